This is an optimization exercise on Yosys and OpenROAD, whose aim is small area and a short achievable clock period, not a production implementation. Where RTL was checked, it was by simulation tests only, not by an equivalence proof against the original. Order is by start time. A run may have started before the one above it ended, and the first run may already hold edits. Some runs may be left out. An edit can pass the tests and still lose a function that they never use. No functional check of the RTL was part of runs 6 to 12, 16, 18 and 29. Power and IR drop assume default switching activity.

## flow/config.mk

```make
export PLATFORM = sky130hd
export DESIGN_NAME = Circuit4
export DESIGN_NICKNAME = Circuit4
export VERILOG_FILES = /design/flow/design.v
export SDC_FILE = /design/flow/constraint.sdc
export NUM_CORES = 4
export LEC_CHECK = 0
export CAP_MARGIN = 20
export CORE_MARGIN = 2
export CORE_UTILIZATION = 40
export SLEW_MARGIN = 20
```

## flow/constraint.sdc

```tcl
create_clock -name core_clock -period 7.0 [get_ports {clk}]
set_input_delay 1.4000 -clock core_clock [delete_from_list [all_inputs] [get_ports {clk}]]
set_output_delay 1.4000 -clock core_clock [all_outputs]
set_load 0.01 [all_outputs]
```

## flow/design.v

```verilog
`timescale 1ns / 1ps
module Adder #(parameter DATAWIDTH = 2)(a, b, sum
    );
    input [DATAWIDTH:0] a;
    input [DATAWIDTH:0] b;
    output reg [DATAWIDTH:0] sum;
    always @(a, b) begin
    sum <= a + b;
    end
endmodule
`timescale 1ns / 1ps
module Subtractor #(parameter DATAWIDTH = 32)(a, b, diff
    );
    input [DATAWIDTH:0] a;
    input [DATAWIDTH:0] b;
    output reg [DATAWIDTH:0] diff;
    always @(a, b) begin
    diff <= a - b;
    end
endmodule
`timescale 1ns / 1ps
module Comparator #(parameter DATAWIDTH = 32)(a, b, gt, lt, eq);
    input [DATAWIDTH-1:0] a, b;
    output reg gt, lt, eq;
    always @(a, b) begin
        if(a > b) begin
            gt <= 1;
            lt <= 0;
            eq <= 0;
        end
        else if(a == b) begin
            gt <= 0;
            lt <= 0;
            eq <= 1;
        end
        else begin
            gt <= 0;
            lt <= 1;
            eq <= 0;
        end
    end
endmodule
`timescale 1ns / 1ps
module Mux2To1 #(parameter DATAWIDTH = 2)(a, b, sel, d);
    input [DATAWIDTH-1:0] a, b;
    input sel;
    output reg [DATAWIDTH-1:0] d;
    always @(a, b, sel) begin
        if(sel == 1'b0) begin
            d <= a;
        end
        else begin
            d <= b;
        end
    end
endmodule
`timescale 1ns / 1ps
module Register #(parameter DATAWIDTH = 32)(d,clk, Rst, q
    );
    input [DATAWIDTH:0] d;
    input clk;
    input Rst;
    output reg [DATAWIDTH:0] q;
    always @(posedge clk)
       if (Rst)
         begin
           q <= 0;
       end else
         begin
           q <= d;
         end
endmodule
`timescale 1ns / 1ps
module shiftLeft #(parameter DATAWIDTH = 8)(sh_amt, a, d);
    input [DATAWIDTH-1 : 0] sh_amt;
    input [DATAWIDTH-1 : 0] a;
    output reg [DATAWIDTH-1 : 0] d;
    always@(sh_amt, a)begin
        d <= a << sh_amt;
    end
endmodule
`timescale 1ns / 1ps
module shiftRight #(parameter DATAWIDTH = 8)(sh_amt, a, d);
    input [DATAWIDTH-1 : 0] sh_amt;
    input [DATAWIDTH-1 : 0] a;
    output reg [DATAWIDTH-1 : 0] d;
    always@(sh_amt, a)begin
        d <= a >> sh_amt;
    end
endmodule
`timescale 1ns / 1ps
module Circuit4(  Rst, clk, a, b, c, z, x
    );
input clk, Rst;
input [63:0] a, b, c;
output [31:0] z, x;
wire [63:0] d, e, f, g, h;
wire dLTe, dEQe;
wire [63:0] xrin, zrin;
wire [63:0] greg, hreg;
Adder #(.DATAWIDTH(64)) Adder_0(a,b,d);
Adder #(.DATAWIDTH(64)) Adder_1(a, c, e);
Subtractor #(.DATAWIDTH(64)) Subtractor_1(a, b, f);
Comparator #(.DATAWIDTH(64)) Comparator_1(.a(d), .b(e), .lt(dLTe), .eq(dEQe));
Mux2To1 #(.DATAWIDTH(64)) Mux2To1_1(e, d, dLTe,g);
Mux2To1 #(.DATAWIDTH(64)) Mux2To1_2(f, g, dEQe,h);
Register #(.DATAWIDTH(64)) Register_1(g, clk, Rst, greg);
Register #(.DATAWIDTH(64)) Register_2(h, clk, Rst, hreg);
shiftLeft #(.DATAWIDTH(64)) shiftLeft_1({63'b0, dLTe}, hreg, xrin);
shiftRight #(.DATAWIDTH(64)) shiftRight_1({63'b0, dEQe}, greg, zrin);
Register #(.DATAWIDTH(64)) Register_3(xrin,clk, Rst, x);
Register #(.DATAWIDTH(64)) Register_4(zrin,clk, Rst, z);
endmodule
```

## flow/run.sh

```bash
#!/bin/bash
# synth_recipe.tcl (not shown) runs the flow's synth.tcl, then flattens the netlist and writes it again
# the make line also repeats each setting of config.mk as NAME=value (left out here)
make -C /OpenROAD-flow-scripts/flow DESIGN_CONFIG=/design/flow/config.mk WORK_HOME=/design/flow/orfs CLKGATE_MAP_FILE= SYNTH_SCRIPT=/design/flow/synth_recipe.tcl finish
```

==> results of run 1 <==
==> worst max-delay path, delay by kind of cell <==
| family | cells | cell delay [ps] |
|---|---|---|
| AOI/OAI and AO/OA | 9 | 2030 |
| and+or+nand+nor | 9 | 1770 |
| buffers and inverters | 2 | 770 |
| adders and majority gates | 2 | 710 |
| muxes | 1 | 320 |
| xor gates and xnor gates | 1 | 130 |
==> registers in the layout, summed over array words and instances (netlist names) <==
register	count
Register_2.q	32
Register_1.q	33
Register_3.q	32
Register_4.q	32
==> synthesized netlist by cell type, types with 6 or more instances <==
cell type and count:
nand2_1 186, dfxtp_1 129, xor2_1 47, a21oi_1 228, o21ai_0 77, clkbuf_1 68, a31oi_1 13, nor2b_1 24
inv_1 111, a221oi_1 7, o211ai_1 13, mux2i_1 57, nor3_1 34, or3_1 6, a211oi_1 19, nor4_1 11
ha_1 221, and3_1 15, o21ai_1 14, buf_2 11, o21bai_1 27, and2_1 9, nand4_1 40, a21o_1 99
xnor2_1 96, o31ai_1 23, nand3_1 35, nor2_1 162, o21a_1 16, nand2b_1 22
==> layer usage <==
layer / vias up / track usage [%] / routed length (um)
li1: 7837 / - / -
met1: 7030 / 35.1 / 23700
met2: 492 / 44.0 / 23400
met3: 73 / 3.04 / 2950
met4: 6 / 6.87 / 1130
met5: - / 0 / 33
==> power by group through the flow <==
stage | clock network, uW | logic [uW] | registers (uW)
2_1_floorplan | 0 | 1290 | 969
6_report | 987 | 2280 | 933
3_3_place_gp | 0 | 2190 | 943
3_5_place_dp | 0 | 2210 | 947
4_1_cts | 1000 | 2230 | 934
5_1_grt | 1040 | 2500 | 948
==> layout make-up <==
class,instances,area (um2),area share (%)
clock buffer,30,684,3.32
tap,461,577,2.80
sequential,129,2580,12.5
antenna,3,7.51,0.0364
inverter,116,435,2.11
multi-input combinational,1584,11300,54.9
timing repair buffer,568,5000,24.3
clock inverter,2,10.0,0.0486
==> timing repair <==
| action | CTS | global route |
|---|---|---|
| gates resized for setup | 16 | 38 |
| cloned | 0 | 1 |
| setup endpoints to repair | 103 | 123 |
| pin swaps | 10 | 23 |
| setup buffers | 1 | 0 |
==> cells by family after synthesis <==
| logic type | Yosys count | synth area share [%] |
|---|---|---|
| flops | 129 | 17.9 |
| mux | 59 | 4.12 |
| xor+xnor | 143 | 8.69 |
| buf+inv | 201 | 5.38 |
| compound gates | 591 | 26.0 |
| fa+ha+maj | 224 | 19.6 |
| simple gates | 567 | 18.3 |
==> through the flow <==
stage / worst slack [ps] / hold slack [ps] / TNS (ps)
final: 231 / 436 / 0
after global routing: 39.3 / 465 / 0
after CTS: 5.36 / 440 / 0
after detailed placement: -682 / 435 / -64400
after global placement: -514 / 423 / -45280
after floorplan: 294 / 417 / 0
==> layout by cell type, fill, tap and decap left out, types with 75 or more instances in the layout <==
cell type          n
xnor2_1           96
dfxtp_1          129
inv_1            110
o21ai_0           75
clkdlybuf4s50_1  248
a21o_1            99
buf_4            306
ha_1             215
a21oi_1          225
nor2_1           162
nand2_1          186
==> final timing paths <==
kind	slack, ps	cells after the start	end	from
max	230	24	Register_2.q[7]	a[16]
min	440	2	Register_4.q[0]	Register_1.q[0]
min reg2reg	440	2	Register_4.q[0]	Register_1.q[0]
max reg2reg	6330	2	Register_4.q[23]	Register_1.q[24]
==> results.json, run 1 <==
{
  "grt_pass1_wl_um": 79900,
  "synth_flop_cell": "dfxtp_1",
  "nFillCells": 3331,
  "arrival_ps": 7150,
  "criticalPathCategory": "in -> reg",
  "die_w_um": 194,
  "initial_core_util_pct": 40.6,
  "die-area_um2": 37600,
  "clockBufferDepth": 3,
  "worst_pin_slew_ps": 826,
  "pwr-share-seq_pct": 22.2,
  "hpwl_um": 44200,
  "cpPeakStageDelay_ps": 580,
  "drive_gt1_share_pct": 16.9,
  "ir_drop_mv": 0.260,
  "htree_levels": 4,
  "core-area_um2": 35500,
  "startpoint_type": "input pin",
  "rows": 69,
  "worstSetupEndpointType": "register",
  "clk_latency_ps": 450,
  "grt_use_total_pct": 26.1,
  "timing.fmax_ghz": 0.148,
  "cts_tree": "built",
  "placed_cells_incl_taps": 2856,
  "synth_top_area_share_pct": 19.2,
  "syn_area_per_cell_um2": 7.53,
  "ys_seq_area_share_pct": 17.9,
  "wl_per_cell_um": 17.7,
  "cts_hold_buf": 0,
  "switchingPower_uw": 1530,
  "postLayoutCellArea_um2": 20600,
  "hold_class": "reg -> reg",
  "path_cells": "clkdlybuf4s50_1, ha_1, nor4_1, nand2_1, o21bai_4, a21oi_2, o211ai_1, o31ai_2, a221oi_2, o31a_1, o311a_1, xnor2_1, ha_1, nand4_1, nor4_2, buf_4, nand4_1, or3_4, nand3_1, nor2_1, o211a_4, mux2_4, o21ai_1, nor2b_1",
  "place.gp.congestion": 0.997,
  "relSlewSlack_pct": 44.4,
  "period_needed_ps": 6770,
  "grt-ovfl-total": 0,
  "setup_viol": 0,
  "synth-edff-count": 0,
  "firstDrtPassIters": 5,
  "clockRootBuffer": "clkbuf_16",
  "grt_pass1_vias": 15300,
  "combPwrFrac_pct": 54.3,
  "viasPerCell": 5.34,
  "powerDensity_nw_per_um2": 204,
  "cts_sinks": 129,
  "fin_worst_skew_ps": 14.9,
  "finalPower_uw": 4200,
  "yosys_warnings": 24,
  "synth_nets": 2332,
  "final_nets": 2842,
  "pwr-share-clk_pct": 23.5,
  "grt_max_degree": 72,
  "cp_slowest_cell": "clkdlybuf4s50_1",
  "cts_buffers": 25,
  "internal_power_uw": 2670,
  "ys_ff_latch": 129,
  "maxSlewViolCount": 0,
  "min_period_over_period_pct": 96.7,
  "clk_pin_slew_worst_paths_ps": 50,
  "io_buffers": 257,
  "drc": 0,
  "synthCells": 1914,
  "ys_top_cells_by_area": "ha_1 (19%), dfxtp_1 (18%), a21oi_1 (7.9%), xnor2_1 (5.8%), a21o_1 (5.2%)",
  "die_y_um": 194,
  "cp_max_fo": 7,
  "fin_cells": 2893,
  "num_vias": 15400,
  "drt_iter0_markers": 894,
  "fin_util_pct": 58.0,
  "yosysTopAreaCell": "ha_1",
  "crit_required_ps": 7380,
  "rsz0062_at_grt": "false",
  "post_dp_cell_area_um2": 19600,
  "areaGrowthSynthToFinish_pct": 43.0,
  "wl_um": 51200,
  "finalHoldViolCount": 0,
  "ioPinCount": 258,
  "drtAntennaViolNets": 0,
  "yosysUniqueCellTypes": 77,
  "antenna_found_initial": 6,
  "maxCapViolations": 0,
  "syn_area_um2": 14400,
  "synthArstFlopShare_pct": 0,
  "switching_share_pct": 36.5,
  "status": "complete, no violations",
  "p_leak_uw": 0.00976
}
==> run 2, diff against run 1 <==
==> flow/design.v (replaced) <==
`timescale 1ns / 1ps
`timescale 1ns / 1ps
`timescale 1ns / 1ps
`timescale 1ns / 1ps
`timescale 1ns / 1ps
`timescale 1ns / 1ps
`timescale 1ns / 1ps
`timescale 1ns / 1ps
module Circuit4(Rst, clk, a, b, c, z, x);
  input clk, Rst;
  input [63:0] a, b, c;
  output reg [31:0] z, x;
  wire [64:0] sb = {1'b0, a} + {1'b0, b};
  wire [64:0] sc = {1'b0, a} + {1'b0, c};
  wire [31:0] f  = a[31:0] - b[31:0];
  wire bltc = b < c;
  wire dEQe = (b == c);
  wire dLTe = (sb[64] ^ sc[64]) ? sb[64] : bltc;
  wire [32:0] g = dLTe ? sb[32:0] : sc[32:0];
  wire [31:0] h = dEQe ? sb[31:0] : f;
  reg [32:0] greg;
  reg [31:0] hreg;
  reg rstd;
  always @(posedge clk) begin
    greg <= g;
    hreg <= h;
    rstd <= Rst;
    if (Rst | rstd) begin
      x <= 32'd0;
      z <= 32'd0;
    end else begin
      x <= dLTe ? {hreg[30:0], 1'b0} : hreg;
      z <= dEQe ? greg[32:1] : greg[31:0];
    end
  end
endmodule
==> run 2 against run 1 <==
Compared with the run above:
- still clean
- sequential share of layout area rose by 4.4 points
- die area fell by 17%
- register-to-register slack got worse by 650 ps
- via count fell by 28%
- flip-flop and latch count rose by 1
- wire length fell by 27%
- sequential power rose by 1%
- critical path type unchanged
==> results.json, run 2 <==
{
  "cts_sinks": 130,
  "final_nets": 2107,
  "yosysTopAreaCell": "ha_1",
  "regToRegSetupSlack_ps": 5680,
  "antenna_found_initial": 2,
  "wl_um": 37300,
  "drt_iter0_markers": 595,
  "cts_tree": "built",
  "fin_tns_setup_ps": 0,
  "maxCapViolations": 0,
  "drive_gt1_share_pct": 3.18,
  "pre_cts_slack_ps": 1140,
  "timing.fmax_ghz": 0.182,
  "synth_most_common_cell": "ha_1",
  "rows": 63,
  "synth_common_cells": "ha_1 (223), a21oi_1 (166), nand2_1 (146)",
  "firstDrtPassIters": 5,
  "areaGrowthSynthToFinish_pct": 29.1,
  "yosys_warnings": 1,
  "die_w_um": 177,
  "regMostFlops": "greg",
  "mostFrequentLayoutCells": "clkdlybuf4s50_1 (257), ha_1 (223), a21oi_1 (166)",
  "clockBufferDepth": 2,
  "synthArstFlopShare_pct": 0,
  "holdPathStages": 2,
  "grt_pass1_vias": 10900,
  "p_leak_uw": 0.00720,
  "core-area_um2": 29500,
  "grt-ovfl-total": 0,
  "syn_area_um2": 11900,
  "drtAntennaViolNets": 0,
  "arrival_ps": 5800,
  "post_dp_cell_area_um2": 14800,
  "syn_area_per_cell_um2": 8.19,
  "postLayoutCellArea_um2": 15400,
  "crit_required_ps": 7300,
  "min_period_over_period_pct": 78.6,
  "grt_pass1_wl_um": 59000,
  "post_cts_buffers": 0,
  "layout_commonest_cell": "clkdlybuf4s50_1",
  "synthCells": 1454,
  "cts_hold_buf": 0,
  "drc": 0,
  "cp_max_fo": 16,
  "cts_buffers": 17,
  "synth_flop_cell": "dfxtp_1",
  "nFillCells": 2816,
  "relSlewSlack_pct": 48.7,
  "r2r-start": "rstd",
  "synth-edff-count": 0,
  "status": "complete, no violations",
  "powerDensity_nw_per_um2": 190,
  "fin_worst_skew_ps": 10.3,
  "yosysUniqueCellTypes": 71,
  "setup_slack_ps": 1500,
  "r2r_cells": 3,
  "startpoint_type": "input pin",
  "die-area_um2": 31200,
  "worst_pin_slew_ps": 763,
  "hp-start": "hreg[0]",
  "synth_top_area_share_pct": 23.4,
  "synth_nets": 1874,
  "grt_use_total_pct": 24.0,
  "initial_core_util_pct": 40.4,
  "criticalPathCategory": "in -> reg",
  "grt_max_degree": 51,
  "hold_class": "reg -> reg",
  "ir_drop_mv": 0.163,
  "num_vias": 11100,
  "holdPathEnd": "x[0]",
  "maxSlewViolCount": 0,
  "largest_register_ffs": 33,
  "viasPerCell": 5.30,
  "finalHoldViolCount": 0,
  "worstSetupEndpointType": "register",
  "ys_seq_area_share_pct": 21.8,
  "place.gp.congestion": 0.934,
  "clk_pin_slew_worst_paths_ps": 50,
  "htree_levels": 4,
  "clockRootBuffer": "clkbuf_16",
  "die_y_um": 177,
  "ioPinCount": 258,
  "hpwl_um": 32100,
  "fin_util_pct": 52.2,
  "clk_latency_ps": 420,
  "setup_viol": 0,
  "io_buffers": 257,
  "rsz0062_at_grt": "false",
  "r2r-end": "x[12]",
  "period_needed_ps": 5500,
  "wl_per_cell_um": 17.8,
  "ys_ff_latch": 130,
  "ys_top_cells_by_area": "ha_1 (23%), dfxtp_1 (22%), a21oi_1 (7.0%), mux2i_1 (5.5%), xnor2_1 (5.4%)",
  "postCtsResizedCells": 0
}
## run 2: metrics by stage
stage | hold slack, ps | cells | power (uW)
2_1_floorplan | 417 | 1454 | 1620
3_3_place_gp | 437 | 2058 | 2040
3_5_place_dp | 440 | 2058 | 2050
4_1_cts | 448 | 2089 | 2930
5_1_grt | 469 | 2090 | 3100
6_report | 446 | 2090 | 2910
## run 2: logic make-up (layout without fill, tap and decap cells)
kind of cell               count (synthesis)  after routing  synth area share, %
other                                      0              1                    0
DFF                                      130            130                 21.8
xor gates and xnor gates                  89             89                 6.54
buffers and inverters                    188            433                 6.44
AOI/OAI and AO/OA                        408            408                 21.7
and+or+nand+nor                          340            340                 13.3
adders and majority gates                228            228                 24.1
muxes                                     71             71                 6.09
## run 2: area by class of cell
type | instances | area (um2) | area share [%]
repair buffers | 263 | 2630 | 17.1
clock buffers | 22 | 444 | 2.89
diodes | 1 | 2.50 | 0.0163
inverters | 139 | 522 | 3.39
clock inverters | 9 | 133 | 0.862
well taps | 390 | 488 | 3.17
multi-input cells | 1136 | 8560 | 55.6
flip-flops and latches | 130 | 2600 | 16.9
## run 2: how the worst max path moves through the flow
stage	start	endpoint	slack, ps	cells after the start
floorplan	a[0]	greg[19]	2400	15
global placement	b[7]	greg[14]	1330	14
detailed placement	b[7]	greg[14]	1140	14
CTS	b[7]	greg[14]	1570	14
global route	b[7]	greg[14]	1340	14
finish	b[7]	greg[14]	1500	14
## run 2: worst max-delay path, cell delays in order
cell and delay, ps:
clkdlybuf4s50_1 520, inv_1 60, ha_1 430, nor4_1 640
o211ai_1 260, nand4b_1 200, a311o_2 240, a41oi_2 180
o21a_2 300, o31ai_2 290, a31o_1 190, maj3_2 340
buf_4 350, mux2_2 380
## run 2: power breakdown
group / internal [uW] / switching (uW)
combinational: 527 / 572
clock: 558 / 316
sequential: 887 / 54.9
## run 2: layer usage
| metal | global-route usage (%) | vias to the layer above | part of all wire (%) |
|---|---|---|---|
| li1 | - | 5645 | - |
| met1 | 32.5 | 5032 | 47 |
| met2 | 39.9 | 363 | 46 |
| met3 | 4.16 | 44 | 5.8 |
| met4 | 5.13 | 2 | 1.6 |
| met5 | 0 | - | 0.035 |
==> run 3, diff against run 2 <==
==> flow/flow/run.sh (new file) <==
#!/bin/bash
# Standard ORFS layout (standard.sh, unchanged synthesis), with:
#  - port buffers of sky130_fd_sc_hd__buf_1 instead of the default choice
#    (every input and output port still gets its own buffer);
#  - clock tree synthesis without dummy loads.
# Each tool's full output is in orfs/logs/...; make's own output in make.log.
set -euo pipefail
export BUFFER_PORTS_ARGS="-buffer_cell sky130_fd_sc_hd__buf_1"
export CTS_ARGS="-sink_clustering_enable -repair_clock_nets -dont_use_dummy_load"
bash standard.sh finish > make.log 2>&1
==> flow/standard.sh (new file) <==
#!/bin/bash
# synth_recipe.tcl (not shown) runs the flow's synth.tcl, then flattens the netlist and writes it again
# the make line also repeats each setting of config.mk as NAME=value (left out here)
make -C /OpenROAD-flow-scripts/flow DESIGN_CONFIG=/design/flow/config.mk WORK_HOME=/design/flow/orfs CLKGATE_MAP_FILE= SYNTH_SCRIPT=/design/flow/synth_recipe.tcl "${@:-finish}"
removed: flow/run.sh
==> run 3 against run 2 <==
Compared with the run above:
- largest power group unchanged
- combinational power is 11% lower
- via count is 0.82% higher
- final cell count is 0.67% lower
- power is 10% lower
- sequential share of layout area is 2.2 points higher
- sequential power hardly changed
==> results.json, run 3 <==
{
  "htree_levels": 4,
  "synthCells": 1454,
  "hold_class": "reg -> reg",
  "initial_core_util_pct": 40.4,
  "worstSetupEndpointType": "register",
  "viasPerCell": 5.38,
  "regToRegSetupSlack_ps": 5610,
  "die_w_um": 177,
  "worst_pin_slew_ps": 865,
  "regMostFlops": "greg",
  "maxSlewViolCount": 0,
  "min_period_over_period_pct": 75.0,
  "drc": 0,
  "ir_drop_mv": 0.179,
  "yosysTopAreaCell": "ha_1",
  "cts_tree": "built",
  "synth_common_cells": "ha_1 (223), a21oi_1 (166), nand2_1 (146)",
  "startpoint_type": "input pin",
  "yosys_warnings": 1,
  "synth_top_family_by_area": "adder cells",
  "synthAdderAreaFrac_pct": 24.1,
  "drtAntennaViolNets": 0,
  "cts_sinks": 130,
  "syn_area_um2": 11900,
  "synth_simple_gate_area_share_pct": 13.3,
  "firstDrtPassIters": 5,
  "num_vias": 11200,
  "ys_top_cells_by_area": "ha_1 (23%), dfxtp_1 (22%), a21oi_1 (7.0%), mux2i_1 (5.5%), xnor2_1 (5.4%)",
  "die_y_um": 177,
  "grt_max_degree": 51,
  "synth_top_area_share_pct": 23.4,
  "layout_commonest_cell": "buf_1",
  "die-area_um2": 31200,
  "synth_flop_cell": "dfxtp_1",
  "clk_pin_slew_worst_paths_ps": 60,
  "status": "complete, no violations",
  "synthArstFlopShare_pct": 0,
  "synth-edff-count": 0,
  "drive_gt1_share_pct": 2.61,
  "largest_register_ffs": 33,
  "clockRootBuffer": "clkbuf_16",
  "relSlewSlack_pct": 42.3,
  "ys_ff_latch": 130,
  "mostFrequentLayoutCells": "buf_1 (257), ha_1 (223), a21oi_1 (166)",
  "criticalPathCategory": "in -> reg",
  "muxShareOfSynthArea_pct": 6.09,
  "cts_buffers": 17,
  "synth_xor_xnor_area_share_pct": 6.54,
  "period_needed_ps": 5250,
  "synth_most_common_cell": "ha_1",
  "rows": 63,
  "postCtsResizedCells": 0,
  "grt-ovfl-total": 0,
  "syn_area_per_cell_um2": 8.19,
  "drt_iter0_markers": 601,
  "crit_required_ps": 7330,
  "cp_max_fo": 26,
  "core-area_um2": 29500,
  "rsz0062_at_grt": "false",
  "io_buffers": 257,
  "synth_nets": 1874,
  "post_cts_buffers": 0,
  "cts_hold_buf": 0,
  "grt_use_total_pct": 23.3,
  "maxCapViolations": 0,
  "synth_compound_area_share_pct": 21.7,
  "place.gp.congestion": 0.937,
  "powerDensity_nw_per_um2": 193,
  "final_nets": 2106,
  "grt_pass1_vias": 10900,
  "p_leak_uw": 0.00645,
  "fin_tns_setup_ps": 0,
  "hpwl_um": 31400,
  "setup_viol": 0,
  "yosysUniqueCellTypes": 71,
  "ys_seq_area_share_pct": 21.8,
  "arrival_ps": 5580,
  "finalHoldViolCount": 0,
  "fin_worst_skew_ps": 13.7,
  "antenna_found_initial": 3,
  "clk_latency_ps": 410,
  "wl_um": 37100,
  "timing.fmax_ghz": 0.190,
  "finalPower_uw": 2620,
  "ioPinCount": 258,
  "grt_pass1_wl_um": 57200,
  "clockBufferDepth": 2,
  "areaGrowthSynthToFinish_pct": 14.3,
  "wl_per_cell_um": 17.9
}
==> run 3: cell counts after synthesis <==
Identical to the previous run, type by type.
==> run 3: power by group <==
part / internal [uW] / switching, uW
combinational: 404 / 579
clock: 419 / 277
sequential: 888 / 55.4
==> run 3: worst max-delay path, cell delays in order <==
cell and delay (ps):
buf_1 140, inv_1 60, ha_1 430, nor4_1 570, o211ai_1 260, nand4b_1 190, a311o_2 240, a41oi_2 190
o21a_2 300, o31ai_2 280, a31o_1 180, maj3_2 760, buf_12 300, mux2i_1 230
==> run 3: metrics by stage <==
step	hold WS, ps	setup slack, ps	area (um2)	util [%]	cells
floorplan	417	2400	11900	-	1454
global placement	432	1520	13200	44.7	2057
detailed placement	431	1410	13200	44.7	2057
CTS	448	1790	13600	46.2	2074
finish	446	1750	13600	46.2	2076
global route	464	1460	13600	46.2	2076
==> run 3: layout make-up <==
class	count	area, um2
antenna	2	5.00
clock buffer	17	425
fill	3119	15900
inverter	139	522
multi-input combinational	1136	8560
sequential	130	2600
tap	390	488
timing repair buffer	262	1010
==> run 3: logic make-up (layout without fill, tap and decap cells) <==
logic type,Yosys count,count (layout)
XOR/XNOR,89,89
AO/OA/AOI/OAI,408,408
adder cells (fa/ha/maj),228,228
buffers and inverters,188,418
other,0,2
multiplexers,71,71
flip-flops,130,130
AND/OR/NAND/NOR,340,340
==> run 3: path summary, 6_finish.rpt <==
check | end | from | cells past startpoint
worst min register to register | x[0] | hreg[0] | 2
worst max-delay path | x[11] | b[7] | 14
worst max register to register | x[11] | rstd | 3
worst min-delay path | x[0] | hreg[0] | 2
==> run 3: metal layers <==
layer	part of all wire, %	routed length [um]	global-route usage [%]	vias up
li1	-	-	-	5636
met1	46	17100	31.1	5108
met2	45	16500	38.0	383
met3	7.0	2610	4.82	48
met4	2.3	842	6.78	2
met5	0.035	13	0	-
==> run 4, diff against run 3 <==
--- a/flow/config.mk
+++ b/flow/config.mk
@@ -8,4 +8,5 @@
 export CAP_MARGIN = 20
 export CORE_MARGIN = 2
 export CORE_UTILIZATION = 40
+export SETUP_SLACK_MARGIN = 3.0
 export SLEW_MARGIN = 20
==> run 4 against run 3 <==
Compared with the run above:
- register-to-register slack worse by 20 ps
- sequential power up 3.6%
- critical endpoint is now x[4]
- count of clock-buffer cells in the layout unchanged
- highest routed layer is now met4
- power up 11%
- flip-flop and latch count unchanged
- via count up 5.0%
- still clean on timing, DRC and antenna
- synthesized cell count unchanged
- first-iteration DRC count down 16%
- clock skew up 4.5 ps
==> results.json, run 4 <==
{
  "antenna_found_initial": 5,
  "yosysTopAreaCell": "ha_1",
  "die-area_um2": 31200,
  "drc": 0,
  "grt_pass1_vias": 11600,
  "drive_gt1_share_pct": 20.9,
  "cp_max_fo": 10,
  "grt_pass1_wl_um": 61400,
  "wl_per_cell_um": 18.9,
  "largest_register_ffs": 33,
  "cts_buffers": 17,
  "multi_input_area_um2": 9910,
  "clockRootBuffer": "clkbuf_16",
  "r2r-start": "rstd",
  "rsz0062_at_grt": "true",
  "fin_cells": 2168,
  "ys_top_cells_by_area": "ha_1 (23%), dfxtp_1 (22%), a21oi_1 (7.0%), mux2i_1 (5.5%), xnor2_1 (5.4%)",
  "areaGrowthSynthToFinish_pct": 37.4,
  "clk_latency_ps": 410,
  "grt_max_degree": 51,
  "arrival_ps": 4750,
  "crit_required_ps": 7280,
  "syn_area_per_cell_um2": 8.19,
  "cts_tree": "built",
  "ioPinCount": 258,
  "final_nets": 2195,
  "num_vias": 11700,
  "ir_drop_mv": 0.172,
  "startpoint": "b[11]",
  "drtAntennaViolNets": 0,
  "r2r-end": "z[17]",
  "rows": 63,
  "powerDensity_nw_per_um2": 178,
  "p_leak_uw": 0.00760,
  "timing.fmax_ghz": 0.224,
  "grt_use_total_pct": 25.2,
  "r2r_cells": 2,
  "cts_hold_buf": 0,
  "fin_worst_skew_ps": 18.2,
  "period_needed_ps": 4470,
  "min_period_over_period_pct": 63.8,
  "layout_commonest_cell": "buf_1",
  "regToRegSetupSlack_ps": 5590,
  "worst_pin_slew_ps": 1060,
  "criticalPathCategory": "in -> reg",
  "die_y_um": 177,
  "yosys_warnings": 1,
  "finalHoldViolCount": 0,
  "worstSetupEndpointType": "register",
  "synth_most_common_cell": "ha_1",
  "worstSetupEndpoint": "x[4]",
  "io_buffers": 257,
  "hold_class": "reg -> reg",
  "core-area_um2": 29500,
  "relSlewSlack_pct": 29.5,
  "seq_area_um2": 2600,
  "wl_um": 40900,
  "synth-edff-count": 0,
  "maxCapViolations": 0,
  "startpoint_type": "input pin",
  "setup_viol": 0,
  "clockBufferDepth": 2,
  "ys_ff_latch": 130,
  "yosysUniqueCellTypes": 71,
  "nFillCells": 2721,
  "maxSlewViolCount": 0,
  "clk_pin_slew_worst_paths_ps": 50,
  "synth_flop_cell": "dfxtp_1",
  "firstDrtPassIters": 5,
  "fin_tns_setup_ps": 0,
  "initial_core_util_pct": 40.4,
  "status": "complete, no violations",
  "die_w_um": 177,
  "cts_sinks": 130,
  "htree_levels": 4,
  "syn_area_um2": 11900,
  "synth_top_area_share_pct": 23.4,
  "viasPerCell": 5.41,
  "drt_iter0_markers": 507,
  "regMostFlops": "greg",
  "place.gp.congestion": 0.949,
  "synthCells": 1454,
  "ys_seq_area_share_pct": 21.8,
  "placed_cells_incl_taps": 2057,
  "synth_common_cells": "ha_1 (223), a21oi_1 (166), nand2_1 (146)",
  "synthArstFlopShare_pct": 0,
  "grt-ovfl-total": 0,
  "synth_nets": 1874,
  "hpwl_um": 30500,
  "mostFrequentLayoutCells": "buf_1 (211), ha_1 (193), dfxtp_1 (130)"
}
-- run 4: cell counts after synthesis --
Identical to the previous run, type by type.
-- run 4: per-stage QoR --
stage	util [%]	cell area [um2]	hold slack (ps)	total power, uW	setup slack (ps)
floorplan	-	12000	417	1630	2560
global route	55.5	16400	486	3080	2480
finish	55.5	16400	452	2920	2530
detailed placement	44.9	13200	437	1930	1430
global placement	44.9	13200	430	1920	1510
CTS	52.5	15500	453	2810	2620
-- run 4: layout make-up --
class                   instances  share of cell area (%)
well taps                     390                    2.98
diodes                          5                  0.0765
clock buffers                  17                    2.60
flip-flops and latches        130                    15.9
multi-input cells            1140                    60.6
inverters                     139                    3.33
repair buffers                347                    14.5
-- run 4: worst min path at each step --
stage / from / endpoint / slack, ps / depth (start not counted)
4_1_cts: hreg[22] / x[22] / 450 / 2
3_3_place_gp: hreg[0] / x[0] / 430 / 2
2_1_floorplan: greg[0] / z[0] / 420 / 2
6_report: hreg[22] / x[22] / 450 / 2
3_5_place_dp: greg[0] / z[0] / 440 / 2
5_1_grt: greg[26] / z[25] / 490 / 2
-- run 4: where the power goes --
| group | switching [uW] | internal (uW) |
|---|---|---|
| clock network | 276 | 419 |
| registers | 89.2 | 889 |
| logic | 686 | 560 |
| total | 1050 | 1870 |
-- run 4: layer usage --
metal | track usage [%] | part of all wire, %
met3 | 4.57 | 6.6
met2 | 43.1 | 47
met1 | 32.1 | 44
met4 | 7.92 | 2.3
met5 | 0 | 0
-- run 4: what timing repair did --
action	4_1_cts	5_1_grt
pin swaps	96	78
setup buffers	64	11
endpoints found under the setup margin	123	123
cloned	13	1
resized for setup	220	200
-- run 4: worst max-delay path, stage by stage --
cell	delay, ps
buf_1	190
inv_1	110
ha_4	360
inv_1	90
a21oi_1	150
o211a_1	200
nand4b_1	150
a311o_2	440
a41oi_4	190
o21a_4	200
o31ai_4	100
a31o_1	250
maj3_4	420
buf_6	180
buf_12	150
mux2i_2	140
-- run 4: logic make-up after synthesis --
kind of cell               count (synthesis)  share of synthesized area [%]
xor gates and xnor gates                  89                           6.54
buffers and inverters                    188                           6.44
and+or+nand+nor                          340                           13.3
AOI/OAI and AO/OA                        408                           21.7
adders and majority gates                228                           24.1
muxes                                     71                           6.09
DFF                                      130                           21.8
==> run 5, diff against run 4 <==
--- a/flow/config.mk
+++ b/flow/config.mk
@@ -5,8 +5,8 @@
 export SDC_FILE = /design/flow/constraint.sdc
 export NUM_CORES = 4
 export LEC_CHECK = 0
+export ABC_AREA = 1
 export CAP_MARGIN = 20
 export CORE_MARGIN = 2
 export CORE_UTILIZATION = 40
-export SETUP_SLACK_MARGIN = 3.0
 export SLEW_MARGIN = 20
==> run 5 against run 4 <==
Compared with the run above:
- still clean on timing, DRC and antenna
- non-clock buffer count is 86 lower
- combinational power is 7% lower
- clock power is 32% higher
- critical path type unchanged
- largest cell class unchanged
==> results.json, run 5 <==
{
  "status": "complete, no violations",
  "viasPerCell": 5.10,
  "firstDrtPassIters": 5,
  "mostFrequentLayoutCells": "nand2_1 (568), inv_1 (285), buf_1 (257)",
  "setup_viol": 0,
  "largest_register_ffs": 33,
  "fin_tns_setup_ps": 0,
  "powerDensity_nw_per_um2": 196,
  "num_vias": 14300,
  "finalPower_uw": 3020,
  "finalHoldViolCount": 0,
  "maxCapViolations": 0,
  "criticalPathCategory": "in -> reg",
  "core-area_um2": 33400,
  "startpoint": "a[23]",
  "grt_use_total_pct": 26.4,
  "p_leak_uw": 0.00780,
  "drc": 0,
  "ys_ff_latch": 130,
  "relSlewSlack_pct": 38.2,
  "synth-edff-count": 0,
  "ir_drop_mv": 0.178,
  "worst_pin_slew_ps": 927,
  "cts_sinks": 130,
  "timing.fmax_ghz": 0.224,
  "ioPinCount": 258,
  "die_w_um": 188,
  "final_nets": 2773,
  "postCtsResizedCells": 0,
  "yosysUniqueCellTypes": 51,
  "grt_max_degree": 64,
  "synth_most_common_cell": "nand2_1",
  "hp-start": "greg[0]",
  "maxSlewViolCount": 0,
  "place.gp.congestion": 1.00,
  "crit_family": "simple AND/OR/NAND/NOR gates",
  "rsz0062_at_grt": "false",
  "hpwl_um": 41400,
  "min_period_over_period_pct": 63.8,
  "fin_worst_skew_ps": 14.0,
  "cts_tree": "built",
  "synthCells": 2120,
  "syn_area_per_cell_um2": 6.39,
  "synth_top_area_share_pct": 20.6,
  "path_buf_inv": 3,
  "cts_hold_buf": 0,
  "grt_pass1_wl_um": 73400,
  "r2r-start": "rstd",
  "synthArstFlopShare_pct": 0,
  "clockRootBuffer": "clkbuf_16",
  "syn_area_um2": 13500,
  "path_cells": "buf_1, ha_1, nand2_2, inv_1, a21oi_1, nand2_1, a21oi_1, nand2_2, nand2_2, nand3_4, nand2_4, inv_4, nand2_1, nand2_1",
  "antenna_found_initial": 2,
  "layout_commonest_cell": "nand2_1",
  "die_y_um": 188,
  "clk_latency_ps": 450,
  "grt_pass1_vias": 13900,
  "drt_iter0_markers": 872,
  "synth_flop_cell": "dfxtp_1",
  "arrival_ps": 4800,
  "post_cts_buffers": 0,
  "drtAntennaViolNets": 0,
  "initial_core_util_pct": 40.5,
  "wl_per_cell_um": 16.8,
  "grt-ovfl-total": 0,
  "clk_pin_slew_worst_paths_ps": 50,
  "ys_seq_area_share_pct": 19.2,
  "hold_class": "reg -> reg",
  "io_buffers": 257,
  "clockBufferDepth": 3,
  "cp_max_fo": 63,
  "cts_buffers": 25,
  "htree_levels": 4,
  "wl_um": 47000,
  "yosys_warnings": 1,
  "synth_nets": 2540,
  "cp_slowest_cell": "nand2_4",
  "period_needed_ps": 4470,
  "drive_gt1_share_pct": 2.72,
  "ys_top_cells_by_area": "ha_1 (21%), dfxtp_1 (19%), nand2_1 (16%), a21oi_1 (8.6%), inv_1 (7.9%)",
  "crit_required_ps": 7340,
  "worstSetupEndpointType": "register",
  "areaGrowthSynthToFinish_pct": 13.9,
  "synth_common_cells": "nand2_1 (568), inv_1 (285), a21oi_1 (232)",
  "cpPeakStageDelay_ps": 690,
  "nFillCells": 3621,
  "die-area_um2": 35300,
  "rows": 67,
  "startpoint_type": "input pin",
  "yosysTopAreaCell": "ha_1",
  "regMostFlops": "greg"
}
-- run 5: path summary, 6_finish.rpt --
check / cells after the start / slack [ps] / to
worst max-delay path: 14 / 2530 / greg[25]
worst min register to register: 2 / 450 / z[0]
worst min-delay path: 2 / 450 / z[0]
worst max register to register: 4 / 5330 / z[26]
-- run 5: cells by family after synthesis --
| logic type | after synthesis | share of synthesized area [%] |
|---|---|---|
| buffers and inverters | 348 | 10.4 |
| flip-flops | 130 | 19.2 |
| adder cells (fa/ha/maj) | 226 | 21.0 |
| XOR/XNOR | 68 | 4.40 |
| AO/OA/AOI/OAI | 388 | 15.5 |
| AND/OR/NAND/NOR | 960 | 29.4 |
-- run 5: layout make-up --
type,instances,area (um2),area share [%]
Antenna cell,2,5.00,0.0324
Multi-Input combinational cell,1642,9530,61.8
Sequential cell,130,2600,16.9
Inverter,293,1100,7.15
Tap cell,448,561,3.63
Clock buffer,25,626,4.06
Timing Repair Buffer,261,995,6.45
-- run 5: metrics by stage --
stage | setup slack [ps] | util [%] | hold slack (ps) | instances | cell area (um2)
final | 2530 | 46.1 | 453 | 2801 | 15400
after global routing | 2250 | 46.1 | 477 | 2801 | 15400
after CTS | 2640 | 46.1 | 459 | 2799 | 15400
after detailed placement | 2180 | 44.2 | 455 | 2774 | 14800
after global placement | 2180 | 44.2 | 442 | 2774 | 14800
after floorplan | 3660 | - | 423 | 2120 | 13500
-- run 5: worst reg2reg max path, cell delays in order, from the launching register on --
cell	delay, ps
dfxtp_1	300
nor2_2	100
buf_4	330
inv_1	500
a21oi_1	350
-- run 5: layer usage --
layer	routed length (um)	vias up	GRT usage, %	part of all wire (%)
met2	21500	461	45.0	46
met3	2860	72	2.73	6.1
li1	-	7338	-	-
met5	0	-	0	0
met1	21300	6426	34.8	45
met4	1270	0	8.39	2.7
-- run 5: report_power, final --
group,leakage (uW),total (uW),switching [uW],internal [uW]
clock,0.000308,915,295,620
combinational,0.00641,1160,777,385
sequential,0.00108,946,64.5,882
==> run 6, diff against run 5 <==
==> flow/design.v (replaced) <==
`timescale 1ns / 1ps
module Prefix #(parameter W = 8, parameter KIND = 0) (P, G, CO);
  input  [W-1:0] P, G;
  output [W-1:0] CO;
  reg [W-1:0] g, p;
  integer i, l;
  always @* begin
    g = G;
    p = P;
    if (KIND == 0) begin
      for (l = 0; (1 << l) < W; l = l + 1)
        for (i = (2 << l) - 1; i < W; i = i + (2 << l)) begin
          g[i] = g[i] | (p[i] & g[i - (1 << l)]);
          p[i] = p[i] & p[i - (1 << l)];
        end
      for (l = $clog2(W) - 2; l >= 0; l = l - 1)
        for (i = 3 * (1 << l) - 1; i < W; i = i + (2 << l)) begin
          g[i] = g[i] | (p[i] & g[i - (1 << l)]);
          p[i] = p[i] & p[i - (1 << l)];
        end
    end else if (KIND == 1) begin
      for (l = 0; (1 << l) < W; l = l + 1)
        for (i = W - 1; i >= (1 << l); i = i - 1) begin
          g[i] = g[i] | (p[i] & g[i - (1 << l)]);
          p[i] = p[i] & p[i - (1 << l)];
        end
    end else if (KIND == 2) begin
      for (l = 0; (1 << l) < W; l = l + 1)
        for (i = 0; i < W; i = i + 1)
          if ((i >> l) & 1) begin
            g[i] = g[i] | (p[i] & g[((i >> l) << l) - 1]);
            p[i] = p[i] & p[((i >> l) << l) - 1];
          end
    end else begin
      for (i = 1; i < W; i = i + 1) begin
        g[i] = g[i] | (p[i] & g[i - 1]);
        p[i] = p[i] & p[i - 1];
      end
    end
  end
  assign CO = g;
endmodule
`timescale 1ns / 1ps
`timescale 1ns / 1ps
`timescale 1ns / 1ps
`timescale 1ns / 1ps
`timescale 1ns / 1ps
`timescale 1ns / 1ps
`timescale 1ns / 1ps
module Circuit4(Rst, clk, a, b, c, z, x);
  parameter KLT = 0;    
  parameter KSUM = 0;   
  input clk, Rst;
  input [63:0] a, b, c;
  output reg [31:0] z, x;
  wire [63:0] gab = a & b, pab = a ^ b;
  wire [63:0] gac = a & c, pac = a ^ c;
  wire [63:0] gbc = ~b & c, pbc = ~(b ^ c);    
  wire [31:0] gf = a[31:0] & ~b[31:0];         
  wire [31:0] pf = ~pab[31:0];
  wire [63:0] cab, cac, cbc;
  wire [32:0] sab, sac;
  wire [31:0] cf;
  Prefix #(.W(64), .KIND(KLT)) u_ab (.P(pab), .G(gab), .CO(cab));
  Prefix #(.W(64), .KIND(KLT)) u_ac (.P(pac), .G(gac), .CO(cac));
  Prefix #(.W(64), .KIND(KLT)) u_bc (.P(pbc), .G(gbc), .CO(cbc));
  Prefix #(.W(32), .KIND(KSUM)) u_f (.P(pf), .G({gf[31:1], gf[0] | pf[0]}), .CO(cf));
  wire [32:0] d = pab[32:0] ^ {cab[31:0], 1'b0};
  wire [32:0] e = pac[32:0] ^ {cac[31:0], 1'b0};
  wire [31:0] f = pf ^ {cf[30:0], 1'b1};
  wire dEQe = &pbc;
  wire dLTe = cab[63] ^ cac[63] ^ cbc[63];
  wire [32:0] g = dLTe ? d : e;
  wire [31:0] h = dEQe ? d[31:0] : f;
  reg [32:0] greg;
  reg [31:0] hreg;
  reg rstd;
  wire run = ~(Rst | rstd);
  wire xsh = run & dLTe, xkeep = run & ~dLTe;
  wire zsh = run & dEQe, zkeep = run & ~dEQe;
  always @(posedge clk) begin
    greg <= g;
    hreg <= h;
    rstd <= Rst;
    x <= ({32{xsh}} & {hreg[30:0], 1'b0}) | ({32{xkeep}} & hreg);
    z <= ({32{zsh}} & greg[32:1]) | ({32{zkeep}} & greg[31:0]);
  end
endmodule
==> flow/flow/run.sh (replaced) <==
#!/bin/bash
# The standard ORFS layout (standard.sh), with:
#  - synthesis by flow/synth.tcl: the standard script with abc run on
#    flow/abc.script and no full/half-adder extraction;
#  - port buffers of sky130_fd_sc_hd__buf_1 (every input and output port
#    still gets its own buffer);
#  - clock tree synthesis without dummy loads.
# Each tool's full output is in orfs/logs/...; make's own output in make.log.
set -euo pipefail
here=$(pwd)
export MY_ABC_SCRIPT=$here/flow/abc.script
export MY_ABC_D=3000
export BUFFER_PORTS_ARGS="-buffer_cell sky130_fd_sc_hd__buf_1"
export CTS_ARGS="-sink_clustering_enable -repair_clock_nets -dont_use_dummy_load"
bash standard.sh SYNTH_SCRIPT=$here/flow/synth.tcl finish > make.log 2>&1
==> flow/flow/abc.script (new file) <==
strash
dch -f
map
topo
buffer -c
stime -c
upsize -c
dnsize -c
==> flow/flow/synth.tcl (new file) <==
# The standard synthesis script (synth_recipe.tcl), with two changes made
# by overriding Yosys commands before ORFS's synth.tcl runs:
#  - abc uses the mapping script flow/abc.script (the ORFS call and its
#    liberty, dont_use and constraint arguments are otherwise unchanged);
#  - extract_fa is skipped, so adders stay as plain gates for abc to map.
# Registers, their names and cell types are the same as the standard flow's.
proc synth {args} { yosys synth -nofsm -noshare {*}$args }
proc abc {args} {
  set i [lsearch -exact $args -script]
  lset args [expr {$i + 1}] $::env(MY_ABC_SCRIPT)
  set j [lsearch -exact $args -D]
  if { $j >= 0 } {
    lset args [expr {$j + 1}] $::env(MY_ABC_D)
  } else {
    lappend args -D $::env(MY_ABC_D)
  }
  yosys abc {*}$args
}
proc extract_fa {args} { puts "extract_fa skipped" }
source $::env(SCRIPTS_DIR)/synth.tcl
# left out here: clear keep_hierarchy, flatten, clean up, hide names made inside functions, write 1_2_yosys.v
--- a/flow/config.mk
+++ b/flow/config.mk
@@ -5,7 +5,6 @@
 export SDC_FILE = /design/flow/constraint.sdc
 export NUM_CORES = 4
 export LEC_CHECK = 0
-export ABC_AREA = 1
 export CAP_MARGIN = 20
 export CORE_MARGIN = 2
 export CORE_UTILIZATION = 40
==> run 6 against run 5 <==
Compared with the run above:
- still clean on timing, DRC and antenna
- worst setup slack got worse by 330 ps
- global-route usage decreased by 2.4 points
- cell area decreased by 19%
- hold slack improved by 1.6 ps
- via count decreased by 13%
- count of clock-buffer cells in the layout decreased by 8
- clock power decreased by 27%
- highest routed layer is now met5
==> results.json, run 6 <==
{
  "ioPinCount": 258,
  "r2r_cells": 4,
  "holdWs_ps": 455,
  "grt_use_total_pct": 24.0,
  "yosys_warnings": 3,
  "synthArstFlopShare_pct": 0,
  "p_leak_uw": 0.00614,
  "cts_tree": "built",
  "antenna_found_initial": 5,
  "drtAntennaViolNets": 0,
  "layout_commonest_cell": "nand2_1",
  "place.gp.congestion": 0.963,
  "core-area_um2": 26700,
  "die_w_um": 168,
  "syn_area_per_cell_um2": 5.82,
  "synth_nets": 2053,
  "wl_um": 34500,
  "yosysTopAreaCell": "dfxtp_1",
  "mostFrequentLayoutCells": "nand2_1 (417), nor2_1 (302), inv_1 (263)",
  "grt_max_degree": 67,
  "hp-start": "hreg[6]",
  "syn_area_um2": 10800,
  "rows": 60,
  "io_buffers": 257,
  "clockRootBuffer": "clkbuf_16",
  "final_nets": 2297,
  "clockBufferDepth": 2,
  "finalHoldViolCount": 0,
  "ir_drop_mv": 0.139,
  "synthCells": 1859,
  "wl_per_cell_um": 14.1,
  "synth_most_common_cell": "nand2_1",
  "cpPeakStageDelay_ps": 930,
  "cts_sinks": 130,
  "status": "complete, no violations",
  "drt_iter0_markers": 891,
  "cts_buffers": 17,
  "r2r-end": "z[12]",
  "pwr-share-seq_pct": 37.9,
  "timing.fmax_ghz": 0.208,
  "initial_core_util_pct": 40.5,
  "setup_viol": 0,
  "powerDensity_nw_per_um2": 191,
  "die-area_um2": 28400,
  "startpoint_type": "input pin",
  "fin_worst_skew_ps": 25.0,
  "synth_common_cells": "nand2_1 (417), nor2_1 (303), inv_1 (263)",
  "holdPathEnd": "x[7]",
  "htree_levels": 4,
  "areaGrowthSynthToFinish_pct": 15.6,
  "path_buf_inv": 5,
  "cp_max_fo": 33,
  "clk_latency_ps": 400,
  "combPwrFrac_pct": 34.0,
  "ys_seq_area_share_pct": 24.1,
  "synth_flop_cell": "dfxtp_1",
  "arrival_ps": 5010,
  "worstSetupEndpointType": "register",
  "criticalPathCategory": "in -> reg",
  "min_period_over_period_pct": 68.6,
  "nFillCells": 2962,
  "period_needed_ps": 4800,
  "hpwl_um": 29200,
  "finalPower_uw": 2390,
  "crit_family": "simple AND/OR/NAND/NOR gates",
  "hold_class": "reg -> reg",
  "clk_pin_slew_worst_paths_ps": 60,
  "ys_top_cells_by_area": "dfxtp_1 (24%), nand2_1 (14%), nor2_1 (11%), inv_1 (9.1%), o21ai_0 (6.1%)",
  "pwr-share-clk_pct": 28.1,
  "viasPerCell": 5.08,
  "maxSlewViolCount": 0,
  "grt_pass1_vias": 11300,
  "post_cts_buffers": 0,
  "internal_power_uw": 1550,
  "grt_pass1_wl_um": 55400,
  "crit_required_ps": 7210,
  "r2r-start": "rstd",
  "ys_ff_latch": 130,
  "yosysUniqueCellTypes": 57,
  "worst_pin_slew_ps": 1020,
  "switchingPower_uw": 839,
  "fin_tns_setup_ps": 0,
  "grt-ovfl-total": 0,
  "cts_hold_buf": 0,
  "synth_top_area_share_pct": 24.1,
  "relSlewSlack_pct": 31.7,
  "postCtsResizedCells": 0,
  "die_y_um": 168,
  "largest_register_ffs": 33,
  "synth-edff-count": 0,
  "rsz0062_at_grt": "false",
  "drive_gt1_share_pct": 3.00,
  "path_cells": "buf_1, inv_1, nand2_1, nand2_1, nor3_1, nand3_1, nor3_1, nand3_1, nor4_2, inv_1, nor2_2, buf_4, inv_1, nand2_1, o22ai_1",
  "firstDrtPassIters": 6,
  "drc": 0,
  "switching_share_pct": 35.2,
  "cp_slowest_cell": "nand2_1",
  "regToRegSetupSlack_ps": 4810,
  "holdPathStages": 2,
  "num_vias": 12400,
  "regMostFlops": "greg",
  "maxCapViolations": 0
}
-- run 6: cell types whose count changed after synthesis, sizes merged, moves of 41 or more --
cell / before / now
o22ai: 0 / 41
nor2: 197 / 305
nand2: 580 / 417
ha: 223 / 0
a21oi: 232 / 92
o21ai: 95 / 150
-- run 6: metal layers --
layer	up-vias	track usage (%)	part of all wire, %
li1	6552	-	-
met5	-	0	0.038
met2	382	38.7	44
met4	2	8.10	2.3
met3	44	4.04	6.6
met1	5435	32.5	47
-- run 6: power by group through the flow --
stage	Sequential (uW)	Combinational, uW	Clock, uW
global placement	921	794	0
floorplan	929	530	0
detailed placement	921	802	0
finish	906	811	670
global route	917	920	718
CTS	906	806	683
-- run 6: area by class of cell --
cell class                 instances  area, um2  share of cell area [%]
multi-input combinational       1418       7010                    56.1
inverter                         275       1030                    8.26
clock buffer                      17        425                    3.40
sequential                       130       2600                    20.8
timing repair buffer             261        995                    7.96
tap                              341        427                    3.41
antenna                            4       10.0                  0.0801
-- run 6: worst max path at each step --
stage	startpoint	to	slack, ps	depth (start not counted)
3_5_place_dp	b[59]	z[7]	1810	15
4_1_cts	b[59]	z[30]	2230	15
3_3_place_gp	b[59]	z[31]	1900	15
2_1_floorplan	c[6]	x[22]	3680	14
6_report	b[63]	z[30]	2200	15
5_1_grt	b[59]	z[12]	1830	15
-- run 6: metrics by stage --
| stage | setup slack [ps] | util, % | instance area (um2) | cells |
|---|---|---|---|---|
| final | 2200 | 46.8 | 12500 | 2446 |
| after floorplan | 3680 | - | 10800 | 1859 |
| after global placement | 1900 | 45.1 | 12100 | 2425 |
| after global routing | 1830 | 46.8 | 12500 | 2446 |
| after detailed placement | 1810 | 45.1 | 12100 | 2425 |
| after CTS | 2230 | 46.7 | 12500 | 2442 |
-- run 6: kinds of logic (layout without fill, tap and decap cells) --
logic type | Yosys count | in the layout | share of synthesized area (%)
simple gates | 953 | 953 | 36.8
compound gates | 388 | 388 | 21.4
buf+inv | 311 | 553 | 11.3
flops | 130 | 130 | 24.1
xor+xnor | 70 | 70 | 5.74
mux | 5 | 5 | 0.463
fa+ha+maj | 2 | 2 | 0.185
other cells | 0 | 4 | 0
-- run 6: worst register-to-register path, cell delays in order, from the launching register on --
cell and delay (ps):
dfxtp_1 320, nor2_4 90, buf_4 480, nand2_1 770, o22ai_1 410
==> run 7, diff against run 6 <==
--- a/flow/config.mk
+++ b/flow/config.mk
@@ -8,4 +8,5 @@
 export CAP_MARGIN = 20
 export CORE_MARGIN = 2
 export CORE_UTILIZATION = 40
+export SETUP_SLACK_MARGIN = 2.5
 export SLEW_MARGIN = 20
==> run 7 against run 6 <==
Compared with the run above:
- still clean on timing, DRC and antenna
- sequential share of layout area decreased by 0.10 points
- wire length is 2.2% higher
- non-clock buffer count up 2
- die area stayed put
- hold slack barely moved
- count of clock-buffer cells in the layout unchanged
- worst setup slack improved by 640 ps
==> results.json, run 7 <==
{
  "status": "complete, no violations",
  "combPwrFrac_pct": 34.5,
  "num_vias": 12500,
  "ir_drop_mv": 0.150,
  "viasPerCell": 5.11,
  "regMostFlops": "greg",
  "die_w_um": 168,
  "drtAntennaViolNets": 0,
  "rows": 60,
  "hpwl_um": 29200,
  "crit_family": "compound AO/OA/AOI/OAI gates",
  "placed_cells_incl_taps": 2425,
  "ys_top_cells_by_area": "dfxtp_1 (24%), nand2_1 (14%), nor2_1 (11%), inv_1 (9.1%), o21ai_0 (6.1%)",
  "met1_usage_pct": 32.5,
  "mostFrequentLayoutCells": "nand2_1 (415), nor2_1 (302), inv_1 (262)",
  "worstSetupEndpointType": "register",
  "ys_ff_latch": 130,
  "place.gp.congestion": 0.963,
  "cts_tree": "built",
  "pwr-share-seq_pct": 37.7,
  "startpoint_type": "input pin",
  "wl_per_cell_um": 14.4,
  "core-area_um2": 26700,
  "synthArstFlopShare_pct": 0,
  "holdWs_ps": 455,
  "final_nets": 2302,
  "grt_pass1_wl_um": 55400,
  "clockBufferDepth": 2,
  "clockRootBuffer": "clkbuf_16",
  "die-area_um2": 28400,
  "path_buf_inv": 1,
  "setup_viol": 0,
  "synth_most_common_cell": "nand2_1",
  "setup_slack_ps": 2840,
  "synth_top_area_share_pct": 24.1,
  "synth_common_cells": "nand2_1 (417), nor2_1 (303), inv_1 (263)",
  "ys_seq_area_share_pct": 24.1,
  "criticalPathCategory": "in -> reg",
  "path_cells": "buf_1, and2_1, nor2_1, nand4_1, o21bai_1, a21oi_1, o21bai_1, nand3_1, nand3b_1, nand2_1, nand2_1, a31oi_2, o21ai_1",
  "yosys_warnings": 3,
  "fin_tns_setup_ps": 0,
  "p_leak_uw": 0.00615,
  "largest_register_ffs": 33,
  "switchingPower_uw": 852,
  "syn_area_um2": 10800,
  "synth_nets": 2053,
  "hold_class": "reg -> reg",
  "clk_latency_ps": 400,
  "powerDensity_nw_per_um2": 192,
  "antenna_found_initial": 5,
  "cp_max_fo": 16,
  "cts_hold_buf": 0,
  "cts_buffers": 17,
  "cts_sinks": 130,
  "cpPeakStageDelay_ps": 820,
  "maxCapViolations": 0,
  "syn_area_per_cell_um2": 5.82,
  "clk_pin_slew_worst_paths_ps": 60,
  "period_needed_ps": 4160,
  "cp_slowest_cell": "a31oi_2",
  "wl_um": 35300,
  "yosysUniqueCellTypes": 57,
  "grt_use_met2_pct": 38.7,
  "maxSlewViolCount": 0,
  "synthCells": 1859,
  "io_buffers": 257,
  "finalPower_uw": 2410,
  "relSlewSlack_pct": 37.3,
  "htree_levels": 4,
  "timing.fmax_ghz": 0.240,
  "pre_cts_slack_ps": 1810,
  "grt-ovfl-total": 0,
  "rsz0062_at_grt": "false",
  "grt_use_total_pct": 24.0,
  "arrival_ps": 4390,
  "initial_core_util_pct": 40.5,
  "fin_worst_skew_ps": 25.5,
  "grtUsageMet3_pct": 4.04,
  "worst_pin_slew_ps": 938,
  "firstDrtPassIters": 5,
  "synth_flop_cell": "dfxtp_1",
  "grt_max_degree": 67,
  "crit_required_ps": 7230,
  "areaGrowthSynthToFinish_pct": 16.1,
  "internal_power_uw": 1550,
  "die_y_um": 168,
  "min_period_over_period_pct": 59.4,
  "layout_commonest_cell": "nand2_1",
  "busiest_layer": "met2",
  "yosysTopAreaCell": "dfxtp_1",
  "finalHoldViolCount": 0,
  "fin_cells": 2451,
  "pwr-share-clk_pct": 27.9,
  "drive_gt1_share_pct": 3.37,
  "ioPinCount": 258,
  "switching_share_pct": 35.4,
  "grt_pass1_vias": 11300,
  "drc": 0,
  "drt_iter0_markers": 954,
  "synth-edff-count": 0
}
[run 7: cell counts after synthesis]
No cell type changed its count.
[run 7: per-stage QoR]
stage | utilization (%) | instance area [um2]
after global placement | 45.1 | 12100
final | 47.0 | 12600
after detailed placement | 45.1 | 12100
after global routing | 47.0 | 12600
after floorplan | - | 10800
after CTS | 46.7 | 12500
[run 7: worst paths after layout]
check               start       end  slack, ps  cells after the start
setup / recovery     a[6]  greg[16]       2840                     13
hold / removal    hreg[6]      x[7]        450                      2
setup reg to reg     rstd     z[12]       5150                      4
hold reg to reg   hreg[6]      x[7]        450                      2
[run 7: logic make-up (layout without fill, tap and decap cells)]
| family | after synthesis | after routing | share of synthesized area [%] |
|---|---|---|---|
| simple gates | 953 | 953 | 36.8 |
| fa+ha+maj | 2 | 2 | 0.185 |
| buf+inv | 311 | 556 | 11.3 |
| xor+xnor | 70 | 70 | 5.74 |
| mux | 5 | 5 | 0.463 |
| other cells | 0 | 4 | 0 |
| flops | 130 | 130 | 24.1 |
| compound gates | 388 | 390 | 21.4 |
[run 7: repair_timing]
action,CTS,global route
pin swaps,0,2
setup endpoints to repair,31,81
setup buffers,0,2
resized for setup,1,6
cloned,0,3
[run 7: power by group through the flow]
stage	Sequential (uW)	Combinational [uW]	Clock (uW)
after floorplan	929	530	0
after global placement	921	794	0
after detailed placement	921	802	0
after CTS	906	806	683
after global routing	917	936	718
final	906	829	670
[run 7: per-layer routing]
layer	share of wire, %	wire length (um)
met2	44	15500
met4	2.2	768
met1	47	16500
met5	0.037	13
met3	7.2	2530
[run 7: worst reg2reg max path: stages, from the launching register on]
cell and delay, ps:
dfxtp_1 320, nor2_4 90, buf_4 500, nand2_2 530
o22ai_1 310
[run 7: layout make-up]
| cell class | instances | area, um2 |
|---|---|---|
| inverter | 275 | 1040 |
| fill | 2959 | 14200 |
| timing repair inverter | 1 | 5.00 |
| multi-input combinational | 1420 | 7040 |
| sequential | 130 | 2600 |
| timing repair buffer | 263 | 1020 |
| antenna | 4 | 10.0 |
| clock buffer | 17 | 425 |
| tap | 341 | 427 |
==> run 8, diff against run 7 <==
--- a/flow/config.mk
+++ b/flow/config.mk
@@ -8,5 +8,5 @@
 export CAP_MARGIN = 20
 export CORE_MARGIN = 2
 export CORE_UTILIZATION = 40
-export SETUP_SLACK_MARGIN = 2.5
+export SETUP_SLACK_MARGIN = 3.2
 export SLEW_MARGIN = 20
==> run 8 against run 7 <==
Compared with the run above:
- area after synthesis did not move
- combinational power rose by 7.2%
- global-route usage rose by 0.64 points
- synthesized cell count did not move
- via count rose by 1.3%
- register-to-register slack improved by 200 ps
- non-clock buffer count rose by 12
- count of clock-buffer cells in the layout did not move
- clock power barely moved
- die area did not move
- utilization rose by 1.6 points
==> results.json, run 8 <==
{
  "cts_buffers": 17,
  "setup_viol": 0,
  "pre_cts_slack_ps": 1810,
  "yosysUniqueCellTypes": 57,
  "die-area_um2": 28400,
  "grt_max_degree": 67,
  "yosys_warnings": 3,
  "hold_class": "reg -> reg",
  "worstSetupEndpoint": "greg[15]",
  "drtAntennaViolNets": 0,
  "clk_latency_ps": 400,
  "ys_ff_latch": 130,
  "synth_common_cells": "nand2_1 (417), nor2_1 (303), inv_1 (263)",
  "maxSlewViolCount": 0,
  "grt-ovfl-total": 0,
  "startpoint_type": "input pin",
  "worstSetupEndpointType": "register",
  "cts_tree": "built",
  "largest_register_ffs": 33,
  "wl_um": 36200,
  "synth_most_common_cell": "nand2_1",
  "worst_pin_slew_ps": 902,
  "post_dp_cell_area_um2": 12100,
  "timing.fmax_ghz": 0.271,
  "antenna_found_initial": 5,
  "syn_area_um2": 10800,
  "io_buffers": 257,
  "synth_top_area_share_pct": 24.1,
  "arrival_ps": 3930,
  "crit_required_ps": 7230,
  "grt_use_total_pct": 24.6,
  "hpwl_um": 29200,
  "place.gp.congestion": 0.963,
  "rsz0062_at_grt": "false",
  "drc": 0,
  "postLayoutCellArea_um2": 13000,
  "relSlewSlack_pct": 39.3,
  "fin_worst_skew_ps": 24.8,
  "drt_iter0_markers": 909,
  "grt_pass1_vias": 11400,
  "layout_commonest_cell": "nand2_1",
  "synth-edff-count": 0,
  "die_w_um": 168,
  "cts_sinks": 130,
  "die_y_um": 168,
  "setup_slack_ps": 3310,
  "powerDensity_nw_per_um2": 190,
  "criticalPathCategory": "in -> reg",
  "maxCapViolations": 0,
  "clockBufferDepth": 2,
  "num_vias": 12700,
  "ir_drop_mv": 0.144,
  "initial_core_util_pct": 40.5,
  "fin_util_pct": 48.6,
  "synth_flop_cell": "dfxtp_1",
  "r2r-end": "z[30]",
  "cp_max_fo": 29,
  "grt_pass1_wl_um": 56600,
  "r2r-start": "rstd",
  "ys_seq_area_share_pct": 24.1,
  "syn_area_per_cell_um2": 5.82,
  "fin_tns_setup_ps": 0,
  "min_period_over_period_pct": 52.7,
  "areaGrowthSynthToFinish_pct": 20.1,
  "clockRootBuffer": "clkbuf_16",
  "synthArstFlopShare_pct": 0,
  "firstDrtPassIters": 5,
  "finalHoldViolCount": 0,
  "wl_per_cell_um": 14.7,
  "p_leak_uw": 0.00635,
  "synth_nets": 2053,
  "htree_levels": 4,
  "ioPinCount": 258,
  "yosysTopAreaCell": "dfxtp_1",
  "synthCells": 1859,
  "clk_pin_slew_worst_paths_ps": 60,
  "core-area_um2": 26700,
  "drive_gt1_share_pct": 6.14,
  "ys_top_cells_by_area": "dfxtp_1 (24%), nand2_1 (14%), nor2_1 (11%), inv_1 (9.1%), o21ai_0 (6.1%)",
  "viasPerCell": 5.15,
  "rows": 60,
  "mostFrequentLayoutCells": "nand2_1 (412), nor2_1 (289), inv_1 (262)",
  "final_nets": 2314,
  "status": "complete, no violations",
  "regMostFlops": "greg",
  "startpoint": "b[27]",
  "finalPower_uw": 2470,
  "r2r_cells": 4,
  "cts_hold_buf": 0,
  "period_needed_ps": 3690,
  "regToRegSetupSlack_ps": 5350
}
==> run 8: cell counts after synthesis <==
No cell type changed its count.
==> run 8: report_power, final <==
| part | internal (uW) | switching (uW) |
|---|---|---|
| registers | 865 | 41.4 |
| logic | 306 | 583 |
| clock network | 418 | 252 |
==> run 8: worst min path at each step <==
| stage | to | from | slack, ps | cells past startpoint |
|---|---|---|---|---|
| 2_1_floorplan | x[0] | hreg[0] | 420 | 2 |
| 3_3_place_gp | z[31] | greg[32] | 450 | 2 |
| 3_5_place_dp | z[31] | greg[32] | 450 | 2 |
| 4_1_cts | x[7] | hreg[6] | 450 | 2 |
| 5_1_grt | x[4] | hreg[3] | 470 | 2 |
| 6_report | x[7] | hreg[6] | 450 | 2 |
==> run 8: stage by stage <==
step	instances	hold slack, ps
2_1_floorplan	1859	424
3_3_place_gp	2425	451
3_5_place_dp	2425	452
4_1_cts	2454	453
5_1_grt	2463	470
6_report	2463	453
==> run 8: layout make-up <==
| cell class | count | area (um2) |
|---|---|---|
| fillers | 2939 | 13700 |
| multi-input cells | 1420 | 7260 |
| flip-flops and latches | 130 | 2600 |
| repair buffers | 275 | 1220 |
| inverters | 275 | 1040 |
| well taps | 341 | 427 |
| clock buffers | 17 | 425 |
| diodes | 4 | 10.0 |
| repair inverters | 1 | 7.51 |
==> run 8: critical path: stages <==
cell and delay, ps:
buf_1 120, inv_2 60, nor2_1 120, a21oi_1 50, nand3_1 90, nor2_1 60, o21a_1 180, nor4_1 690
nand2_1 120, a21oi_1 200, o21ai_2 130, o21ai_4 220, buf_12 140, buf_12 190, o21ai_0 150
==> run 8: timing repair <==
action / in CTS / in global routing
cloned: 3 / 1
endpoints found under the setup margin: 115 / 115
pin swaps: 4 / 9
buffers inserted: 9 / 4
resized for setup: 20 / 62
endpoints found under the hold margin: 0 / 0
==> run 8: cell families (layout without fill, tap and decap cells) <==
kind of cell	count (synthesis)	count (layout)	synth area share [%]
AND/OR/NAND/NOR	953	953	36.8
flip-flops	130	130	24.1
adder cells (fa/ha/maj)	2	2	0.185
AO/OA/AOI/OAI	388	390	21.4
XOR/XNOR	70	70	5.74
multiplexers	5	5	0.463
buffers and inverters	311	568	11.3
other	0	4	0
==> run 8: routing by layer <==
layer / GRT usage (%) / up-vias / wire, um
li1: - / 6601 / -
met1: 33.3 / 5620 / 16900
met2: 39.7 / 416 / 16000
met3: 4.49 / 50 / 2390
met4: 7.95 / 2 / 906
met5: 0 / - / 13
==> run 9, diff against run 8 <==
--- a/flow/config.mk
+++ b/flow/config.mk
@@ -8,5 +8,5 @@
 export CAP_MARGIN = 20
 export CORE_MARGIN = 2
 export CORE_UTILIZATION = 40
-export SETUP_SLACK_MARGIN = 3.2
+export SETUP_SLACK_MARGIN = 3.6
 export SLEW_MARGIN = 20
==> run 9 against run 8 <==
Compared with the run above:
- still clean
- power grew 13%
- synthesized cell count is the same
- worst setup slack better by 280 ps
- sequential power grew 0.4%
- clock skew is essentially flat
- critical path type unchanged
- largest power group is now combinational cells
==> results.json, run 9 <==
{
  "status": "complete, no violations",
  "synth_xor_xnor_area_share_pct": 5.74,
  "period_needed_ps": 3410,
  "rows": 60,
  "synth-edff-count": 0,
  "synth_compound_area_share_pct": 21.4,
  "die_y_um": 168,
  "clockRootBuffer": "clkbuf_16",
  "layout_commonest_cell": "nand2_1",
  "worstSetupEndpointType": "register",
  "grt_max_degree": 67,
  "drtAntennaViolNets": 0,
  "cp_slowest_cell": "a31oi_4",
  "synthArstFlopShare_pct": 0,
  "core-area_um2": 26700,
  "nFillCells": 2662,
  "crit_required_ps": 7330,
  "ys_ff_latch": 130,
  "antenna_found_initial": 7,
  "syn_area_per_cell_um2": 5.82,
  "synth_top_family_by_area": "simple AND/OR/NAND/NOR gates",
  "io_buffers": 257,
  "largest_register_ffs": 33,
  "fin_tns_setup_ps": 0,
  "synth_common_cells": "nand2_1 (417), nor2_1 (303), inv_1 (263)",
  "wl_per_cell_um": 15.9,
  "grt_pass1_wl_um": 59800,
  "die-area_um2": 28400,
  "grt_use_total_pct": 26.1,
  "synth_simple_gate_area_share_pct": 36.8,
  "drt_iter0_markers": 998,
  "crit_family": "simple AND/OR/NAND/NOR gates",
  "mostFrequentLayoutCells": "nand2_1 (367), nor2_1 (229), inv_1 (224)",
  "setup_viol": 0,
  "synth_top_area_share_pct": 24.1,
  "fin_worst_skew_ps": 24.8,
  "synth_flop_cell": "dfxtp_1",
  "maxSlewViolCount": 0,
  "firstDrtPassIters": 5,
  "cts_buffers": 17,
  "drc": 0,
  "regMostFlops": "greg",
  "arrival_ps": 3740,
  "initial_core_util_pct": 40.5,
  "worst_pin_slew_ps": 931,
  "synth_most_common_cell": "nand2_1",
  "drive_gt1_share_pct": 25.6,
  "holdWs_ps": 451,
  "yosysUniqueCellTypes": 57,
  "min_period_over_period_pct": 48.7,
  "areaGrowthSynthToFinish_pct": 42.9,
  "clk_pin_slew_worst_paths_ps": 70,
  "grt_pass1_vias": 11900,
  "ys_seq_area_share_pct": 24.1,
  "syn_area_um2": 10800,
  "powerDensity_nw_per_um2": 180,
  "grt-ovfl-total": 0,
  "synthAdderAreaFrac_pct": 0.185,
  "muxShareOfSynthArea_pct": 0.463,
  "path_buf_inv": 5,
  "rsz0062_at_grt": "true",
  "ys_top_cells_by_area": "dfxtp_1 (24%), nand2_1 (14%), nor2_1 (11%), inv_1 (9.1%), o21ai_0 (6.1%)",
  "startpoint_type": "input pin",
  "hpwl_um": 29200,
  "yosysTopAreaCell": "dfxtp_1",
  "synth_nets": 2053,
  "place.gp.congestion": 0.963,
  "relSlewSlack_pct": 37.9,
  "yosys_warnings": 3,
  "hold_class": "reg -> reg",
  "final_nets": 2396,
  "cp_max_fo": 6,
  "p_leak_uw": 0.00732,
  "timing.fmax_ghz": 0.293,
  "finalHoldViolCount": 0,
  "htree_levels": 4,
  "num_vias": 13400,
  "clockBufferDepth": 2,
  "die_w_um": 168,
  "synthCells": 1859,
  "criticalPathCategory": "in -> reg",
  "clk_latency_ps": 410,
  "path_cells": "clkbuf_2, inv_2, nor2_2, nor3_2, nand3b_1, nor2_4, nand3_2, nand3b_1, nand3b_1, buf_6, nand2_4, nand2_4, a31oi_4, buf_12, buf_12, nand3_2, nand2_1",
  "maxCapViolations": 0,
  "ir_drop_mv": 0.152,
  "viasPerCell": 5.27,
  "crit_top_cell": "nand3b_1",
  "ioPinCount": 258,
  "cts_sinks": 130,
  "cts_tree": "built",
  "wl_um": 40600,
  "cpPeakStageDelay_ps": 240
}
==> run 9: cell counts after synthesis <==
No cell type changed its count.
==> run 9: repair_timing <==
action / in CTS / in global routing
setup endpoints to repair: 119 / 123
gates resized for setup: 179 / 447
gates cloned: 11 / 8
hold buffers: 0 / 0
endpoints found under the hold margin: 0 / 0
pin swaps: 40 / 129
buffers inserted: 34 / 46
==> run 9: per-stage QoR <==
stage	instance area [um2]	cells	utilization [%]	power, uW	setup WS [ps]
finish	15500	2546	57.8	2780	3590
global route	15400	2545	57.8	2940	3470
CTS	13700	2487	51.1	2570	3510
detailed placement	12100	2425	45.1	1720	1810
global placement	12100	2425	45.1	1720	1900
floorplan	10800	1859	-	1460	3680
==> run 9: path summary, 6_finish.rpt <==
| kind | startpoint | to | slack, ps | depth (start not counted) |
|---|---|---|---|---|
| hold reg to reg | hreg[6] | x[7] | 450 | 2 |
| hold / removal | hreg[6] | x[7] | 450 | 2 |
| setup / recovery | a[62] | x[15] | 3590 | 17 |
| setup reg to reg | rstd | z[13] | 5310 | 4 |
==> run 9: cell families (layout without fill, tap and decap cells) <==
kind of cell,count (synthesis),count (layout)
multiplexers,5,5
AND/OR/NAND/NOR,953,956
buffers and inverters,311,647
other,0,5
flip-flops,130,130
XOR/XNOR,70,70
adder cells (fa/ha/maj),2,2
AO/OA/AOI/OAI,388,390
==> run 9: where the power goes <==
group          switching, uW  internal, uW  total, uW
Clock                    262           418        680
Sequential              44.9           865        910
Combinational            718           477       1190
==> run 9: worst reg2reg max path: cells and delay by family, from the launching register on <==
kind / cells / cell delay (ps)
buffers and inverters: 1 / 700
AND/OR/NAND/NOR: 2 / 370
flip-flops: 1 / 320
AO/OA/AOI/OAI: 1 / 220
==> run 9: area by class of cell <==
type | instances | area, um2 | share of cell area (%)
Antenna cell | 5 | 12.5 | 0.0810
Clock buffer | 17 | 425 | 2.75
Inverter | 275 | 1050 | 6.79
Multi-Input combinational cell | 1423 | 8610 | 55.7
Sequential cell | 130 | 2600 | 16.8
Tap cell | 341 | 427 | 2.76
Timing Repair Buffer | 353 | 2310 | 14.9
Timing Repair inverter | 2 | 15.0 | 0.0972
==> run 9: per-layer routing <==
layer	share of wire (%)	up-vias	global-route usage, %
li1	-	6782	-
met1	43	6115	34.5
met2	48	455	43.8
met3	6.8	54	4.23
met4	1.7	4	7.91
met5	0.052	-	0
==> run 10, diff against run 9 <==
--- a/flow/config.mk
+++ b/flow/config.mk
@@ -8,5 +8,6 @@
 export CAP_MARGIN = 20
 export CORE_MARGIN = 2
 export CORE_UTILIZATION = 40
-export SETUP_SLACK_MARGIN = 3.6
+export SETUP_SLACK_MARGIN = 3.4
 export SLEW_MARGIN = 20
+export TNS_END_PERCENT = 0
==> run 10 against run 9 <==
Compared with the run above:
- still clean on timing, DRC and antenna
- clock skew grew 1.0 ps
- fmax decreased by 4.5%
- wire length down 8.8%
- critical path type unchanged
- largest cell class unchanged
- largest power group unchanged
==> results.json, run 10 <==
{
  "synth_top_family_by_area": "simple AND/OR/NAND/NOR gates",
  "yosys_warnings": 3,
  "final_nets": 2330,
  "ir_drop_mv": 0.146,
  "cts_sinks": 130,
  "ioPinCount": 258,
  "grt-ovfl-total": 0,
  "synth_nets": 2053,
  "maxCapViolations": 0,
  "grt_pass1_wl_um": 57500,
  "synth_xor_xnor_area_share_pct": 5.74,
  "synth_common_cells": "nand2_1 (417), nor2_1 (303), inv_1 (263)",
  "timing.fmax_ghz": 0.280,
  "yosysUniqueCellTypes": 57,
  "period_needed_ps": 3570,
  "htree_levels": 4,
  "pre_cts_slack_ps": 1810,
  "mostFrequentLayoutCells": "nand2_1 (409), nor2_1 (283), inv_1 (262)",
  "clk_latency_ps": 410,
  "grt_pass1_vias": 11600,
  "wl_per_cell_um": 14.9,
  "syn_area_um2": 10800,
  "synth-edff-count": 0,
  "clk_pin_slew_worst_paths_ps": 60,
  "regMostFlops": "greg",
  "viasPerCell": 5.19,
  "crit_required_ps": 7270,
  "die-area_um2": 28400,
  "fin_worst_skew_ps": 25.8,
  "relSlewSlack_pct": 54.5,
  "arrival_ps": 3840,
  "startpoint_type": "input pin",
  "antenna_found_initial": 6,
  "setup_viol": 0,
  "r2r-start": "rstd",
  "num_vias": 12900,
  "synth_top_area_share_pct": 24.1,
  "cp_max_fo": 17,
  "grt_use_total_pct": 25.1,
  "die_w_um": 168,
  "setup_slack_ps": 3430,
  "synth_flop_cell": "dfxtp_1",
  "areaGrowthSynthToFinish_pct": 22.9,
  "path_cells": "buf_1, nor2_1, or2_2, nor4_1, nand2_1, nor4_4, inv_1, nor2_4, buf_12, clkinvlp_4, buf_4, nand2_4, o22ai_1",
  "fin_tns_setup_ps": 0,
  "initial_core_util_pct": 40.5,
  "clockRootBuffer": "clkbuf_16",
  "muxShareOfSynthArea_pct": 0.463,
  "maxSlewViolCount": 0,
  "io_buffers": 257,
  "syn_area_per_cell_um2": 5.82,
  "cts_buffers": 17,
  "synth_simple_gate_area_share_pct": 36.8,
  "post_dp_cell_area_um2": 12100,
  "postLayoutCellArea_um2": 13300,
  "fin_util_pct": 49.7,
  "rsz0062_at_grt": "true",
  "rows": 60,
  "wl_um": 37000,
  "hold_class": "reg -> reg",
  "yosysTopAreaCell": "dfxtp_1",
  "layout_commonest_cell": "nand2_1",
  "min_period_over_period_pct": 51.0,
  "criticalPathCategory": "in -> reg",
  "cpPeakStageDelay_ps": 340,
  "synth_most_common_cell": "nand2_1",
  "status": "complete, no violations",
  "synthAdderAreaFrac_pct": 0.185,
  "grt_max_degree": 67,
  "place.gp.congestion": 0.963,
  "synthCells": 1859,
  "ys_ff_latch": 130,
  "hpwl_um": 29200,
  "drtAntennaViolNets": 0,
  "ys_seq_area_share_pct": 24.1,
  "powerDensity_nw_per_um2": 188,
  "synth_compound_area_share_pct": 21.4,
  "synthArstFlopShare_pct": 0,
  "finalHoldViolCount": 0,
  "worst_pin_slew_ps": 683,
  "core-area_um2": 26700,
  "largest_register_ffs": 33,
  "p_leak_uw": 0.00647,
  "drt_iter0_markers": 920,
  "clockBufferDepth": 2,
  "finalPower_uw": 2500,
  "ys_top_cells_by_area": "dfxtp_1 (24%), nand2_1 (14%), nor2_1 (11%), inv_1 (9.1%), o21ai_0 (6.1%)",
  "cts_tree": "built",
  "hp-start": "hreg[6]",
  "cp_slowest_cell": "nor4_4",
  "regToRegSetupSlack_ps": 5320,
  "die_y_um": 168,
  "startpoint": "b[41]",
  "worstSetupEndpointType": "register",
  "drc": 0,
  "drive_gt1_share_pct": 8.20,
  "firstDrtPassIters": 5
}
-- run 10: cell families (layout without fill, tap and decap cells) --
family,count (synthesis),count (layout)
simple gates,953,954
xor+xnor,70,70
other cells,0,4
mux,5,5
flops,130,130
fa+ha+maj,2,2
compound gates,388,390
buf+inv,311,583
-- run 10: final cells by class --
type / instances / area (um2)
repair buffers: 290 / 1380
clock buffers: 17 / 425
well taps: 341 / 427
diodes: 4 / 10.0
flip-flops and latches: 130 / 2600
multi-input cells: 1421 / 7400
repair inverters: 1 / 7.51
inverters: 275 / 1040
fillers: 2910 / 13400
-- run 10: repair_timing --
item,in CTS,in global routing
gates cloned,4,3
resized for setup,63,61
pin swaps,12,17
hold buffers,0,0
setup buffers,15,11
setup endpoints to repair,115,116
-- run 10: critical path, delay by kind of cell --
family,cells,cell delay [ps]
buffers and inverters,5,850
AO/OA/AOI/OAI,1,90
AND/OR/NAND/NOR,7,1470
-- run 10: through the flow --
step	hold slack (ps)	std cells
after floorplan	424	1859
after global placement	451	2425
after detailed placement	452	2425
after CTS	452	2461
after global routing	470	2479
final	454	2479
-- run 10: worst paths after layout --
path | to | depth (start not counted)
worst min-delay path | x[7] | 2
worst min register to register | x[7] | 2
worst max register to register | z[12] | 4
worst max-delay path | z[16] | 13
-- run 10: power by group --
group,switching [uW],internal (uW)
Sequential,41.1,865
Combinational,599,325
Clock,255,418
Total,895,1610
-- run 10: metal layers --
metal | track usage (%) | wire, um | vias to the layer above
li1 | - | - | 6641
met1 | 33.7 | 16800 | 5743
met5 | 0 | 27 | -
met3 | 4.51 | 2710 | 49
met2 | 40.8 | 16600 | 417
met4 | 7.76 | 890 | 4
==> run 11, diff against run 10 <==
--- a/flow/config.mk
+++ b/flow/config.mk
@@ -8,6 +8,6 @@
 export CAP_MARGIN = 20
 export CORE_MARGIN = 2
 export CORE_UTILIZATION = 40
-export SETUP_SLACK_MARGIN = 3.4
+export SETUP_SLACK_MARGIN = 3.7
 export SLEW_MARGIN = 20
 export TNS_END_PERCENT = 0
==> run 11 against run 10 <==
Compared with the run above:
- utilization grew 0.98 points
- via count is essentially flat
- cell area grew 2.0%
- register-to-register slack is essentially flat
- final cell count grew 0.40%
- synthesized cell count is the same
- sequential power is essentially flat
- count of clock-buffer cells in the layout is the same
- largest power group unchanged
- fmax grew 4.5%
- area after synthesis is the same
- worst setup slack gained 160 ps
==> results.json, run 11 <==
{
  "drtAntennaViolNets": 0,
  "combPwrFrac_pct": 37.8,
  "core-area_um2": 26700,
  "highest_layer": "met4",
  "clk_latency_ps": 410,
  "ys_top_cells_by_area": "dfxtp_1 (24%), nand2_1 (14%), nor2_1 (11%), inv_1 (9.1%), o21ai_0 (6.1%)",
  "switching_share_pct": 35.9,
  "hold_class": "reg -> reg",
  "wl_um": 36900,
  "die-area_um2": 28400,
  "rows": 60,
  "yosysUniqueCellTypes": 57,
  "ir_drop_mv": 0.189,
  "period_needed_ps": 3420,
  "finalHoldViolCount": 0,
  "grt_max_degree": 67,
  "synth_most_common_cell": "nand2_1",
  "synth_nets": 2053,
  "rsz0062_at_grt": "true",
  "pwr-share-seq_pct": 35.5,
  "num_vias": 12900,
  "crit_required_ps": 7340,
  "syn_area_per_cell_um2": 5.82,
  "synthCells": 1859,
  "path_cells": "buf_2, nand2_2, o21ai_2, nand4_1, nand2_2, nand2_1, a21oi_2, nor2_2, o21ai_2, a21o_1, a21oi_4, o21ai_4, buf_12, buf_12, nand3_1, nand2_1",
  "synthArstFlopShare_pct": 0,
  "ioPinCount": 258,
  "cts_sinks": 130,
  "powerDensity_nw_per_um2": 189,
  "grt_use_total_pct": 25.2,
  "startpoint": "c[0]",
  "synth_common_cells": "nand2_1 (417), nor2_1 (303), inv_1 (263)",
  "cp.depth": 16,
  "yosysTopAreaCell": "dfxtp_1",
  "areaGrowthSynthToFinish_pct": 25.3,
  "synth-edff-count": 0,
  "cts_tree": "built",
  "synth_flop_cell": "dfxtp_1",
  "synth_top_area_share_pct": 24.1,
  "antenna_found_initial": 8,
  "internal_power_uw": 1640,
  "ys_ff_latch": 130,
  "crit_family": "compound AO/OA/AOI/OAI gates",
  "clk_pin_slew_worst_paths_ps": 60,
  "pwr-share-clk_pct": 26.7,
  "clockBufferDepth": 2,
  "htree_levels": 4,
  "yosys_warnings": 3,
  "maxSlewViolCount": 0,
  "initial_core_util_pct": 40.5,
  "wl_met1_um": 16800,
  "r2r-end": "z[9]",
  "viasPerCell": 5.17,
  "drt_iter0_markers": 1042,
  "hpwl_um": 28800,
  "mostFrequentLayoutCells": "nand2_1 (405), nor2_1 (275), inv_1 (261)",
  "largest_register_ffs": 33,
  "worstSetupEndpoint": "x[31]",
  "path_buf_inv": 3,
  "fin_util_pct": 50.7,
  "startpoint_type": "input pin",
  "cpPeakStageDelay_ps": 250,
  "worst_pin_slew_ps": 624,
  "timing.fmax_ghz": 0.293,
  "fin_tns_setup_ps": 0,
  "switchingPower_uw": 917,
  "cts_buffers": 17,
  "status": "complete, no violations",
  "fin_worst_skew_ps": 19.0,
  "cp_slowest_cell": "a21o_1",
  "worstSetupEndpointType": "register",
  "drc": 0,
  "grt_pass1_vias": 11700,
  "min_period_over_period_pct": 48.8,
  "syn_area_um2": 10800,
  "grt-ovfl-total": 0,
  "cts_hold_buf": 0,
  "setup_viol": 0,
  "routed-wl-met2_um": 16400,
  "regToRegSetupSlack_ps": 5320,
  "r2r-start": "rstd",
  "wl_met3_um": 2540,
  "clockRootBuffer": "clkbuf_16",
  "die_w_um": 168,
  "firstDrtPassIters": 7,
  "r2r_cells": 4,
  "cp_max_fo": 12,
  "maxCapViolations": 0,
  "grt_pass1_wl_um": 57700,
  "layout_commonest_cell": "nand2_1",
  "drive_gt1_share_pct": 10.4,
  "criticalPathCategory": "in -> reg",
  "ys_seq_area_share_pct": 24.1,
  "regMostFlops": "greg",
  "p_leak_uw": 0.00657,
  "place.gp.congestion": 0.966,
  "io_buffers": 257,
  "wl_per_cell_um": 14.8,
  "die_y_um": 168,
  "relSlewSlack_pct": 58.4,
  "final_nets": 2336,
  "arrival_ps": 3760
}
run 11: cell families after synthesis:
| family | Yosys count | share of synthesized area [%] |
|---|---|---|
| adders and majority gates | 2 | 0.185 |
| buffers and inverters | 311 | 11.3 |
| muxes | 5 | 0.463 |
| xor gates and xnor gates | 70 | 5.74 |
| DFF | 130 | 24.1 |
| and+or+nand+nor | 953 | 36.8 |
| AOI/OAI and AO/OA | 388 | 21.4 |
run 11: worst reg2reg max path, cell delays in order, from the launching register on:
cell	delay (ps)
dfxtp_1	320
nor2_4	90
buf_4	500
nand2_4	360
o22ai_1	300
run 11: power by group through the flow:
| stage | registers (uW) | logic (uW) | clock network (uW) |
|---|---|---|---|
| 5_1_grt | 922 | 1070 | 726 |
| 4_1_cts | 909 | 916 | 697 |
| 2_1_floorplan | 929 | 533 | 0 |
| 3_3_place_gp | 923 | 788 | 0 |
| 6_report | 909 | 967 | 682 |
| 3_5_place_dp | 924 | 794 | 0 |
run 11: worst min-delay path by stage:
stage / from / to / slack (ps) / cells after the start
3_5_place_dp: hreg[0] / x[0] / 450 / 2
3_3_place_gp: greg[0] / z[0] / 450 / 2
6_report: hreg[0] / x[0] / 440 / 2
2_1_floorplan: hreg[0] / x[0] / 420 / 2
5_1_grt: hreg[0] / x[0] / 450 / 2
4_1_cts: hreg[0] / x[0] / 450 / 2
run 11: layout make-up:
cell class | count | area, um2
Antenna cell | 8 | 20.0
Clock buffer | 17 | 425
Fill cell | 2859 | 13200
Inverter | 275 | 1030
Multi-Input combinational cell | 1419 | 7530
Sequential cell | 130 | 2600
Tap cell | 341 | 427
Timing Repair Buffer | 299 | 1520
run 11: through the flow:
step | setup WS (ps) | cell area, um2 | instances | power (uW) | hold WS (ps)
2_1_floorplan | 3720 | 10800 | 1859 | 1460 | 424
3_3_place_gp | 2320 | 12100 | 2426 | 1710 | 452
3_5_place_dp | 2270 | 12100 | 2426 | 1720 | 451
4_1_cts | 3600 | 13200 | 2473 | 2520 | 446
5_1_grt | 3440 | 13600 | 2488 | 2720 | 449
6_report | 3580 | 13600 | 2489 | 2560 | 443
run 11: timing repair:
item,in CTS,in global routing
setup endpoints to repair,128,128
resized for setup,91,87
pin swaps,17,32
setup buffers,24,7
cloned,6,1
run 11: per-layer routing:
layer | up-vias | GRT usage, %
li1 | 6639 | -
met1 | 5716 | 33.2
met2 | 443 | 41.8
met3 | 60 | 3.64
met4 | 0 | 9.60
met5 | - | 0
==> run 12, diff against run 11 <==
--- a/flow/flow/run.sh
+++ b/flow/flow/run.sh
@@ -11,5 +11,5 @@
 export MY_ABC_SCRIPT=$here/flow/abc.script
 export MY_ABC_D=3000
 export BUFFER_PORTS_ARGS="-buffer_cell sky130_fd_sc_hd__buf_1"
-export CTS_ARGS="-sink_clustering_enable -repair_clock_nets -dont_use_dummy_load"
+export CTS_ARGS="-sink_clustering_enable -repair_clock_nets -dont_use_dummy_load -sink_clustering_size 30 -sink_clustering_max_diameter 120 -buf_list {sky130_fd_sc_hd__clkbuf_4 sky130_fd_sc_hd__clkbuf_8}"
 bash standard.sh SYNTH_SCRIPT=$here/flow/synth.tcl finish > make.log 2>&1
--- a/flow/config.mk
+++ b/flow/config.mk
@@ -8,6 +8,6 @@
 export CAP_MARGIN = 20
 export CORE_MARGIN = 2
 export CORE_UTILIZATION = 40
-export SETUP_SLACK_MARGIN = 3.7
+export SETUP_SLACK_MARGIN = 3.4
 export SLEW_MARGIN = 20
 export TNS_END_PERCENT = 0
==> run 12 against run 11 <==
Compared with the run above:
- still clean
- highest routed layer is now met5
- register-to-register slack better by 40 ps
- clock power is 36% lower
- worst setup slack worse by 200 ps
- critical path depth is 3 lower
- final cell count is 0.60% lower
- critical endpoint is now hreg[31]
==> results.json, run 12 <==
{
  "holdWs_ps": 446,
  "regToRegSetupSlack_ps": 5360,
  "hp-start": "hreg[6]",
  "cts_sinks": 130,
  "regMostFlops": "greg",
  "rsz0062_at_grt": "true",
  "rows": 60,
  "maxSlewViolCount": 0,
  "ys_ff_latch": 130,
  "synth_most_common_cell": "nand2_1",
  "antenna_found_initial": 6,
  "grt_use_total_pct": 25.0,
  "ys_seq_area_share_pct": 24.1,
  "ys_top_cells_by_area": "dfxtp_1 (24%), nand2_1 (14%), nor2_1 (11%), inv_1 (9.1%), o21ai_0 (6.1%)",
  "grt_pass1_vias": 11600,
  "path_cells": "buf_1, xor2_2, buf_4, o21ai_0, a31oi_1, a21oi_1, o21bai_1, a21oi_1, o21ai_1, o2bb2ai_1, nand3_1, nand3_1, nand2_1",
  "hpwl_um": 29200,
  "drtAntennaViolNets": 0,
  "cts_hold_buf": 0,
  "yosysUniqueCellTypes": 57,
  "r2r-start": "rstd",
  "crit_required_ps": 7280,
  "finalHoldViolCount": 0,
  "drt_iter0_markers": 892,
  "post_dp_cell_area_um2": 12100,
  "cts_tree": "built",
  "hold_class": "reg -> reg",
  "cp_slowest_cell": "a31oi_1",
  "worstSetupEndpointType": "register",
  "powerDensity_nw_per_um2": 174,
  "final_nets": 2325,
  "fin_tns_setup_ps": 0,
  "synth-edff-count": 0,
  "min_period_over_period_pct": 51.7,
  "setup_slack_ps": 3380,
  "syn_area_per_cell_um2": 5.82,
  "clockBufferDepth": 2,
  "grt_pass1_wl_um": 57100,
  "worst_pin_slew_ps": 649,
  "p_leak_uw": 0.00637,
  "r2r-end": "z[26]",
  "drc": 0,
  "num_vias": 12800,
  "crit_family": "compound AO/OA/AOI/OAI gates",
  "nFillCells": 2935,
  "clockRootBuffer": "clkbuf_8",
  "criticalPathCategory": "in -> reg",
  "synth_flop_cell": "dfxtp_1",
  "yosys_warnings": 3,
  "syn_area_um2": 10800,
  "synth_nets": 2053,
  "status": "complete, no violations",
  "r2r_cells": 4,
  "holdPathStages": 2,
  "fin_worst_skew_ps": 39.3,
  "synthArstFlopShare_pct": 0,
  "wl_per_cell_um": 14.9,
  "core-area_um2": 26700,
  "seq_area_um2": 2600,
  "drive_gt1_share_pct": 7.66,
  "setup_viol": 0,
  "ioPinCount": 258,
  "firstDrtPassIters": 5,
  "synth_top_area_share_pct": 24.1,
  "wl_um": 36900,
  "yosysTopAreaCell": "dfxtp_1",
  "largest_register_ffs": 33,
  "areaGrowthSynthToFinish_pct": 20.8,
  "relSlewSlack_pct": 56.7,
  "io_buffers": 257,
  "cp_max_fo": 7,
  "cpPeakStageDelay_ps": 320,
  "viasPerCell": 5.17,
  "holdPathEnd": "x[7]",
  "ir_drop_mv": 0.107,
  "synthCells": 1859,
  "multi_input_area_um2": 7380,
  "clk_latency_ps": 430,
  "startpoint_type": "input pin",
  "mostFrequentLayoutCells": "nand2_1 (409), nor2_1 (285), inv_1 (262)",
  "initial_core_util_pct": 40.5,
  "cts_buffers": 17,
  "synth_common_cells": "nand2_1 (417), nor2_1 (303), inv_1 (263)",
  "arrival_ps": 3900,
  "maxCapViolations": 0,
  "place.gp.congestion": 0.963,
  "path_buf_inv": 2,
  "htree_levels": 4,
  "die-area_um2": 28400,
  "timing.fmax_ghz": 0.276,
  "layout_commonest_cell": "nand2_1",
  "postLayoutCellArea_um2": 13100,
  "die_w_um": 168,
  "clk_pin_slew_worst_paths_ps": 90,
  "grt-ovfl-total": 0,
  "period_needed_ps": 3620,
  "pre_cts_slack_ps": 1810,
  "die_y_um": 168,
  "grt_max_degree": 67
}
## run 12: final cells by class
type | instances | share of cell area (%)
flip-flops and latches | 130 | 19.9
clock buffers | 17 | 1.79
inverters | 275 | 7.93
well taps | 341 | 3.27
repair inverters | 1 | 0.0575
diodes | 4 | 0.0766
multi-input cells | 1420 | 56.5
repair buffers | 286 | 10.5
## run 12: worst reg2reg max path, delay by kind of cell (launching register included)
kind | cells | cell delay [ps]
buffers and inverters | 1 | 520
AO/OA/AOI/OAI | 1 | 250
flip-flops | 1 | 330
AND/OR/NAND/NOR | 2 | 450
## run 12: power breakdown
part / internal, uW / total, uW / leakage (uW) / switching (uW)
Combinational: 325 / 925 / 0.00517 / 600
Sequential: 863 / 904 / 0.00108 / 41.2
Clock: 213 / 439 / 0.000122 / 226
## run 12: per-layer routing
metal,track usage [%],vias to the layer above,part of all wire (%)
li1,-,6624,-
met1,33.3,5660,45
met2,39.7,426,44
met3,5.36,70,7.6
met4,9.22,4,3.2
met5,0,-,0.073
## run 12: cells by family after synthesis
| family | share of synthesized area, % |
|---|---|
| simple gates | 36.8 |
| compound gates | 21.4 |
| buf+inv | 11.3 |
| flops | 24.1 |
| xor+xnor | 5.74 |
| mux | 0.463 |
| fa+ha+maj | 0.185 |
## run 12: repair_timing
| action | 4_1_cts | 5_1_grt |
|---|---|---|
| endpoints found under the hold margin | 0 | 0 |
| gates cloned | 4 | 4 |
| pin swaps | 9 | 14 |
| setup endpoints to repair | 115 | 116 |
| setup buffers | 12 | 8 |
| resized for setup | 47 | 73 |
## run 12: worst max path at each step
stage / startpoint / end / slack, ps / depth (start not counted)
after global placement: b[59] / z[31] / 1900 / 15
after floorplan: c[6] / x[22] / 3680 / 14
after detailed placement: b[59] / z[7] / 1810 / 15
after global routing: a[29] / x[15] / 3300 / 16
final: a[7] / hreg[31] / 3380 / 13
after CTS: a[0] / x[17] / 3330 / 16
## run 12: per-stage QoR
stage | power, uW | utilization, % | cells
floorplan | 1460 | - | 1859
global placement | 1720 | 45.1 | 2425
detailed placement | 1720 | 45.1 | 2425
CTS | 2220 | 47.2 | 2458
global route | 2430 | 48.9 | 2474
finish | 2270 | 48.9 | 2474
==> run 13, diff against run 12 <==
--- a/flow/design.v
+++ b/flow/design.v
@@ -13,11 +13,12 @@
           g[i] = g[i] | (p[i] & g[i - (1 << l)]);
           p[i] = p[i] & p[i - (1 << l)];
         end
-      for (l = $clog2(W) - 2; l >= 0; l = l - 1)
-        for (i = 3 * (1 << l) - 1; i < W; i = i + (2 << l)) begin
-          g[i] = g[i] | (p[i] & g[i - (1 << l)]);
-          p[i] = p[i] & p[i - (1 << l)];
-        end
+      for (l = 15; l >= 0; l = l - 1)
+        if ((2 << l) < W)
+          for (i = 3 * (1 << l) - 1; i < W; i = i + (2 << l)) begin
+            g[i] = g[i] | (p[i] & g[i - (1 << l)]);
+            p[i] = p[i] & p[i - (1 << l)];
+          end
     end else if (KIND == 1) begin
       for (l = 0; (1 << l) < W; l = l + 1)
         for (i = W - 1; i >= (1 << l); i = i - 1) begin
--- a/flow/flow/run.sh
+++ b/flow/flow/run.sh
@@ -11,5 +11,5 @@
 export MY_ABC_SCRIPT=$here/flow/abc.script
 export MY_ABC_D=3000
 export BUFFER_PORTS_ARGS="-buffer_cell sky130_fd_sc_hd__buf_1"
-export CTS_ARGS="-sink_clustering_enable -repair_clock_nets -dont_use_dummy_load -sink_clustering_size 30 -sink_clustering_max_diameter 120 -buf_list {sky130_fd_sc_hd__clkbuf_4 sky130_fd_sc_hd__clkbuf_8}"
+export CTS_ARGS="-sink_clustering_enable -repair_clock_nets -dont_use_dummy_load"
 bash standard.sh SYNTH_SCRIPT=$here/flow/synth.tcl finish > make.log 2>&1
==> run 13 against run 12 <==
Compared with the run above:
- still clean on timing, DRC and antenna
- non-clock buffer count up 4
- die area unchanged
- first-iteration DRC count up 3.1%
- global-route usage up 0.084 points
- power up 10%
- clock power up 53%
- area after synthesis unchanged
- synthesized cell count unchanged
- sequential share of layout area down 0.34 points
- largest cell class unchanged
==> results.json, run 13 <==
{
  "min_period_over_period_pct": 51.0,
  "clk_latency_ps": 410,
  "cts_hold_buf": 0,
  "worstSetupEndpointType": "register",
  "drtAntennaViolNets": 0,
  "finalHoldViolCount": 0,
  "ys_ff_latch": 130,
  "synth-edff-count": 0,
  "fin_worst_skew_ps": 25.8,
  "criticalPathCategory": "in -> reg",
  "worstSetupEndpoint": "z[16]",
  "startpoint": "b[41]",
  "syn_area_um2": 10800,
  "core-area_um2": 26700,
  "mostFrequentLayoutCells": "nand2_1 (409), nor2_1 (283), inv_1 (262)",
  "setup_viol": 0,
  "wl_um": 37000,
  "p_leak_uw": 0.00647,
  "synthCells": 1859,
  "maxCapViolations": 0,
  "hpwl_um": 29200,
  "maxSlewViolCount": 0,
  "synth_nets": 2053,
  "r2r-start": "rstd",
  "clockRootBuffer": "clkbuf_16",
  "powerDensity_nw_per_um2": 188,
  "firstDrtPassIters": 5,
  "clk_pin_slew_worst_paths_ps": 60,
  "synth_flop_cell": "dfxtp_1",
  "layout_commonest_cell": "nand2_1",
  "r2r_cells": 4,
  "met1_usage_pct": 33.7,
  "yosys_warnings": 3,
  "regToRegSetupSlack_ps": 5320,
  "regMostFlops": "greg",
  "io_buffers": 257,
  "busiest_layer": "met2",
  "syn_area_per_cell_um2": 5.82,
  "timing.fmax_ghz": 0.280,
  "synth_most_common_cell": "nand2_1",
  "ir_drop_mv": 0.146,
  "grt-ovfl-total": 0,
  "period_needed_ps": 3570,
  "htree_levels": 4,
  "ys_top_cells_by_area": "dfxtp_1 (24%), nand2_1 (14%), nor2_1 (11%), inv_1 (9.1%), o21ai_0 (6.1%)",
  "rows": 60,
  "holdPathStages": 2,
  "synth_common_cells": "nand2_1 (417), nor2_1 (303), inv_1 (263)",
  "cts_tree": "built",
  "clockBufferDepth": 2,
  "yosysTopAreaCell": "dfxtp_1",
  "largest_register_ffs": 33,
  "fin_tns_setup_ps": 0,
  "die_w_um": 168,
  "rsz0062_at_grt": "true",
  "cts_sinks": 130,
  "nFillCells": 2910,
  "grt_pass1_wl_um": 57500,
  "grt_max_degree": 67,
  "ys_seq_area_share_pct": 24.1,
  "die_y_um": 168,
  "cts_buffers": 17,
  "grt_use_total_pct": 25.1,
  "relSlewSlack_pct": 54.5,
  "crit_required_ps": 7270,
  "r2r-end": "z[12]",
  "status": "complete, no violations",
  "cp_max_fo": 17,
  "ioPinCount": 258,
  "place.gp.congestion": 0.963,
  "hold_class": "reg -> reg",
  "areaGrowthSynthToFinish_pct": 22.9,
  "worst_pin_slew_ps": 683,
  "antenna_found_initial": 6,
  "drt_iter0_markers": 920,
  "final_nets": 2330,
  "drc": 0,
  "grt_use_met2_pct": 40.8,
  "grt_pass1_vias": 11600,
  "grtUsageMet3_pct": 4.51,
  "arrival_ps": 3840,
  "viasPerCell": 5.19,
  "initial_core_util_pct": 40.5,
  "wl_per_cell_um": 14.9,
  "drive_gt1_share_pct": 8.20,
  "synth_top_area_share_pct": 24.1,
  "startpoint_type": "input pin",
  "finalPower_uw": 2500,
  "die-area_um2": 28400,
  "yosysUniqueCellTypes": 57,
  "num_vias": 12900,
  "synthArstFlopShare_pct": 0
}
==> run 13: cell counts after synthesis <==
No cell type changed its count.
==> run 13: what timing repair did <==
action	in CTS	in global routing
gates cloned	4	3
buffers inserted	15	11
pin swaps	12	17
resized for setup	63	61
endpoints found under the setup margin	115	116
==> run 13: worst min path at each step <==
| stage | from | endpoint | slack (ps) |
|---|---|---|---|
| 3_5_place_dp | greg[32] | z[31] | 450 |
| 4_1_cts | hreg[6] | x[7] | 450 |
| 3_3_place_gp | greg[32] | z[31] | 450 |
| 6_report | hreg[6] | x[7] | 450 |
| 5_1_grt | hreg[3] | x[4] | 470 |
| 2_1_floorplan | hreg[0] | x[0] | 420 |
==> run 13: layout make-up <==
cell class              count  area, um2  area share [%]
flip-flops and latches    130       2600            19.6
repair buffers            290       1380            10.4
clock buffers              17        425            3.20
inverters                 275       1040            7.79
multi-input cells        1421       7400            55.7
well taps                 341        427            3.21
diodes                      4       10.0          0.0753
repair inverters            1       7.51          0.0565
==> run 13: worst max-delay path: stages <==
cell	delay [ps]
buf_1	160
nor2_1	80
or2_2	290
nor4_1	210
nand2_1	190
nor4_4	340
inv_1	150
nor2_4	190
buf_12	210
clkinvlp_4	140
buf_4	190
nand2_4	170
o22ai_1	90
==> run 13: stage by stage <==
step / utilization (%) / cells / worst slack, ps / instance area (um2) / hold slack, ps
finish: 49.7 / 2479 / 3430 / 13300 / 454
global route: 49.7 / 2479 / 3280 / 13300 / 470
CTS: 48.3 / 2461 / 3370 / 12900 / 452
detailed placement: 45.1 / 2425 / 1810 / 12100 / 452
global placement: 45.1 / 2425 / 1900 / 12100 / 451
floorplan: - / 1859 / 3680 / 10800 / 424
==> run 13: kinds of logic (layout without fill, tap and decap cells) <==
logic type,after synthesis,in the layout,share of synthesized area (%)
adders and majority gates,2,2,0.185
DFF,130,130,24.1
buffers and inverters,311,583,11.3
and+or+nand+nor,953,954,36.8
AOI/OAI and AO/OA,388,390,21.4
muxes,5,5,0.463
other,0,4,0
xor gates and xnor gates,70,70,5.74
==> run 13: power by group <==
| group | switching, uW | total, uW | internal [uW] | leakage, uW |
|---|---|---|---|---|
| Combinational | 599 | 924 | 325 | 0.00518 |
| Sequential | 41.1 | 906 | 865 | 0.00108 |
| Clock | 255 | 673 | 418 | 0.000210 |
==> run 13: metal layers <==
layer | wire length (um) | vias up
met5 | 27 | -
met4 | 890 | 4
met3 | 2710 | 49
met2 | 16600 | 417
met1 | 16800 | 5743
li1 | - | 6641
==> run 14, diff against run 13 <==
--- a/flow/config.mk
+++ b/flow/config.mk
@@ -8,6 +8,6 @@
 export CAP_MARGIN = 20
 export CORE_MARGIN = 2
 export CORE_UTILIZATION = 40
-export SETUP_SLACK_MARGIN = 3.4
+export SETUP_SLACK_MARGIN = 4.0
 export SLEW_MARGIN = 20
 export TNS_END_PERCENT = 0
==> run 14 against run 13 <==
Compared with the run above:
- area after synthesis did not move
- fmax rose by 6.3%
- count of clock-buffer cells in the layout rose by 8
- critical path depth rose by 2
- largest cell class unchanged
- highest routed layer is now met4
==> results.json, run 14 <==
{
  "synth_common_cells": "nand2_1 (417), nor2_1 (303), inv_1 (263)",
  "grt_pass1_vias": 12100,
  "r2r_cells": 4,
  "die_w_um": 168,
  "finalHoldViolCount": 0,
  "synthCells": 1859,
  "hpwl_um": 29500,
  "cts_hold_buf": 0,
  "die_y_um": 168,
  "maxSlewViolCount": 0,
  "viasPerCell": 5.24,
  "drc": 0,
  "regToRegSetupSlack_ps": 5230,
  "pre_cts_slack_ps": 1990,
  "rsz0062_at_grt": "true",
  "mostFrequentLayoutCells": "nand2_1 (395), nor2_1 (249), inv_1 (240)",
  "fin_cells": 2533,
  "hp-start": "hreg[4]",
  "fin_tns_setup_ps": 0,
  "synth_flop_cell": "dfxtp_1",
  "timing.fmax_ghz": 0.298,
  "rows": 60,
  "criticalPathCategory": "in -> reg",
  "ioPinCount": 258,
  "period_needed_ps": 3360,
  "layout_commonest_cell": "nand2_1",
  "grt_max_degree": 68,
  "largest_register_ffs": 33,
  "yosysUniqueCellTypes": 57,
  "grt-ovfl-total": 0,
  "cts_sinks": 130,
  "io_buffers": 257,
  "relSlewSlack_pct": 47.9,
  "regMostFlops": "greg",
  "wl_per_cell_um": 15.6,
  "drt_iter0_markers": 1094,
  "wl_um": 39500,
  "r2r-start": "rstd",
  "clockRootBuffer": "clkbuf_16",
  "yosys_warnings": 3,
  "holdWs_ps": 466,
  "worstSetupEndpointType": "register",
  "die-area_um2": 28400,
  "antenna_found_initial": 8,
  "holdPathStages": 2,
  "grt_use_total_pct": 25.4,
  "powerDensity_nw_per_um2": 198,
  "ys_ff_latch": 130,
  "r2r-end": "z[0]",
  "ys_seq_area_share_pct": 24.1,
  "fin_worst_skew_ps": 16.7,
  "hold_class": "reg -> reg",
  "setup_viol": 0,
  "status": "complete, no violations",
  "crit_required_ps": 7350,
  "syn_area_per_cell_um2": 5.82,
  "finalPower_uw": 2930,
  "setup_slack_ps": 3640,
  "clk_pin_slew_worst_paths_ps": 50,
  "firstDrtPassIters": 6,
  "holdPathEnd": "x[5]",
  "htree_levels": 4,
  "synth_top_area_share_pct": 24.1,
  "cts_tree": "built",
  "arrival_ps": 3710,
  "areaGrowthSynthToFinish_pct": 36.5,
  "clockBufferDepth": 3,
  "cts_buffers": 25,
  "startpoint_type": "input pin",
  "maxCapViolations": 0,
  "cp_max_fo": 5,
  "final_nets": 2380,
  "yosysTopAreaCell": "dfxtp_1",
  "ir_drop_mv": 0.121,
  "place.gp.congestion": 1.00,
  "syn_area_um2": 10800,
  "worst_pin_slew_ps": 781,
  "synth-edff-count": 0,
  "initial_core_util_pct": 40.5,
  "synth_most_common_cell": "nand2_1",
  "grt_pass1_wl_um": 58700,
  "core-area_um2": 26700,
  "min_period_over_period_pct": 48.0,
  "synthArstFlopShare_pct": 0,
  "num_vias": 13300,
  "ys_top_cells_by_area": "dfxtp_1 (24%), nand2_1 (14%), nor2_1 (11%), inv_1 (9.1%), o21ai_0 (6.1%)",
  "p_leak_uw": 0.00712,
  "synth_nets": 2053,
  "clk_latency_ps": 460,
  "placed_cells_incl_taps": 2426,
  "drtAntennaViolNets": 0,
  "drive_gt1_share_pct": 19.1
}
[run 14: cell counts after synthesis]
Identical to the previous run, type by type.
[run 14: metrics by stage]
stage	utilization [%]	area (um2)
floorplan	-	10800
global placement	45.2	12100
detailed placement	45.2	12100
CTS	50.6	13500
global route	55.2	14800
finish	55.2	14800
[run 14: final cells by class]
cell class	count	area, um2
flip-flops and latches	130	2600
diodes	8	20.0
well taps	341	427
repair buffers	333	2020
multi-input cells	1421	8040
clock buffers	25	626
inverters	275	1030
fillers	2709	12000
[run 14: cells by family after synthesis]
logic type	synth area share, %
AND/OR/NAND/NOR	36.8
AO/OA/AOI/OAI	21.4
buffers and inverters	11.3
flip-flops	24.1
XOR/XNOR	5.74
multiplexers	0.463
adder cells (fa/ha/maj)	0.185
[run 14: per-layer routing]
layer	track usage (%)	share of wire [%]	routed length (um)	vias up
met1	33.3	44	17400	5963
met2	42.6	46	18300	480
met3	3.88	6.5	2570	73
met5	0	0	0	-
li1	-	-	-	6766
met4	8.96	3.2	1270	0
[run 14: what timing repair did]
| item | in CTS | in global routing |
|---|---|---|
| buffers inserted | 27 | 31 |
| gates resized for setup | 135 | 257 |
| pin swaps | 28 | 90 |
| endpoints found under the setup margin | 128 | 128 |
| gates cloned | 6 | 10 |
[run 14: worst max-delay path by stage]
stage          slack [ps]  endpoint  startpoint
2_1_floorplan        3720     x[22]        c[6]
3_3_place_gp         2120     z[31]        b[7]
3_5_place_dp         1990     z[18]        b[7]
4_1_cts              3610     x[12]       b[61]
5_1_grt              3500     x[14]        b[8]
6_report             3640  greg[32]       a[15]
[run 14: where the power goes]
group / switching (uW) / internal (uW)
sequential: 43.7 / 865
combinational: 673 / 426
clock: 301 / 620
total: 1020 / 1910
[run 14: critical path, stage by stage]
cell	delay (ps)
clkbuf_2	140
inv_2	100
nand2_1	80
and2_2	220
a31oi_1	240
o21ai_2	120
o21bai_4	220
nand3_2	90
nand3b_1	220
a21oi_4	110
buf_12	140
buf_4	130
o21ai_4	220
nand2_1	80
o21ai_1	180
==> run 15, diff against run 14 <==
==> flow/flow/abc.script (replaced) <==
strash
balance
rewrite
refactor
balance
rewrite -z
refactor -z
balance
dch -f
map -D 1000
topo
buffer -c
stime -c
upsize -c -D 1000
dnsize -c -D 1000
--- a/flow/config.mk
+++ b/flow/config.mk
@@ -8,6 +8,6 @@
 export CAP_MARGIN = 20
 export CORE_MARGIN = 2
 export CORE_UTILIZATION = 40
-export SETUP_SLACK_MARGIN = 4.0
+export SETUP_SLACK_MARGIN = 3.7
 export SLEW_MARGIN = 20
 export TNS_END_PERCENT = 0
==> run 15 against run 14 <==
Compared with the run above:
- first-iteration DRC count shrank 28%
- utilization shrank 5.4 points
- combinational power shrank 19%
- wire length shrank 9.8%
- register-to-register slack gained 60 ps
- still clean
- critical endpoint is now x[12]
- critical path type unchanged
- cell area shrank 13%
- clock skew shrank 2.1 ps
- power shrank 15%
- die area shrank 3.0%
- critical path depth grew 2
- largest cell class unchanged
- clock power shrank 24%
- flip-flop and latch count is the same
==> results.json, run 15 <==
{
  "clk_latency_ps": 420,
  "setup_viol": 0,
  "drt_iter0_markers": 785,
  "viasPerCell": 5.27,
  "synth_compound_area_share_pct": 23.1,
  "r2r-end": "z[12]",
  "worst_pin_slew_ps": 697,
  "synth_top_family_by_area": "simple AND/OR/NAND/NOR gates",
  "yosys_warnings": 3,
  "yosysTopAreaCell": "dfxtp_1",
  "cts_buffers": 17,
  "holdPathEnd": "x[31]",
  "mostFrequentLayoutCells": "nand2_1 (412), inv_1 (247), buf_1 (244)",
  "rsz0062_at_grt": "true",
  "syn_area_per_cell_um2": 5.98,
  "regToRegSetupSlack_ps": 5290,
  "arrival_ps": 3930,
  "wl_per_cell_um": 15.1,
  "htree_levels": 4,
  "synth_top_area_share_pct": 24.8,
  "num_vias": 12400,
  "synthAdderAreaFrac_pct": 0.203,
  "die_y_um": 166,
  "hpwl_um": 27300,
  "yosysUniqueCellTypes": 58,
  "initial_core_util_pct": 40.5,
  "hold_class": "reg -> reg",
  "relSlewSlack_pct": 53.5,
  "period_needed_ps": 3580,
  "finalHoldViolCount": 0,
  "ir_drop_mv": 0.235,
  "ys_top_cells_by_area": "dfxtp_1 (25%), nand2_1 (15%), inv_1 (8.9%), nor2_1 (7.3%), nand3_1 (6.2%)",
  "firstDrtPassIters": 6,
  "syn_area_um2": 10500,
  "synth_xor_xnor_area_share_pct": 5.09,
  "synth_common_cells": "nand2_1 (424), inv_1 (248), nor2_1 (204)",
  "ys_ff_latch": 130,
  "hp-start": "hreg[31]",
  "final_nets": 2219,
  "r2r-start": "rstd",
  "wl_um": 35600,
  "cts_sinks": 130,
  "die_w_um": 166,
  "seq_area_um2": 2600,
  "status": "complete, no violations",
  "grt_max_degree": 67,
  "cts_tree": "built",
  "grt_use_total_pct": 24.0,
  "synthArstFlopShare_pct": 0,
  "startpoint_type": "input pin",
  "antenna_found_initial": 2,
  "multi_input_area_um2": 7070,
  "ioPinCount": 258,
  "drc": 0,
  "grt-ovfl-total": 0,
  "layout_commonest_cell": "nand2_1",
  "criticalPathCategory": "in -> reg",
  "nFillCells": 2775,
  "grt_pass1_wl_um": 54000,
  "regMostFlops": "greg",
  "synth_simple_gate_area_share_pct": 35.7,
  "clockBufferDepth": 2,
  "core-area_um2": 25900,
  "maxSlewViolCount": 0,
  "p_leak_uw": 0.00613,
  "maxCapViolations": 0,
  "r2r_cells": 5,
  "crit_required_ps": 7350,
  "grt_pass1_vias": 11200,
  "finalPower_uw": 2500,
  "largest_register_ffs": 33,
  "synth_flop_cell": "dfxtp_1",
  "powerDensity_nw_per_um2": 194,
  "rows": 59,
  "place.gp.congestion": 0.970,
  "startpoint": "b[18]",
  "synth_most_common_cell": "nand2_1",
  "fin_tns_setup_ps": 0,
  "fin_worst_skew_ps": 14.5,
  "ys_seq_area_share_pct": 24.8,
  "synthCells": 1753,
  "areaGrowthSynthToFinish_pct": 23.2,
  "clk_pin_slew_worst_paths_ps": 50,
  "synth_nets": 1947,
  "synth-edff-count": 0,
  "holdPathStages": 2,
  "cp_max_fo": 9,
  "min_period_over_period_pct": 51.2,
  "clockRootBuffer": "clkbuf_16",
  "drtAntennaViolNets": 0,
  "die-area_um2": 27500,
  "io_buffers": 257,
  "timing.fmax_ghz": 0.279,
  "worstSetupEndpointType": "register",
  "muxShareOfSynthArea_pct": 0,
  "drive_gt1_share_pct": 7.96
}
==> run 15: logic make-up after synthesis <==
family / after synthesis
compound gates: 401
xor+xnor: 61
fa+ha+maj: 2
buf+inv: 287
flops: 130
simple gates: 872
==> run 15: power breakdown <==
| group | switching, uW | internal (uW) |
|---|---|---|
| Clock | 278 | 419 |
| Sequential | 45.1 | 864 |
| Combinational | 566 | 330 |
==> run 15: worst max-delay path by stage <==
stage | to | cells past startpoint
CTS | x[20] | 15
floorplan | greg[27] | 17
global placement | z[15] | 12
global route | greg[22] | 15
detailed placement | z[25] | 12
finish | x[12] | 17
==> run 15: timing repair <==
item | CTS | global route
pin swaps | 7 | 18
resized for setup | 33 | 90
hold buffers | 0 | 0
cloned | 3 | 7
endpoints found under the setup margin | 128 | 128
setup buffers | 9 | 6
==> run 15: critical path, stage by stage <==
cell       delay, ps
buf_1            220
inv_1            120
nand2_1          140
nand2_1          120
nand3_1          130
a21oi_1           80
or2_2            350
nand2_1           90
o2111ai_2        160
nand2_1          120
nand2_2          100
a21oi_4          190
buf_4            150
a21o_4           200
buf_6            200
nand3_1           80
nand2_1           80
==> run 15: layer usage <==
metal	vias to the layer above	part of all wire (%)	track usage [%]
met4	0	2.6	8.24
met2	391	47	41.7
met3	57	6.2	4.05
met5	-	0	0
li1	6397	-	-
met1	5593	44	29.9
==> run 15: through the flow <==
step                      util, %  hold WS [ps]  worst slack (ps)  instances  instance area [um2]
final                        49.9           444              3420       2360                12900
after global routing         49.9           470              3300       2360                12900
after detailed placement     45.4           444              2090       2316                11800
after global placement       45.4           442              2220       2316                11800
after floorplan                 -           413              3690       1753                10500
after CTS                    48.1           446              3350       2345                12500
==> run 15: final cells by class <==
cell class	instances	share of cell area (%)
sequential	130	20.1
antenna	2	0.0387
timing repair buffer	287	11.2
multi-input combinational	1337	54.7
clock buffer	17	3.29
inverter	252	7.38
tap	335	3.24
==> run 16, diff against run 15 <==
--- a/flow/design.v
+++ b/flow/design.v
@@ -68,11 +68,10 @@
   Prefix #(.W(32), .KIND(KSUM)) u_f (.P(pf), .G({gf[31:1], gf[0] | pf[0]}), .CO(cf));
   wire [32:0] d = pab[32:0] ^ {cab[31:0], 1'b0};
   wire [32:0] e = pac[32:0] ^ {cac[31:0], 1'b0};
-  wire [31:0] f = pf ^ {cf[30:0], 1'b1};
   wire dEQe = &pbc;
   wire dLTe = cab[63] ^ cac[63] ^ cbc[63];
   wire [32:0] g = dLTe ? d : e;
-  wire [31:0] h = dEQe ? d[31:0] : f;
+  wire [31:0] h = pab[31:0] ^ (dEQe ? {cab[30:0], 1'b0} : ~{cf[30:0], 1'b1});
   reg [32:0] greg;
   reg [31:0] hreg;
   reg rstd;
--- a/flow/flow/run.sh
+++ b/flow/flow/run.sh
@@ -11,5 +11,5 @@
 export MY_ABC_SCRIPT=$here/flow/abc.script
 export MY_ABC_D=3000
 export BUFFER_PORTS_ARGS="-buffer_cell sky130_fd_sc_hd__buf_1"
-export CTS_ARGS="-sink_clustering_enable -repair_clock_nets -dont_use_dummy_load"
+export CTS_ARGS="-sink_clustering_enable -repair_clock_nets -dont_use_dummy_load -sink_clustering_size 30 -sink_clustering_max_diameter 120 -buf_list {sky130_fd_sc_hd__clkbuf_4 sky130_fd_sc_hd__clkbuf_8}"
 bash standard.sh SYNTH_SCRIPT=$here/flow/synth.tcl finish > make.log 2>&1
==> run 16 against run 15 <==
Compared with the run above:
- power is 4.4% lower
- sequential power is 1% lower
- highest routed layer is now met5
- wire length grew 8.6%
==> results.json, run 16 <==
{
  "grt_use_total_pct": 26.1,
  "nFillCells": 2489,
  "setup_viol": 0,
  "htree_levels": 4,
  "rsz0062_at_grt": "true",
  "ir_drop_mv": 0.139,
  "yosysUniqueCellTypes": 61,
  "switching_share_pct": 38.3,
  "firstDrtPassIters": 8,
  "mostFrequentLayoutCells": "nand2_1 (322), inv_1 (258), buf_1 (183)",
  "viasPerCell": 5.41,
  "drive_gt1_share_pct": 22.0,
  "cts_buffers": 17,
  "finalHoldViolCount": 0,
  "fin_tns_setup_ps": 0,
  "synthCells": 1678,
  "post_dp_cell_area_um2": 11500,
  "internal_power_uw": 1480,
  "initial_core_util_pct": 40.4,
  "cp_max_fo": 7,
  "r2r_cells": 5,
  "die_w_um": 163,
  "die_y_um": 163,
  "synth_most_common_cell": "nand2_1",
  "powerDensity_nw_per_um2": 170,
  "hold_class": "reg -> reg",
  "num_vias": 12700,
  "layout_commonest_cell": "nand2_1",
  "worst_pin_slew_ps": 681,
  "yosysTopAreaCell": "dfxtp_1",
  "drtAntennaViolNets": 0,
  "status": "complete, no violations",
  "startpoint_type": "input pin",
  "switchingPower_uw": 917,
  "areaGrowthSynthToFinish_pct": 39.0,
  "syn_area_um2": 10100,
  "maxCapViolations": 0,
  "clockRootBuffer": "clkbuf_8",
  "arrival_ps": 3800,
  "die-area_um2": 26500,
  "ioPinCount": 258,
  "synth-edff-count": 0,
  "drt_iter0_markers": 1114,
  "maxSlewViolCount": 0,
  "clk_latency_ps": 440,
  "grt-ovfl-total": 0,
  "ys_seq_area_share_pct": 25.8,
  "combPwrFrac_pct": 43.2,
  "criticalPathCategory": "in -> reg",
  "pwr-share-seq_pct": 37.6,
  "syn_area_per_cell_um2": 6.02,
  "postLayoutCellArea_um2": 14000,
  "cts_tree": "built",
  "wl_per_cell_um": 16.4,
  "final_nets": 2218,
  "antenna_found_initial": 8,
  "min_period_over_period_pct": 49.2,
  "drc": 0,
  "ys_top_cells_by_area": "dfxtp_1 (26%), nand2_1 (13%), inv_1 (11%), nor2_1 (8.4%), o21ai_0 (6.5%)",
  "rows": 58,
  "yosys_warnings": 3,
  "p_leak_uw": 0.00664,
  "clk_pin_slew_worst_paths_ps": 70,
  "wl_um": 38600,
  "synth_top_area_share_pct": 25.8,
  "crit_required_ps": 7360,
  "synthArstFlopShare_pct": 0,
  "synth_nets": 1872,
  "grt_max_degree": 57,
  "hpwl_um": 28300,
  "ys_ff_latch": 130,
  "largest_register_ffs": 33,
  "place.gp.congestion": 0.953,
  "io_buffers": 257,
  "synth_common_cells": "nand2_1 (359), inv_1 (285), nor2_1 (226)",
  "grt_pass1_wl_um": 55400,
  "worstSetupEndpointType": "register",
  "cts_sinks": 130,
  "core-area_um2": 25000,
  "timing.fmax_ghz": 0.290,
  "relSlewSlack_pct": 54.2,
  "holdPathStages": 2,
  "pwr-share-clk_pct": 19.1,
  "fin_worst_skew_ps": 22.7,
  "grt_pass1_vias": 11200,
  "regMostFlops": "greg",
  "synth_flop_cell": "dfxtp_1",
  "period_needed_ps": 3440,
  "clockBufferDepth": 2
}
run 16: cell count changes in the layout (fill, tap and decap cells not counted), sizes merged, moves of 9 or more:
| cell | change |
|---|---|
| nand3 | -73 |
| nand2 | -62 |
| clkbuf | +42 |
| o22ai | +34 |
| inv | +32 |
| buf | +21 |
| nor2 | +17 |
| o211ai | +14 |
| nor3 | -11 |
| o21ai | -9 |
run 16: cells by family after synthesis:
logic type	share of synthesized area, %
AO/OA/AOI/OAI	26.5
XOR/XNOR	5.38
adder cells (fa/ha/maj)	0.112
buffers and inverters	11.8
flip-flops	25.8
multiplexers	0.298
AND/OR/NAND/NOR	30.2
run 16: layout make-up:
| cell class | instances | area, um2 | share of cell area (%) |
|---|---|---|---|
| Clock buffer | 17 | 234 | 1.67 |
| Timing Repair Buffer | 350 | 2070 | 14.8 |
| Antenna cell | 6 | 15.0 | 0.107 |
| Multi-Input combinational cell | 1240 | 7610 | 54.2 |
| Sequential cell | 130 | 2600 | 18.5 |
| Tap cell | 330 | 413 | 2.94 |
| Inverter | 285 | 1090 | 7.77 |
run 16: worst paths after layout:
path	startpoint	end	slack, ps
min	greg[29]	z[28]	450
max reg2reg	rstd	z[13]	5580
max	b[11]	hreg[13]	3560
min reg2reg	greg[29]	z[28]	450
run 16: what timing repair did:
item | 4_1_cts | 5_1_grt
gates cloned | 2 | 9
hold endpoints to repair | 0 | 0
pin swaps | 34 | 85
setup endpoints to repair | 128 | 128
hold buffers | 0 | 0
gates resized for setup | 134 | 322
buffers inserted | 40 | 40
run 16: power groups by stage:
stage	Clock, uW	Combinational, uW	Sequential [uW]
2_1_floorplan	0	505	926
3_3_place_gp	0	772	918
3_5_place_dp	0	774	917
4_1_cts	467	874	901
5_1_grt	498	1130	910
6_report	458	1030	900
run 16: worst max-delay path: stages:
cell and delay [ps]:
clkbuf_2 120, inv_1 60, a22oi_2 160, o211ai_1 130, buf_4 160, nor4_4 340
nor4b_4 400, nand3_4 230, buf_12 200, clkbuf_16 170, mux2i_1 260, xor2_1 170
run 16: routing by layer:
metal	wire length (um)	global-route usage, %	vias up	share of wire, %
met2	18100	43.7	611	47
met5	13	0	-	0.034
met3	3340	5.14	94	8.6
met4	1270	8.21	2	3.3
met1	15900	33.7	5760	41
li1	-	-	6282	-
run 16: metrics by stage:
| stage | total power (uW) | worst slack (ps) | utilization, % | hold WS (ps) | std cells |
|---|---|---|---|---|---|
| final | 2390 | 3560 | 56.2 | 453 | 2358 |
| after global routing | 2540 | 3420 | 56.2 | 485 | 2357 |
| after CTS | 2240 | 3660 | 50.5 | 458 | 2303 |
| after detailed placement | 1690 | 2220 | 46.0 | 456 | 2244 |
| after global placement | 1690 | 2230 | 46.0 | 459 | 2244 |
| after floorplan | 1430 | 3640 | - | 416 | 1678 |
==> run 17, diff against run 16 <==
--- a/flow/design.v
+++ b/flow/design.v
@@ -68,10 +68,11 @@
   Prefix #(.W(32), .KIND(KSUM)) u_f (.P(pf), .G({gf[31:1], gf[0] | pf[0]}), .CO(cf));
   wire [32:0] d = pab[32:0] ^ {cab[31:0], 1'b0};
   wire [32:0] e = pac[32:0] ^ {cac[31:0], 1'b0};
+  wire [31:0] f = pf ^ {cf[30:0], 1'b1};
   wire dEQe = &pbc;
   wire dLTe = cab[63] ^ cac[63] ^ cbc[63];
   wire [32:0] g = dLTe ? d : e;
-  wire [31:0] h = pab[31:0] ^ (dEQe ? {cab[30:0], 1'b0} : ~{cf[30:0], 1'b1});
+  wire [31:0] h = dEQe ? d[31:0] : f;
   reg [32:0] greg;
   reg [31:0] hreg;
   reg rstd;
--- a/flow/flow/run.sh
+++ b/flow/flow/run.sh
@@ -11,5 +11,5 @@
 export MY_ABC_SCRIPT=$here/flow/abc.script
 export MY_ABC_D=3000
 export BUFFER_PORTS_ARGS="-buffer_cell sky130_fd_sc_hd__buf_1"
-export CTS_ARGS="-sink_clustering_enable -repair_clock_nets -dont_use_dummy_load -sink_clustering_size 30 -sink_clustering_max_diameter 120 -buf_list {sky130_fd_sc_hd__clkbuf_4 sky130_fd_sc_hd__clkbuf_8}"
+export CTS_ARGS="-sink_clustering_enable -repair_clock_nets -dont_use_dummy_load"
 bash standard.sh SYNTH_SCRIPT=$here/flow/synth.tcl finish > make.log 2>&1
==> flow/flow/abc.script (replaced) <==
strash
dch -f
map
topo
buffer -c
stime -c
upsize -c
dnsize -c
--- a/flow/config.mk
+++ b/flow/config.mk
@@ -7,7 +7,7 @@
 export LEC_CHECK = 0
 export CAP_MARGIN = 20
 export CORE_MARGIN = 2
-export CORE_UTILIZATION = 40
+export CORE_UTILIZATION = 60
 export SETUP_SLACK_MARGIN = 3.7
 export SLEW_MARGIN = 20
 export TNS_END_PERCENT = 0
==> run 17 against run 16 <==
Compared with the run above:
- largest power group unchanged
- sequential share of layout area decreased by 0.47 points
- final cell count up 2.2%
- sequential power increased by 2.3%
- critical path depth up 4
- still clean
- flip-flop and latch count did not move
- via count is 10% higher
- wire length up 3.9%
- global-route usage is 9.7 points higher
- register-to-register slack worse by 480 ps
- cell area increased by 2.6%
==> results.json, run 17 <==
{
  "p_leak_uw": 0.00703,
  "cp_slowest_cell": "nor4b_4",
  "finalHoldViolCount": 0,
  "r2r-start": "rstd",
  "hold_class": "reg -> reg",
  "cp_max_fo": 8,
  "cts_buffers": 17,
  "final_nets": 2375,
  "setup_viol": 0,
  "hp-start": "hreg[27]",
  "clockRootBuffer": "clkbuf_16",
  "pwr-share-clk_pct": 25.1,
  "wl_per_cell_um": 16.7,
  "holdPathEnd": "x[27]",
  "num_vias": 14100,
  "synth_common_cells": "nand2_1 (417), nor2_1 (303), inv_1 (263)",
  "worst_pin_slew_ps": 753,
  "io_buffers": 257,
  "yosys_warnings": 3,
  "fin_util_pct": 80.7,
  "synthArstFlopShare_pct": 0,
  "arrival_ps": 3900,
  "cts_tree": "built",
  "crit_family": "simple AND/OR/NAND/NOR gates",
  "pwr-share-seq_pct": 33.9,
  "grt_use_total_pct": 35.8,
  "die_w_um": 138,
  "startpoint_type": "input pin",
  "maxSlewViolCount": 0,
  "cts_sinks": 130,
  "fin_worst_skew_ps": 16.3,
  "clk_pin_slew_worst_paths_ps": 60,
  "die_y_um": 138,
  "regToRegSetupSlack_ps": 5100,
  "synth-edff-count": 0,
  "rows": 49,
  "grt_max_degree": 67,
  "path_cells": "clkbuf_2, nor2_1, nor2_1, nand4_1, buf_4, nor4b_4, nand3_1, nor2_2, a21o_1, nand3_4, o21ai_4, buf_6, buf_12, buf_16, nand3_1, nand2_1",
  "htree_levels": 4,
  "nFillCells": 1290,
  "period_needed_ps": 3550,
  "worstSetupEndpointType": "register",
  "grt-ovfl-total": 0,
  "largest_register_ffs": 33,
  "core-area_um2": 17800,
  "mostFrequentLayoutCells": "nand2_1 (387), nor2_1 (245), inv_1 (239)",
  "switching_share_pct": 37.3,
  "ys_seq_area_share_pct": 24.1,
  "synth_most_common_cell": "nand2_1",
  "drive_gt1_share_pct": 19.2,
  "die-area_um2": 19100,
  "ys_top_cells_by_area": "dfxtp_1 (24%), nand2_1 (14%), nor2_1 (11%), inv_1 (9.1%), o21ai_0 (6.1%)",
  "grt_pass1_vias": 12000,
  "relSlewSlack_pct": 49.8,
  "drc": 0,
  "crit_required_ps": 7350,
  "min_period_over_period_pct": 50.8,
  "path_buf_inv": 5,
  "syn_area_per_cell_um2": 5.82,
  "initial_core_util_pct": 60.6,
  "regMostFlops": "greg",
  "syn_area_um2": 10800,
  "antenna_found_initial": 1,
  "ir_drop_mv": 0.352,
  "drt_iter0_markers": 1829,
  "internal_power_uw": 1700,
  "firstDrtPassIters": 6,
  "layout_commonest_cell": "nand2_1",
  "ys_ff_latch": 130,
  "timing.fmax_ghz": 0.281,
  "rsz0062_at_grt": "true",
  "ioPinCount": 258,
  "r2r_cells": 4,
  "synthCells": 1859,
  "clk_latency_ps": 420,
  "wl_um": 40200,
  "grt_pass1_wl_um": 56700,
  "combPwrFrac_pct": 40.9,
  "cpPeakStageDelay_ps": 270,
  "viasPerCell": 5.84,
  "hpwl_um": 26300,
  "powerDensity_nw_per_um2": 188,
  "maxCapViolations": 0,
  "yosysUniqueCellTypes": 57,
  "status": "complete, no violations",
  "yosysTopAreaCell": "dfxtp_1",
  "synth_top_area_share_pct": 24.1,
  "place.gp.congestion": 0.965,
  "holdPathStages": 2,
  "cts_hold_buf": 0,
  "areaGrowthSynthToFinish_pct": 33.2,
  "clockBufferDepth": 2,
  "synth_flop_cell": "dfxtp_1",
  "r2r-end": "z[28]",
  "criticalPathCategory": "in -> reg",
  "finalPower_uw": 2710,
  "fin_tns_setup_ps": 0,
  "drtAntennaViolNets": 0,
  "switchingPower_uw": 1010,
  "synth_nets": 2053
}
-- run 17: power groups by stage --
stage	clock, uW	sequential [uW]	combinational, uW
floorplan	0	929	533
finish	682	921	1110
detailed placement	0	921	786
CTS	672	910	910
global placement	0	918	772
global route	704	927	1190
-- run 17: cells by family (layout without fill, tap and decap cells) --
logic type      Yosys count  after routing  share of synthesized area (%)
compound gates          388            389                           21.4
xor+xnor                 70             70                           5.74
fa+ha+maj                 2              2                          0.185
buf+inv                 311            630                           11.3
flops                   130            130                           24.1
mux                       5              5                          0.463
other cells               0              1                              0
simple gates            953            953                           36.8
-- run 17: worst max path at each step --
stage,from,to,cells after the start,slack (ps)
after CTS,b[61],greg[21],16,3530
after global routing,c[15],x[18],17,3310
after detailed placement,b[63],z[1],15,1830
final,a[59],x[15],16,3450
after global placement,b[63],z[31],15,1940
after floorplan,c[62],z[10],14,3720
-- run 17: area by class of cell --
cell class	instances	area [um2]	share of cell area, %
Antenna cell	1	2.50	0.0174
Clock buffer	17	425	2.95
Inverter	275	1050	7.28
Multi-Input combinational cell	1419	7980	55.4
Sequential cell	130	2600	18.1
Tap cell	229	287	1.99
Timing Repair Buffer	337	2050	14.2
Timing Repair inverter	1	7.51	0.0521
-- run 17: tightest hold or removal path, cell delays in order (launching register included) --
cell and delay (ps):
dfxtp_1 300, nand3_1 70, nand2_1 50
-- run 17: metrics by stage --
stage / std cells / cell area [um2] / setup slack (ps) / hold slack [ps]
floorplan: 1859 / 10800 / 3720 / 424
global placement: 2313 / 11900 / 1940 / 444
detailed placement: 2313 / 11900 / 1830 / 451
CTS: 2367 / 13200 / 3530 / 454
global route: 2409 / 14400 / 3310 / 490
finish: 2409 / 14400 / 3450 / 455
-- run 17: timing repair --
action / CTS / global route
buffers inserted: 29 / 34
gates resized for setup: 106 / 305
setup endpoints to repair: 127 / 128
gates cloned: 8 / 7
pin swaps: 24 / 91
-- run 17: per-layer routing --
metal	global-route usage, %	wire, um	vias up
li1	-	-	6730
met5	0	0	-
met3	7.93	4050	177
met2	59.9	18600	861
met1	45.1	15400	6303
met4	14.2	2150	0
==> run 18, diff against run 17 <==
--- a/flow/design.v
+++ b/flow/design.v
@@ -59,18 +59,20 @@
   wire [63:0] gbc = ~b & c, pbc = ~(b ^ c);    
   wire [31:0] gf = a[31:0] & ~b[31:0];         
   wire [31:0] pf = ~pab[31:0];
-  wire [63:0] cab, cac, cbc;
-  wire [32:0] sab, sac;
+  wire [32:0] cab, cac;
   wire [31:0] cf;
-  Prefix #(.W(64), .KIND(KLT)) u_ab (.P(pab), .G(gab), .CO(cab));
-  Prefix #(.W(64), .KIND(KLT)) u_ac (.P(pac), .G(gac), .CO(cac));
-  Prefix #(.W(64), .KIND(KLT)) u_bc (.P(pbc), .G(gbc), .CO(cbc));
+  Prefix #(.W(33), .KIND(KSUM)) u_ab (.P(pab[32:0]), .G(gab[32:0]), .CO(cab));
+  Prefix #(.W(33), .KIND(KSUM)) u_ac (.P(pac[32:0]), .G(gac[32:0]), .CO(cac));
   Prefix #(.W(32), .KIND(KSUM)) u_f (.P(pf), .G({gf[31:1], gf[0] | pf[0]}), .CO(cf));
+  wire [63:0] lab, lac, lbc;
+  Prefix #(.W(64), .KIND(KLT)) l_ab (.P(a | b), .G(gab), .CO(lab));
+  Prefix #(.W(64), .KIND(KLT)) l_ac (.P(a | c), .G(gac), .CO(lac));
+  Prefix #(.W(64), .KIND(KLT)) l_bc (.P(~b | c), .G(gbc), .CO(lbc));
   wire [32:0] d = pab[32:0] ^ {cab[31:0], 1'b0};
   wire [32:0] e = pac[32:0] ^ {cac[31:0], 1'b0};
   wire [31:0] f = pf ^ {cf[30:0], 1'b1};
   wire dEQe = &pbc;
-  wire dLTe = cab[63] ^ cac[63] ^ cbc[63];
+  wire dLTe = lab[63] ^ lac[63] ^ lbc[63];
   wire [32:0] g = dLTe ? d : e;
   wire [31:0] h = dEQe ? d[31:0] : f;
   reg [32:0] greg;
--- a/flow/flow/run.sh
+++ b/flow/flow/run.sh
@@ -11,5 +11,5 @@
 export MY_ABC_SCRIPT=$here/flow/abc.script
 export MY_ABC_D=3000
 export BUFFER_PORTS_ARGS="-buffer_cell sky130_fd_sc_hd__buf_1"
-export CTS_ARGS="-sink_clustering_enable -repair_clock_nets -dont_use_dummy_load"
+export CTS_ARGS="-sink_clustering_enable -repair_clock_nets -dont_use_dummy_load -sink_clustering_size 30 -sink_clustering_max_diameter 120 -buf_list {sky130_fd_sc_hd__clkbuf_4 sky130_fd_sc_hd__clkbuf_8}"
 bash standard.sh SYNTH_SCRIPT=$here/flow/synth.tcl finish > make.log 2>&1
==> flow/flow/abc.script (replaced) <==
strash
balance
rewrite
refactor
balance
rewrite -z
refactor -z
balance
dch -f
map -D 1000
topo
buffer -c
stime -c
upsize -c -D 1000
dnsize -c -D 1000
--- a/flow/config.mk
+++ b/flow/config.mk
@@ -7,7 +7,7 @@
 export LEC_CHECK = 0
 export CAP_MARGIN = 20
 export CORE_MARGIN = 2
-export CORE_UTILIZATION = 60
+export CORE_UTILIZATION = 40
 export SETUP_SLACK_MARGIN = 3.7
 export SLEW_MARGIN = 20
 export TNS_END_PERCENT = 0
==> run 18 against run 17 <==
Compared with the run above:
- register-to-register slack gained 310 ps
- sequential power fell by 1%
- utilization is 29 points lower
==> results.json, run 18 <==
{
  "status": "complete, no violations",
  "ys_seq_area_share_pct": 25.8,
  "busiest_layer": "met2",
  "cts_sinks": 130,
  "grt_use_total_pct": 27.2,
  "grt_use_met2_pct": 45.1,
  "clk_latency_ps": 420,
  "synth_flop_cell": "dfxtp_1",
  "die_y_um": 163,
  "finalHoldViolCount": 0,
  "die_w_um": 163,
  "grt_pass1_vias": 10900,
  "synthCells": 1661,
  "ioPinCount": 258,
  "grt_max_degree": 71,
  "areaGrowthSynthToFinish_pct": 27.8,
  "regMostFlops": "greg",
  "holdPathStages": 2,
  "clk_pin_slew_worst_paths_ps": 60,
  "mostFrequentLayoutCells": "nand2_1 (346), inv_1 (244), buf_1 (213)",
  "r2r-end": "z[26]",
  "ir_drop_mv": 0.130,
  "grt-ovfl-total": 0,
  "syn_area_per_cell_um2": 6.08,
  "setup_viol": 0,
  "firstDrtPassIters": 6,
  "fin_tns_setup_ps": 0,
  "r2r-start": "rstd",
  "drive_gt1_share_pct": 13.3,
  "synthArstFlopShare_pct": 0,
  "synth_nets": 1855,
  "nFillCells": 2697,
  "antenna_found_initial": 2,
  "wl_per_cell_um": 16.6,
  "htree_levels": 4,
  "ys_ff_latch": 130,
  "clockRootBuffer": "clkbuf_8",
  "syn_area_um2": 10100,
  "worstSetupEndpoint": "greg[31]",
  "place.gp.congestion": 0.985,
  "synth-edff-count": 0,
  "io_buffers": 257,
  "die-area_um2": 26500,
  "hold_class": "reg -> reg",
  "hpwl_um": 29900,
  "synth_top_area_share_pct": 25.8,
  "period_needed_ps": 3370,
  "maxSlewViolCount": 0,
  "relSlewSlack_pct": 45.0,
  "drtAntennaViolNets": 0,
  "grtUsageMet3_pct": 4.79,
  "synth_common_cells": "nand2_1 (354), inv_1 (247), nor2_1 (205)",
  "drc": 0,
  "r2r_cells": 4,
  "powerDensity_nw_per_um2": 182,
  "cts_buffers": 17,
  "rsz0062_at_grt": "true",
  "p_leak_uw": 0.00597,
  "yosys_warnings": 4,
  "timing.fmax_ghz": 0.297,
  "arrival_ps": 3670,
  "yosysUniqueCellTypes": 56,
  "initial_core_util_pct": 40.5,
  "yosysTopAreaCell": "dfxtp_1",
  "cts_tree": "built",
  "num_vias": 12000,
  "worst_pin_slew_ps": 825,
  "grt_pass1_wl_um": 56500,
  "cp_max_fo": 7,
  "rows": 58,
  "core-area_um2": 25000,
  "pre_cts_slack_ps": 2040,
  "clockBufferDepth": 2,
  "ys_top_cells_by_area": "dfxtp_1 (26%), nand2_1 (13%), inv_1 (9.2%), nor2_1 (7.6%), nand3_1 (5.9%)",
  "startpoint": "a[0]",
  "maxCapViolations": 0,
  "startpoint_type": "input pin",
  "synth_most_common_cell": "nand2_1",
  "setup_slack_ps": 3630,
  "largest_register_ffs": 33,
  "layout_commonest_cell": "nand2_1",
  "drt_iter0_markers": 974,
  "crit_required_ps": 7310,
  "min_period_over_period_pct": 48.1,
  "worstSetupEndpointType": "register",
  "regToRegSetupSlack_ps": 5410,
  "met1_usage_pct": 36.4,
  "viasPerCell": 5.30,
  "wl_um": 37700,
  "final_nets": 2135,
  "fin_worst_skew_ps": 23.2,
  "criticalPathCategory": "in -> reg"
}
run 18: logic make-up (layout without fill, tap and decap cells):
family | Yosys count | after routing | synth area share (%)
AO/OA/AOI/OAI | 412 | 417 | 25.2
XOR/XNOR | 64 | 64 | 5.55
buffers and inverters | 287 | 556 | 11.3
flip-flops | 130 | 130 | 25.8
other | 0 | 2 | 0
AND/OR/NAND/NOR | 768 | 772 | 32.2
run 18: critical path: stages:
cell      delay [ps]
buf_2            160
nand2_1          100
nand2_1          110
nand3_2          110
nand2_2          120
a21oi_4          100
o21bai_4         200
inv_2             70
nor3_4           290
o21ai_4          110
a21oi_4          210
o21a_4           250
buf_12           160
nand3_1           90
o21ai_1          170
run 18: power by group:
| part | internal (uW) | switching [uW] | total [uW] |
|---|---|---|---|
| clock | 213 | 220 | 433 |
| combinational | 367 | 633 | 1000 |
| sequential | 871 | 39.1 | 910 |
run 18: area by class of cell:
| cell class | count | area (um2) | area share (%) |
|---|---|---|---|
| antenna | 2 | 5.00 | 0.0388 |
| clock buffer | 17 | 234 | 1.81 |
| inverter | 252 | 958 | 7.42 |
| multi-input combinational | 1253 | 7220 | 55.9 |
| sequential | 130 | 2600 | 20.2 |
| tap | 330 | 413 | 3.20 |
| timing repair buffer | 287 | 1480 | 11.4 |
run 18: worst min path at each step:
| stage | startpoint | end | slack (ps) |
|---|---|---|---|
| CTS | greg[10] | z[10] | 450 |
| detailed placement | hreg[31] | x[31] | 450 |
| global placement | hreg[31] | x[31] | 440 |
| floorplan | hreg[31] | x[31] | 430 |
| finish | greg[10] | z[10] | 440 |
| global route | greg[10] | z[10] | 460 |
run 18: layer usage:
layer | vias to the layer above | share of wire, %
li1 | 6135 | -
met1 | 5352 | 45
met2 | 498 | 45
met3 | 55 | 7.5
met4 | 2 | 2.5
met5 | - | 0.035
run 18: per-stage QoR:
step / area (um2) / instances / total power [uW] / hold WS (ps) / utilization [%]
after floorplan: 10100 / 1661 / 1470 / 431 / -
after global routing: 12900 / 2269 / 2500 / 460 / 51.7
after CTS: 12400 / 2260 / 2280 / 448 / 49.8
after detailed placement: 11300 / 2218 / 1730 / 447 / 45.4
after global placement: 11300 / 2218 / 1730 / 443 / 45.4
final: 12900 / 2271 / 2340 / 444 / 51.7
run 18: timing repair:
| action | 4_1_cts | 5_1_grt |
|---|---|---|
| gates cloned | 11 | 3 |
| hold buffers | 0 | 0 |
| pin swaps | 29 | 35 |
| setup buffers | 14 | 6 |
| gates resized for setup | 139 | 105 |
| endpoints found under the setup margin | 127 | 128 |
==> run 19, diff against run 18 <==
--- a/flow/design.v
+++ b/flow/design.v
@@ -70,11 +70,10 @@
   Prefix #(.W(64), .KIND(KLT)) l_bc (.P(~b | c), .G(gbc), .CO(lbc));
   wire [32:0] d = pab[32:0] ^ {cab[31:0], 1'b0};
   wire [32:0] e = pac[32:0] ^ {cac[31:0], 1'b0};
-  wire [31:0] f = pf ^ {cf[30:0], 1'b1};
   wire dEQe = &pbc;
   wire dLTe = lab[63] ^ lac[63] ^ lbc[63];
   wire [32:0] g = dLTe ? d : e;
-  wire [31:0] h = dEQe ? d[31:0] : f;
+  wire [31:0] h = pab[31:0] ^ (dEQe ? {cab[30:0], 1'b0} : ~{cf[30:0], 1'b1});
   reg [32:0] greg;
   reg [31:0] hreg;
   reg rstd;
--- a/flow/config.mk
+++ b/flow/config.mk
@@ -8,6 +8,6 @@
 export CAP_MARGIN = 20
 export CORE_MARGIN = 2
 export CORE_UTILIZATION = 40
-export SETUP_SLACK_MARGIN = 3.7
+export SETUP_SLACK_MARGIN = 3.85
 export SLEW_MARGIN = 20
 export TNS_END_PERCENT = 0
==> run 19 against run 18 <==
Compared with the run above:
- sequential power increased by 0.5%
- flip-flop and latch count unchanged
- wire length is 0.25% lower
- fmax shrank 0.28%
- critical path type unchanged
- largest cell class unchanged
- largest power group unchanged
==> results.json, run 19 <==
{
  "grt_pass1_wl_um": 57800,
  "rows": 58,
  "synth_most_common_cell": "nand2_1",
  "hold_class": "reg -> reg",
  "fin_worst_skew_ps": 28.4,
  "yosysUniqueCellTypes": 57,
  "seq_area_um2": 2600,
  "yosys_warnings": 4,
  "combPwrFrac_pct": 42.5,
  "clk_pin_slew_worst_paths_ps": 70,
  "core-area_um2": 25100,
  "final_nets": 2164,
  "synthCells": 1681,
  "die_w_um": 163,
  "firstDrtPassIters": 5,
  "criticalPathCategory": "in -> reg",
  "areaGrowthSynthToFinish_pct": 28.0,
  "ys_top_cells_by_area": "dfxtp_1 (26%), nand2_1 (14%), inv_1 (9.7%), nor2_1 (7.5%), o21ai_0 (5.5%)",
  "clk_latency_ps": 420,
  "crit_required_ps": 7300,
  "grt_max_degree": 46,
  "io_buffers": 257,
  "min_period_over_period_pct": 48.2,
  "num_vias": 12200,
  "pwr-share-seq_pct": 39.0,
  "worstSetupEndpointType": "register",
  "wl_per_cell_um": 16.3,
  "startpoint_type": "input pin",
  "period_needed_ps": 3380,
  "rsz0062_at_grt": "true",
  "postLayoutCellArea_um2": 13000,
  "synth_common_cells": "nand2_1 (392), inv_1 (262), nor2_1 (202)",
  "htree_levels": 4,
  "ioPinCount": 258,
  "synth_nets": 1875,
  "cts_buffers": 17,
  "ir_drop_mv": 0.117,
  "maxCapViolations": 0,
  "clockRootBuffer": "clkbuf_8",
  "drc": 0,
  "viasPerCell": 5.31,
  "pre_cts_slack_ps": 2160,
  "die-area_um2": 26700,
  "maxSlewViolCount": 0,
  "cp_max_fo": 5,
  "drt_iter0_markers": 929,
  "finalPower_uw": 2350,
  "p_leak_uw": 0.00624,
  "post_dp_cell_area_um2": 11400,
  "drive_gt1_share_pct": 13.9,
  "ys_seq_area_share_pct": 25.6,
  "layout_commonest_cell": "nand2_1",
  "clockBufferDepth": 2,
  "antenna_found_initial": 2,
  "initial_core_util_pct": 40.5,
  "place.gp.congestion": 0.971,
  "switching_share_pct": 37.7,
  "pwr-share-clk_pct": 18.5,
  "powerDensity_nw_per_um2": 180,
  "synthArstFlopShare_pct": 0,
  "drtAntennaViolNets": 0,
  "ys_ff_latch": 130,
  "status": "complete, no violations",
  "internal_power_uw": 1460,
  "switchingPower_uw": 886,
  "fin_util_pct": 51.9,
  "synth_flop_cell": "dfxtp_1",
  "relSlewSlack_pct": 57.2,
  "finalHoldViolCount": 0,
  "nFillCells": 2690,
  "yosysTopAreaCell": "dfxtp_1",
  "regMostFlops": "greg",
  "cts_sinks": 130,
  "mostFrequentLayoutCells": "nand2_1 (380), inv_1 (257), buf_1 (197)",
  "largest_register_ffs": 33,
  "grt-ovfl-total": 0,
  "timing.fmax_ghz": 0.296,
  "cts_tree": "built",
  "hpwl_um": 29800,
  "fin_tns_setup_ps": 0,
  "wl_um": 37600,
  "syn_area_um2": 10200,
  "setup_viol": 0,
  "syn_area_per_cell_um2": 6.05,
  "setup_slack_ps": 3620,
  "multi_input_area_um2": 7170,
  "worst_pin_slew_ps": 636,
  "synth_top_area_share_pct": 25.6,
  "arrival_ps": 3680,
  "grt_use_total_pct": 27.3,
  "grt_pass1_vias": 11200,
  "synth-edff-count": 0,
  "die_y_um": 163
}
run 19: cell count changes in the layout (fill, tap and decap cells not counted), sizes merged, moves of 8 or more:
cell	before	now
a21boi	2	10
nand2	358	392
inv	252	262
o22ai	66	77
nand3	119	75
clkbuf	32	40
a21oi	86	97
run 19: path summary, 6_finish.rpt:
kind,start,cells past startpoint,slack (ps),endpoint
max reg2reg,rstd,7,5510,x[28]
max,b[30],14,3620,greg[30]
min reg2reg,hreg[10],2,440,x[11]
min,hreg[10],2,440,x[11]
run 19: logic make-up after synthesis:
family                    after synthesis  share of synthesized area [%]
DFF                                   130                           25.6
and+or+nand+nor                       755                           30.8
xor gates and xnor gates               68                           5.85
buffers and inverters                 293                           11.2
muxes                                   1                         0.0984
AOI/OAI and AO/OA                     434                           26.4
run 19: repair_timing:
item	CTS	global route
hold buffers	0	0
endpoints found under the hold margin	0	0
gates resized for setup	167	105
endpoints found under the setup margin	128	126
setup buffers	25	7
gates cloned	7	1
pin swaps	39	37
run 19: area by class of cell:
cell class | count | share of cell area [%]
Inverter | 262 | 7.55
Antenna cell | 3 | 0.0576
Clock buffer | 17 | 1.80
Timing Repair Buffer | 298 | 12.4
Sequential cell | 130 | 20.0
Tap cell | 330 | 3.17
Multi-Input combinational cell | 1261 | 55.0
run 19: routing by layer:
layer,share of wire (%),GRT usage [%],vias up
met3,7.9,4.72,77
met5,0,0,-
met4,3.6,11.1,0
li1,-,-,6186
met1,44,36.5,5459
met2,44,43.6,485
run 19: power groups by stage:
stage	registers, uW	clock network (uW)	logic (uW)
after floorplan	942	0	517
after global placement	933	0	795
after detailed placement	932	0	801
after CTS	916	452	950
after global routing	930	486	1090
final	915	436	998
run 19: stage by stage:
| stage | cells | hold WS [ps] |
|---|---|---|
| after detailed placement | 2241 | 426 |
| after global routing | 2300 | 470 |
| final | 2301 | 445 |
| after CTS | 2290 | 444 |
| after floorplan | 1681 | 411 |
| after global placement | 2241 | 430 |
run 19: critical path, cell delays in order:
cell and delay [ps]:
buf_1 110, nor2_1 80, nor2_1 160, nand3_2 140, nor4_4 400, nand3b_1 170, o21ai_4 260, a21oi_4 100
nand2_2 100, buf_4 130, buf_12 100, a21oi_4 60, buf_12 130, o31ai_2 320
==> run 20, diff against run 19 <==
--- a/flow/config.mk
+++ b/flow/config.mk
@@ -8,6 +8,6 @@
 export CAP_MARGIN = 20
 export CORE_MARGIN = 2
 export CORE_UTILIZATION = 40
-export SETUP_SLACK_MARGIN = 3.85
+export SETUP_SLACK_MARGIN = 4.0
 export SLEW_MARGIN = 20
 export TNS_END_PERCENT = 0
==> run 20 against run 19 <==
Compared with the run above:
- still clean on timing, DRC and antenna
- count of clock-buffer cells in the layout stayed put
- sequential power hardly changed
- clock power is 1% lower
- non-clock buffer count is 10 higher
- first-iteration DRC count is 22% higher
- largest power group unchanged
==> results.json, run 20 <==
{
  "seq_area_um2": 2600,
  "die_y_um": 163,
  "rows": 58,
  "viasPerCell": 5.33,
  "grt_max_degree": 46,
  "multi_input_area_um2": 7460,
  "status": "complete, no violations",
  "fin_worst_skew_ps": 32.4,
  "maxCapViolations": 0,
  "path_cells": "buf_2, a22oi_2, nand2_1, nor3_2, nand3_2, nor4_4, and3_4, buf_12, nor2_1, a31oi_2, o21ai_1, nand2_1, nand2_2",
  "maxSlewViolCount": 0,
  "synth_top_area_share_pct": 25.6,
  "regMostFlops": "greg",
  "final_nets": 2172,
  "areaGrowthSynthToFinish_pct": 32.4,
  "fin_tns_setup_ps": 0,
  "cts_sinks": 130,
  "clockRootBuffer": "clkbuf_8",
  "grt_pass1_wl_um": 57200,
  "ys_ff_latch": 130,
  "timing.fmax_ghz": 0.301,
  "htree_levels": 4,
  "crit_family": "simple AND/OR/NAND/NOR gates",
  "nFillCells": 2641,
  "yosysUniqueCellTypes": 57,
  "grt-ovfl-total": 0,
  "ir_drop_mv": 0.137,
  "clk_latency_ps": 430,
  "grt_pass1_vias": 11000,
  "rsz0062_at_grt": "true",
  "cts_buffers": 17,
  "io_buffers": 257,
  "die-area_um2": 26700,
  "hold_class": "reg -> reg",
  "crit_required_ps": 7290,
  "cts_tree": "built",
  "p_leak_uw": 0.00644,
  "antenna_found_initial": 4,
  "worst_pin_slew_ps": 516,
  "path_buf_inv": 2,
  "place.gp.congestion": 0.976,
  "powerDensity_nw_per_um2": 176,
  "wl_per_cell_um": 16.9,
  "mostFrequentLayoutCells": "nand2_1 (372), inv_1 (254), buf_1 (182)",
  "finalHoldViolCount": 0,
  "core-area_um2": 25100,
  "die_w_um": 163,
  "num_vias": 12300,
  "initial_core_util_pct": 40.5,
  "clockBufferDepth": 2,
  "synth_common_cells": "nand2_1 (392), inv_1 (262), nor2_1 (202)",
  "relSlewSlack_pct": 65.2,
  "drtAntennaViolNets": 0,
  "ioPinCount": 258,
  "min_period_over_period_pct": 47.4,
  "grt_use_total_pct": 27.2,
  "synth_flop_cell": "dfxtp_1",
  "syn_area_per_cell_um2": 6.05,
  "period_needed_ps": 3320,
  "wl_um": 39000,
  "largest_register_ffs": 33,
  "yosysTopAreaCell": "dfxtp_1",
  "cpPeakStageDelay_ps": 370,
  "startpoint_type": "input pin",
  "cp_slowest_cell": "nor4_4",
  "layout_commonest_cell": "nand2_1",
  "ys_top_cells_by_area": "dfxtp_1 (26%), nand2_1 (14%), inv_1 (9.7%), nor2_1 (7.5%), o21ai_0 (5.5%)",
  "setup_viol": 0,
  "synth_most_common_cell": "nand2_1",
  "clk_pin_slew_worst_paths_ps": 70,
  "yosys_warnings": 4,
  "ys_seq_area_share_pct": 25.6,
  "worstSetupEndpointType": "register",
  "cp_max_fo": 8,
  "drive_gt1_share_pct": 17.7,
  "hpwl_um": 30500,
  "arrival_ps": 3610,
  "synthArstFlopShare_pct": 0,
  "criticalPathCategory": "in -> reg",
  "synth_nets": 1875,
  "syn_area_um2": 10200,
  "synth-edff-count": 0,
  "crit_top_cell": "nand2_1",
  "firstDrtPassIters": 6,
  "synthCells": 1681,
  "fin_util_pct": 53.7,
  "drt_iter0_markers": 1129,
  "drc": 0
}
run 20: cell counts after synthesis:
No cell type changed its count.
run 20: logic make-up after synthesis:
kind of cell | synth area share, %
AOI/OAI and AO/OA | 26.4
muxes | 0.0984
buffers and inverters | 11.2
DFF | 25.6
xor gates and xnor gates | 5.85
and+or+nand+nor | 30.8
run 20: cell type report:
class                      instances  area share (%)
tap                              330            3.06
multi-input combinational       1259            55.4
antenna                            3          0.0557
timing repair buffer             308            13.2
inverter                         262            7.30
clock buffer                      17            1.74
sequential                       130            19.3
run 20: worst reg2reg max path: cells and delay by family, from the launching register on:
| kind | cells | cell delay (ps) |
|---|---|---|
| buf+inv | 3 | 740 |
| flops | 1 | 300 |
| simple gates | 4 | 460 |
run 20: path summary, 6_finish.rpt:
path	slack, ps	depth (start not counted)	to	start
max	3680	13	hreg[19]	b[3]
max reg2reg	5460	7	x[16]	rstd
min	430	2	x[7]	hreg[6]
min reg2reg	430	2	x[7]	hreg[6]
run 20: metal layers:
metal	wire length [um]	track usage [%]
met5	11	0
met1	17100	36.5
met4	1120	7.78
met2	17800	44.7
met3	2970	4.65
run 20: power breakdown:
| group | internal, uW | switching (uW) |
|---|---|---|
| registers | 873 | 41.9 |
| clock network | 212 | 218 |
| logic | 391 | 640 |
run 20: timing repair:
item | in CTS | in global routing
buffers inserted | 19 | 18
resized for setup | 185 | 176
hold buffers | 0 | 0
hold endpoints to repair | 0 | 0
cloned | 4 | 6
endpoints found under the setup margin | 128 | 128
pin swaps | 45 | 73
run 20: per-stage QoR:
| step | cell area, um2 | total power [uW] | hold WS (ps) | cells | setup slack, ps |
|---|---|---|---|---|---|
| global placement | 11500 | 1730 | 429 | 2241 | 2390 |
| finish | 13500 | 2380 | 433 | 2309 | 3680 |
| global route | 13500 | 2530 | 453 | 2309 | 3610 |
| detailed placement | 11500 | 1740 | 433 | 2242 | 2380 |
| floorplan | 10200 | 1460 | 411 | 1681 | 3840 |
| CTS | 12600 | 2280 | 432 | 2282 | 3740 |
==> run 21, diff against run 20 <==
--- a/flow/config.mk
+++ b/flow/config.mk
@@ -8,6 +8,6 @@
 export CAP_MARGIN = 20
 export CORE_MARGIN = 2
 export CORE_UTILIZATION = 40
-export SETUP_SLACK_MARGIN = 4.0
+export SETUP_SLACK_MARGIN = 3.7
 export SLEW_MARGIN = 20
 export TNS_END_PERCENT = 0
==> run 21 against run 20 <==
Compared with the run above:
- area after synthesis unchanged
- highest routed layer is now met4
- still clean
- first-iteration DRC count decreased by 11%
- via count is 1.2% lower
- critical endpoint is now x[8]
==> results.json, run 21 <==
{
  "synthCells": 1681,
  "drtAntennaViolNets": 0,
  "htree_levels": 4,
  "relSlewSlack_pct": 58.7,
  "holdWs_ps": 438,
  "nFillCells": 2701,
  "cts_tree": "built",
  "regMostFlops": "greg",
  "criticalPathCategory": "in -> reg",
  "grt_use_total_pct": 27.6,
  "synth_nets": 1875,
  "ir_drop_mv": 0.0956,
  "finalHoldViolCount": 0,
  "crit_required_ps": 7370,
  "die_w_um": 163,
  "syn_area_per_cell_um2": 6.05,
  "clockBufferDepth": 2,
  "syn_area_um2": 10200,
  "clockRootBuffer": "clkbuf_8",
  "final_nets": 2154,
  "min_period_over_period_pct": 47.6,
  "ioPinCount": 258,
  "arrival_ps": 3700,
  "wl_per_cell_um": 16.7,
  "internal_power_uw": 1460,
  "cp_max_fo": 8,
  "cp_slowest_cell": "o22ai_2",
  "timing.fmax_ghz": 0.300,
  "hpwl_um": 30600,
  "worstSetupEndpointType": "register",
  "grt_max_degree": 46,
  "maxCapViolations": 0,
  "grt_pass1_vias": 11200,
  "synth_top_area_share_pct": 25.6,
  "cts_sinks": 130,
  "multi_input_area_um2": 7140,
  "p_leak_uw": 0.00618,
  "layout_commonest_cell": "nand2_1",
  "period_needed_ps": 3330,
  "synth_most_common_cell": "nand2_1",
  "num_vias": 12200,
  "cpPeakStageDelay_ps": 260,
  "clk_pin_slew_worst_paths_ps": 80,
  "pwr-share-clk_pct": 19.1,
  "switching_share_pct": 38.2,
  "core-area_um2": 25100,
  "grt-ovfl-total": 0,
  "pwr-share-seq_pct": 39.0,
  "ys_top_cells_by_area": "dfxtp_1 (26%), nand2_1 (14%), inv_1 (9.7%), nor2_1 (7.5%), o21ai_0 (5.5%)",
  "hold_class": "reg -> reg",
  "setup_viol": 0,
  "largest_register_ffs": 33,
  "path_buf_inv": 5,
  "ys_seq_area_share_pct": 25.6,
  "synth_common_cells": "nand2_1 (392), inv_1 (262), nor2_1 (202)",
  "grt_pass1_wl_um": 58000,
  "drt_iter0_markers": 1005,
  "place.gp.congestion": 0.943,
  "mostFrequentLayoutCells": "nand2_1 (372), inv_1 (260), buf_1 (203)",
  "switchingPower_uw": 903,
  "synth-edff-count": 0,
  "yosysUniqueCellTypes": 57,
  "startpoint_type": "input pin",
  "rows": 58,
  "fin_worst_skew_ps": 26.8,
  "clk_latency_ps": 420,
  "crit_family": "compound AO/OA/AOI/OAI gates",
  "areaGrowthSynthToFinish_pct": 27.3,
  "ys_ff_latch": 130,
  "firstDrtPassIters": 8,
  "io_buffers": 257,
  "yosys_warnings": 4,
  "initial_core_util_pct": 40.5,
  "maxSlewViolCount": 0,
  "rsz0062_at_grt": "true",
  "yosysTopAreaCell": "dfxtp_1",
  "antenna_found_initial": 2,
  "synthArstFlopShare_pct": 0,
  "fin_tns_setup_ps": 0,
  "worst_pin_slew_ps": 615,
  "synth_flop_cell": "dfxtp_1",
  "drive_gt1_share_pct": 13.5,
  "cts_hold_buf": 0,
  "viasPerCell": 5.31,
  "die-area_um2": 26700,
  "combPwrFrac_pct": 41.9,
  "drc": 0,
  "status": "complete, no violations",
  "die_y_um": 163,
  "path_cells": "buf_1, inv_1, o22ai_2, o221ai_1, a21oi_1, a21oi_1, o221ai_2, o21ai_1, nand3_2, a21oi_4, buf_12, buf_8, nor2_4, clkbuf_16, nand2_1, nand2_1",
  "cts_buffers": 17,
  "wl_um": 38300,
  "seq_area_um2": 2600,
  "powerDensity_nw_per_um2": 183
}
==> run 21: cell counts after synthesis <==
No cell type changed its count.
==> run 21: kinds of logic after synthesis <==
group           Yosys count  share of synthesized area (%)
xor+xnor                 68                           5.85
flops                   130                           25.6
simple gates            755                           30.8
buf+inv                 293                           11.2
compound gates          434                           26.4
mux                       1                         0.0984
==> run 21: layout make-up <==
cell class | instances | area share (%)
multi-input combinational | 1259 | 55.1
antenna | 2 | 0.0386
inverter | 262 | 7.59
clock buffer | 17 | 1.81
sequential | 130 | 20.1
timing repair buffer | 290 | 12.2
tap | 330 | 3.19
==> run 21: worst paths after layout <==
kind	start	to	slack [ps]	cells past startpoint
worst max-delay path	c[20]	x[8]	3670	16
worst min-delay path	hreg[13]	x[14]	440	2
worst max register to register	rstd	x[8]	5430	7
worst min register to register	hreg[13]	x[14]	440	2
==> run 21: repair_timing <==
action | CTS | global route
pin swaps | 21 | 44
resized for setup | 80 | 186
cloned | 5 | 3
endpoints found under the setup margin | 125 | 125
buffers inserted | 9 | 12
==> run 21: routing by layer <==
layer  GRT usage [%]  vias to the layer above  part of all wire [%]
met4            8.93                        0                   3.3
met1            37.4                     5418                    45
li1                -                     6174                     -
met5               0                        -                     0
met2            44.5                      501                    44
met3            4.88                       73                   7.6
==> run 21: worst reg2reg max path, cell delays in order, from the launching register on <==
cell       delay, ps
dfxtp_1          310
nor2_2            90
buf_4            370
inv_1            220
nor2_4           220
clkbuf_16        200
nand2_1           50
nand2_1           70
==> run 21: metrics by stage <==
step / setup slack [ps] / cells / total power [uW] / area, um2 / utilization, %
after detailed placement: 2320 / 2242 / 1730 / 11400 / 45.5
after global placement: 2340 / 2242 / 1730 / 11400 / 45.5
after floorplan: 3780 / 1681 / 1460 / 10200 / -
final: 3670 / 2290 / 2370 / 13000 / 51.6
after CTS: 3620 / 2273 / 2270 / 12200 / 48.6
after global routing: 3590 / 2290 / 2520 / 13000 / 51.6
==> run 21: power groups by stage <==
stage	registers [uW]	logic, uW	clock network [uW]
after floorplan	942	517	0
after global placement	938	792	0
after detailed placement	936	798	0
after CTS	919	889	466
after global routing	934	1090	498
final	922	992	452
==> run 22, diff against run 21 <==
==> flow/flow/abc.script (replaced) <==
&get -n
&st
&dch
&nf
&put
buffer -c
topo
stime -c
upsize -c -D 1000
dnsize -c -D 1000
==> run 22 against run 21 <==
Compared with the run above:
- final cell count is 19% lower
- die area is 5.5% lower
- non-clock buffer count is 33 higher
- worst setup slack worse by 460 ps
- count of clock-buffer cells in the layout stayed put
- critical path type unchanged
- highest routed layer is now met5
==> results.json, run 22 <==
{
  "rsz0062_at_grt": "true",
  "die-area_um2": 25200,
  "synth_common_cells": "dfxtp_1 (130), nand2_1 (119), nor2_1 (106)",
  "clk_latency_ps": 410,
  "synth_flop_cell": "dfxtp_1",
  "fin_worst_skew_ps": 13.9,
  "viasPerCell": 5.48,
  "hold_class": "reg -> reg",
  "holdPathStages": 1,
  "final_nets": 1724,
  "r2r_cells": 3,
  "synth_top_area_share_pct": 27.1,
  "synthAdderAreaFrac_pct": 0.730,
  "synth_nets": 1435,
  "drt_iter0_markers": 786,
  "min_period_over_period_pct": 54.1,
  "grt_max_degree": 43,
  "clockBufferDepth": 2,
  "syn_area_per_cell_um2": 7.73,
  "drtAntennaViolNets": 0,
  "clk_pin_slew_worst_paths_ps": 50,
  "cpPeakStageDelay_ps": 410,
  "grt_pass1_wl_um": 49300,
  "areaGrowthSynthToFinish_pct": 31.9,
  "firstDrtPassIters": 6,
  "pre_cts_slack_ps": 1550,
  "setup_slack_ps": 3210,
  "finalPower_uw": 2620,
  "die_y_um": 159,
  "mostFrequentLayoutCells": "buf_1 (178), dfxtp_1 (130), nand2_1 (118)",
  "drc": 0,
  "status": "complete, no violations",
  "hpwl_um": 25500,
  "period_needed_ps": 3790,
  "grt_use_total_pct": 24.3,
  "cts_tree": "built",
  "finalHoldViolCount": 0,
  "drive_gt1_share_pct": 18.8,
  "startpoint_type": "input pin",
  "ys_seq_area_share_pct": 27.1,
  "arrival_ps": 4130,
  "crit_required_ps": 7350,
  "ys_top_cells_by_area": "dfxtp_1 (27%), xnor2_1 (7.8%), a22o_1 (6.3%), xor2_1 (5.9%), nand2_1 (4.7%)",
  "grt_pass1_vias": 9439,
  "antenna_found_initial": 5,
  "yosysTopAreaCell": "dfxtp_1",
  "wl_per_cell_um": 17.7,
  "regMostFlops": "greg",
  "io_buffers": 257,
  "holdWs_ps": 451,
  "maxSlewViolCount": 0,
  "initial_core_util_pct": 40.8,
  "synthArstFlopShare_pct": 0,
  "muxShareOfSynthArea_pct": 1.37,
  "core-area_um2": 23500,
  "cts_sinks": 130,
  "synth_most_common_cell": "dfxtp_1",
  "cts_hold_buf": 0,
  "cp_slowest_cell": "or3_4",
  "cts_buffers": 17,
  "largest_register_ffs": 33,
  "path_cells": "buf_4, xor2_4, nand4_1, or3_4, or2_4, o21ai_4, a41oi_2, xor2_2, xnor2_4, nor3b_4, buf_12, clkbuf_16, a22o_1",
  "place.gp.congestion": 0.948,
  "nFillCells": 2338,
  "synth-edff-count": 0,
  "yosys_warnings": 4,
  "yosysUniqueCellTypes": 76,
  "relSlewSlack_pct": 51.0,
  "criticalPathCategory": "in -> reg",
  "clockRootBuffer": "clkbuf_8",
  "setup_viol": 0,
  "synth_top_family_by_area": "compound AO/OA/AOI/OAI gates",
  "rows": 56,
  "worst_pin_slew_ps": 735,
  "synthCells": 1241,
  "die_w_um": 159,
  "worstSetupEndpointType": "register",
  "ioPinCount": 258,
  "p_leak_uw": 0.00511,
  "syn_area_um2": 9600,
  "synth_simple_gate_area_share_pct": 18.7,
  "wl_um": 32800,
  "fin_tns_setup_ps": 0,
  "htree_levels": 4,
  "cp_max_fo": 8,
  "timing.fmax_ghz": 0.264,
  "synth_compound_area_share_pct": 30.6,
  "num_vias": 10100,
  "powerDensity_nw_per_um2": 207,
  "ys_ff_latch": 130,
  "fin_util_pct": 53.8,
  "ir_drop_mv": 0.131,
  "grt-ovfl-total": 0,
  "synth_xor_xnor_area_share_pct": 15.7,
  "layout_commonest_cell": "buf_1",
  "maxCapViolations": 0
}
## run 22: cell count changes in the layout (fill, tap and decap cells not counted), sizes merged, moves of 53 or more
| cell | change |
|---|---|
| xnor2 | +73 |
| nand2 | -272 |
| a22o | +67 |
| inv | -191 |
| buf | +53 |
| nor2 | -98 |
| nand3 | -61 |
## run 22: kinds of logic (layout without fill, tap and decap cells)
group / Yosys count / count (layout)
xor gates and xnor gates: 162 / 162
buffers and inverters: 125 / 411
AOI/OAI and AO/OA: 427 / 427
other: 0 / 5
muxes: 13 / 13
DFF: 130 / 130
adders and majority gates: 7 / 7
and+or+nand+nor: 377 / 378
## run 22: worst paths after layout
check,slack (ps),from,to
setup / recovery,3210,a[21],x[16]
hold / removal,450,hreg[31],x[31]
setup reg to reg,5540,rstd,z[31]
hold reg to reg,450,hreg[31],x[31]
## run 22: stage by stage
stage,cell area (um2),std cells
floorplan,9780,1241
global placement,10900,1768
detailed placement,10900,1769
CTS,11900,1817
global route,12700,1851
finish,12700,1852
## run 22: routing by layer
metal  routed length, um  vias up  global-route usage, %
li1                    -     5055                      -
met5                  13        -                      0
met3                2280       55                   4.44
met4                 818        2                   7.64
met1               14700     4629                   32.9
met2               15000      401                   39.2
## run 22: repair_timing
| action | in CTS | in global routing |
|---|---|---|
| resized for setup | 131 | 148 |
| setup endpoints to repair | 128 | 128 |
| pin swaps | 36 | 60 |
| gates cloned | 3 | 3 |
| setup buffers | 28 | 27 |
## run 22: cell type report
class / count / area [um2] / area share (%)
clock buffers: 17 / 234 / 1.85
well taps: 319 / 399 / 3.15
inverters: 71 / 277 / 2.18
flip-flops and latches: 130 / 2600 / 20.6
multi-input cells: 987 / 7270 / 57.4
repair buffers: 323 / 1860 / 14.7
diodes: 5 / 12.5 / 0.0989
## run 22: worst max-delay path: cells and delay by family
| family | cells | cell delay (ps) |
|---|---|---|
| xor gates and xnor gates | 3 | 630 |
| buffers and inverters | 3 | 500 |
| and+or+nand+nor | 4 | 1120 |
| AOI/OAI and AO/OA | 3 | 470 |
## run 22: power by group
group	switching [uW]	internal [uW]
Combinational	635	513
Clock	218	213
Sequential	91.0	946
==> run 23, diff against run 22 <==
==> flow/flow/abc.script (replaced) <==
strash
balance
rewrite
refactor
balance
rewrite -z
refactor -z
balance
dch -f
map -D 1000
topo
buffer -c
stime -c
upsize -c -D 1000
dnsize -c -D 1000
--- a/flow/config.mk
+++ b/flow/config.mk
@@ -8,6 +8,7 @@
 export CAP_MARGIN = 20
 export CORE_MARGIN = 2
 export CORE_UTILIZATION = 40
+export GPL_TIMING_DRIVEN = 0
 export SETUP_SLACK_MARGIN = 3.7
 export SLEW_MARGIN = 20
 export TNS_END_PERCENT = 0
==> run 23 against run 22 <==
Compared with the run above:
- synthesized cell count is 35% higher
- count of clock-buffer cells in the layout stayed put
- critical path depth is 4 higher
- area after synthesis is 6.0% higher
- critical path type unchanged
==> results.json, run 23 <==
{
  "status": "complete, no violations",
  "fin_worst_skew_ps": 21.1,
  "initial_core_util_pct": 40.5,
  "yosys_warnings": 4,
  "firstDrtPassIters": 5,
  "ys_top_cells_by_area": "dfxtp_1 (26%), nand2_1 (14%), inv_1 (9.7%), nor2_1 (7.5%), o21ai_0 (5.5%)",
  "io_buffers": 255,
  "maxSlewViolCount": 0,
  "grt_max_degree": 17,
  "relSlewSlack_pct": 42.1,
  "pre_cts_slack_ps": 2620,
  "synth_flop_cell": "dfxtp_1",
  "die_w_um": 163,
  "synthCells": 1681,
  "clk_latency_ps": 420,
  "grt_pass1_wl_um": 57000,
  "regMostFlops": "greg",
  "p_leak_uw": 0.00636,
  "startpoint_type": "input pin",
  "rsz0062_at_grt": "true",
  "die_y_um": 163,
  "rows": 58,
  "grt-ovfl-total": 0,
  "wl_um": 38600,
  "clockRootBuffer": "clkbuf_8",
  "cpPeakStageDelay_ps": 270,
  "setup_slack_ps": 3690,
  "cts_hold_buf": 0,
  "synth-edff-count": 0,
  "crit_top_cell": "a21oi_4",
  "wl_per_cell_um": 16.6,
  "fin_tns_setup_ps": 0,
  "holdWs_ps": 433,
  "yosysTopAreaCell": "dfxtp_1",
  "htree_levels": 4,
  "drc": 0,
  "drtAntennaViolNets": 0,
  "cts_buffers": 17,
  "placed_cells_incl_taps": 2266,
  "powerDensity_nw_per_um2": 178,
  "synth_most_common_cell": "nand2_1",
  "cts_tree": "built",
  "drive_gt1_share_pct": 17.7,
  "ir_drop_mv": 0.177,
  "areaGrowthSynthToFinish_pct": 28.3,
  "synth_top_area_share_pct": 25.6,
  "final_nets": 2183,
  "synthArstFlopShare_pct": 0,
  "syn_area_per_cell_um2": 6.05,
  "hold_class": "reg -> reg",
  "grt_pass1_vias": 10900,
  "ioPinCount": 258,
  "place.gp.congestion": 1.01,
  "maxCapViolations": 0,
  "cts_sinks": 130,
  "arrival_ps": 3600,
  "core-area_um2": 25100,
  "mostFrequentLayoutCells": "nand2_1 (367), inv_1 (256), nor2_1 (171)",
  "min_period_over_period_pct": 47.3,
  "crit_required_ps": 7290,
  "fin_util_pct": 52.0,
  "timing.fmax_ghz": 0.302,
  "worst_pin_slew_ps": 866,
  "yosysUniqueCellTypes": 57,
  "path_cells": "buf_4, or2_4, a21oi_4, o21ai_2, a21o_1, a21oi_4, o21ai_4, a21oi_2, nand2_2, a21oi_4, buf_12, buf_6, nor2_4, buf_12, buf_4, nand2_1, nand2_1",
  "grt_use_total_pct": 27.4,
  "clk_pin_slew_worst_paths_ps": 70,
  "largest_register_ffs": 33,
  "cp_slowest_cell": "or2_4",
  "antenna_found_initial": 3,
  "worstSetupEndpointType": "register",
  "finalHoldViolCount": 0,
  "viasPerCell": 5.31,
  "clockBufferDepth": 2,
  "hpwl_um": 32100,
  "drt_iter0_markers": 1038,
  "criticalPathCategory": "in -> reg",
  "cp_max_fo": 8,
  "ys_ff_latch": 130,
  "ys_seq_area_share_pct": 25.6,
  "die-area_um2": 26700,
  "syn_area_um2": 10200,
  "layout_commonest_cell": "nand2_1",
  "num_vias": 12300,
  "synth_nets": 1875,
  "period_needed_ps": 3310,
  "fin_cells": 2320,
  "setup_viol": 0,
  "synth_common_cells": "nand2_1 (392), inv_1 (262), nor2_1 (202)"
}
==> run 23: changes by cell type in the layout (fill, tap and decap cells not counted), moves of 55 or more <==
cell	previous run	this run
nand2_1	118	367
xnor2_1	73	18
a22o_1	69	2
inv_1	64	256
clkbuf_2	15	72
nor2_1	103	171
==> run 23: metal layers <==
metal	part of all wire, %	routed length, um	vias up	global-route usage (%)
li1	-	-	6222	-
met1	45	17300	5561	36.9
met2	45	17400	494	44.6
met3	7.6	2950	47	4.75
met4	2.4	907	0	8.97
met5	0	0	-	0
==> run 23: worst max-delay path, delay by kind of cell <==
kind / cells / cell delay [ps]
and+or+nand+nor: 5 / 480
AOI/OAI and AO/OA: 7 / 1020
buffers and inverters: 5 / 670
==> run 23: timing repair <==
action | 4_1_cts | 5_1_grt
endpoints found under the setup margin | 128 | 128
endpoints found under the hold margin | 0 | 0
pin swaps | 17 | 70
cloned | 0 | 3
resized for setup | 104 | 264
buffers inserted | 10 | 21
==> run 23: final timing paths <==
kind	start	to	slack, ps	depth (start not counted)
min	hreg[11]	x[12]	430	2
max reg2reg	rstd	z[6]	5150	4
max	a[11]	x[30]	3690	17
min reg2reg	hreg[11]	x[12]	430	2
==> run 23: where the power goes <==
group / switching (uW) / internal (uW)
combinational: 627 / 357
clock: 214 / 213
sequential: 37.6 / 873
==> run 23: logic make-up (layout without fill, tap and decap cells) <==
kind of cell / after synthesis / in the layout / synth area share, %
other cells: 0 / 3 / 0
flops: 130 / 130 / 25.6
mux: 1 / 1 / 0.0984
xor+xnor: 68 / 68 / 5.85
buf+inv: 293 / 599 / 11.2
simple gates: 755 / 755 / 30.8
compound gates: 434 / 434 / 26.4
==> run 23: metrics by stage <==
stage	power [uW]	instance area, um2
global route	2480	13100
finish	2320	13100
detailed placement	1760	11500
floorplan	1460	10200
global placement	1760	11500
CTS	2250	12200
==> run 23: final cells by class <==
class                      count  area, um2
buffer                        31        254
timing repair buffer         289       1370
sequential                   130       2600
clock buffer                  17        234
tap                          330        413
fill                        2770      12100
multi-input combinational   1258       7190
antenna                        3       7.51
inverter                     262        983
==> run 24, diff against run 23 <==
--- a/flow/config.mk
+++ b/flow/config.mk
@@ -7,8 +7,7 @@
 export LEC_CHECK = 0
 export CAP_MARGIN = 20
 export CORE_MARGIN = 2
-export CORE_UTILIZATION = 40
-export GPL_TIMING_DRIVEN = 0
+export CORE_UTILIZATION = 50
 export SETUP_SLACK_MARGIN = 3.7
 export SLEW_MARGIN = 20
 export TNS_END_PERCENT = 0
==> run 24 against run 23 <==
Compared with the run above:
- critical path depth shrank 2
- highest routed layer unchanged
- final cell count shrank 3.7%
- worst setup slack lost 50 ps
- still clean on timing, DRC and antenna
- die area shrank 20%
- hold slack lost 5.8 ps
- non-clock buffer count shrank 27
- clock power grew 5.2%
- synthesized cell count is the same
- fmax shrank 1.5%
- sequential power grew 0.9%
==> results.json, run 24 <==
{
  "drive_gt1_share_pct": 12.1,
  "drt_iter0_markers": 1207,
  "regMostFlops": "greg",
  "finalHoldViolCount": 0,
  "fin_tns_setup_ps": 0,
  "criticalPathCategory": "in -> reg",
  "grt_use_met2_pct": 48.6,
  "place.gp.congestion": 0.950,
  "min_period_over_period_pct": 48.0,
  "worst_pin_slew_ps": 473,
  "grt_pass1_wl_um": 53600,
  "final_nets": 2156,
  "yosys_warnings": 4,
  "met1_usage_pct": 43.4,
  "syn_area_um2": 10200,
  "cts_buffers": 17,
  "p_leak_uw": 0.00611,
  "status": "complete, no violations",
  "setup_viol": 0,
  "yosysTopAreaCell": "dfxtp_1",
  "clockBufferDepth": 2,
  "wl_per_cell_um": 16.1,
  "die_y_um": 147,
  "cts_sinks": 130,
  "wl_um": 36000,
  "num_vias": 12300,
  "yosysUniqueCellTypes": 57,
  "synth_top_area_share_pct": 25.6,
  "grt_pass1_vias": 10700,
  "clockRootBuffer": "clkbuf_8",
  "startpoint_type": "input pin",
  "powerDensity_nw_per_um2": 182,
  "cp_max_fo": 10,
  "worstSetupEndpointType": "register",
  "synth_flop_cell": "dfxtp_1",
  "relSlewSlack_pct": 68.2,
  "io_buffers": 257,
  "hold_class": "reg -> reg",
  "synth_common_cells": "nand2_1 (392), inv_1 (262), nor2_1 (202)",
  "htree_levels": 4,
  "areaGrowthSynthToFinish_pct": 24.8,
  "largest_register_ffs": 33,
  "grtUsageMet3_pct": 5.50,
  "layout_commonest_cell": "nand2_1",
  "ir_drop_mv": 0.121,
  "ys_seq_area_share_pct": 25.6,
  "cts_tree": "built",
  "maxSlewViolCount": 0,
  "fin_worst_skew_ps": 27.6,
  "maxCapViolations": 0,
  "die-area_um2": 21500,
  "ys_ff_latch": 130,
  "synthCells": 1681,
  "drc": 0,
  "synthArstFlopShare_pct": 0,
  "ys_top_cells_by_area": "dfxtp_1 (26%), nand2_1 (14%), inv_1 (9.7%), nor2_1 (7.5%), o21ai_0 (5.5%)",
  "hpwl_um": 28100,
  "rsz0062_at_grt": "true",
  "viasPerCell": 5.52,
  "clk_latency_ps": 410,
  "clk_pin_slew_worst_paths_ps": 80,
  "firstDrtPassIters": 7,
  "drtAntennaViolNets": 0,
  "period_needed_ps": 3360,
  "synth_nets": 1875,
  "die_w_um": 147,
  "ioPinCount": 258,
  "timing.fmax_ghz": 0.298,
  "grt_max_degree": 50,
  "nFillCells": 2034,
  "synth_most_common_cell": "nand2_1",
  "core-area_um2": 20100,
  "grt_use_total_pct": 31.1,
  "arrival_ps": 3650,
  "busiest_layer": "met2",
  "synth-edff-count": 0,
  "holdWs_ps": 428,
  "rows": 52,
  "initial_core_util_pct": 50.6,
  "syn_area_per_cell_um2": 6.05,
  "antenna_found_initial": 4,
  "crit_required_ps": 7290,
  "grt-ovfl-total": 0,
  "mostFrequentLayoutCells": "nand2_1 (378), inv_1 (261), buf_1 (214)"
}
run 24: cell counts after synthesis:
Identical to the previous run, type by type.
run 24: metrics by stage:
stage / util [%] / instances / total power [uW] / cell area [um2] / setup slack (ps)
after floorplan: - / 1681 / 1460 / 10200 / 3780
final: 63.2 / 2235 / 2310 / 12700 / 3640
after global routing: 63.1 / 2234 / 2450 / 12700 / 3590
after global placement: 56.5 / 2181 / 1700 / 11400 / 2390
after CTS: 59.7 / 2212 / 2220 / 12000 / 3650
after detailed placement: 56.5 / 2182 / 1720 / 11400 / 2320
run 24: timing repair:
| action | CTS | global route |
|---|---|---|
| hold buffers | 0 | 0 |
| buffers inserted | 11 | 13 |
| setup endpoints to repair | 127 | 120 |
| pin swaps | 19 | 32 |
| gates resized for setup | 63 | 147 |
| cloned | 2 | 5 |
run 24: final cells by class:
type | count | area [um2] | share of cell area (%)
repair buffers | 293 | 1500 | 11.8
inverters | 262 | 983 | 7.75
clock buffers | 17 | 234 | 1.84
well taps | 270 | 338 | 2.66
flip-flops and latches | 130 | 2600 | 20.5
multi-input cells | 1258 | 7030 | 55.4
diodes | 5 | 12.5 | 0.0985
run 24: critical path, cell delays in order:
cell       delay [ps]
buf_1             220
inv_1             140
a22oi_2           260
a21oi_1           150
a21oi_1           140
o221ai_1          160
o21ai_1           210
nand3_2           140
a21oi_4           230
buf_4             150
nor2_4             30
buf_12            140
clkbuf_16         160
nand2_1            60
nand2_1            40
run 24: kinds of logic (layout without fill, tap and decap cells):
group           Yosys count  after routing  synth area share (%)
simple gates            755            755                  30.8
xor+xnor                 68             68                  5.85
compound gates          434            434                  26.4
buf+inv                 293            572                  11.2
flops                   130            130                  25.6
mux                       1              1                0.0984
other cells               0              5                     0
run 24: power breakdown:
group / switching, uW / total (uW) / internal (uW)
Combinational: 601 / 946 / 345
Clock: 235 / 448 / 213
Sequential: 46.2 / 919 / 873
Total: 882 / 2310 / 1430
run 24: path summary, 6_finish.rpt:
kind | startpoint | to | slack, ps | depth (start not counted)
worst max register to register | rstd | z[31] | 5500 | 4
worst min register to register | hreg[7] | x[8] | 430 | 2
worst max-delay path | b[23] | x[18] | 3640 | 15
worst min-delay path | hreg[7] | x[8] | 430 | 2
run 24: metal layers:
metal  wire length [um]  share of wire, %  vias up
met4               1090               3.0        0
met3               3350               9.3       67
li1                   -                 -     6168
met2              15600                43      617
met1              16000                44     5489
met5                  0                 0        -
==> run 25, diff against run 24 <==
==> flow/flow/abc.script (replaced) <==
strash
balance
rewrite
refactor
balance
rewrite -z
refactor -z
balance
dch -f
map -B 0.9
topo
stime -c
buffer -c
upsize -c
dnsize -c
--- a/flow/config.mk
+++ b/flow/config.mk
@@ -7,7 +7,7 @@
 export LEC_CHECK = 0
 export CAP_MARGIN = 20
 export CORE_MARGIN = 2
-export CORE_UTILIZATION = 50
+export CORE_UTILIZATION = 40
 export SETUP_SLACK_MARGIN = 3.7
 export SLEW_MARGIN = 20
 export TNS_END_PERCENT = 0
==> run 25 against run 24 <==
Compared with the run above:
- count of clock-buffer cells in the layout up 8
- hold slack better by 17 ps
- flip-flop and latch count unchanged
- worst setup slack better by 83 ps
- fmax up 2.5%
- combinational power up 0.5%
- critical endpoint is now greg[32]
- largest cell class unchanged
==> results.json, run 25 <==
{
  "wl_per_cell_um": 14.3,
  "maxCapViolations": 0,
  "crit_required_ps": 7340,
  "ys_ff_latch": 130,
  "drive_gt1_share_pct": 6.70,
  "synth_flop_cell": "dfxtp_1",
  "die-area_um2": 27900,
  "grt_use_met2_pct": 39.1,
  "synth_top_area_share_pct": 24.5,
  "startpoint_type": "input pin",
  "clk_pin_slew_worst_paths_ps": 70,
  "relSlewSlack_pct": 56.7,
  "fin_worst_skew_ps": 18.0,
  "cts_buffers": 25,
  "met1_usage_pct": 33.0,
  "ioPinCount": 258,
  "core-area_um2": 26100,
  "postLayoutCellArea_um2": 12600,
  "ir_drop_mv": 0.167,
  "die_y_um": 167,
  "criticalPathCategory": "in -> reg",
  "cts_hold_buf": 0,
  "wl_um": 35800,
  "viasPerCell": 4.95,
  "grt_max_degree": 68,
  "hpwl_um": 29300,
  "yosysUniqueCellTypes": 40,
  "largest_register_ffs": 33,
  "layout_commonest_cell": "nand2_1",
  "cts_sinks": 130,
  "synth_most_common_cell": "nand2_1",
  "initial_core_util_pct": 40.8,
  "min_period_over_period_pct": 46.8,
  "worstSetupEndpointType": "register",
  "die_w_um": 167,
  "grt_use_total_pct": 24.2,
  "clockBufferDepth": 3,
  "drtAntennaViolNets": 0,
  "drc": 0,
  "arrival_ps": 3620,
  "yosysTopAreaCell": "dfxtp_1",
  "antenna_found_initial": 4,
  "grt_pass1_wl_um": 55100,
  "fin_tns_setup_ps": 0,
  "synth_common_cells": "nand2_1 (669), inv_1 (300), nor2_1 (184)",
  "grt-ovfl-total": 0,
  "synth-edff-count": 0,
  "areaGrowthSynthToFinish_pct": 18.5,
  "ys_seq_area_share_pct": 24.5,
  "status": "complete, no violations",
  "yosys_warnings": 4,
  "p_leak_uw": 0.00675,
  "cts_tree": "built",
  "syn_area_um2": 10600,
  "cp_max_fo": 5,
  "grt_pass1_vias": 11100,
  "synthCells": 1900,
  "finalHoldViolCount": 0,
  "firstDrtPassIters": 6,
  "syn_area_per_cell_um2": 5.59,
  "io_buffers": 257,
  "clockRootBuffer": "clkbuf_8",
  "clk_latency_ps": 460,
  "synth_nets": 2094,
  "htree_levels": 4,
  "busiest_layer": "met2",
  "worst_pin_slew_ps": 650,
  "drt_iter0_markers": 878,
  "regMostFlops": "greg",
  "rows": 59,
  "maxSlewViolCount": 0,
  "num_vias": 12400,
  "synthArstFlopShare_pct": 0,
  "regToRegSetupSlack_ps": 5310,
  "post_dp_cell_area_um2": 11800,
  "rsz0062_at_grt": "true",
  "mostFrequentLayoutCells": "nand2_1 (654), inv_1 (300), buf_1 (243)",
  "place.gp.congestion": 0.949,
  "setup_viol": 0,
  "timing.fmax_ghz": 0.305,
  "period_needed_ps": 3280,
  "grtUsageMet3_pct": 3.97,
  "hold_class": "reg -> reg",
  "ys_top_cells_by_area": "dfxtp_1 (25%), nand2_1 (24%), inv_1 (11%), nand3_1 (7.2%), nor2_1 (6.5%)",
  "final_nets": 2361,
  "powerDensity_nw_per_um2": 194
}
## run 25: where the power goes
group	switching [uW]	total, uW	internal [uW]
registers	42.9	919	876
clock network	254	569	315
logic	622	951	329
## run 25: repair_timing
item                                    in CTS  in global routing
cloned                                       2                  4
pin swaps                                    2                  6
hold endpoints to repair                     0                  0
endpoints found under the setup margin     116                119
resized for setup                           25                 49
buffers inserted                             3                  2
## run 25: through the flow
| stage | utilization, % | setup slack, ps | hold slack (ps) | total power [uW] | instances |
|---|---|---|---|---|---|
| 6_report | 48.3 | 3720 | 445 | 2440 | 2503 |
| 5_1_grt | 48.3 | 3590 | 461 | 2610 | 2503 |
| 4_1_cts | 47.3 | 3690 | 446 | 2400 | 2494 |
| 3_5_place_dp | 45.4 | 2170 | 446 | 1780 | 2464 |
| 3_3_place_gp | 45.4 | 2080 | 444 | 1780 | 2464 |
| 2_1_floorplan | - | 3930 | 431 | 1530 | 1900 |
## run 25: cell type report
class	instances	area [um2]
fill	2883	13500
multi-input combinational	1431	6830
sequential	130	2600
timing repair buffer	269	1190
inverter	310	1190
tap	335	419
clock buffer	25	344
antenna	3	7.51
## run 25: worst paths after layout
kind	start	to	cells past startpoint
worst max-delay path	a[21]	greg[32]	15
worst min-delay path	hreg[8]	x[9]	2
worst max register to register	rstd	z[29]	4
worst min register to register	hreg[8]	x[9]	2
## run 25: logic make-up (layout without fill, tap and decap cells)
family                 count (synthesis)  in the layout  synth area share (%)
AND/OR/NAND/NOR                     1088           1091                  42.3
buffers and inverters                342            604                  13.0
AO/OA/AOI/OAI                        276            276                  14.9
flip-flops                           130            130                  24.5
XOR/XNOR                              64             64                  5.28
other                                  0              3                     0
## run 25: worst max-delay path, stage by stage
cell and delay (ps):
buf_1 170, nor2_4 180, inv_1 100, a21oi_4 180, nor2_1 60, nor2_1 80
nand2_1 130, a21oi_2 170, nand2_2 110, a21oi_1 200, nand2_2 120, nand3_4 200
buf_4 150, nand2_4 70, o21ai_1 290
## run 25: metal layers
metal,share of wire (%),vias up
met2,44,446
met5,0.036,-
met3,7.2,58
met1,46,5367
li1,-,6509
met4,2.5,2
==> run 26, diff against run 25 <==
--- a/flow/config.mk
+++ b/flow/config.mk
@@ -5,9 +5,9 @@
 export SDC_FILE = /design/flow/constraint.sdc
 export NUM_CORES = 4
 export LEC_CHECK = 0
-export CAP_MARGIN = 20
+export CAP_MARGIN = 0
 export CORE_MARGIN = 2
 export CORE_UTILIZATION = 40
 export SETUP_SLACK_MARGIN = 3.7
-export SLEW_MARGIN = 20
+export SLEW_MARGIN = 0
 export TNS_END_PERCENT = 0
==> run 26 against run 25 <==
Compared with the run above:
- worst setup slack stayed put
- flip-flop and latch count stayed put
- sequential power hardly changed
- cell area stayed put
- wire length stayed put
- area after synthesis stayed put
- utilization stayed put
==> results.json, run 26 <==
{
  "fin_cells": 2503,
  "viasPerCell": 4.95,
  "maxCapViolations": 0,
  "relSlewSlack_pct": 56.7,
  "p_leak_uw": 0.00675,
  "criticalPathCategory": "in -> reg",
  "timing.fmax_ghz": 0.305,
  "hold_class": "reg -> reg",
  "r2r-end": "z[29]",
  "worstSetupEndpointType": "register",
  "fin_worst_skew_ps": 18.0,
  "drt_iter0_markers": 878,
  "grt_max_degree": 68,
  "ys_ff_latch": 130,
  "core-area_um2": 26100,
  "period_needed_ps": 3280,
  "busiest_layer": "met2",
  "largest_register_ffs": 33,
  "crit_required_ps": 7340,
  "rows": 59,
  "grt_pass1_vias": 11100,
  "path_buf_inv": 3,
  "firstDrtPassIters": 6,
  "num_vias": 12400,
  "r2r_cells": 4,
  "initial_core_util_pct": 40.8,
  "met1_usage_pct": 33.0,
  "cts_tree": "built",
  "status": "complete, no violations",
  "cts_buffers": 25,
  "grt-ovfl-total": 0,
  "ys_top_cells_by_area": "dfxtp_1 (25%), nand2_1 (24%), inv_1 (11%), nand3_1 (7.2%), nor2_1 (6.5%)",
  "regMostFlops": "greg",
  "ys_seq_area_share_pct": 24.5,
  "mostFrequentLayoutCells": "nand2_1 (654), inv_1 (300), buf_1 (243)",
  "regToRegSetupSlack_ps": 5310,
  "synthCells": 1900,
  "syn_area_per_cell_um2": 5.59,
  "yosysTopAreaCell": "dfxtp_1",
  "place.gp.congestion": 0.949,
  "synth_flop_cell": "dfxtp_1",
  "r2r-start": "rstd",
  "clk_pin_slew_worst_paths_ps": 70,
  "setup_viol": 0,
  "arrival_ps": 3620,
  "final_nets": 2361,
  "hp-start": "hreg[8]",
  "htree_levels": 4,
  "cts_hold_buf": 0,
  "holdPathStages": 2,
  "fin_util_pct": 48.3,
  "areaGrowthSynthToFinish_pct": 18.5,
  "cp_max_fo": 5,
  "die-area_um2": 27900,
  "synth-edff-count": 0,
  "powerDensity_nw_per_um2": 194,
  "drtAntennaViolNets": 0,
  "yosys_warnings": 4,
  "syn_area_um2": 10600,
  "antenna_found_initial": 4,
  "clk_latency_ps": 460,
  "layout_commonest_cell": "nand2_1",
  "worst_pin_slew_ps": 650,
  "drc": 0,
  "drive_gt1_share_pct": 6.70,
  "fin_tns_setup_ps": 0,
  "clockRootBuffer": "clkbuf_8",
  "rsz0062_at_grt": "true",
  "cpPeakStageDelay_ps": 290,
  "min_period_over_period_pct": 46.8,
  "synth_common_cells": "nand2_1 (669), inv_1 (300), nor2_1 (184)",
  "ir_drop_mv": 0.167,
  "grt_pass1_wl_um": 55100,
  "grt_use_met2_pct": 39.1,
  "cts_sinks": 130,
  "path_cells": "buf_1, nor2_4, inv_1, a21oi_4, nor2_1, nor2_1, nand2_1, a21oi_2, nand2_2, a21oi_1, nand2_2, nand3_4, buf_4, nand2_4, o21ai_1",
  "synth_most_common_cell": "nand2_1",
  "ioPinCount": 258,
  "die_y_um": 167,
  "wl_um": 35800,
  "synth_top_area_share_pct": 24.5,
  "holdPathEnd": "x[9]",
  "synth_nets": 2094,
  "yosysUniqueCellTypes": 40,
  "io_buffers": 257,
  "clockBufferDepth": 3,
  "grt_use_total_pct": 24.2,
  "hpwl_um": 29300,
  "crit_family": "simple AND/OR/NAND/NOR gates",
  "setup_slack_ps": 3720,
  "die_w_um": 167,
  "placed_cells_incl_taps": 2464,
  "cp_slowest_cell": "o21ai_1",
  "startpoint_type": "input pin",
  "finalHoldViolCount": 0,
  "synthArstFlopShare_pct": 0,
  "wl_per_cell_um": 14.3,
  "grtUsageMet3_pct": 3.97,
  "maxSlewViolCount": 0,
  "pre_cts_slack_ps": 2170
}
==> run 26: cell counts after synthesis <==
No cell type changed its count.
==> run 26: kinds of logic (layout without fill, tap and decap cells) <==
logic type,after synthesis,after routing,synth area share (%)
and+or+nand+nor,1088,1091,42.3
DFF,130,130,24.5
other,0,3,0
AOI/OAI and AO/OA,276,276,14.9
xor gates and xnor gates,64,64,5.28
buffers and inverters,342,604,13.0
==> run 26: worst max-delay path by stage <==
stage	from	endpoint	cells after the start	slack (ps)
final	a[21]	greg[32]	15	3720
after CTS	b[22]	z[29]	14	3690
after global placement	c[22]	z[29]	12	2080
after floorplan	b[1]	greg[13]	18	3930
after global routing	a[21]	greg[25]	16	3590
after detailed placement	b[23]	z[29]	13	2170
==> run 26: timing repair <==
action | in CTS | in global routing
resized for setup | 25 | 49
gates cloned | 2 | 4
setup endpoints to repair | 116 | 119
pin swaps | 2 | 6
buffers inserted | 3 | 2
==> run 26: area by class of cell <==
cell class | instances | area, um2
fill | 2883 | 13500
sequential | 130 | 2600
antenna | 3 | 7.51
multi-input combinational | 1431 | 6830
clock buffer | 25 | 344
tap | 335 | 419
timing repair buffer | 269 | 1190
inverter | 310 | 1190
==> run 26: layer usage <==
metal	vias up	part of all wire, %
li1	6509	-
met1	5367	46
met2	446	44
met3	58	7.2
met4	2	2.5
met5	-	0.036
==> run 26: power by group <==
group	internal (uW)	leakage (uW)	total, uW	switching [uW]
clock network	315	0.000180	569	254
logic	329	0.00548	951	622
registers	876	0.00108	919	42.9
total	1520	0.00675	2440	919
==> run 26: worst register-to-register path: stages, from the launching register on <==
cell,delay [ps]
dfxtp_1,320
nor2_4,90
buf_4,540
nand2_4,340
o22ai_1,300
==> run 26: stage by stage <==
stage / hold slack, ps / total power, uW / instance area, um2
2_1_floorplan: 431 / 1530 / 10600
4_1_cts: 446 / 2400 / 12300
5_1_grt: 461 / 2610 / 12600
3_3_place_gp: 444 / 1780 / 11800
3_5_place_dp: 446 / 1780 / 11800
6_report: 445 / 2440 / 12600
==> run 27, diff against run 26 <==
==> flow/config.mk (replaced) <==
export PLATFORM = sky130hd
export DESIGN_NAME = Circuit4
export DESIGN_NICKNAME = Circuit4
export VERILOG_FILES = /design/flow/design.v
export SDC_FILE = /design/flow/constraint.sdc
export NUM_CORES = 4
export LEC_CHECK = 0
export CAP_MARGIN = 20
export CORE_MARGIN = 2
export CORE_UTILIZATION = 40
export SETUP_SLACK_MARGIN = 3.85
export SLEW_MARGIN = 20
export TNS_END_PERCENT = 0
==> run 27 against run 26 <==
Compared with the run above:
- first-iteration DRC count up 6.9%
- utilization up 2.8 points
- flip-flop and latch count unchanged
- final cell count up 1.0%
- combinational power up 9%
- via count up 0.82%
- clock skew up 2.6 ps
- count of clock-buffer cells in the layout unchanged
- area after synthesis unchanged
- wire length up 3.5%
- cell area up 5.7%
- sequential share of layout area down 1.1 points
- highest routed layer unchanged
==> results.json, run 27 <==
{
  "status": "complete, no violations",
  "die_w_um": 167,
  "clockRootBuffer": "clkbuf_8",
  "r2r-end": "z[31]",
  "num_vias": 12500,
  "post_dp_cell_area_um2": 11800,
  "htree_levels": 4,
  "maxCapViolations": 0,
  "synth_common_cells": "nand2_1 (669), inv_1 (300), nor2_1 (184)",
  "powerDensity_nw_per_um2": 190,
  "io_buffers": 257,
  "ys_top_cells_by_area": "dfxtp_1 (25%), nand2_1 (24%), inv_1 (11%), nand3_1 (7.2%), nor2_1 (6.5%)",
  "finalHoldViolCount": 0,
  "grt_pass1_wl_um": 56200,
  "clk_latency_ps": 460,
  "firstDrtPassIters": 5,
  "synth-edff-count": 0,
  "fin_worst_skew_ps": 20.6,
  "die-area_um2": 27900,
  "synthCells": 1900,
  "setup_viol": 0,
  "r2r_cells": 4,
  "holdPathEnd": "x[9]",
  "antenna_found_initial": 5,
  "cts_tree": "built",
  "postLayoutCellArea_um2": 13300,
  "setup_slack_ps": 3860,
  "r2r-start": "rstd",
  "cts_buffers": 25,
  "yosys_warnings": 4,
  "synth_compound_area_share_pct": 14.9,
  "largest_register_ffs": 33,
  "holdWs_ps": 441,
  "ys_seq_area_share_pct": 24.5,
  "hpwl_um": 29300,
  "initial_core_util_pct": 40.8,
  "place.gp.congestion": 0.949,
  "muxShareOfSynthArea_pct": 0,
  "cp_max_fo": 5,
  "synth_simple_gate_area_share_pct": 42.3,
  "drtAntennaViolNets": 0,
  "pre_cts_slack_ps": 2170,
  "drc": 0,
  "criticalPathCategory": "in -> reg",
  "drt_iter0_markers": 939,
  "min_period_over_period_pct": 44.8,
  "grt_pass1_vias": 11300,
  "rsz0062_at_grt": "true",
  "synth_top_area_share_pct": 24.5,
  "synth_nets": 2094,
  "wl_um": 37100,
  "synth_xor_xnor_area_share_pct": 5.28,
  "clockBufferDepth": 3,
  "yosysUniqueCellTypes": 40,
  "hold_class": "reg -> reg",
  "regMostFlops": "greg",
  "worst_pin_slew_ps": 640,
  "synthAdderAreaFrac_pct": 0,
  "drive_gt1_share_pct": 14.2,
  "areaGrowthSynthToFinish_pct": 25.3,
  "syn_area_per_cell_um2": 5.59,
  "worstSetupEndpointType": "register",
  "die_y_um": 167,
  "switching_share_pct": 37.8,
  "timing.fmax_ghz": 0.319,
  "rows": 59,
  "startpoint_type": "input pin",
  "arrival_ps": 3490,
  "core-area_um2": 26100,
  "ioPinCount": 258,
  "final_nets": 2386,
  "cts_hold_buf": 0,
  "wl_per_cell_um": 14.7,
  "nFillCells": 2836,
  "hp-start": "hreg[8]",
  "cts_sinks": 130,
  "yosysTopAreaCell": "dfxtp_1",
  "syn_area_um2": 10600,
  "layout_commonest_cell": "nand2_1",
  "grt-ovfl-total": 0,
  "holdPathStages": 2,
  "synth_flop_cell": "dfxtp_1",
  "fin_tns_setup_ps": 0,
  "mostFrequentLayoutCells": "nand2_1 (616), inv_1 (289), buf_1 (192)",
  "combPwrFrac_pct": 41.1,
  "viasPerCell": 4.94,
  "crit_required_ps": 7350,
  "synthArstFlopShare_pct": 0,
  "ys_ff_latch": 130,
  "internal_power_uw": 1580,
  "clk_pin_slew_worst_paths_ps": 70,
  "switchingPower_uw": 956,
  "p_leak_uw": 0.00713,
  "grt_use_total_pct": 24.8,
  "relSlewSlack_pct": 57.3,
  "period_needed_ps": 3140,
  "regToRegSetupSlack_ps": 5330,
  "synth_most_common_cell": "nand2_1",
  "synth_top_family_by_area": "simple AND/OR/NAND/NOR gates",
  "grt_max_degree": 68,
  "pwr-share-seq_pct": 36.3,
  "ir_drop_mv": 0.180,
  "pwr-share-clk_pct": 22.6,
  "maxSlewViolCount": 0
}
## run 27: through the flow
| stage | utilization (%) | total power (uW) | instances |
|---|---|---|---|
| 2_1_floorplan | - | 1530 | 1900 |
| 3_3_place_gp | 45.4 | 1780 | 2464 |
| 3_5_place_dp | 45.4 | 1780 | 2464 |
| 4_1_cts | 48.3 | 2470 | 2504 |
| 5_1_grt | 51.1 | 2700 | 2529 |
| 6_report | 51.1 | 2530 | 2529 |
## run 27: worst max path at each step
| stage | start | to | slack, ps | depth (start not counted) |
|---|---|---|---|---|
| after floorplan | b[1] | greg[13] | 3930 | 18 |
| after global placement | c[22] | z[29] | 2080 | 12 |
| after detailed placement | b[23] | z[29] | 2170 | 13 |
| after CTS | a[24] | x[14] | 3830 | 15 |
| after global routing | a[21] | x[14] | 3760 | 17 |
| final | a[63] | greg[7] | 3860 | 15 |
## run 27: final cells by class
| class | count | area [um2] | area share (%) |
|---|---|---|---|
| multi-input cells | 1431 | 7180 | 54.0 |
| clock buffers | 25 | 344 | 2.59 |
| inverters | 310 | 1190 | 8.94 |
| diodes | 4 | 10.0 | 0.0752 |
| well taps | 335 | 419 | 3.15 |
| repair buffers | 294 | 1560 | 11.7 |
| flip-flops and latches | 130 | 2600 | 19.6 |
## run 27: logic make-up after synthesis
| group | Yosys count |
|---|---|
| flops | 130 |
| xor+xnor | 64 |
| compound gates | 276 |
| simple gates | 1088 |
| buf+inv | 342 |
## run 27: worst max-delay path, cell delays in order
cell	delay (ps)
buf_1	150
inv_1	100
a21oi_2	190
nand2_1	120
nor2_2	140
nand3_1	140
nor2_1	140
and3_1	210
nand2_2	60
nand2_1	100
nand2_4	80
nand3_4	130
buf_12	150
nand2_4	90
o21ai_1	280
## run 27: what timing repair did
item,4_1_cts,5_1_grt
endpoints found under the hold margin,0,0
pin swaps,11,50
cloned,6,5
gates resized for setup,56,190
setup endpoints to repair,122,124
setup buffers,9,16
## run 27: metal layers
metal  vias up  GRT usage (%)  share of wire (%)
met1      5425           33.5                 45
met2       423           39.7                 44
met5         -              0              0.043
met4         2           8.73                2.7
li1       6567              -                  -
met3        67           4.54                7.5
## run 27: power groups by stage
stage | clock network [uW] | registers, uW | logic [uW]
3_3_place_gp | 0 | 936 | 842
5_1_grt | 616 | 931 | 1150
2_1_floorplan | 0 | 946 | 582
6_report | 571 | 920 | 1040
4_1_cts | 587 | 919 | 961
3_5_place_dp | 0 | 935 | 849
==> run 28, diff against run 27 <==
--- a/flow/flow/run.sh
+++ b/flow/flow/run.sh
@@ -4,7 +4,7 @@
 #    flow/abc.script and no full/half-adder extraction;
 #  - port buffers of sky130_fd_sc_hd__buf_1 (every input and output port
 #    still gets its own buffer);
-#  - clock tree synthesis without dummy loads.
+#  - clock tree synthesis without dummy loads, from clkbuf_4/clkbuf_8 cells.
 # Each tool's full output is in orfs/logs/...; make's own output in make.log.
 set -euo pipefail
 here=$(pwd)
--- a/flow/config.mk
+++ b/flow/config.mk
@@ -8,6 +8,6 @@
 export CAP_MARGIN = 20
 export CORE_MARGIN = 2
 export CORE_UTILIZATION = 40
-export SETUP_SLACK_MARGIN = 3.85
+export SETUP_SLACK_MARGIN = 3.7
 export SLEW_MARGIN = 20
 export TNS_END_PERCENT = 0
==> run 28 against run 27 <==
Compared with the run above:
- final cell count decreased by 1.0%
- largest power group unchanged
- largest cell class unchanged
- sequential power about the same
- die area unchanged
- hold slack improved by 3.8 ps
- combinational power decreased by 9%
- global-route usage decreased by 0.60 points
- cell area decreased by 5.4%
- clock power about the same
- via count decreased by 0.82%
==> results.json, run 28 <==
{
  "status": "complete, no violations",
  "io_buffers": 257,
  "cts_sinks": 130,
  "fin_worst_skew_ps": 18.0,
  "drive_gt1_share_pct": 6.70,
  "ys_seq_area_share_pct": 24.5,
  "core-area_um2": 26100,
  "timing.fmax_ghz": 0.305,
  "drc": 0,
  "clockBufferDepth": 3,
  "grt_use_total_pct": 24.2,
  "ys_top_cells_by_area": "dfxtp_1 (25%), nand2_1 (24%), inv_1 (11%), nand3_1 (7.2%), nor2_1 (6.5%)",
  "final_nets": 2361,
  "yosys_warnings": 4,
  "powerDensity_nw_per_um2": 194,
  "path_buf_inv": 3,
  "worst_pin_slew_ps": 650,
  "p_leak_uw": 0.00675,
  "arrival_ps": 3620,
  "synth_flop_cell": "dfxtp_1",
  "cp_max_fo": 5,
  "cts_tree": "built",
  "fin_tns_setup_ps": 0,
  "path_cells": "buf_1, nor2_4, inv_1, a21oi_4, nor2_1, nor2_1, nand2_1, a21oi_2, nand2_2, a21oi_1, nand2_2, nand3_4, buf_4, nand2_4, o21ai_1",
  "setup_viol": 0,
  "viasPerCell": 4.95,
  "grt-ovfl-total": 0,
  "crit_required_ps": 7340,
  "place.gp.congestion": 0.949,
  "wl_per_cell_um": 14.3,
  "num_vias": 12400,
  "grt_max_degree": 68,
  "clk_pin_slew_worst_paths_ps": 70,
  "cp_slowest_cell": "o21ai_1",
  "ys_ff_latch": 130,
  "wl_um": 35800,
  "maxCapViolations": 0,
  "multi_input_area_um2": 6830,
  "regMostFlops": "greg",
  "startpoint_type": "input pin",
  "hold_class": "reg -> reg",
  "nFillCells": 2883,
  "criticalPathCategory": "in -> reg",
  "die-area_um2": 27900,
  "synth_common_cells": "nand2_1 (669), inv_1 (300), nor2_1 (184)",
  "antenna_found_initial": 4,
  "die_w_um": 167,
  "period_needed_ps": 3280,
  "clockRootBuffer": "clkbuf_8",
  "yosysTopAreaCell": "dfxtp_1",
  "synthArstFlopShare_pct": 0,
  "worstSetupEndpointType": "register",
  "firstDrtPassIters": 6,
  "seq_area_um2": 2600,
  "ir_drop_mv": 0.167,
  "die_y_um": 167,
  "largest_register_ffs": 33,
  "clk_latency_ps": 460,
  "layout_commonest_cell": "nand2_1",
  "drtAntennaViolNets": 0,
  "synth_most_common_cell": "nand2_1",
  "crit_family": "simple AND/OR/NAND/NOR gates",
  "min_period_over_period_pct": 46.8,
  "relSlewSlack_pct": 56.7,
  "maxSlewViolCount": 0,
  "areaGrowthSynthToFinish_pct": 18.5,
  "mostFrequentLayoutCells": "nand2_1 (654), inv_1 (300), buf_1 (243)",
  "yosysUniqueCellTypes": 40,
  "syn_area_um2": 10600,
  "synth_top_area_share_pct": 24.5,
  "grt_pass1_wl_um": 55100,
  "finalHoldViolCount": 0,
  "synth_nets": 2094,
  "rsz0062_at_grt": "true",
  "htree_levels": 4,
  "grt_pass1_vias": 11100,
  "ioPinCount": 258,
  "cpPeakStageDelay_ps": 290,
  "rows": 59,
  "synth-edff-count": 0,
  "initial_core_util_pct": 40.8,
  "hpwl_um": 29300,
  "synthCells": 1900,
  "post_dp_cell_area_um2": 11800,
  "cts_buffers": 25,
  "drt_iter0_markers": 878,
  "syn_area_per_cell_um2": 5.59,
  "postLayoutCellArea_um2": 12600
}
## run 28: cell type report
type | instances | area share (%)
Antenna cell | 3 | 0.0596
Clock buffer | 25 | 2.73
Inverter | 310 | 9.45
Multi-Input combinational cell | 1431 | 54.3
Sequential cell | 130 | 20.7
Tap cell | 335 | 3.33
Timing Repair Buffer | 269 | 9.49
## run 28: report_power, final
part | leakage [uW] | internal, uW | total, uW | switching (uW)
registers | 0.00108 | 876 | 919 | 42.9
logic | 0.00548 | 329 | 951 | 622
clock network | 0.000180 | 315 | 569 | 254
## run 28: worst reg2reg max path: stages (launching register included)
cell,delay (ps)
dfxtp_1,320
nor2_4,90
buf_4,540
nand2_4,340
o22ai_1,300
## run 28: cells by family after synthesis
logic type,after synthesis,share of synthesized area [%]
and+or+nand+nor,1088,42.3
DFF,130,24.5
buffers and inverters,342,13.0
xor gates and xnor gates,64,5.28
AOI/OAI and AO/OA,276,14.9
## run 28: repair_timing
item / CTS / global route
setup endpoints to repair: 116 / 119
buffers inserted: 3 / 2
hold buffers: 0 / 0
pin swaps: 2 / 6
gates cloned: 2 / 4
resized for setup: 25 / 49
## run 28: path summary, 6_finish.rpt
path | end | slack [ps] | start | cells after the start
setup / recovery | greg[32] | 3720 | a[21] | 15
hold reg to reg | x[9] | 450 | hreg[8] | 2
setup reg to reg | z[29] | 5310 | rstd | 4
hold / removal | x[9] | 450 | hreg[8] | 2
## run 28: per-layer routing
layer	vias to the layer above	routed length (um)	track usage, %
li1	6509	-	-
met1	5367	16600	33.0
met2	446	15800	39.1
met3	58	2590	3.97
met4	2	886	7.98
met5	-	13	0
## run 28: per-stage QoR
| stage | util (%) | power [uW] | instances | setup WS (ps) | hold WS [ps] |
|---|---|---|---|---|---|
| floorplan | - | 1530 | 1900 | 3930 | 431 |
| global placement | 45.4 | 1780 | 2464 | 2080 | 444 |
| detailed placement | 45.4 | 1780 | 2464 | 2170 | 446 |
| CTS | 47.3 | 2400 | 2494 | 3690 | 446 |
| global route | 48.3 | 2610 | 2503 | 3590 | 461 |
| finish | 48.3 | 2440 | 2503 | 3720 | 445 |
==> run 29, diff against run 28 <==
--- a/flow/design.v
+++ b/flow/design.v
@@ -70,10 +70,11 @@
   Prefix #(.W(64), .KIND(KLT)) l_bc (.P(~b | c), .G(gbc), .CO(lbc));
   wire [32:0] d = pab[32:0] ^ {cab[31:0], 1'b0};
   wire [32:0] e = pac[32:0] ^ {cac[31:0], 1'b0};
+  wire [31:0] f = pf ^ {cf[30:0], 1'b1};
   wire dEQe = &pbc;
   wire dLTe = lab[63] ^ lac[63] ^ lbc[63];
   wire [32:0] g = dLTe ? d : e;
-  wire [31:0] h = pab[31:0] ^ (dEQe ? {cab[30:0], 1'b0} : ~{cf[30:0], 1'b1});
+  wire [31:0] h = dEQe ? d[31:0] : f;
   reg [32:0] greg;
   reg [31:0] hreg;
   reg rstd;
==> run 29 against run 28 <==
Compared with the run above:
- critical path depth rose by 2
- cell area barely moved
- hold slack improved by 7.4 ps
- die area fell by 2.5%
- sequential share of layout area barely moved
- via count fell by 2.7%
- count of clock-buffer cells in the layout did not move
- fmax rose by 1.0%
- utilization rose by 1.4 points
- non-clock buffer count rose by 10
- largest power group unchanged
- critical path type unchanged
- wire length rose by 1.7%
==> results.json, run 29 <==
{
  "status": "complete, no violations",
  "synth_nets": 1992,
  "ir_drop_mv": 0.161,
  "worst_pin_slew_ps": 713,
  "drive_gt1_share_pct": 10.6,
  "ys_ff_latch": 130,
  "grt_pass1_wl_um": 54500,
  "maxSlewViolCount": 0,
  "synth_flop_cell": "dfxtp_1",
  "syn_area_per_cell_um2": 5.76,
  "finalHoldViolCount": 0,
  "synth_common_cells": "nand2_1 (515), inv_1 (293), nor2_1 (211)",
  "nFillCells": 2827,
  "initial_core_util_pct": 40.9,
  "worstSetupEndpointType": "register",
  "core-area_um2": 25300,
  "criticalPathCategory": "in -> reg",
  "mostFrequentLayoutCells": "nand2_1 (497), inv_1 (290), buf_1 (218)",
  "die_y_um": 165,
  "arrival_ps": 3630,
  "fin_util_pct": 49.7,
  "clockRootBuffer": "clkbuf_8",
  "crit_required_ps": 7390,
  "cts_tree": "built",
  "io_buffers": 257,
  "synth_top_area_share_pct": 25.1,
  "synthArstFlopShare_pct": 0,
  "rsz0062_at_grt": "true",
  "startpoint_type": "input pin",
  "powerDensity_nw_per_um2": 196,
  "drt_iter0_markers": 871,
  "synthCells": 1798,
  "yosysTopAreaCell": "dfxtp_1",
  "wl_um": 36400,
  "cp_max_fo": 10,
  "fin_worst_skew_ps": 13.4,
  "maxCapViolations": 0,
  "ys_seq_area_share_pct": 25.1,
  "cts_hold_buf": 0,
  "rows": 58,
  "clockBufferDepth": 3,
  "regMostFlops": "greg",
  "wl_per_cell_um": 15.2,
  "grt_pass1_vias": 10900,
  "setup_viol": 0,
  "synth-edff-count": 0,
  "yosysUniqueCellTypes": 50,
  "htree_levels": 4,
  "place.gp.congestion": 0.944,
  "synth_most_common_cell": "nand2_1",
  "syn_area_um2": 10400,
  "min_period_over_period_pct": 46.3,
  "drc": 0,
  "clk_pin_slew_worst_paths_ps": 60,
  "areaGrowthSynthToFinish_pct": 21.5,
  "holdWs_ps": 452,
  "num_vias": 12000,
  "die_w_um": 165,
  "hold_class": "reg -> reg",
  "yosys_warnings": 4,
  "ioPinCount": 258,
  "p_leak_uw": 0.00660,
  "viasPerCell": 5.02,
  "timing.fmax_ghz": 0.308,
  "final_nets": 2266,
  "cts_buffers": 25,
  "firstDrtPassIters": 5,
  "grt_use_total_pct": 25.4,
  "relSlewSlack_pct": 52.4,
  "clk_latency_ps": 450,
  "ys_top_cells_by_area": "dfxtp_1 (25%), nand2_1 (19%), inv_1 (11%), nor2_1 (7.7%), nand3_1 (6.0%)",
  "layout_commonest_cell": "nand2_1",
  "cts_sinks": 130,
  "fin_tns_setup_ps": 0,
  "period_needed_ps": 3240,
  "drtAntennaViolNets": 0,
  "largest_register_ffs": 33,
  "hpwl_um": 29300,
  "die-area_um2": 27200,
  "grt_max_degree": 68,
  "antenna_found_initial": 3,
  "grt-ovfl-total": 0
}
[run 29: cell count changes in the layout (fill, tap and decap cells not counted), sizes merged, moves of 9 or more]
cell    before  now
a21oi       54   81
a22o         0   10
buf        252  235
clkbuf      42   69
nand2      686  532
nand3      154  137
nor2       189  221
nor3        14   23
nor4         6   15
o21ai      129  116
o22ai       63   77
xor2        51   37
[run 29: per-layer routing]
metal | vias to the layer above | global-route usage (%) | routed length (um)
li1 | 6280 | - | -
met1 | 5261 | 34.7 | 16500
met2 | 456 | 41.1 | 16000
met3 | 52 | 4.45 | 3020
met4 | 0 | 7.35 | 924
met5 | - | 0 | 0
[run 29: repair_timing]
action,CTS,global route
cloned,1,6
pin swaps,0,14
endpoints found under the hold margin,0,0
resized for setup,12,126
endpoints found under the setup margin,98,109
setup buffers,1,10
[run 29: power breakdown]
group	internal [uW]	total, uW	switching (uW)
registers	871	914	43.9
clock network	315	565	250
logic	353	990	637
total	1540	2470	931
[run 29: critical path: stages]
cell and delay (ps):
buf_1 120, or2_1 280, nand2_1 150, nor2_1 80, a21oi_2 190, o21ai_0 120
a21oi_1 160, nand2_2 130, nand2_2 100, nand2_4 70, nor2_8 120, inv_2 50
o21ai_4 80, buf_4 160, buf_12 140, nand3_1 130, nand2_1 130
[run 29: final cells by class]
type	instances	area (um2)	area share [%]
sequential	130	2600	20.7
timing repair buffer	279	1360	10.8
antenna	2	5.00	0.0398
inverter	306	1150	9.16
tap	330	413	3.28
multi-input combinational	1330	6700	53.2
clock buffer	25	344	2.74
[run 29: logic make-up (layout without fill, tap and decap cells)]
logic type / count (synthesis) / in the layout / share of synthesized area, %
AND/OR/NAND/NOR: 957 / 957 / 39.3
flip-flops: 130 / 130 / 25.1
AO/OA/AOI/OAI: 316 / 316 / 17.6
XOR/XNOR: 55 / 55 / 4.65
multiplexers: 2 / 2 / 0.193
buffers and inverters: 338 / 610 / 13.0
other: 0 / 2 / 0
[run 29: stage by stage]
stage	cell area [um2]	total power, uW	worst slack [ps]	instances
finish	12600	2470	3760	2402
global placement	11600	1760	2420	2357
detailed placement	11600	1770	2310	2357
floorplan	10400	1500	3900	1798
CTS	12000	2360	3630	2384
global route	12600	2640	3660	2402
[run 29: worst paths after layout]
path,end,start,cells past startpoint,slack (ps)
max,greg[30],a[27],17,3760
min,z[31],greg[32],2,450
max reg2reg,z[22],rstd,4,5290
min reg2reg,z[31],greg[32],2,450
==> run 30, diff against run 29 <==
--- a/flow/design.v
+++ b/flow/design.v
@@ -70,11 +70,10 @@
   Prefix #(.W(64), .KIND(KLT)) l_bc (.P(~b | c), .G(gbc), .CO(lbc));
   wire [32:0] d = pab[32:0] ^ {cab[31:0], 1'b0};
   wire [32:0] e = pac[32:0] ^ {cac[31:0], 1'b0};
-  wire [31:0] f = pf ^ {cf[30:0], 1'b1};
   wire dEQe = &pbc;
   wire dLTe = lab[63] ^ lac[63] ^ lbc[63];
   wire [32:0] g = dLTe ? d : e;
-  wire [31:0] h = dEQe ? d[31:0] : f;
+  wire [31:0] h = pab[31:0] ^ (dEQe ? {cab[30:0], 1'b0} : ~{cf[30:0], 1'b1});
   reg [32:0] greg;
   reg [31:0] hreg;
   reg rstd;
--- a/flow/config.mk
+++ b/flow/config.mk
@@ -8,6 +8,6 @@
 export CAP_MARGIN = 20
 export CORE_MARGIN = 2
 export CORE_UTILIZATION = 40
-export SETUP_SLACK_MARGIN = 3.7
+export SETUP_SLACK_MARGIN = 3.55
 export SLEW_MARGIN = 20
 export TNS_END_PERCENT = 0
==> run 30 against run 29 <==
Compared with the run above:
- combinational power decreased by 11%
- sequential power increased by 0.5%
- global-route usage decreased by 1.3 points
- first-iteration DRC count increased by 12%
- sequential share of layout area increased by 0.50 points
- area after synthesis increased by 2.6%
- critical path depth decreased by 1
- highest routed layer is now met5
- hold slack got worse by 12 ps
- final cell count increased by 3.8%
- fmax decreased by 6.0%
==> results.json, run 30 <==
{
  "status": "complete, no violations",
  "yosysTopAreaCell": "dfxtp_1",
  "grtUsageMet3_pct": 3.97,
  "clk_latency_ps": 450,
  "final_nets": 2352,
  "cts_sinks": 130,
  "yosys_warnings": 4,
  "cts_hold_buf": 0,
  "post_cts_buffers": 0,
  "clk_pin_slew_worst_paths_ps": 70,
  "drtAntennaViolNets": 0,
  "timing.fmax_ghz": 0.290,
  "largest_register_ffs": 33,
  "initial_core_util_pct": 40.8,
  "synth_nets": 2094,
  "drt_iter0_markers": 975,
  "p_leak_uw": 0.00660,
  "wl_um": 34900,
  "grt_use_total_pct": 24.2,
  "firstDrtPassIters": 5,
  "die_w_um": 167,
  "combPwrFrac_pct": 37.3,
  "maxCapViolations": 0,
  "wl_per_cell_um": 14.0,
  "grt_max_degree": 68,
  "powerDensity_nw_per_um2": 193,
  "viasPerCell": 4.90,
  "core-area_um2": 26100,
  "synth_compound_area_share_pct": 14.9,
  "regMostFlops": "greg",
  "worstSetupEndpointType": "register",
  "hold_class": "reg -> reg",
  "switchingPower_uw": 889,
  "ys_top_cells_by_area": "dfxtp_1 (25%), nand2_1 (24%), inv_1 (11%), nand3_1 (7.2%), nor2_1 (6.5%)",
  "grt-ovfl-total": 0,
  "synthArstFlopShare_pct": 0,
  "startpoint_type": "input pin",
  "pwr-share-clk_pct": 24.0,
  "synth_flop_cell": "dfxtp_1",
  "syn_area_per_cell_um2": 5.59,
  "htree_levels": 4,
  "setup_viol": 0,
  "switching_share_pct": 37.5,
  "die-area_um2": 27900,
  "syn_area_um2": 10600,
  "synth_most_common_cell": "nand2_1",
  "rows": 59,
  "drc": 0,
  "nFillCells": 2894,
  "finalHoldViolCount": 0,
  "arrival_ps": 3840,
  "grt_pass1_vias": 11100,
  "cts_buffers": 25,
  "crit_required_ps": 7390,
  "holdWs_ps": 440,
  "cts_tree": "built",
  "mostFrequentLayoutCells": "nand2_1 (665), inv_1 (300), buf_1 (257)",
  "num_vias": 12200,
  "ys_seq_area_share_pct": 24.5,
  "fin_worst_skew_ps": 21.0,
  "ys_ff_latch": 130,
  "ir_drop_mv": 0.167,
  "synth_common_cells": "nand2_1 (669), inv_1 (300), nor2_1 (184)",
  "areaGrowthSynthToFinish_pct": 15.7,
  "io_buffers": 257,
  "grt_pass1_wl_um": 55000,
  "synthCells": 1900,
  "clockRootBuffer": "clkbuf_8",
  "synth_top_area_share_pct": 24.5,
  "rsz0062_at_grt": "true",
  "criticalPathCategory": "in -> reg",
  "met1_usage_pct": 32.9,
  "internal_power_uw": 1480,
  "ioPinCount": 258,
  "yosysUniqueCellTypes": 40,
  "min_period_over_period_pct": 49.3,
  "period_needed_ps": 3450,
  "maxSlewViolCount": 0,
  "relSlewSlack_pct": 58.6,
  "clockBufferDepth": 3,
  "pwr-share-seq_pct": 38.8,
  "hpwl_um": 29300,
  "antenna_found_initial": 4,
  "cp_max_fo": 46,
  "synth-edff-count": 0,
  "place.gp.congestion": 0.949,
  "busiest_layer": "met2",
  "synthAdderAreaFrac_pct": 0,
  "drive_gt1_share_pct": 4.50,
  "layout_commonest_cell": "nand2_1",
  "worst_pin_slew_ps": 620,
  "fin_tns_setup_ps": 0,
  "die_y_um": 167,
  "synth_xor_xnor_area_share_pct": 5.28,
  "synth_simple_gate_area_share_pct": 42.3,
  "synth_top_family_by_area": "simple AND/OR/NAND/NOR gates",
  "grt_use_met2_pct": 38.9,
  "muxShareOfSynthArea_pct": 0
}
==> run 30: cell types whose count changed after synthesis, moves of 9 or more <==
cell,delta
nor4_1,-9
a21oi_1,-26
nand3_2,-11
o21ai_2,+9
nand3_1,+29
xor2_1,+14
nand2_1,+154
a22o_1,-10
o22ai_1,-14
nor3_1,-9
o21ai_0,-10
o21ai_1,+15
nor2_1,-27
==> run 30: path summary, 6_finish.rpt <==
check	startpoint	end	slack [ps]	depth (start not counted)
setup reg to reg	rstd	z[29]	5110	4
setup / recovery	b[7]	greg[28]	3550	16
hold / removal	hreg[8]	x[9]	440	2
hold reg to reg	hreg[8]	x[9]	440	2
==> run 30: critical path, stage by stage <==
cell,delay [ps]
buf_1,130
nor2_2,180
a21oi_1,80
a21oi_2,220
nand2_1,160
nand2_1,140
nand2_2,130
nand2_1,110
nand2_2,100
nand2_1,80
nand2_1,80
nand2_4,190
a21boi_4,220
buf_8,290
nand3_1,180
nand2_1,140
==> run 30: power by group through the flow <==
stage | Sequential (uW) | Combinational, uW | Clock [uW]
floorplan | 946 | 582 | 0
global placement | 936 | 842 | 0
detailed placement | 935 | 849 | 0
CTS | 919 | 876 | 587
global route | 930 | 993 | 614
finish | 919 | 883 | 568
==> run 30: timing repair <==
action | CTS | global route
setup endpoints to repair | 112 | 115
pin swaps | 1 | 0
gates cloned | 2 | 0
resized for setup | 15 | 4
==> run 30: layout make-up <==
class | instances | area, um2 | area share (%)
clock buffers | 25 | 344 | 2.80
well taps | 335 | 419 | 3.41
repair buffers | 261 | 1010 | 8.26
flip-flops and latches | 130 | 2600 | 21.2
inverters | 310 | 1170 | 9.51
diodes | 3 | 7.51 | 0.0611
multi-input cells | 1430 | 6730 | 54.8
==> run 30: layer usage <==
metal | vias to the layer above | part of all wire [%]
li1 | 6486 | -
met1 | 5262 | 47
met2 | 404 | 43
met3 | 55 | 7.0
met4 | 2 | 2.5
met5 | - | 0.037
==> run 30: per-stage QoR <==
stage | cells | utilization [%] | setup WS [ps] | area, um2 | power (uW)
3_3_place_gp | 2464 | 45.4 | 2080 | 11800 | 1780
5_1_grt | 2494 | 47.1 | 3350 | 12300 | 2540
4_1_cts | 2491 | 47.0 | 3530 | 12300 | 2380
6_report | 2494 | 47.1 | 3550 | 12300 | 2370
2_1_floorplan | 1900 | - | 3930 | 10600 | 1530
3_5_place_dp | 2464 | 45.4 | 2170 | 11800 | 1780
==> run 30: cells by family (layout without fill, tap and decap cells) <==
group,Yosys count,after routing
AND/OR/NAND/NOR,1088,1090
buffers and inverters,342,596
AO/OA/AOI/OAI,276,276
flip-flops,130,130
XOR/XNOR,64,64
other,0,3
==> run 31, diff against run 30 <==
--- a/flow/config.mk
+++ b/flow/config.mk
@@ -7,7 +7,7 @@
 export LEC_CHECK = 0
 export CAP_MARGIN = 20
 export CORE_MARGIN = 2
-export CORE_UTILIZATION = 40
-export SETUP_SLACK_MARGIN = 3.55
+export CORE_UTILIZATION = 55
+export SETUP_SLACK_MARGIN = 3.7
 export SLEW_MARGIN = 20
 export TNS_END_PERCENT = 0
==> run 31 against run 30 <==
Compared with the run above:
- critical path type unchanged
- fmax up 4.9%
- worst setup slack improved by 160 ps
- largest cell class unchanged
- critical path depth unchanged
- still clean on timing, DRC and antenna
- register-to-register slack better by 120 ps
- utilization up 20 points
- cell area is 2.4% higher
- sequential power is 0.5% higher
==> results.json, run 31 <==
{
  "status": "complete, no violations",
  "finalHoldViolCount": 0,
  "rsz0062_at_grt": "true",
  "core-area_um2": 18800,
  "synthCells": 1900,
  "synthArstFlopShare_pct": 0,
  "cp_max_fo": 12,
  "areaGrowthSynthToFinish_pct": 18.4,
  "clockRootBuffer": "clkbuf_8",
  "grt_max_degree": 68,
  "grt_pass1_wl_um": 51200,
  "muxShareOfSynthArea_pct": 0,
  "timing.fmax_ghz": 0.304,
  "holdWs_ps": 442,
  "drc": 0,
  "clk_pin_slew_worst_paths_ps": 80,
  "hpwl_um": 26000,
  "cts_tree": "built",
  "setup_viol": 0,
  "crit_family": "simple AND/OR/NAND/NOR gates",
  "cpPeakStageDelay_ps": 190,
  "holdPathEnd": "x[30]",
  "synth_xor_xnor_area_share_pct": 5.28,
  "synth_top_area_share_pct": 24.5,
  "die_y_um": 143,
  "arrival_ps": 3600,
  "drive_gt1_share_pct": 8.42,
  "ys_ff_latch": 130,
  "regMostFlops": "greg",
  "ioPinCount": 258,
  "initial_core_util_pct": 56.4,
  "p_leak_uw": 0.00678,
  "grt_pass1_vias": 11000,
  "syn_area_per_cell_um2": 5.59,
  "largest_register_ffs": 33,
  "synth_simple_gate_area_share_pct": 42.3,
  "worst_pin_slew_ps": 684,
  "grt_use_total_pct": 31.0,
  "die_w_um": 143,
  "maxSlewViolCount": 0,
  "startpoint_type": "input pin",
  "mostFrequentLayoutCells": "nand2_1 (650), inv_1 (299), buf_1 (230)",
  "relSlewSlack_pct": 54.4,
  "wl_um": 33300,
  "cts_hold_buf": 0,
  "synth_common_cells": "nand2_1 (669), inv_1 (300), nor2_1 (184)",
  "synthAdderAreaFrac_pct": 0,
  "min_period_over_period_pct": 47.0,
  "clk_latency_ps": 420,
  "synth_most_common_cell": "nand2_1",
  "io_buffers": 257,
  "cts_sinks": 130,
  "crit_required_ps": 7310,
  "drt_iter0_markers": 995,
  "worstSetupEndpointType": "register",
  "period_needed_ps": 3290,
  "hold_class": "reg -> reg",
  "syn_area_um2": 10600,
  "holdPathStages": 2,
  "synth_compound_area_share_pct": 14.9,
  "cp_slowest_cell": "a21oi_1",
  "r2r_cells": 4,
  "place.gp.congestion": 0.941,
  "synth-edff-count": 0,
  "fin_tns_setup_ps": 0,
  "drtAntennaViolNets": 0,
  "r2r-end": "z[21]",
  "antenna_found_initial": 1,
  "grt-ovfl-total": 0,
  "maxCapViolations": 0,
  "cts_buffers": 17,
  "htree_levels": 4,
  "hp-start": "hreg[29]",
  "layout_commonest_cell": "nand2_1",
  "viasPerCell": 5.19,
  "criticalPathCategory": "in -> reg",
  "synth_nets": 2094,
  "final_nets": 2358,
  "n_antenna_cell": 0,
  "yosys_warnings": 4,
  "die-area_um2": 20400,
  "clockBufferDepth": 2,
  "synth_top_family_by_area": "simple AND/OR/NAND/NOR gates",
  "ys_top_cells_by_area": "dfxtp_1 (25%), nand2_1 (24%), inv_1 (11%), nand3_1 (7.2%), nor2_1 (6.5%)",
  "firstDrtPassIters": 6,
  "path_buf_inv": 4,
  "yosysUniqueCellTypes": 40,
  "path_cells": "buf_1, nor2_2, inv_1, a21oi_2, nor2_1, nor2_1, nand2_1, a21oi_2, nand2_2, a21oi_1, nand2_2, a21boi_4, buf_12, buf_12, nand2_1, and2_1",
  "fin_util_pct": 66.8,
  "powerDensity_nw_per_um2": 188,
  "ys_seq_area_share_pct": 24.5,
  "fin_worst_skew_ps": 26.1,
  "ir_drop_mv": 0.117,
  "num_vias": 12600,
  "synth_flop_cell": "dfxtp_1",
  "yosysTopAreaCell": "dfxtp_1",
  "r2r-start": "rstd",
  "regToRegSetupSlack_ps": 5230,
  "wl_per_cell_um": 13.7,
  "rows": 50
}
## run 31: changes by cell type in the layout (fill, tap and decap cells not counted), moves of 12 or more
cell,change
clkbuf_2,+25
nand2_2,+12
nand2_1,-15
buf_1,-27
nor2_1,-13
nor2_2,+13
## run 31: area by class of cell
type | instances | area [um2]
timing repair buffer | 277 | 1340
inverter | 310 | 1180
multi-input combinational | 1428 | 6900
tap | 260 | 325
fill | 1874 | 6250
clock buffer | 17 | 234
sequential | 130 | 2600
## run 31: logic make-up (layout without fill, tap and decap cells)
| group | count (synthesis) | in the layout |
|---|---|---|
| simple gates | 1088 | 1088 |
| buf+inv | 342 | 604 |
| compound gates | 276 | 276 |
| flops | 130 | 130 |
| xor+xnor | 64 | 64 |
## run 31: power by group
group	switching [uW]	total [uW]	internal [uW]	leakage (uW)
Clock	246	459	213	0.000122
Combinational	623	983	360	0.00558
Sequential	47.9	924	876	0.00108
## run 31: tightest hold or removal path: stages, from the launching register on
cell,delay [ps]
dfxtp_1,310
nand3_1,70
nand2_1,40
## run 31: stage by stage
step / area, um2 / cells / power (uW) / worst slack [ps]
after floorplan: 10600 / 1900 / 1530 / 3930
after global placement: 11700 / 2389 / 1760 / 2320
after detailed placement: 11700 / 2389 / 1770 / 2190
after CTS: 12100 / 2411 / 2260 / 3630
after global routing: 12600 / 2422 / 2520 / 3630
final: 12600 / 2422 / 2370 / 3710
## run 31: what timing repair did
item	in CTS	in global routing
buffers inserted	3	5
endpoints found under the setup margin	108	125
gates cloned	2	6
gates resized for setup	21	98
pin swaps	2	12
## run 31: metal layers
metal / global-route usage [%] / wire length, um / vias to the layer above
met1: 42.4 / 15100 / 5559
met2: 51.9 / 15300 / 460
li1: - / - / 6514
met3: 4.56 / 2450 / 40
met5: 0 / 0 / -
met4: 6.72 / 452 / 0
## run 31: worst max path at each step
stage	startpoint	endpoint	slack, ps	cells after the start
final	a[21]	greg[25]	3710	16
after global routing	c[6]	greg[25]	3630	18
after CTS	c[22]	z[21]	3630	12
after detailed placement	c[22]	z[21]	2190	12
after global placement	b[22]	z[0]	2320	14
after floorplan	b[1]	greg[13]	3930	18

[re-timing with driven ports]
The results above use ideal ports. As a check the final layouts listed here were re-extracted and re-timed, cells and wires unchanged.
Step 1 sets driving cells, clkbuf_16 on the clock port and buf_2 on the other inputs (assumed; they add their load-dependent delay and slew).
Step 2 also shifts input and output timing later by t, the mid clock arrival at the registers, as if the neighbouring blocks saw the same clock.
Three values: no drivers, after step 1, after step 2; two values: the first two.
| run | t, ns | slack for setup (ns) | hold slack, ns |
|---|---|---|---|
| run 1 | 0.485 | 0.231 / 0.250 / -0.235 | 0.436 / 0.436 / 0.436 |
| run 2 | 0.453 | 1.500 / 1.519 / 1.066 | 0.446 / 0.446 / 0.446 |
| run 3 | 0.442 | 1.749 / 1.767 / 1.325 | 0.446 / 0.446 / 0.446 |
| run 4 | 0.446 | 2.533 / 2.550 / 2.104 | 0.452 / 0.452 / 0.452 |
| run 5 | 0.480 | 2.533 / 2.551 / 2.071 | 0.453 / 0.453 / 0.453 |
| run 6 | 0.429 | 2.200 / 2.208 / 1.779 | 0.455 / 0.455 / 0.455 |
| run 7 | 0.429 | 2.841 / 2.849 / 2.420 | 0.455 / 0.455 / 0.455 |
| run 8 | 0.429 | 3.309 / 3.328 / 2.898 | 0.453 / 0.453 / 0.453 |
| run 9 | 0.435 | 3.588 / 3.575 / 3.140 | 0.451 / 0.451 / 0.451 |
| run 10 | 0.436 | 3.428 / 3.428 / 2.992 | 0.454 / 0.454 / 0.454 |
| run 11 | 0.444 | 3.583 / 3.602 / 3.158 | 0.443 / 0.443 / 0.443 |
| run 12 | 0.447 | 3.381 / 3.384 / 2.937 | 0.446 / 0.446 / 0.446 |
| run 13 | 0.436 | 3.428 / 3.428 / 2.992 | 0.454 / 0.454 / 0.454 |
| run 14 | 0.493 | 3.639 / 3.627 / 3.133 | 0.466 / 0.466 / 0.466 |
| run 15 | 0.448 | 3.417 / 3.421 / 2.973 | 0.444 / 0.444 / 0.444 |
| run 16 | 0.471 | 3.557 / 3.570 / 3.099 | 0.453 / 0.453 / 0.453 |
| run 17 | 0.446 | 3.447 / 3.464 / 3.018 | 0.455 / 0.455 / 0.455 |
| run 18 | 0.441 | 3.633 / 3.627 / 3.186 | 0.444 / 0.444 / 0.444 |
| run 19 | 0.441 | 3.624 / 3.613 / 3.173 | 0.445 / 0.445 / 0.445 |
| run 20 | 0.449 | 3.681 / 3.696 / 3.248 | 0.433 / 0.433 / 0.433 |
| run 21 | 0.441 | 3.669 / 3.668 / 3.227 | 0.438 / 0.438 / 0.438 |
| run 22 | 0.437 | 3.212 / 3.195 / 2.758 | 0.451 / 0.451 / 0.451 |
| run 23 | 0.442 | 3.690 / 3.684 / 3.242 | 0.433 / 0.433 / 0.433 |
| run 24 | 0.443 | 3.640 / 3.651 / 3.208 | 0.428 / 0.428 / 0.428 |
| run 25 | 0.484 | 3.723 / 3.722 / 3.238 | 0.445 / 0.445 / 0.445 |
| run 26 | 0.484 | 3.723 / 3.722 / 3.238 | 0.445 / 0.445 / 0.445 |
| run 27 | 0.485 | 3.862 / 3.875 / 3.390 | 0.441 / 0.441 / 0.441 |
| run 28 | 0.484 | 3.723 / 3.722 / 3.238 | 0.445 / 0.445 / 0.445 |
| run 29 | 0.486 | 3.756 / 3.758 / 3.271 | 0.452 / 0.452 / 0.452 |
| run 30 | 0.481 | 3.549 / 3.561 / 3.080 | 0.440 / 0.440 / 0.440 |
| run 31 | 0.453 | 3.710 / 3.727 / 3.274 | 0.442 / 0.442 / 0.442 |
With both steps, setup timing fails in run 1, where it was met with ideal ports. The setup slack of run 14, which loses most, moves by -0.012 ns with the drivers and by -0.506 ns with both steps.
